What follows belongs to an exercise in optimizing a design on an open flow for small area; a production flow would make more cautious choices.
Function was checked by simulation only, so behaviour that the tests miss may differ from the original.
Runs are listed by start time; runs that overlapped did not see each other's results, and the first one shown may already differ from the original design.
Not every run is shown, and edits may drop behaviour that the tests do not exercise.

File: run.sh
#!/bin/bash
# synth_recipe.tcl (not shown) runs the flow's synth.tcl, then flattens the netlist and writes it again
# the make line also repeats each setting of config.mk as NAME=value (left out here)
make -C /OpenROAD-flow-scripts/flow DESIGN_CONFIG=/design/flow/config.mk WORK_HOME=/design/flow/orfs CLKGATE_MAP_FILE= SYNTH_SCRIPT=/design/flow/synth_recipe.tcl finish
File: config.mk
export PLATFORM = sky130hd
export DESIGN_NAME = matmul3x3_top
export DESIGN_NICKNAME = matmul3x3_top
export VERILOG_FILES = /design/flow/design.v
export SDC_FILE = /design/flow/constraint.sdc
export NUM_CORES = 4
export LEC_CHECK = 0
export CAP_MARGIN = 20
export CORE_MARGIN = 2
export CORE_UTILIZATION = 40
export SLEW_MARGIN = 20
File: constraint.sdc
create_clock -name core_clock -period 11.0 [get_ports {clk}]
set_input_delay 2.2000 -clock core_clock [delete_from_list [all_inputs] [get_ports {clk}]]
set_output_delay 2.2000 -clock core_clock [all_outputs]
set_load 0.01 [all_outputs]
File: design.v
module matmul3x3_top (
    input clk,
    input [143:0] A,
    input [143:0] B,
    output reg [287:0] C
);
    wire [287:0] c_next;
    matrix_multiplication_3x3 mm (
        .A(A),
        .B(B),
        .C(c_next)
    );
    always @(posedge clk)
        C <= c_next;
endmodule

module matrix_multiplication_3x3 (
    input [143:0] A,   
    input [143:0] B,   
    output reg [287:0] C   
);
    integer i, j, k;
    always @(*) begin
        for (i = 0; i < 3; i = i + 1) begin
            for (j = 0; j < 3; j = j + 1) begin
                C[(i*3+j)*32 +: 32] = 0;
            end
        end
        for (i = 0; i < 3; i = i + 1) begin
            for (j = 0; j < 3; j = j + 1) begin
                for (k = 0; k < 3; k = k + 1) begin
                    C[(i*3+j)*32 +: 32] = C[(i*3+j)*32 +: 32] + (A[(i*3+k)*16 +: 16] * B[(k*3+j)*16 +: 16]);
                end
            end
        end
    end
endmodule
==> results of run 1 <==
==> worst paths after layout <==
check | cells past startpoint | slack (ps) | end
hold / removal | 3 | 2310 | C[64]
setup / recovery | 28 | 840 | C[127]
==> kinds of logic (layout without fill, tap and decap cells) <==
family,after synthesis,after routing
compound gates,607,607
fa+ha+maj,8734,8734
xor+xnor,327,327
buf+inv,9190,9260
mux,1,1
flops,288,288
other cells,0,99
simple gates,7338,7338
==> synth_stat cells (99+ instances only) <==
| master | instances | area, um2 |
|---|---|---|
| and2_1 | 4002 | 25000 |
| nand2_1 | 3007 | 11300 |
| inv_1 | 7744 | 29100 |
| clkbuf_1 | 1436 | 5390 |
| fa_1 | 6300 | 126000 |
| dfxtp_1 | 288 | 5770 |
| xnor2_1 | 259 | 2270 |
| a21o_1 | 105 | 788 |
| ha_1 | 2434 | 30500 |
| o21ai_0 | 99 | 495 |
| nor2_1 | 121 | 454 |
| a21oi_1 | 199 | 996 |
==> metal layers <==
metal	GRT usage	vias to the layer above	part of all wire
li1	-	74000	-
met1	0.376	90600	0.43
met2	0.430	6155	0.45
met3	0.0473	1122	0.082
met4	0.0772	72	0.035
met5	0	-	0.00053
==> through the flow <==
| stage | setup slack (ps) | area [um2] |
|---|---|---|
| after floorplan | 1230 | 242000 |
| after global placement | 118 | 259000 |
| after detailed placement | 74.3 | 259000 |
| after CTS | 934 | 261000 |
| after global routing | 474 | 261000 |
| final | 838 | 261000 |
==> critical path: cells and delay by family <==
kind                       cells  cell delay, ps
buffers and inverters          7            1350
and+or+nand+nor                3             600
xor gates and xnor gates       1             140
AOI/OAI and AO/OA              7            1510
adders and majority gates     10            5070
==> final cells by class <==
class                   instances  area share
well taps                    8036      0.0385
clock inverters                33     0.00146
diodes                         99    0.000949
repair buffers               1425      0.0490
inverters                    7744       0.111
flip-flops and latches        288      0.0221
clock buffers                  58     0.00510
multi-input cells           17000       0.772
==> results.cfg, run 1 <==
[clock_network]
clkTransAtPathRegs_ps = 70
hold_buffers = 0
root_buffer = clkbuf_16
cts_tree = done
cts_resized = 0
cts_made_buffers = 49
cts_htree_levels = 2
clk_path_buf_depth = 3
cts.sinks = 288
post-cts-setup-buffer-count = 0

[finish]
regMostFlops = C
mostFrequentLayoutCells = inv_1 (7,744), fa_1 (6,300), and2_1 (4,002), nand2_1 (3,007), ha_1 (2,434)
nets = 35500
largest_reg_flops = 288
final_cells = 34700
regArea_um2 = 5770
fill_cells = 59100
multi_input_area_um2 = 201000
reg_top3 = C: 288 flops
utilization = 0.433
drive_above_1_share = 0.0473
final_common_cell = inv_1
syn_to_final_growth_pct = 8.03

[synthesis]
synth_compound_area_frac = 0.0162
synth_cells = 26500
synth_seq_area_share = 0.0239
synth_top_family_by_area = adder cells
synthAdderAreaFrac = 0.648
yosys.area_share.simple = 0.157
netlist_area_um2 = 242000
synthMuxAreaShare = 0.0000414
synth.distinct_cells = 73
synth-async-reset-ratio = 0
synth_edf_count = 0
synth_xor_area_frac = 0.0119
synth-seq-cells = 288
avgSynthCellArea_um2 = 9.12
ys.flop_type = dfxtp_1
ys_warn_count = 2

[worst_setup_path]
path_common_cell = fa_1
required_ps = 11730
path_class = input port to flop
crit_path_start = B[6]
max_stage_delay_ps = 860
critPathArrivalTime_ps = 10890
worstSetupEndpointType = flop
crit_slowest_cell = buf_2
critPathLaunchType = input port
crit_fanout = 23

[timing]
drv_slew = 0
whs_ps = 2310
fin_crit_sh = 0.924
tightest_slew_ps = 1160
tns_ps = 0
fmax_mhz = 98.4
hold_viol_final = 0
relSlewSlack = 0.226
setup_violations = 0
finalCriticalPeriod_ps = 10160
rsz0062_at_grt = false

[detailed_routing]
vias = 172000
via_per_inst = 4.96
drt_iter0_markers = 12600
wl_per_cell_um = 23.1
ant_nets = 0
routed_wl_um = 800000
drcViolationCount = 0
dr.pass1.iters = 6

[global_route]
grt_pass1_vias = 189000
grt_pass1_wl_um = 1220000
grt_util_all_layers = 0.269
grt_overflow = 0
antenna_found_initial = 192
grt_max_degree = 49

[placement]
post-dp-hpwl_um = 688000
dp.cells = 34500
gp_congestion = 0.935
port_buffers = 576

[die]
dieHeight_um = 781
dieArea_um2 = 610000
die_w_um = 781
io_pins = 577
start_util = 0.401
coreArea_um2 = 602000
rows = 285

[job]
drv_cap = 0

[outcome]
outcome = timing/DRC/antenna clean

[worst_hold_path]
hp-class = input port to flop
hold_start = B[32]
Power of run 1 is not shown: default switching activity piles up to over one toggle a cycle in this logic, so the estimate is an artifact.
==> inputs of run 2 (changes only) <==
==> design.v (replaced) <==
module matmul3x3_top (
    input clk,
    input [143:0] A,
    input [143:0] B,
    output reg [287:0] C
);
    wire [287:0] c_next;
    matrix_multiplication_3x3 mm (
        .A(A),
        .B(B),
        .C(c_next)
    );
    always @(posedge clk)
        C <= c_next;
endmodule

module matrix_multiplication_3x3 (
    input [143:0] A,   
    input [143:0] B,   
    output [287:0] C   
);
    genvar i, j;
    generate
        for (i = 0; i < 3; i = i + 1) begin : row
            for (j = 0; j < 3; j = j + 1) begin : col
                dot3 d (
                    .a0(A[(i*3+0)*16 +: 16]), .a1(A[(i*3+1)*16 +: 16]), .a2(A[(i*3+2)*16 +: 16]),
                    .b0(B[(0*3+j)*16 +: 16]), .b1(B[(1*3+j)*16 +: 16]), .b2(B[(2*3+j)*16 +: 16]),
                    .c(C[(i*3+j)*32 +: 32])
                );
            end
        end
    endgenerate
endmodule
module fa (input x, input y, input z, output s, output c);
    assign s = x ^ y ^ z;
    assign c = (x & y) | (x & z) | (y & z);
endmodule
module han (input x, input y, output s, output c);
    assign s = ~(x ^ y);
    assign c = x | y;
endmodule
module dot3 (
    input [15:0] a0, a1, a2, b0, b1, b2,
    output [31:0] c
);
    wire [2332:0] n;
  assign n[0] = ~(a0[0] & b0[0]);
  assign n[1] = ~(a0[0] & b0[1]);
  assign n[2] = ~(a0[0] & b0[2]);
  assign n[3] = ~(a0[0] & b0[3]);
  assign n[4] = ~(a0[0] & b0[4]);
  assign n[5] = ~(a0[0] & b0[5]);
  assign n[6] = ~(a0[0] & b0[6]);
  assign n[7] = ~(a0[0] & b0[7]);
  assign n[8] = ~(a0[0] & b0[8]);
  assign n[9] = ~(a0[0] & b0[9]);
  assign n[10] = ~(a0[0] & b0[10]);
  assign n[11] = ~(a0[0] & b0[11]);
  assign n[12] = ~(a0[0] & b0[12]);
  assign n[13] = ~(a0[0] & b0[13]);
  assign n[14] = ~(a0[0] & b0[14]);
  assign n[15] = ~(a0[0] & b0[15]);
  assign n[16] = ~(a0[1] & b0[0]);
  assign n[17] = ~(a0[1] & b0[1]);
  assign n[18] = ~(a0[1] & b0[2]);
  assign n[19] = ~(a0[1] & b0[3]);
  assign n[20] = ~(a0[1] & b0[4]);
  assign n[21] = ~(a0[1] & b0[5]);
  assign n[22] = ~(a0[1] & b0[6]);
  assign n[23] = ~(a0[1] & b0[7]);
  assign n[24] = ~(a0[1] & b0[8]);
  assign n[25] = ~(a0[1] & b0[9]);
  assign n[26] = ~(a0[1] & b0[10]);
  assign n[27] = ~(a0[1] & b0[11]);
  assign n[28] = ~(a0[1] & b0[12]);
  assign n[29] = ~(a0[1] & b0[13]);
  assign n[30] = ~(a0[1] & b0[14]);
  assign n[31] = ~(a0[1] & b0[15]);
  assign n[32] = ~(a0[2] & b0[0]);
  assign n[33] = ~(a0[2] & b0[1]);
  assign n[34] = ~(a0[2] & b0[2]);
  assign n[35] = ~(a0[2] & b0[3]);
  assign n[36] = ~(a0[2] & b0[4]);
  assign n[37] = ~(a0[2] & b0[5]);
  assign n[38] = ~(a0[2] & b0[6]);
  assign n[39] = ~(a0[2] & b0[7]);
  assign n[40] = ~(a0[2] & b0[8]);
  assign n[41] = ~(a0[2] & b0[9]);
  assign n[42] = ~(a0[2] & b0[10]);
  assign n[43] = ~(a0[2] & b0[11]);
  assign n[44] = ~(a0[2] & b0[12]);
  assign n[45] = ~(a0[2] & b0[13]);
  assign n[46] = ~(a0[2] & b0[14]);
  assign n[47] = ~(a0[2] & b0[15]);
  assign n[48] = ~(a0[3] & b0[0]);
  assign n[49] = ~(a0[3] & b0[1]);
  assign n[50] = ~(a0[3] & b0[2]);
  assign n[51] = ~(a0[3] & b0[3]);
  assign n[52] = ~(a0[3] & b0[4]);
  assign n[53] = ~(a0[3] & b0[5]);
  assign n[54] = ~(a0[3] & b0[6]);
  assign n[55] = ~(a0[3] & b0[7]);
  assign n[56] = ~(a0[3] & b0[8]);
  assign n[57] = ~(a0[3] & b0[9]);
  assign n[58] = ~(a0[3] & b0[10]);
  assign n[59] = ~(a0[3] & b0[11]);
  assign n[60] = ~(a0[3] & b0[12]);
  assign n[61] = ~(a0[3] & b0[13]);
  assign n[62] = ~(a0[3] & b0[14]);
  assign n[63] = ~(a0[3] & b0[15]);
  assign n[64] = ~(a0[4] & b0[0]);
  assign n[65] = ~(a0[4] & b0[1]);
  assign n[66] = ~(a0[4] & b0[2]);
  assign n[67] = ~(a0[4] & b0[3]);
  assign n[68] = ~(a0[4] & b0[4]);
  assign n[69] = ~(a0[4] & b0[5]);
  assign n[70] = ~(a0[4] & b0[6]);
  assign n[71] = ~(a0[4] & b0[7]);
  assign n[72] = ~(a0[4] & b0[8]);
  assign n[73] = ~(a0[4] & b0[9]);
  assign n[74] = ~(a0[4] & b0[10]);
  assign n[75] = ~(a0[4] & b0[11]);
  assign n[76] = ~(a0[4] & b0[12]);
  assign n[77] = ~(a0[4] & b0[13]);
  assign n[78] = ~(a0[4] & b0[14]);
  assign n[79] = ~(a0[4] & b0[15]);
  assign n[80] = ~(a0[5] & b0[0]);
  assign n[81] = ~(a0[5] & b0[1]);
  assign n[82] = ~(a0[5] & b0[2]);
  assign n[83] = ~(a0[5] & b0[3]);
  assign n[84] = ~(a0[5] & b0[4]);
  assign n[85] = ~(a0[5] & b0[5]);
  assign n[86] = ~(a0[5] & b0[6]);
  assign n[87] = ~(a0[5] & b0[7]);
  assign n[88] = ~(a0[5] & b0[8]);
  assign n[89] = ~(a0[5] & b0[9]);
  assign n[90] = ~(a0[5] & b0[10]);
  assign n[91] = ~(a0[5] & b0[11]);
  assign n[92] = ~(a0[5] & b0[12]);
  assign n[93] = ~(a0[5] & b0[13]);
  assign n[94] = ~(a0[5] & b0[14]);
  assign n[95] = ~(a0[5] & b0[15]);
  assign n[96] = ~(a0[6] & b0[0]);
  assign n[97] = ~(a0[6] & b0[1]);
  assign n[98] = ~(a0[6] & b0[2]);
  assign n[99] = ~(a0[6] & b0[3]);
  assign n[100] = ~(a0[6] & b0[4]);
  assign n[101] = ~(a0[6] & b0[5]);
  assign n[102] = ~(a0[6] & b0[6]);
  assign n[103] = ~(a0[6] & b0[7]);
  assign n[104] = ~(a0[6] & b0[8]);
  assign n[105] = ~(a0[6] & b0[9]);
  assign n[106] = ~(a0[6] & b0[10]);
  assign n[107] = ~(a0[6] & b0[11]);
  assign n[108] = ~(a0[6] & b0[12]);
  assign n[109] = ~(a0[6] & b0[13]);
  assign n[110] = ~(a0[6] & b0[14]);
  assign n[111] = ~(a0[6] & b0[15]);
  assign n[112] = ~(a0[7] & b0[0]);
  assign n[113] = ~(a0[7] & b0[1]);
  assign n[114] = ~(a0[7] & b0[2]);
  assign n[115] = ~(a0[7] & b0[3]);
  assign n[116] = ~(a0[7] & b0[4]);
  assign n[117] = ~(a0[7] & b0[5]);
  assign n[118] = ~(a0[7] & b0[6]);
  assign n[119] = ~(a0[7] & b0[7]);
  assign n[120] = ~(a0[7] & b0[8]);
  assign n[121] = ~(a0[7] & b0[9]);
  assign n[122] = ~(a0[7] & b0[10]);
  assign n[123] = ~(a0[7] & b0[11]);
  assign n[124] = ~(a0[7] & b0[12]);
  assign n[125] = ~(a0[7] & b0[13]);
  assign n[126] = ~(a0[7] & b0[14]);
  assign n[127] = ~(a0[7] & b0[15]);
  assign n[128] = ~(a0[8] & b0[0]);
  assign n[129] = ~(a0[8] & b0[1]);
  assign n[130] = ~(a0[8] & b0[2]);
  assign n[131] = ~(a0[8] & b0[3]);
  assign n[132] = ~(a0[8] & b0[4]);
  assign n[133] = ~(a0[8] & b0[5]);
  assign n[134] = ~(a0[8] & b0[6]);
  assign n[135] = ~(a0[8] & b0[7]);
  assign n[136] = ~(a0[8] & b0[8]);
  assign n[137] = ~(a0[8] & b0[9]);
  assign n[138] = ~(a0[8] & b0[10]);
  assign n[139] = ~(a0[8] & b0[11]);
  assign n[140] = ~(a0[8] & b0[12]);
  assign n[141] = ~(a0[8] & b0[13]);
  assign n[142] = ~(a0[8] & b0[14]);
  assign n[143] = ~(a0[8] & b0[15]);
  assign n[144] = ~(a0[9] & b0[0]);
  assign n[145] = ~(a0[9] & b0[1]);
  assign n[146] = ~(a0[9] & b0[2]);
  assign n[147] = ~(a0[9] & b0[3]);
  assign n[148] = ~(a0[9] & b0[4]);
  assign n[149] = ~(a0[9] & b0[5]);
  assign n[150] = ~(a0[9] & b0[6]);
  assign n[151] = ~(a0[9] & b0[7]);
  assign n[152] = ~(a0[9] & b0[8]);
  assign n[153] = ~(a0[9] & b0[9]);
  assign n[154] = ~(a0[9] & b0[10]);
  assign n[155] = ~(a0[9] & b0[11]);
  assign n[156] = ~(a0[9] & b0[12]);
  assign n[157] = ~(a0[9] & b0[13]);
  assign n[158] = ~(a0[9] & b0[14]);
  assign n[159] = ~(a0[9] & b0[15]);
  assign n[160] = ~(a0[10] & b0[0]);
  assign n[161] = ~(a0[10] & b0[1]);
  assign n[162] = ~(a0[10] & b0[2]);
  assign n[163] = ~(a0[10] & b0[3]);
  assign n[164] = ~(a0[10] & b0[4]);
  assign n[165] = ~(a0[10] & b0[5]);
  assign n[166] = ~(a0[10] & b0[6]);
  assign n[167] = ~(a0[10] & b0[7]);
  assign n[168] = ~(a0[10] & b0[8]);
  assign n[169] = ~(a0[10] & b0[9]);
  assign n[170] = ~(a0[10] & b0[10]);
  assign n[171] = ~(a0[10] & b0[11]);
  assign n[172] = ~(a0[10] & b0[12]);
  assign n[173] = ~(a0[10] & b0[13]);
  assign n[174] = ~(a0[10] & b0[14]);
  assign n[175] = ~(a0[10] & b0[15]);
  assign n[176] = ~(a0[11] & b0[0]);
  assign n[177] = ~(a0[11] & b0[1]);
  assign n[178] = ~(a0[11] & b0[2]);
  assign n[179] = ~(a0[11] & b0[3]);
  assign n[180] = ~(a0[11] & b0[4]);
  assign n[181] = ~(a0[11] & b0[5]);
  assign n[182] = ~(a0[11] & b0[6]);
  assign n[183] = ~(a0[11] & b0[7]);
  assign n[184] = ~(a0[11] & b0[8]);
  assign n[185] = ~(a0[11] & b0[9]);
  assign n[186] = ~(a0[11] & b0[10]);
  assign n[187] = ~(a0[11] & b0[11]);
  assign n[188] = ~(a0[11] & b0[12]);
  assign n[189] = ~(a0[11] & b0[13]);
  assign n[190] = ~(a0[11] & b0[14]);
  assign n[191] = ~(a0[11] & b0[15]);
  assign n[192] = ~(a0[12] & b0[0]);
  assign n[193] = ~(a0[12] & b0[1]);
  assign n[194] = ~(a0[12] & b0[2]);
  assign n[195] = ~(a0[12] & b0[3]);
  assign n[196] = ~(a0[12] & b0[4]);
  assign n[197] = ~(a0[12] & b0[5]);
  assign n[198] = ~(a0[12] & b0[6]);
  assign n[199] = ~(a0[12] & b0[7]);
  assign n[200] = ~(a0[12] & b0[8]);
  assign n[201] = ~(a0[12] & b0[9]);
  assign n[202] = ~(a0[12] & b0[10]);
  assign n[203] = ~(a0[12] & b0[11]);
  assign n[204] = ~(a0[12] & b0[12]);
  assign n[205] = ~(a0[12] & b0[13]);
  assign n[206] = ~(a0[12] & b0[14]);
  assign n[207] = ~(a0[12] & b0[15]);
  assign n[208] = ~(a0[13] & b0[0]);
  assign n[209] = ~(a0[13] & b0[1]);
  assign n[210] = ~(a0[13] & b0[2]);
  assign n[211] = ~(a0[13] & b0[3]);
  assign n[212] = ~(a0[13] & b0[4]);
  assign n[213] = ~(a0[13] & b0[5]);
  assign n[214] = ~(a0[13] & b0[6]);
  assign n[215] = ~(a0[13] & b0[7]);
  assign n[216] = ~(a0[13] & b0[8]);
  assign n[217] = ~(a0[13] & b0[9]);
  assign n[218] = ~(a0[13] & b0[10]);
  assign n[219] = ~(a0[13] & b0[11]);
  assign n[220] = ~(a0[13] & b0[12]);
  assign n[221] = ~(a0[13] & b0[13]);
  assign n[222] = ~(a0[13] & b0[14]);
  assign n[223] = ~(a0[13] & b0[15]);
  assign n[224] = ~(a0[14] & b0[0]);
  assign n[225] = ~(a0[14] & b0[1]);
  assign n[226] = ~(a0[14] & b0[2]);
  assign n[227] = ~(a0[14] & b0[3]);
  assign n[228] = ~(a0[14] & b0[4]);
  assign n[229] = ~(a0[14] & b0[5]);
  assign n[230] = ~(a0[14] & b0[6]);
  assign n[231] = ~(a0[14] & b0[7]);
  assign n[232] = ~(a0[14] & b0[8]);
  assign n[233] = ~(a0[14] & b0[9]);
  assign n[234] = ~(a0[14] & b0[10]);
  assign n[235] = ~(a0[14] & b0[11]);
  assign n[236] = ~(a0[14] & b0[12]);
  assign n[237] = ~(a0[14] & b0[13]);
  assign n[238] = ~(a0[14] & b0[14]);
  assign n[239] = ~(a0[14] & b0[15]);
  assign n[240] = ~(a0[15] & b0[0]);
  assign n[241] = ~(a0[15] & b0[1]);
  assign n[242] = ~(a0[15] & b0[2]);
  assign n[243] = ~(a0[15] & b0[3]);
  assign n[244] = ~(a0[15] & b0[4]);
  assign n[245] = ~(a0[15] & b0[5]);
  assign n[246] = ~(a0[15] & b0[6]);
  assign n[247] = ~(a0[15] & b0[7]);
  assign n[248] = ~(a0[15] & b0[8]);
  assign n[249] = ~(a0[15] & b0[9]);
  assign n[250] = ~(a0[15] & b0[10]);
  assign n[251] = ~(a0[15] & b0[11]);
  assign n[252] = ~(a0[15] & b0[12]);
  assign n[253] = ~(a0[15] & b0[13]);
  assign n[254] = ~(a0[15] & b0[14]);
  assign n[255] = ~(a0[15] & b0[15]);
  assign n[256] = ~(a1[0] & b1[0]);
  assign n[257] = ~(a1[0] & b1[1]);
  assign n[258] = ~(a1[0] & b1[2]);
  assign n[259] = ~(a1[0] & b1[3]);
  assign n[260] = ~(a1[0] & b1[4]);
  assign n[261] = ~(a1[0] & b1[5]);
  assign n[262] = ~(a1[0] & b1[6]);
  assign n[263] = ~(a1[0] & b1[7]);
  assign n[264] = ~(a1[0] & b1[8]);
  assign n[265] = ~(a1[0] & b1[9]);
  assign n[266] = ~(a1[0] & b1[10]);
  assign n[267] = ~(a1[0] & b1[11]);
  assign n[268] = ~(a1[0] & b1[12]);
  assign n[269] = ~(a1[0] & b1[13]);
  assign n[270] = ~(a1[0] & b1[14]);
  assign n[271] = ~(a1[0] & b1[15]);
  assign n[272] = ~(a1[1] & b1[0]);
  assign n[273] = ~(a1[1] & b1[1]);
  assign n[274] = ~(a1[1] & b1[2]);
  assign n[275] = ~(a1[1] & b1[3]);
  assign n[276] = ~(a1[1] & b1[4]);
  assign n[277] = ~(a1[1] & b1[5]);
  assign n[278] = ~(a1[1] & b1[6]);
  assign n[279] = ~(a1[1] & b1[7]);
  assign n[280] = ~(a1[1] & b1[8]);
  assign n[281] = ~(a1[1] & b1[9]);
  assign n[282] = ~(a1[1] & b1[10]);
  assign n[283] = ~(a1[1] & b1[11]);
  assign n[284] = ~(a1[1] & b1[12]);
  assign n[285] = ~(a1[1] & b1[13]);
  assign n[286] = ~(a1[1] & b1[14]);
  assign n[287] = ~(a1[1] & b1[15]);
  assign n[288] = ~(a1[2] & b1[0]);
  assign n[289] = ~(a1[2] & b1[1]);
  assign n[290] = ~(a1[2] & b1[2]);
  assign n[291] = ~(a1[2] & b1[3]);
  assign n[292] = ~(a1[2] & b1[4]);
  assign n[293] = ~(a1[2] & b1[5]);
  assign n[294] = ~(a1[2] & b1[6]);
  assign n[295] = ~(a1[2] & b1[7]);
  assign n[296] = ~(a1[2] & b1[8]);
  assign n[297] = ~(a1[2] & b1[9]);
  assign n[298] = ~(a1[2] & b1[10]);
  assign n[299] = ~(a1[2] & b1[11]);
  assign n[300] = ~(a1[2] & b1[12]);
  assign n[301] = ~(a1[2] & b1[13]);
  assign n[302] = ~(a1[2] & b1[14]);
  assign n[303] = ~(a1[2] & b1[15]);
  assign n[304] = ~(a1[3] & b1[0]);
  assign n[305] = ~(a1[3] & b1[1]);
  assign n[306] = ~(a1[3] & b1[2]);
  assign n[307] = ~(a1[3] & b1[3]);
  assign n[308] = ~(a1[3] & b1[4]);
  assign n[309] = ~(a1[3] & b1[5]);
  assign n[310] = ~(a1[3] & b1[6]);
  assign n[311] = ~(a1[3] & b1[7]);
  assign n[312] = ~(a1[3] & b1[8]);
  assign n[313] = ~(a1[3] & b1[9]);
  assign n[314] = ~(a1[3] & b1[10]);
  assign n[315] = ~(a1[3] & b1[11]);
  assign n[316] = ~(a1[3] & b1[12]);
  assign n[317] = ~(a1[3] & b1[13]);
  assign n[318] = ~(a1[3] & b1[14]);
  assign n[319] = ~(a1[3] & b1[15]);
  assign n[320] = ~(a1[4] & b1[0]);
  assign n[321] = ~(a1[4] & b1[1]);
  assign n[322] = ~(a1[4] & b1[2]);
  assign n[323] = ~(a1[4] & b1[3]);
  assign n[324] = ~(a1[4] & b1[4]);
  assign n[325] = ~(a1[4] & b1[5]);
  assign n[326] = ~(a1[4] & b1[6]);
  assign n[327] = ~(a1[4] & b1[7]);
  assign n[328] = ~(a1[4] & b1[8]);
  assign n[329] = ~(a1[4] & b1[9]);
  assign n[330] = ~(a1[4] & b1[10]);
  assign n[331] = ~(a1[4] & b1[11]);
  assign n[332] = ~(a1[4] & b1[12]);
  assign n[333] = ~(a1[4] & b1[13]);
  assign n[334] = ~(a1[4] & b1[14]);
  assign n[335] = ~(a1[4] & b1[15]);
  assign n[336] = ~(a1[5] & b1[0]);
  assign n[337] = ~(a1[5] & b1[1]);
  assign n[338] = ~(a1[5] & b1[2]);
  assign n[339] = ~(a1[5] & b1[3]);
  assign n[340] = ~(a1[5] & b1[4]);
  assign n[341] = ~(a1[5] & b1[5]);
  assign n[342] = ~(a1[5] & b1[6]);
  assign n[343] = ~(a1[5] & b1[7]);
  assign n[344] = ~(a1[5] & b1[8]);
  assign n[345] = ~(a1[5] & b1[9]);
  assign n[346] = ~(a1[5] & b1[10]);
  assign n[347] = ~(a1[5] & b1[11]);
  assign n[348] = ~(a1[5] & b1[12]);
  assign n[349] = ~(a1[5] & b1[13]);
  assign n[350] = ~(a1[5] & b1[14]);
  assign n[351] = ~(a1[5] & b1[15]);
  assign n[352] = ~(a1[6] & b1[0]);
  assign n[353] = ~(a1[6] & b1[1]);
  assign n[354] = ~(a1[6] & b1[2]);
  assign n[355] = ~(a1[6] & b1[3]);
  assign n[356] = ~(a1[6] & b1[4]);
  assign n[357] = ~(a1[6] & b1[5]);
  assign n[358] = ~(a1[6] & b1[6]);
  assign n[359] = ~(a1[6] & b1[7]);
  assign n[360] = ~(a1[6] & b1[8]);
  assign n[361] = ~(a1[6] & b1[9]);
  assign n[362] = ~(a1[6] & b1[10]);
  assign n[363] = ~(a1[6] & b1[11]);
  assign n[364] = ~(a1[6] & b1[12]);
  assign n[365] = ~(a1[6] & b1[13]);
  assign n[366] = ~(a1[6] & b1[14]);
  assign n[367] = ~(a1[6] & b1[15]);
  assign n[368] = ~(a1[7] & b1[0]);
  assign n[369] = ~(a1[7] & b1[1]);
  assign n[370] = ~(a1[7] & b1[2]);
  assign n[371] = ~(a1[7] & b1[3]);
  assign n[372] = ~(a1[7] & b1[4]);
  assign n[373] = ~(a1[7] & b1[5]);
  assign n[374] = ~(a1[7] & b1[6]);
  assign n[375] = ~(a1[7] & b1[7]);
  assign n[376] = ~(a1[7] & b1[8]);
  assign n[377] = ~(a1[7] & b1[9]);
  assign n[378] = ~(a1[7] & b1[10]);
  assign n[379] = ~(a1[7] & b1[11]);
  assign n[380] = ~(a1[7] & b1[12]);
  assign n[381] = ~(a1[7] & b1[13]);
  assign n[382] = ~(a1[7] & b1[14]);
  assign n[383] = ~(a1[7] & b1[15]);
  assign n[384] = ~(a1[8] & b1[0]);
  assign n[385] = ~(a1[8] & b1[1]);
  assign n[386] = ~(a1[8] & b1[2]);
  assign n[387] = ~(a1[8] & b1[3]);
  assign n[388] = ~(a1[8] & b1[4]);
  assign n[389] = ~(a1[8] & b1[5]);
  assign n[390] = ~(a1[8] & b1[6]);
  assign n[391] = ~(a1[8] & b1[7]);
  assign n[392] = ~(a1[8] & b1[8]);
  assign n[393] = ~(a1[8] & b1[9]);
  assign n[394] = ~(a1[8] & b1[10]);
  assign n[395] = ~(a1[8] & b1[11]);
  assign n[396] = ~(a1[8] & b1[12]);
  assign n[397] = ~(a1[8] & b1[13]);
  assign n[398] = ~(a1[8] & b1[14]);
  assign n[399] = ~(a1[8] & b1[15]);
  assign n[400] = ~(a1[9] & b1[0]);
  assign n[401] = ~(a1[9] & b1[1]);
  assign n[402] = ~(a1[9] & b1[2]);
  assign n[403] = ~(a1[9] & b1[3]);
  assign n[404] = ~(a1[9] & b1[4]);
  assign n[405] = ~(a1[9] & b1[5]);
  assign n[406] = ~(a1[9] & b1[6]);
  assign n[407] = ~(a1[9] & b1[7]);
  assign n[408] = ~(a1[9] & b1[8]);
  assign n[409] = ~(a1[9] & b1[9]);
  assign n[410] = ~(a1[9] & b1[10]);
  assign n[411] = ~(a1[9] & b1[11]);
  assign n[412] = ~(a1[9] & b1[12]);
  assign n[413] = ~(a1[9] & b1[13]);
  assign n[414] = ~(a1[9] & b1[14]);
  assign n[415] = ~(a1[9] & b1[15]);
  assign n[416] = ~(a1[10] & b1[0]);
  assign n[417] = ~(a1[10] & b1[1]);
  assign n[418] = ~(a1[10] & b1[2]);
  assign n[419] = ~(a1[10] & b1[3]);
  assign n[420] = ~(a1[10] & b1[4]);
  assign n[421] = ~(a1[10] & b1[5]);
  assign n[422] = ~(a1[10] & b1[6]);
  assign n[423] = ~(a1[10] & b1[7]);
  assign n[424] = ~(a1[10] & b1[8]);
  assign n[425] = ~(a1[10] & b1[9]);
  assign n[426] = ~(a1[10] & b1[10]);
  assign n[427] = ~(a1[10] & b1[11]);
  assign n[428] = ~(a1[10] & b1[12]);
  assign n[429] = ~(a1[10] & b1[13]);
  assign n[430] = ~(a1[10] & b1[14]);
  assign n[431] = ~(a1[10] & b1[15]);
  assign n[432] = ~(a1[11] & b1[0]);
  assign n[433] = ~(a1[11] & b1[1]);
  assign n[434] = ~(a1[11] & b1[2]);
  assign n[435] = ~(a1[11] & b1[3]);
  assign n[436] = ~(a1[11] & b1[4]);
  assign n[437] = ~(a1[11] & b1[5]);
  assign n[438] = ~(a1[11] & b1[6]);
  assign n[439] = ~(a1[11] & b1[7]);
  assign n[440] = ~(a1[11] & b1[8]);
  assign n[441] = ~(a1[11] & b1[9]);
  assign n[442] = ~(a1[11] & b1[10]);
  assign n[443] = ~(a1[11] & b1[11]);
  assign n[444] = ~(a1[11] & b1[12]);
  assign n[445] = ~(a1[11] & b1[13]);
  assign n[446] = ~(a1[11] & b1[14]);
  assign n[447] = ~(a1[11] & b1[15]);
  assign n[448] = ~(a1[12] & b1[0]);
  assign n[449] = ~(a1[12] & b1[1]);
  assign n[450] = ~(a1[12] & b1[2]);
  assign n[451] = ~(a1[12] & b1[3]);
  assign n[452] = ~(a1[12] & b1[4]);
  assign n[453] = ~(a1[12] & b1[5]);
  assign n[454] = ~(a1[12] & b1[6]);
  assign n[455] = ~(a1[12] & b1[7]);
  assign n[456] = ~(a1[12] & b1[8]);
  assign n[457] = ~(a1[12] & b1[9]);
  assign n[458] = ~(a1[12] & b1[10]);
  assign n[459] = ~(a1[12] & b1[11]);
  assign n[460] = ~(a1[12] & b1[12]);
  assign n[461] = ~(a1[12] & b1[13]);
  assign n[462] = ~(a1[12] & b1[14]);
  assign n[463] = ~(a1[12] & b1[15]);
  assign n[464] = ~(a1[13] & b1[0]);
  assign n[465] = ~(a1[13] & b1[1]);
  assign n[466] = ~(a1[13] & b1[2]);
  assign n[467] = ~(a1[13] & b1[3]);
  assign n[468] = ~(a1[13] & b1[4]);
  assign n[469] = ~(a1[13] & b1[5]);
  assign n[470] = ~(a1[13] & b1[6]);
  assign n[471] = ~(a1[13] & b1[7]);
  assign n[472] = ~(a1[13] & b1[8]);
  assign n[473] = ~(a1[13] & b1[9]);
  assign n[474] = ~(a1[13] & b1[10]);
  assign n[475] = ~(a1[13] & b1[11]);
  assign n[476] = ~(a1[13] & b1[12]);
  assign n[477] = ~(a1[13] & b1[13]);
  assign n[478] = ~(a1[13] & b1[14]);
  assign n[479] = ~(a1[13] & b1[15]);
  assign n[480] = ~(a1[14] & b1[0]);
  assign n[481] = ~(a1[14] & b1[1]);
  assign n[482] = ~(a1[14] & b1[2]);
  assign n[483] = ~(a1[14] & b1[3]);
  assign n[484] = ~(a1[14] & b1[4]);
  assign n[485] = ~(a1[14] & b1[5]);
  assign n[486] = ~(a1[14] & b1[6]);
  assign n[487] = ~(a1[14] & b1[7]);
  assign n[488] = ~(a1[14] & b1[8]);
  assign n[489] = ~(a1[14] & b1[9]);
  assign n[490] = ~(a1[14] & b1[10]);
  assign n[491] = ~(a1[14] & b1[11]);
  assign n[492] = ~(a1[14] & b1[12]);
  assign n[493] = ~(a1[14] & b1[13]);
  assign n[494] = ~(a1[14] & b1[14]);
  assign n[495] = ~(a1[14] & b1[15]);
  assign n[496] = ~(a1[15] & b1[0]);
  assign n[497] = ~(a1[15] & b1[1]);
  assign n[498] = ~(a1[15] & b1[2]);
  assign n[499] = ~(a1[15] & b1[3]);
  assign n[500] = ~(a1[15] & b1[4]);
  assign n[501] = ~(a1[15] & b1[5]);
  assign n[502] = ~(a1[15] & b1[6]);
  assign n[503] = ~(a1[15] & b1[7]);
  assign n[504] = ~(a1[15] & b1[8]);
  assign n[505] = ~(a1[15] & b1[9]);
  assign n[506] = ~(a1[15] & b1[10]);
  assign n[507] = ~(a1[15] & b1[11]);
  assign n[508] = ~(a1[15] & b1[12]);
  assign n[509] = ~(a1[15] & b1[13]);
  assign n[510] = ~(a1[15] & b1[14]);
  assign n[511] = ~(a1[15] & b1[15]);
  assign n[512] = ~(a2[0] & b2[0]);
  assign n[513] = ~(a2[0] & b2[1]);
  assign n[514] = ~(a2[0] & b2[2]);
  assign n[515] = ~(a2[0] & b2[3]);
  assign n[516] = ~(a2[0] & b2[4]);
  assign n[517] = ~(a2[0] & b2[5]);
  assign n[518] = ~(a2[0] & b2[6]);
  assign n[519] = ~(a2[0] & b2[7]);
  assign n[520] = ~(a2[0] & b2[8]);
  assign n[521] = ~(a2[0] & b2[9]);
  assign n[522] = ~(a2[0] & b2[10]);
  assign n[523] = ~(a2[0] & b2[11]);
  assign n[524] = ~(a2[0] & b2[12]);
  assign n[525] = ~(a2[0] & b2[13]);
  assign n[526] = ~(a2[0] & b2[14]);
  assign n[527] = ~(a2[0] & b2[15]);
  assign n[528] = ~(a2[1] & b2[0]);
  assign n[529] = ~(a2[1] & b2[1]);
  assign n[530] = ~(a2[1] & b2[2]);
  assign n[531] = ~(a2[1] & b2[3]);
  assign n[532] = ~(a2[1] & b2[4]);
  assign n[533] = ~(a2[1] & b2[5]);
  assign n[534] = ~(a2[1] & b2[6]);
  assign n[535] = ~(a2[1] & b2[7]);
  assign n[536] = ~(a2[1] & b2[8]);
  assign n[537] = ~(a2[1] & b2[9]);
  assign n[538] = ~(a2[1] & b2[10]);
  assign n[539] = ~(a2[1] & b2[11]);
  assign n[540] = ~(a2[1] & b2[12]);
  assign n[541] = ~(a2[1] & b2[13]);
  assign n[542] = ~(a2[1] & b2[14]);
  assign n[543] = ~(a2[1] & b2[15]);
  assign n[544] = ~(a2[2] & b2[0]);
  assign n[545] = ~(a2[2] & b2[1]);
  assign n[546] = ~(a2[2] & b2[2]);
  assign n[547] = ~(a2[2] & b2[3]);
  assign n[548] = ~(a2[2] & b2[4]);
  assign n[549] = ~(a2[2] & b2[5]);
  assign n[550] = ~(a2[2] & b2[6]);
  assign n[551] = ~(a2[2] & b2[7]);
  assign n[552] = ~(a2[2] & b2[8]);
  assign n[553] = ~(a2[2] & b2[9]);
  assign n[554] = ~(a2[2] & b2[10]);
  assign n[555] = ~(a2[2] & b2[11]);
  assign n[556] = ~(a2[2] & b2[12]);
  assign n[557] = ~(a2[2] & b2[13]);
  assign n[558] = ~(a2[2] & b2[14]);
  assign n[559] = ~(a2[2] & b2[15]);
  assign n[560] = ~(a2[3] & b2[0]);
  assign n[561] = ~(a2[3] & b2[1]);
  assign n[562] = ~(a2[3] & b2[2]);
  assign n[563] = ~(a2[3] & b2[3]);
  assign n[564] = ~(a2[3] & b2[4]);
  assign n[565] = ~(a2[3] & b2[5]);
  assign n[566] = ~(a2[3] & b2[6]);
  assign n[567] = ~(a2[3] & b2[7]);
  assign n[568] = ~(a2[3] & b2[8]);
  assign n[569] = ~(a2[3] & b2[9]);
  assign n[570] = ~(a2[3] & b2[10]);
  assign n[571] = ~(a2[3] & b2[11]);
  assign n[572] = ~(a2[3] & b2[12]);
  assign n[573] = ~(a2[3] & b2[13]);
  assign n[574] = ~(a2[3] & b2[14]);
  assign n[575] = ~(a2[3] & b2[15]);
  assign n[576] = ~(a2[4] & b2[0]);
  assign n[577] = ~(a2[4] & b2[1]);
  assign n[578] = ~(a2[4] & b2[2]);
  assign n[579] = ~(a2[4] & b2[3]);
  assign n[580] = ~(a2[4] & b2[4]);
  assign n[581] = ~(a2[4] & b2[5]);
  assign n[582] = ~(a2[4] & b2[6]);
  assign n[583] = ~(a2[4] & b2[7]);
  assign n[584] = ~(a2[4] & b2[8]);
  assign n[585] = ~(a2[4] & b2[9]);
  assign n[586] = ~(a2[4] & b2[10]);
  assign n[587] = ~(a2[4] & b2[11]);
  assign n[588] = ~(a2[4] & b2[12]);
  assign n[589] = ~(a2[4] & b2[13]);
  assign n[590] = ~(a2[4] & b2[14]);
  assign n[591] = ~(a2[4] & b2[15]);
  assign n[592] = ~(a2[5] & b2[0]);
  assign n[593] = ~(a2[5] & b2[1]);
  assign n[594] = ~(a2[5] & b2[2]);
  assign n[595] = ~(a2[5] & b2[3]);
  assign n[596] = ~(a2[5] & b2[4]);
  assign n[597] = ~(a2[5] & b2[5]);
  assign n[598] = ~(a2[5] & b2[6]);
  assign n[599] = ~(a2[5] & b2[7]);
  assign n[600] = ~(a2[5] & b2[8]);
  assign n[601] = ~(a2[5] & b2[9]);
  assign n[602] = ~(a2[5] & b2[10]);
  assign n[603] = ~(a2[5] & b2[11]);
  assign n[604] = ~(a2[5] & b2[12]);
  assign n[605] = ~(a2[5] & b2[13]);
  assign n[606] = ~(a2[5] & b2[14]);
  assign n[607] = ~(a2[5] & b2[15]);
  assign n[608] = ~(a2[6] & b2[0]);
  assign n[609] = ~(a2[6] & b2[1]);
  assign n[610] = ~(a2[6] & b2[2]);
  assign n[611] = ~(a2[6] & b2[3]);
  assign n[612] = ~(a2[6] & b2[4]);
  assign n[613] = ~(a2[6] & b2[5]);
  assign n[614] = ~(a2[6] & b2[6]);
  assign n[615] = ~(a2[6] & b2[7]);
  assign n[616] = ~(a2[6] & b2[8]);
  assign n[617] = ~(a2[6] & b2[9]);
  assign n[618] = ~(a2[6] & b2[10]);
  assign n[619] = ~(a2[6] & b2[11]);
  assign n[620] = ~(a2[6] & b2[12]);
  assign n[621] = ~(a2[6] & b2[13]);
  assign n[622] = ~(a2[6] & b2[14]);
  assign n[623] = ~(a2[6] & b2[15]);
  assign n[624] = ~(a2[7] & b2[0]);
  assign n[625] = ~(a2[7] & b2[1]);
  assign n[626] = ~(a2[7] & b2[2]);
  assign n[627] = ~(a2[7] & b2[3]);
  assign n[628] = ~(a2[7] & b2[4]);
  assign n[629] = ~(a2[7] & b2[5]);
  assign n[630] = ~(a2[7] & b2[6]);
  assign n[631] = ~(a2[7] & b2[7]);
  assign n[632] = ~(a2[7] & b2[8]);
  assign n[633] = ~(a2[7] & b2[9]);
  assign n[634] = ~(a2[7] & b2[10]);
  assign n[635] = ~(a2[7] & b2[11]);
  assign n[636] = ~(a2[7] & b2[12]);
  assign n[637] = ~(a2[7] & b2[13]);
  assign n[638] = ~(a2[7] & b2[14]);
  assign n[639] = ~(a2[7] & b2[15]);
  assign n[640] = ~(a2[8] & b2[0]);
  assign n[641] = ~(a2[8] & b2[1]);
  assign n[642] = ~(a2[8] & b2[2]);
  assign n[643] = ~(a2[8] & b2[3]);
  assign n[644] = ~(a2[8] & b2[4]);
  assign n[645] = ~(a2[8] & b2[5]);
  assign n[646] = ~(a2[8] & b2[6]);
  assign n[647] = ~(a2[8] & b2[7]);
  assign n[648] = ~(a2[8] & b2[8]);
  assign n[649] = ~(a2[8] & b2[9]);
  assign n[650] = ~(a2[8] & b2[10]);
  assign n[651] = ~(a2[8] & b2[11]);
  assign n[652] = ~(a2[8] & b2[12]);
  assign n[653] = ~(a2[8] & b2[13]);
  assign n[654] = ~(a2[8] & b2[14]);
  assign n[655] = ~(a2[8] & b2[15]);
  assign n[656] = ~(a2[9] & b2[0]);
  assign n[657] = ~(a2[9] & b2[1]);
  assign n[658] = ~(a2[9] & b2[2]);
  assign n[659] = ~(a2[9] & b2[3]);
  assign n[660] = ~(a2[9] & b2[4]);
  assign n[661] = ~(a2[9] & b2[5]);
  assign n[662] = ~(a2[9] & b2[6]);
  assign n[663] = ~(a2[9] & b2[7]);
  assign n[664] = ~(a2[9] & b2[8]);
  assign n[665] = ~(a2[9] & b2[9]);
  assign n[666] = ~(a2[9] & b2[10]);
  assign n[667] = ~(a2[9] & b2[11]);
  assign n[668] = ~(a2[9] & b2[12]);
  assign n[669] = ~(a2[9] & b2[13]);
  assign n[670] = ~(a2[9] & b2[14]);
  assign n[671] = ~(a2[9] & b2[15]);
  assign n[672] = ~(a2[10] & b2[0]);
  assign n[673] = ~(a2[10] & b2[1]);
  assign n[674] = ~(a2[10] & b2[2]);
  assign n[675] = ~(a2[10] & b2[3]);
  assign n[676] = ~(a2[10] & b2[4]);
  assign n[677] = ~(a2[10] & b2[5]);
  assign n[678] = ~(a2[10] & b2[6]);
  assign n[679] = ~(a2[10] & b2[7]);
  assign n[680] = ~(a2[10] & b2[8]);
  assign n[681] = ~(a2[10] & b2[9]);
  assign n[682] = ~(a2[10] & b2[10]);
  assign n[683] = ~(a2[10] & b2[11]);
  assign n[684] = ~(a2[10] & b2[12]);
  assign n[685] = ~(a2[10] & b2[13]);
  assign n[686] = ~(a2[10] & b2[14]);
  assign n[687] = ~(a2[10] & b2[15]);
  assign n[688] = ~(a2[11] & b2[0]);
  assign n[689] = ~(a2[11] & b2[1]);
  assign n[690] = ~(a2[11] & b2[2]);
  assign n[691] = ~(a2[11] & b2[3]);
  assign n[692] = ~(a2[11] & b2[4]);
  assign n[693] = ~(a2[11] & b2[5]);
  assign n[694] = ~(a2[11] & b2[6]);
  assign n[695] = ~(a2[11] & b2[7]);
  assign n[696] = ~(a2[11] & b2[8]);
  assign n[697] = ~(a2[11] & b2[9]);
  assign n[698] = ~(a2[11] & b2[10]);
  assign n[699] = ~(a2[11] & b2[11]);
  assign n[700] = ~(a2[11] & b2[12]);
  assign n[701] = ~(a2[11] & b2[13]);
  assign n[702] = ~(a2[11] & b2[14]);
  assign n[703] = ~(a2[11] & b2[15]);
  assign n[704] = ~(a2[12] & b2[0]);
  assign n[705] = ~(a2[12] & b2[1]);
  assign n[706] = ~(a2[12] & b2[2]);
  assign n[707] = ~(a2[12] & b2[3]);
  assign n[708] = ~(a2[12] & b2[4]);
  assign n[709] = ~(a2[12] & b2[5]);
  assign n[710] = ~(a2[12] & b2[6]);
  assign n[711] = ~(a2[12] & b2[7]);
  assign n[712] = ~(a2[12] & b2[8]);
  assign n[713] = ~(a2[12] & b2[9]);
  assign n[714] = ~(a2[12] & b2[10]);
  assign n[715] = ~(a2[12] & b2[11]);
  assign n[716] = ~(a2[12] & b2[12]);
  assign n[717] = ~(a2[12] & b2[13]);
  assign n[718] = ~(a2[12] & b2[14]);
  assign n[719] = ~(a2[12] & b2[15]);
  assign n[720] = ~(a2[13] & b2[0]);
  assign n[721] = ~(a2[13] & b2[1]);
  assign n[722] = ~(a2[13] & b2[2]);
  assign n[723] = ~(a2[13] & b2[3]);
  assign n[724] = ~(a2[13] & b2[4]);
  assign n[725] = ~(a2[13] & b2[5]);
  assign n[726] = ~(a2[13] & b2[6]);
  assign n[727] = ~(a2[13] & b2[7]);
  assign n[728] = ~(a2[13] & b2[8]);
  assign n[729] = ~(a2[13] & b2[9]);
  assign n[730] = ~(a2[13] & b2[10]);
  assign n[731] = ~(a2[13] & b2[11]);
  assign n[732] = ~(a2[13] & b2[12]);
  assign n[733] = ~(a2[13] & b2[13]);
  assign n[734] = ~(a2[13] & b2[14]);
  assign n[735] = ~(a2[13] & b2[15]);
  assign n[736] = ~(a2[14] & b2[0]);
  assign n[737] = ~(a2[14] & b2[1]);
  assign n[738] = ~(a2[14] & b2[2]);
  assign n[739] = ~(a2[14] & b2[3]);
  assign n[740] = ~(a2[14] & b2[4]);
  assign n[741] = ~(a2[14] & b2[5]);
  assign n[742] = ~(a2[14] & b2[6]);
  assign n[743] = ~(a2[14] & b2[7]);
  assign n[744] = ~(a2[14] & b2[8]);
  assign n[745] = ~(a2[14] & b2[9]);
  assign n[746] = ~(a2[14] & b2[10]);
  assign n[747] = ~(a2[14] & b2[11]);
  assign n[748] = ~(a2[14] & b2[12]);
  assign n[749] = ~(a2[14] & b2[13]);
  assign n[750] = ~(a2[14] & b2[14]);
  assign n[751] = ~(a2[14] & b2[15]);
  assign n[752] = ~(a2[15] & b2[0]);
  assign n[753] = ~(a2[15] & b2[1]);
  assign n[754] = ~(a2[15] & b2[2]);
  assign n[755] = ~(a2[15] & b2[3]);
  assign n[756] = ~(a2[15] & b2[4]);
  assign n[757] = ~(a2[15] & b2[5]);
  assign n[758] = ~(a2[15] & b2[6]);
  assign n[759] = ~(a2[15] & b2[7]);
  assign n[760] = ~(a2[15] & b2[8]);
  assign n[761] = ~(a2[15] & b2[9]);
  assign n[762] = ~(a2[15] & b2[10]);
  assign n[763] = ~(a2[15] & b2[11]);
  assign n[764] = ~(a2[15] & b2[12]);
  assign n[765] = ~(a2[15] & b2[13]);
  assign n[766] = ~(a2[15] & b2[14]);
  assign n[767] = ~(a2[15] & b2[15]);
  fa u1 (n[0], n[256], n[512], n[768], n[769]);
  fa u2 (n[1], n[16], n[257], n[770], n[771]);
  fa u3 (n[272], n[513], n[528], n[772], n[773]);
  fa u4 (n[769], n[770], n[772], n[774], n[775]);
  fa u5 (n[2], n[17], n[32], n[776], n[777]);
  fa u6 (n[258], n[273], n[288], n[778], n[779]);
  fa u7 (n[514], n[529], n[544], n[780], n[781]);
  fa u8 (n[771], n[773], n[776], n[782], n[783]);
  fa u9 (n[778], n[780], n[775], n[784], n[785]);
  han h1 (n[782], n[784], n[786], n[787]);
  fa u10 (n[3], n[18], n[33], n[788], n[789]);
  fa u11 (n[48], n[259], n[274], n[790], n[791]);
  fa u12 (n[289], n[304], n[515], n[792], n[793]);
  fa u13 (n[530], n[545], n[560], n[794], n[795]);
  fa u14 (n[777], n[779], n[781], n[796], n[797]);
  fa u15 (n[788], n[790], n[792], n[798], n[799]);
  fa u16 (n[794], n[783], n[796], n[800], n[801]);
  fa u17 (n[798], n[785], n[800], n[802], n[803]);
  han h2 (n[787], n[802], n[804], n[805]);
  fa u18 (n[4], n[19], n[34], n[806], n[807]);
  fa u19 (n[49], n[64], n[260], n[808], n[809]);
  fa u20 (n[275], n[290], n[305], n[810], n[811]);
  fa u21 (n[320], n[516], n[531], n[812], n[813]);
  fa u22 (n[546], n[561], n[576], n[814], n[815]);
  fa u23 (n[789], n[791], n[793], n[816], n[817]);
  fa u24 (n[795], n[806], n[808], n[818], n[819]);
  fa u25 (n[810], n[812], n[814], n[820], n[821]);
  fa u26 (n[797], n[799], n[816], n[822], n[823]);
  fa u27 (n[818], n[820], n[801], n[824], n[825]);
  fa u28 (n[822], n[803], n[824], n[826], n[827]);
  han h3 (n[805], n[826], n[828], n[829]);
  fa u29 (n[5], n[20], n[35], n[830], n[831]);
  fa u30 (n[50], n[65], n[80], n[832], n[833]);
  fa u31 (n[261], n[276], n[291], n[834], n[835]);
  fa u32 (n[306], n[321], n[336], n[836], n[837]);
  fa u33 (n[517], n[532], n[547], n[838], n[839]);
  fa u34 (n[562], n[577], n[592], n[840], n[841]);
  fa u35 (n[807], n[809], n[811], n[842], n[843]);
  fa u36 (n[813], n[815], n[830], n[844], n[845]);
  fa u37 (n[832], n[834], n[836], n[846], n[847]);
  fa u38 (n[838], n[840], n[817], n[848], n[849]);
  fa u39 (n[819], n[821], n[842], n[850], n[851]);
  fa u40 (n[844], n[846], n[823], n[852], n[853]);
  fa u41 (n[848], n[850], n[825], n[854], n[855]);
  fa u42 (n[852], n[827], n[854], n[856], n[857]);
  han h4 (n[829], n[856], n[858], n[859]);
  fa u43 (n[6], n[21], n[36], n[860], n[861]);
  fa u44 (n[51], n[66], n[81], n[862], n[863]);
  fa u45 (n[96], n[262], n[277], n[864], n[865]);
  fa u46 (n[292], n[307], n[322], n[866], n[867]);
  fa u47 (n[337], n[352], n[518], n[868], n[869]);
  fa u48 (n[533], n[548], n[563], n[870], n[871]);
  fa u49 (n[578], n[593], n[608], n[872], n[873]);
  fa u50 (n[831], n[833], n[835], n[874], n[875]);
  fa u51 (n[837], n[839], n[841], n[876], n[877]);
  fa u52 (n[860], n[862], n[864], n[878], n[879]);
  fa u53 (n[866], n[868], n[870], n[880], n[881]);
  fa u54 (n[872], n[843], n[845], n[882], n[883]);
  fa u55 (n[847], n[874], n[876], n[884], n[885]);
  fa u56 (n[878], n[880], n[849], n[886], n[887]);
  fa u57 (n[851], n[882], n[884], n[888], n[889]);
  fa u58 (n[853], n[886], n[888], n[890], n[891]);
  fa u59 (n[855], n[890], n[857], n[892], n[893]);
  han h5 (n[859], n[892], n[894], n[895]);
  fa u60 (n[7], n[22], n[37], n[896], n[897]);
  fa u61 (n[52], n[67], n[82], n[898], n[899]);
  fa u62 (n[97], n[112], n[263], n[900], n[901]);
  fa u63 (n[278], n[293], n[308], n[902], n[903]);
  fa u64 (n[323], n[338], n[353], n[904], n[905]);
  fa u65 (n[368], n[519], n[534], n[906], n[907]);
  fa u66 (n[549], n[564], n[579], n[908], n[909]);
  fa u67 (n[594], n[609], n[624], n[910], n[911]);
  fa u68 (n[861], n[863], n[865], n[912], n[913]);
  fa u69 (n[867], n[869], n[871], n[914], n[915]);
  fa u70 (n[873], n[896], n[898], n[916], n[917]);
  fa u71 (n[900], n[902], n[904], n[918], n[919]);
  fa u72 (n[906], n[908], n[910], n[920], n[921]);
  fa u73 (n[875], n[877], n[879], n[922], n[923]);
  fa u74 (n[881], n[912], n[914], n[924], n[925]);
  fa u75 (n[916], n[918], n[920], n[926], n[927]);
  fa u76 (n[883], n[885], n[922], n[928], n[929]);
  fa u77 (n[924], n[926], n[887], n[930], n[931]);
  fa u78 (n[889], n[928], n[930], n[932], n[933]);
  fa u79 (n[891], n[932], n[893], n[934], n[935]);
  han h6 (n[895], n[934], n[936], n[937]);
  fa u80 (n[8], n[23], n[38], n[938], n[939]);
  fa u81 (n[53], n[68], n[83], n[940], n[941]);
  fa u82 (n[98], n[113], n[128], n[942], n[943]);
  fa u83 (n[264], n[279], n[294], n[944], n[945]);
  fa u84 (n[309], n[324], n[339], n[946], n[947]);
  fa u85 (n[354], n[369], n[384], n[948], n[949]);
  fa u86 (n[520], n[535], n[550], n[950], n[951]);
  fa u87 (n[565], n[580], n[595], n[952], n[953]);
  fa u88 (n[610], n[625], n[640], n[954], n[955]);
  fa u89 (n[897], n[899], n[901], n[956], n[957]);
  fa u90 (n[903], n[905], n[907], n[958], n[959]);
  fa u91 (n[909], n[911], n[938], n[960], n[961]);
  fa u92 (n[940], n[942], n[944], n[962], n[963]);
  fa u93 (n[946], n[948], n[950], n[964], n[965]);
  fa u94 (n[952], n[954], n[913], n[966], n[967]);
  fa u95 (n[915], n[917], n[919], n[968], n[969]);
  fa u96 (n[921], n[956], n[958], n[970], n[971]);
  fa u97 (n[960], n[962], n[964], n[972], n[973]);
  fa u98 (n[923], n[925], n[966], n[974], n[975]);
  fa u99 (n[927], n[968], n[970], n[976], n[977]);
  fa u100 (n[972], n[929], n[974], n[978], n[979]);
  fa u101 (n[976], n[931], n[978], n[980], n[981]);
  fa u102 (n[933], n[980], n[935], n[982], n[983]);
  han h7 (n[937], n[982], n[984], n[985]);
  fa u103 (n[9], n[24], n[39], n[986], n[987]);
  fa u104 (n[54], n[69], n[84], n[988], n[989]);
  fa u105 (n[99], n[114], n[129], n[990], n[991]);
  fa u106 (n[144], n[265], n[280], n[992], n[993]);
  fa u107 (n[295], n[310], n[325], n[994], n[995]);
  fa u108 (n[340], n[355], n[370], n[996], n[997]);
  fa u109 (n[385], n[400], n[521], n[998], n[999]);
  fa u110 (n[536], n[551], n[566], n[1000], n[1001]);
  fa u111 (n[581], n[596], n[611], n[1002], n[1003]);
  fa u112 (n[626], n[641], n[656], n[1004], n[1005]);
  fa u113 (n[939], n[941], n[943], n[1006], n[1007]);
  fa u114 (n[945], n[947], n[949], n[1008], n[1009]);
  fa u115 (n[951], n[953], n[955], n[1010], n[1011]);
  fa u116 (n[986], n[988], n[990], n[1012], n[1013]);
  fa u117 (n[992], n[994], n[996], n[1014], n[1015]);
  fa u118 (n[998], n[1000], n[1002], n[1016], n[1017]);
  fa u119 (n[1004], n[957], n[959], n[1018], n[1019]);
  fa u120 (n[961], n[963], n[965], n[1020], n[1021]);
  fa u121 (n[1006], n[1008], n[1010], n[1022], n[1023]);
  fa u122 (n[1012], n[1014], n[1016], n[1024], n[1025]);
  fa u123 (n[967], n[969], n[971], n[1026], n[1027]);
  fa u124 (n[1018], n[973], n[1020], n[1028], n[1029]);
  fa u125 (n[1022], n[1024], n[975], n[1030], n[1031]);
  fa u126 (n[977], n[1026], n[1028], n[1032], n[1033]);
  fa u127 (n[979], n[1030], n[1032], n[1034], n[1035]);
  han h8 (n[981], n[1034], n[1036], n[1037]);
  fa u128 (n[10], n[25], n[40], n[1038], n[1039]);
  fa u129 (n[55], n[70], n[85], n[1040], n[1041]);
  fa u130 (n[100], n[115], n[130], n[1042], n[1043]);
  fa u131 (n[145], n[160], n[266], n[1044], n[1045]);
  fa u132 (n[281], n[296], n[311], n[1046], n[1047]);
  fa u133 (n[326], n[341], n[356], n[1048], n[1049]);
  fa u134 (n[371], n[386], n[401], n[1050], n[1051]);
  fa u135 (n[416], n[522], n[537], n[1052], n[1053]);
  fa u136 (n[552], n[567], n[582], n[1054], n[1055]);
  fa u137 (n[597], n[612], n[627], n[1056], n[1057]);
  fa u138 (n[642], n[657], n[672], n[1058], n[1059]);
  fa u139 (n[987], n[989], n[991], n[1060], n[1061]);
  fa u140 (n[993], n[995], n[997], n[1062], n[1063]);
  fa u141 (n[999], n[1001], n[1003], n[1064], n[1065]);
  fa u142 (n[1005], n[1038], n[1040], n[1066], n[1067]);
  fa u143 (n[1042], n[1044], n[1046], n[1068], n[1069]);
  fa u144 (n[1048], n[1050], n[1052], n[1070], n[1071]);
  fa u145 (n[1054], n[1056], n[1058], n[1072], n[1073]);
  fa u146 (n[1007], n[1009], n[1011], n[1074], n[1075]);
  fa u147 (n[1013], n[1015], n[1017], n[1076], n[1077]);
  fa u148 (n[1060], n[1062], n[1064], n[1078], n[1079]);
  fa u149 (n[1066], n[1068], n[1070], n[1080], n[1081]);
  fa u150 (n[1072], n[1019], n[1021], n[1082], n[1083]);
  fa u151 (n[1023], n[1074], n[1025], n[1084], n[1085]);
  fa u152 (n[1076], n[1078], n[1080], n[1086], n[1087]);
  fa u153 (n[1027], n[1029], n[1082], n[1088], n[1089]);
  fa u154 (n[1084], n[1086], n[1031], n[1090], n[1091]);
  fa u155 (n[1033], n[1088], n[1090], n[1092], n[1093]);
  han h9 (n[1035], n[1037], n[1094], n[1095]);
  fa u156 (n[11], n[26], n[41], n[1096], n[1097]);
  fa u157 (n[56], n[71], n[86], n[1098], n[1099]);
  fa u158 (n[101], n[116], n[131], n[1100], n[1101]);
  fa u159 (n[146], n[161], n[176], n[1102], n[1103]);
  fa u160 (n[267], n[282], n[297], n[1104], n[1105]);
  fa u161 (n[312], n[327], n[342], n[1106], n[1107]);
  fa u162 (n[357], n[372], n[387], n[1108], n[1109]);
  fa u163 (n[402], n[417], n[432], n[1110], n[1111]);
  fa u164 (n[523], n[538], n[553], n[1112], n[1113]);
  fa u165 (n[568], n[583], n[598], n[1114], n[1115]);
  fa u166 (n[613], n[628], n[643], n[1116], n[1117]);
  fa u167 (n[658], n[673], n[688], n[1118], n[1119]);
  fa u168 (n[1039], n[1041], n[1043], n[1120], n[1121]);
  fa u169 (n[1045], n[1047], n[1049], n[1122], n[1123]);
  fa u170 (n[1051], n[1053], n[1055], n[1124], n[1125]);
  fa u171 (n[1057], n[1059], n[1096], n[1126], n[1127]);
  fa u172 (n[1098], n[1100], n[1102], n[1128], n[1129]);
  fa u173 (n[1104], n[1106], n[1108], n[1130], n[1131]);
  fa u174 (n[1110], n[1112], n[1114], n[1132], n[1133]);
  fa u175 (n[1116], n[1118], n[1061], n[1134], n[1135]);
  fa u176 (n[1063], n[1065], n[1067], n[1136], n[1137]);
  fa u177 (n[1069], n[1071], n[1073], n[1138], n[1139]);
  fa u178 (n[1120], n[1122], n[1124], n[1140], n[1141]);
  fa u179 (n[1126], n[1128], n[1130], n[1142], n[1143]);
  fa u180 (n[1132], n[1075], n[1077], n[1144], n[1145]);
  fa u181 (n[1079], n[1134], n[1081], n[1146], n[1147]);
  fa u182 (n[1136], n[1138], n[1140], n[1148], n[1149]);
  fa u183 (n[1142], n[1083], n[1085], n[1150], n[1151]);
  fa u184 (n[1144], n[1087], n[1146], n[1152], n[1153]);
  fa u185 (n[1148], n[1089], n[1150], n[1154], n[1155]);
  fa u186 (n[1152], n[1091], n[1154], n[1156], n[1157]);
  han h10 (n[1093], n[1156], n[1158], n[1159]);
  fa u187 (n[12], n[27], n[42], n[1160], n[1161]);
  fa u188 (n[57], n[72], n[87], n[1162], n[1163]);
  fa u189 (n[102], n[117], n[132], n[1164], n[1165]);
  fa u190 (n[147], n[162], n[177], n[1166], n[1167]);
  fa u191 (n[192], n[268], n[283], n[1168], n[1169]);
  fa u192 (n[298], n[313], n[328], n[1170], n[1171]);
  fa u193 (n[343], n[358], n[373], n[1172], n[1173]);
  fa u194 (n[388], n[403], n[418], n[1174], n[1175]);
  fa u195 (n[433], n[448], n[524], n[1176], n[1177]);
  fa u196 (n[539], n[554], n[569], n[1178], n[1179]);
  fa u197 (n[584], n[599], n[614], n[1180], n[1181]);
  fa u198 (n[629], n[644], n[659], n[1182], n[1183]);
  fa u199 (n[674], n[689], n[704], n[1184], n[1185]);
  fa u200 (n[1097], n[1099], n[1101], n[1186], n[1187]);
  fa u201 (n[1103], n[1105], n[1107], n[1188], n[1189]);
  fa u202 (n[1109], n[1111], n[1113], n[1190], n[1191]);
  fa u203 (n[1115], n[1117], n[1119], n[1192], n[1193]);
  fa u204 (n[1160], n[1162], n[1164], n[1194], n[1195]);
  fa u205 (n[1166], n[1168], n[1170], n[1196], n[1197]);
  fa u206 (n[1172], n[1174], n[1176], n[1198], n[1199]);
  fa u207 (n[1178], n[1180], n[1182], n[1200], n[1201]);
  fa u208 (n[1184], n[1121], n[1123], n[1202], n[1203]);
  fa u209 (n[1125], n[1127], n[1129], n[1204], n[1205]);
  fa u210 (n[1131], n[1133], n[1186], n[1206], n[1207]);
  fa u211 (n[1188], n[1190], n[1192], n[1208], n[1209]);
  fa u212 (n[1194], n[1196], n[1198], n[1210], n[1211]);
  fa u213 (n[1200], n[1135], n[1137], n[1212], n[1213]);
  fa u214 (n[1139], n[1141], n[1202], n[1214], n[1215]);
  fa u215 (n[1143], n[1204], n[1206], n[1216], n[1217]);
  fa u216 (n[1208], n[1210], n[1145], n[1218], n[1219]);
  fa u217 (n[1147], n[1149], n[1212], n[1220], n[1221]);
  fa u218 (n[1214], n[1216], n[1151], n[1222], n[1223]);
  fa u219 (n[1218], n[1153], n[1220], n[1224], n[1225]);
  fa u220 (n[1155], n[1222], n[1224], n[1226], n[1227]);
  han h11 (n[1157], n[1226], n[1228], n[1229]);
  fa u221 (n[13], n[28], n[43], n[1230], n[1231]);
  fa u222 (n[58], n[73], n[88], n[1232], n[1233]);
  fa u223 (n[103], n[118], n[133], n[1234], n[1235]);
  fa u224 (n[148], n[163], n[178], n[1236], n[1237]);
  fa u225 (n[193], n[208], n[269], n[1238], n[1239]);
  fa u226 (n[284], n[299], n[314], n[1240], n[1241]);
  fa u227 (n[329], n[344], n[359], n[1242], n[1243]);
  fa u228 (n[374], n[389], n[404], n[1244], n[1245]);
  fa u229 (n[419], n[434], n[449], n[1246], n[1247]);
  fa u230 (n[464], n[525], n[540], n[1248], n[1249]);
  fa u231 (n[555], n[570], n[585], n[1250], n[1251]);
  fa u232 (n[600], n[615], n[630], n[1252], n[1253]);
  fa u233 (n[645], n[660], n[675], n[1254], n[1255]);
  fa u234 (n[690], n[705], n[720], n[1256], n[1257]);
  fa u235 (n[1161], n[1163], n[1165], n[1258], n[1259]);
  fa u236 (n[1167], n[1169], n[1171], n[1260], n[1261]);
  fa u237 (n[1173], n[1175], n[1177], n[1262], n[1263]);
  fa u238 (n[1179], n[1181], n[1183], n[1264], n[1265]);
  fa u239 (n[1185], n[1230], n[1232], n[1266], n[1267]);
  fa u240 (n[1234], n[1236], n[1238], n[1268], n[1269]);
  fa u241 (n[1240], n[1242], n[1244], n[1270], n[1271]);
  fa u242 (n[1246], n[1248], n[1250], n[1272], n[1273]);
  fa u243 (n[1252], n[1254], n[1256], n[1274], n[1275]);
  fa u244 (n[1187], n[1189], n[1191], n[1276], n[1277]);
  fa u245 (n[1193], n[1195], n[1197], n[1278], n[1279]);
  fa u246 (n[1199], n[1201], n[1258], n[1280], n[1281]);
  fa u247 (n[1260], n[1262], n[1264], n[1282], n[1283]);
  fa u248 (n[1266], n[1268], n[1270], n[1284], n[1285]);
  fa u249 (n[1272], n[1274], n[1203], n[1286], n[1287]);
  fa u250 (n[1205], n[1207], n[1209], n[1288], n[1289]);
  fa u251 (n[1276], n[1211], n[1278], n[1290], n[1291]);
  fa u252 (n[1280], n[1282], n[1284], n[1292], n[1293]);
  fa u253 (n[1213], n[1215], n[1286], n[1294], n[1295]);
  fa u254 (n[1217], n[1288], n[1290], n[1296], n[1297]);
  fa u255 (n[1292], n[1219], n[1221], n[1298], n[1299]);
  fa u256 (n[1294], n[1296], n[1223], n[1300], n[1301]);
  fa u257 (n[1225], n[1298], n[1300], n[1302], n[1303]);
  han h12 (n[1227], n[1229], n[1304], n[1305]);
  fa u258 (n[14], n[29], n[44], n[1306], n[1307]);
  fa u259 (n[59], n[74], n[89], n[1308], n[1309]);
  fa u260 (n[104], n[119], n[134], n[1310], n[1311]);
  fa u261 (n[149], n[164], n[179], n[1312], n[1313]);
  fa u262 (n[194], n[209], n[224], n[1314], n[1315]);
  fa u263 (n[270], n[285], n[300], n[1316], n[1317]);
  fa u264 (n[315], n[330], n[345], n[1318], n[1319]);
  fa u265 (n[360], n[375], n[390], n[1320], n[1321]);
  fa u266 (n[405], n[420], n[435], n[1322], n[1323]);
  fa u267 (n[450], n[465], n[480], n[1324], n[1325]);
  fa u268 (n[526], n[541], n[556], n[1326], n[1327]);
  fa u269 (n[571], n[586], n[601], n[1328], n[1329]);
  fa u270 (n[616], n[631], n[646], n[1330], n[1331]);
  fa u271 (n[661], n[676], n[691], n[1332], n[1333]);
  fa u272 (n[706], n[721], n[736], n[1334], n[1335]);
  fa u273 (n[1231], n[1233], n[1235], n[1336], n[1337]);
  fa u274 (n[1237], n[1239], n[1241], n[1338], n[1339]);
  fa u275 (n[1243], n[1245], n[1247], n[1340], n[1341]);
  fa u276 (n[1249], n[1251], n[1253], n[1342], n[1343]);
  fa u277 (n[1255], n[1257], n[1306], n[1344], n[1345]);
  fa u278 (n[1308], n[1310], n[1312], n[1346], n[1347]);
  fa u279 (n[1314], n[1316], n[1318], n[1348], n[1349]);
  fa u280 (n[1320], n[1322], n[1324], n[1350], n[1351]);
  fa u281 (n[1326], n[1328], n[1330], n[1352], n[1353]);
  fa u282 (n[1332], n[1334], n[1259], n[1354], n[1355]);
  fa u283 (n[1261], n[1263], n[1265], n[1356], n[1357]);
  fa u284 (n[1267], n[1269], n[1271], n[1358], n[1359]);
  fa u285 (n[1273], n[1275], n[1336], n[1360], n[1361]);
  fa u286 (n[1338], n[1340], n[1342], n[1362], n[1363]);
  fa u287 (n[1344], n[1346], n[1348], n[1364], n[1365]);
  fa u288 (n[1350], n[1352], n[1277], n[1366], n[1367]);
  fa u289 (n[1279], n[1281], n[1283], n[1368], n[1369]);
  fa u290 (n[1354], n[1356], n[1285], n[1370], n[1371]);
  fa u291 (n[1358], n[1360], n[1362], n[1372], n[1373]);
  fa u292 (n[1364], n[1287], n[1289], n[1374], n[1375]);
  fa u293 (n[1366], n[1291], n[1368], n[1376], n[1377]);
  fa u294 (n[1293], n[1370], n[1372], n[1378], n[1379]);
  fa u295 (n[1295], n[1374], n[1297], n[1380], n[1381]);
  fa u296 (n[1376], n[1378], n[1299], n[1382], n[1383]);
  fa u297 (n[1380], n[1301], n[1382], n[1384], n[1385]);
  han h13 (n[1303], n[1384], n[1386], n[1387]);
  fa u298 (n[15], n[30], n[45], n[1388], n[1389]);
  fa u299 (n[60], n[75], n[90], n[1390], n[1391]);
  fa u300 (n[105], n[120], n[135], n[1392], n[1393]);
  fa u301 (n[150], n[165], n[180], n[1394], n[1395]);
  fa u302 (n[195], n[210], n[225], n[1396], n[1397]);
  fa u303 (n[240], n[271], n[286], n[1398], n[1399]);
  fa u304 (n[301], n[316], n[331], n[1400], n[1401]);
  fa u305 (n[346], n[361], n[376], n[1402], n[1403]);
  fa u306 (n[391], n[406], n[421], n[1404], n[1405]);
  fa u307 (n[436], n[451], n[466], n[1406], n[1407]);
  fa u308 (n[481], n[496], n[527], n[1408], n[1409]);
  fa u309 (n[542], n[557], n[572], n[1410], n[1411]);
  fa u310 (n[587], n[602], n[617], n[1412], n[1413]);
  fa u311 (n[632], n[647], n[662], n[1414], n[1415]);
  fa u312 (n[677], n[692], n[707], n[1416], n[1417]);
  fa u313 (n[722], n[737], n[752], n[1418], n[1419]);
  fa u314 (n[1307], n[1309], n[1311], n[1420], n[1421]);
  fa u315 (n[1313], n[1315], n[1317], n[1422], n[1423]);
  fa u316 (n[1319], n[1321], n[1323], n[1424], n[1425]);
  fa u317 (n[1325], n[1327], n[1329], n[1426], n[1427]);
  fa u318 (n[1331], n[1333], n[1335], n[1428], n[1429]);
  fa u319 (n[1388], n[1390], n[1392], n[1430], n[1431]);
  fa u320 (n[1394], n[1396], n[1398], n[1432], n[1433]);
  fa u321 (n[1400], n[1402], n[1404], n[1434], n[1435]);
  fa u322 (n[1406], n[1408], n[1410], n[1436], n[1437]);
  fa u323 (n[1412], n[1414], n[1416], n[1438], n[1439]);
  fa u324 (n[1418], n[1337], n[1339], n[1440], n[1441]);
  fa u325 (n[1341], n[1343], n[1345], n[1442], n[1443]);
  fa u326 (n[1347], n[1349], n[1351], n[1444], n[1445]);
  fa u327 (n[1353], n[1420], n[1422], n[1446], n[1447]);
  fa u328 (n[1424], n[1426], n[1428], n[1448], n[1449]);
  fa u329 (n[1430], n[1432], n[1434], n[1450], n[1451]);
  fa u330 (n[1436], n[1438], n[1355], n[1452], n[1453]);
  fa u331 (n[1357], n[1359], n[1361], n[1454], n[1455]);
  fa u332 (n[1363], n[1440], n[1365], n[1456], n[1457]);
  fa u333 (n[1442], n[1444], n[1446], n[1458], n[1459]);
  fa u334 (n[1448], n[1450], n[1367], n[1460], n[1461]);
  fa u335 (n[1369], n[1452], n[1371], n[1462], n[1463]);
  fa u336 (n[1373], n[1454], n[1456], n[1464], n[1465]);
  fa u337 (n[1458], n[1375], n[1460], n[1466], n[1467]);
  fa u338 (n[1377], n[1379], n[1462], n[1468], n[1469]);
  fa u339 (n[1464], n[1466], n[1381], n[1470], n[1471]);
  fa u340 (n[1468], n[1383], n[1470], n[1472], n[1473]);
  han h14 (n[1385], n[1472], n[1474], n[1475]);
  fa u341 (n[31], n[46], n[61], n[1476], n[1477]);
  fa u342 (n[76], n[91], n[106], n[1478], n[1479]);
  fa u343 (n[121], n[136], n[151], n[1480], n[1481]);
  fa u344 (n[166], n[181], n[196], n[1482], n[1483]);
  fa u345 (n[211], n[226], n[241], n[1484], n[1485]);
  fa u346 (n[287], n[302], n[317], n[1486], n[1487]);
  fa u347 (n[332], n[347], n[362], n[1488], n[1489]);
  fa u348 (n[377], n[392], n[407], n[1490], n[1491]);
  fa u349 (n[422], n[437], n[452], n[1492], n[1493]);
  fa u350 (n[467], n[482], n[497], n[1494], n[1495]);
  fa u351 (n[543], n[558], n[573], n[1496], n[1497]);
  fa u352 (n[588], n[603], n[618], n[1498], n[1499]);
  fa u353 (n[633], n[648], n[663], n[1500], n[1501]);
  fa u354 (n[678], n[693], n[708], n[1502], n[1503]);
  fa u355 (n[723], n[738], n[753], n[1504], n[1505]);
  fa u356 (n[1389], n[1391], n[1393], n[1506], n[1507]);
  fa u357 (n[1395], n[1397], n[1399], n[1508], n[1509]);
  fa u358 (n[1401], n[1403], n[1405], n[1510], n[1511]);
  fa u359 (n[1407], n[1409], n[1411], n[1512], n[1513]);
  fa u360 (n[1413], n[1415], n[1417], n[1514], n[1515]);
  fa u361 (n[1419], n[1476], n[1478], n[1516], n[1517]);
  fa u362 (n[1480], n[1482], n[1484], n[1518], n[1519]);
  fa u363 (n[1486], n[1488], n[1490], n[1520], n[1521]);
  fa u364 (n[1492], n[1494], n[1496], n[1522], n[1523]);
  fa u365 (n[1498], n[1500], n[1502], n[1524], n[1525]);
  fa u366 (n[1504], n[1421], n[1423], n[1526], n[1527]);
  fa u367 (n[1425], n[1427], n[1429], n[1528], n[1529]);
  fa u368 (n[1431], n[1433], n[1435], n[1530], n[1531]);
  fa u369 (n[1437], n[1439], n[1506], n[1532], n[1533]);
  fa u370 (n[1508], n[1510], n[1512], n[1534], n[1535]);
  fa u371 (n[1514], n[1516], n[1518], n[1536], n[1537]);
  fa u372 (n[1520], n[1522], n[1524], n[1538], n[1539]);
  fa u373 (n[1441], n[1443], n[1445], n[1540], n[1541]);
  fa u374 (n[1447], n[1449], n[1526], n[1542], n[1543]);
  fa u375 (n[1528], n[1451], n[1530], n[1544], n[1545]);
  fa u376 (n[1532], n[1534], n[1536], n[1546], n[1547]);
  fa u377 (n[1538], n[1453], n[1455], n[1548], n[1549]);
  fa u378 (n[1457], n[1459], n[1540], n[1550], n[1551]);
  fa u379 (n[1542], n[1544], n[1461], n[1552], n[1553]);
  fa u380 (n[1546], n[1463], n[1548], n[1554], n[1555]);
  fa u381 (n[1465], n[1550], n[1467], n[1556], n[1557]);
  fa u382 (n[1552], n[1469], n[1554], n[1558], n[1559]);
  fa u383 (n[1556], n[1471], n[1558], n[1560], n[1561]);
  han h15 (n[1473], n[1560], n[1562], n[1563]);
  fa u384 (n[47], n[62], n[77], n[1564], n[1565]);
  fa u385 (n[92], n[107], n[122], n[1566], n[1567]);
  fa u386 (n[137], n[152], n[167], n[1568], n[1569]);
  fa u387 (n[182], n[197], n[212], n[1570], n[1571]);
  fa u388 (n[227], n[242], n[303], n[1572], n[1573]);
  fa u389 (n[318], n[333], n[348], n[1574], n[1575]);
  fa u390 (n[363], n[378], n[393], n[1576], n[1577]);
  fa u391 (n[408], n[423], n[438], n[1578], n[1579]);
  fa u392 (n[453], n[468], n[483], n[1580], n[1581]);
  fa u393 (n[498], n[559], n[574], n[1582], n[1583]);
  fa u394 (n[589], n[604], n[619], n[1584], n[1585]);
  fa u395 (n[634], n[649], n[664], n[1586], n[1587]);
  fa u396 (n[679], n[694], n[709], n[1588], n[1589]);
  fa u397 (n[724], n[739], n[754], n[1590], n[1591]);
  fa u398 (n[1477], n[1479], n[1481], n[1592], n[1593]);
  fa u399 (n[1483], n[1485], n[1487], n[1594], n[1595]);
  fa u400 (n[1489], n[1491], n[1493], n[1596], n[1597]);
  fa u401 (n[1495], n[1497], n[1499], n[1598], n[1599]);
  fa u402 (n[1501], n[1503], n[1505], n[1600], n[1601]);
  fa u403 (n[1564], n[1566], n[1568], n[1602], n[1603]);
  fa u404 (n[1570], n[1572], n[1574], n[1604], n[1605]);
  fa u405 (n[1576], n[1578], n[1580], n[1606], n[1607]);
  fa u406 (n[1582], n[1584], n[1586], n[1608], n[1609]);
  fa u407 (n[1588], n[1590], n[1507], n[1610], n[1611]);
  fa u408 (n[1509], n[1511], n[1513], n[1612], n[1613]);
  fa u409 (n[1515], n[1517], n[1519], n[1614], n[1615]);
  fa u410 (n[1521], n[1523], n[1525], n[1616], n[1617]);
  fa u411 (n[1592], n[1594], n[1596], n[1618], n[1619]);
  fa u412 (n[1598], n[1600], n[1602], n[1620], n[1621]);
  fa u413 (n[1604], n[1606], n[1608], n[1622], n[1623]);
  fa u414 (n[1527], n[1529], n[1531], n[1624], n[1625]);
  fa u415 (n[1533], n[1535], n[1610], n[1626], n[1627]);
  fa u416 (n[1612], n[1537], n[1539], n[1628], n[1629]);
  fa u417 (n[1614], n[1616], n[1618], n[1630], n[1631]);
  fa u418 (n[1620], n[1622], n[1541], n[1632], n[1633]);
  fa u419 (n[1543], n[1545], n[1624], n[1634], n[1635]);
  fa u420 (n[1626], n[1547], n[1628], n[1636], n[1637]);
  fa u421 (n[1630], n[1549], n[1551], n[1638], n[1639]);
  fa u422 (n[1632], n[1634], n[1553], n[1640], n[1641]);
  fa u423 (n[1636], n[1555], n[1638], n[1642], n[1643]);
  fa u424 (n[1557], n[1640], n[1559], n[1644], n[1645]);
  fa u425 (n[1642], n[1561], n[1644], n[1646], n[1647]);
  fa u426 (n[63], n[78], n[93], n[1648], n[1649]);
  fa u427 (n[108], n[123], n[138], n[1650], n[1651]);
  fa u428 (n[153], n[168], n[183], n[1652], n[1653]);
  fa u429 (n[198], n[213], n[228], n[1654], n[1655]);
  fa u430 (n[243], n[319], n[334], n[1656], n[1657]);
  fa u431 (n[349], n[364], n[379], n[1658], n[1659]);
  fa u432 (n[394], n[409], n[424], n[1660], n[1661]);
  fa u433 (n[439], n[454], n[469], n[1662], n[1663]);
  fa u434 (n[484], n[499], n[575], n[1664], n[1665]);
  fa u435 (n[590], n[605], n[620], n[1666], n[1667]);
  fa u436 (n[635], n[650], n[665], n[1668], n[1669]);
  fa u437 (n[680], n[695], n[710], n[1670], n[1671]);
  fa u438 (n[725], n[740], n[755], n[1672], n[1673]);
  fa u439 (n[1565], n[1567], n[1569], n[1674], n[1675]);
  fa u440 (n[1571], n[1573], n[1575], n[1676], n[1677]);
  fa u441 (n[1577], n[1579], n[1581], n[1678], n[1679]);
  fa u442 (n[1583], n[1585], n[1587], n[1680], n[1681]);
  fa u443 (n[1589], n[1591], n[1648], n[1682], n[1683]);
  fa u444 (n[1650], n[1652], n[1654], n[1684], n[1685]);
  fa u445 (n[1656], n[1658], n[1660], n[1686], n[1687]);
  fa u446 (n[1662], n[1664], n[1666], n[1688], n[1689]);
  fa u447 (n[1668], n[1670], n[1672], n[1690], n[1691]);
  fa u448 (n[1593], n[1595], n[1597], n[1692], n[1693]);
  fa u449 (n[1599], n[1601], n[1603], n[1694], n[1695]);
  fa u450 (n[1605], n[1607], n[1609], n[1696], n[1697]);
  fa u451 (n[1674], n[1676], n[1678], n[1698], n[1699]);
  fa u452 (n[1680], n[1682], n[1684], n[1700], n[1701]);
  fa u453 (n[1686], n[1688], n[1690], n[1702], n[1703]);
  fa u454 (n[1611], n[1613], n[1615], n[1704], n[1705]);
  fa u455 (n[1617], n[1619], n[1692], n[1706], n[1707]);
  fa u456 (n[1621], n[1623], n[1694], n[1708], n[1709]);
  fa u457 (n[1696], n[1698], n[1700], n[1710], n[1711]);
  fa u458 (n[1702], n[1625], n[1627], n[1712], n[1713]);
  fa u459 (n[1629], n[1631], n[1704], n[1714], n[1715]);
  fa u460 (n[1706], n[1708], n[1710], n[1716], n[1717]);
  fa u461 (n[1633], n[1635], n[1712], n[1718], n[1719]);
  fa u462 (n[1637], n[1714], n[1716], n[1720], n[1721]);
  fa u463 (n[1639], n[1718], n[1641], n[1722], n[1723]);
  fa u464 (n[1720], n[1643], n[1722], n[1724], n[1725]);
  han h16 (n[1645], n[1724], n[1726], n[1727]);
  fa u465 (n[79], n[94], n[109], n[1728], n[1729]);
  fa u466 (n[124], n[139], n[154], n[1730], n[1731]);
  fa u467 (n[169], n[184], n[199], n[1732], n[1733]);
  fa u468 (n[214], n[229], n[244], n[1734], n[1735]);
  fa u469 (n[335], n[350], n[365], n[1736], n[1737]);
  fa u470 (n[380], n[395], n[410], n[1738], n[1739]);
  fa u471 (n[425], n[440], n[455], n[1740], n[1741]);
  fa u472 (n[470], n[485], n[500], n[1742], n[1743]);
  fa u473 (n[591], n[606], n[621], n[1744], n[1745]);
  fa u474 (n[636], n[651], n[666], n[1746], n[1747]);
  fa u475 (n[681], n[696], n[711], n[1748], n[1749]);
  fa u476 (n[726], n[741], n[756], n[1750], n[1751]);
  fa u477 (n[1649], n[1651], n[1653], n[1752], n[1753]);
  fa u478 (n[1655], n[1657], n[1659], n[1754], n[1755]);
  fa u479 (n[1661], n[1663], n[1665], n[1756], n[1757]);
  fa u480 (n[1667], n[1669], n[1671], n[1758], n[1759]);
  fa u481 (n[1673], n[1728], n[1730], n[1760], n[1761]);
  fa u482 (n[1732], n[1734], n[1736], n[1762], n[1763]);
  fa u483 (n[1738], n[1740], n[1742], n[1764], n[1765]);
  fa u484 (n[1744], n[1746], n[1748], n[1766], n[1767]);
  fa u485 (n[1750], n[1675], n[1677], n[1768], n[1769]);
  fa u486 (n[1679], n[1681], n[1683], n[1770], n[1771]);
  fa u487 (n[1685], n[1687], n[1689], n[1772], n[1773]);
  fa u488 (n[1691], n[1752], n[1754], n[1774], n[1775]);
  fa u489 (n[1756], n[1758], n[1760], n[1776], n[1777]);
  fa u490 (n[1762], n[1764], n[1766], n[1778], n[1779]);
  fa u491 (n[1693], n[1695], n[1697], n[1780], n[1781]);
  fa u492 (n[1699], n[1768], n[1701], n[1782], n[1783]);
  fa u493 (n[1703], n[1770], n[1772], n[1784], n[1785]);
  fa u494 (n[1774], n[1776], n[1778], n[1786], n[1787]);
  fa u495 (n[1705], n[1707], n[1709], n[1788], n[1789]);
  fa u496 (n[1780], n[1711], n[1782], n[1790], n[1791]);
  fa u497 (n[1784], n[1786], n[1713], n[1792], n[1793]);
  fa u498 (n[1715], n[1788], n[1717], n[1794], n[1795]);
  fa u499 (n[1790], n[1719], n[1792], n[1796], n[1797]);
  fa u500 (n[1721], n[1794], n[1796], n[1798], n[1799]);
  fa u501 (n[1723], n[1798], n[1725], n[1800], n[1801]);
  fa u502 (n[95], n[110], n[125], n[1802], n[1803]);
  fa u503 (n[140], n[155], n[170], n[1804], n[1805]);
  fa u504 (n[185], n[200], n[215], n[1806], n[1807]);
  fa u505 (n[230], n[245], n[351], n[1808], n[1809]);
  fa u506 (n[366], n[381], n[396], n[1810], n[1811]);
  fa u507 (n[411], n[426], n[441], n[1812], n[1813]);
  fa u508 (n[456], n[471], n[486], n[1814], n[1815]);
  fa u509 (n[501], n[607], n[622], n[1816], n[1817]);
  fa u510 (n[637], n[652], n[667], n[1818], n[1819]);
  fa u511 (n[682], n[697], n[712], n[1820], n[1821]);
  fa u512 (n[727], n[742], n[757], n[1822], n[1823]);
  fa u513 (n[1729], n[1731], n[1733], n[1824], n[1825]);
  fa u514 (n[1735], n[1737], n[1739], n[1826], n[1827]);
  fa u515 (n[1741], n[1743], n[1745], n[1828], n[1829]);
  fa u516 (n[1747], n[1749], n[1751], n[1830], n[1831]);
  fa u517 (n[1802], n[1804], n[1806], n[1832], n[1833]);
  fa u518 (n[1808], n[1810], n[1812], n[1834], n[1835]);
  fa u519 (n[1814], n[1816], n[1818], n[1836], n[1837]);
  fa u520 (n[1820], n[1822], n[1753], n[1838], n[1839]);
  fa u521 (n[1755], n[1757], n[1759], n[1840], n[1841]);
  fa u522 (n[1761], n[1763], n[1765], n[1842], n[1843]);
  fa u523 (n[1767], n[1824], n[1826], n[1844], n[1845]);
  fa u524 (n[1828], n[1830], n[1832], n[1846], n[1847]);
  fa u525 (n[1834], n[1836], n[1769], n[1848], n[1849]);
  fa u526 (n[1771], n[1773], n[1775], n[1850], n[1851]);
  fa u527 (n[1838], n[1840], n[1777], n[1852], n[1853]);
  fa u528 (n[1779], n[1842], n[1844], n[1854], n[1855]);
  fa u529 (n[1846], n[1781], n[1848], n[1856], n[1857]);
  fa u530 (n[1783], n[1785], n[1850], n[1858], n[1859]);
  fa u531 (n[1787], n[1852], n[1854], n[1860], n[1861]);
  fa u532 (n[1789], n[1856], n[1791], n[1862], n[1863]);
  fa u533 (n[1858], n[1860], n[1793], n[1864], n[1865]);
  fa u534 (n[1795], n[1862], n[1797], n[1866], n[1867]);
  fa u535 (n[1864], n[1799], n[1866], n[1868], n[1869]);
  fa u536 (n[111], n[126], n[141], n[1870], n[1871]);
  fa u537 (n[156], n[171], n[186], n[1872], n[1873]);
  fa u538 (n[201], n[216], n[231], n[1874], n[1875]);
  fa u539 (n[246], n[367], n[382], n[1876], n[1877]);
  fa u540 (n[397], n[412], n[427], n[1878], n[1879]);
  fa u541 (n[442], n[457], n[472], n[1880], n[1881]);
  fa u542 (n[487], n[502], n[623], n[1882], n[1883]);
  fa u543 (n[638], n[653], n[668], n[1884], n[1885]);
  fa u544 (n[683], n[698], n[713], n[1886], n[1887]);
  fa u545 (n[728], n[743], n[758], n[1888], n[1889]);
  fa u546 (n[1803], n[1805], n[1807], n[1890], n[1891]);
  fa u547 (n[1809], n[1811], n[1813], n[1892], n[1893]);
  fa u548 (n[1815], n[1817], n[1819], n[1894], n[1895]);
  fa u549 (n[1821], n[1823], n[1870], n[1896], n[1897]);
  fa u550 (n[1872], n[1874], n[1876], n[1898], n[1899]);
  fa u551 (n[1878], n[1880], n[1882], n[1900], n[1901]);
  fa u552 (n[1884], n[1886], n[1888], n[1902], n[1903]);
  fa u553 (n[1825], n[1827], n[1829], n[1904], n[1905]);
  fa u554 (n[1831], n[1833], n[1835], n[1906], n[1907]);
  fa u555 (n[1837], n[1890], n[1892], n[1908], n[1909]);
  fa u556 (n[1894], n[1896], n[1898], n[1910], n[1911]);
  fa u557 (n[1900], n[1902], n[1839], n[1912], n[1913]);
  fa u558 (n[1841], n[1843], n[1845], n[1914], n[1915]);
  fa u559 (n[1904], n[1847], n[1906], n[1916], n[1917]);
  fa u560 (n[1908], n[1910], n[1849], n[1918], n[1919]);
  fa u561 (n[1851], n[1912], n[1853], n[1920], n[1921]);
  fa u562 (n[1855], n[1914], n[1916], n[1922], n[1923]);
  fa u563 (n[1857], n[1918], n[1859], n[1924], n[1925]);
  fa u564 (n[1861], n[1920], n[1922], n[1926], n[1927]);
  fa u565 (n[1863], n[1924], n[1865], n[1928], n[1929]);
  fa u566 (n[1926], n[1867], n[1928], n[1930], n[1931]);
  fa u567 (n[127], n[142], n[157], n[1932], n[1933]);
  fa u568 (n[172], n[187], n[202], n[1934], n[1935]);
  fa u569 (n[217], n[232], n[247], n[1936], n[1937]);
  fa u570 (n[383], n[398], n[413], n[1938], n[1939]);
  fa u571 (n[428], n[443], n[458], n[1940], n[1941]);
  fa u572 (n[473], n[488], n[503], n[1942], n[1943]);
  fa u573 (n[639], n[654], n[669], n[1944], n[1945]);
  fa u574 (n[684], n[699], n[714], n[1946], n[1947]);
  fa u575 (n[729], n[744], n[759], n[1948], n[1949]);
  fa u576 (n[1871], n[1873], n[1875], n[1950], n[1951]);
  fa u577 (n[1877], n[1879], n[1881], n[1952], n[1953]);
  fa u578 (n[1883], n[1885], n[1887], n[1954], n[1955]);
  fa u579 (n[1889], n[1932], n[1934], n[1956], n[1957]);
  fa u580 (n[1936], n[1938], n[1940], n[1958], n[1959]);
  fa u581 (n[1942], n[1944], n[1946], n[1960], n[1961]);
  fa u582 (n[1948], n[1891], n[1893], n[1962], n[1963]);
  fa u583 (n[1895], n[1897], n[1899], n[1964], n[1965]);
  fa u584 (n[1901], n[1903], n[1950], n[1966], n[1967]);
  fa u585 (n[1952], n[1954], n[1956], n[1968], n[1969]);
  fa u586 (n[1958], n[1960], n[1905], n[1970], n[1971]);
  fa u587 (n[1907], n[1909], n[1962], n[1972], n[1973]);
  fa u588 (n[1911], n[1964], n[1966], n[1974], n[1975]);
  fa u589 (n[1968], n[1913], n[1915], n[1976], n[1977]);
  fa u590 (n[1970], n[1917], n[1972], n[1978], n[1979]);
  fa u591 (n[1974], n[1919], n[1921], n[1980], n[1981]);
  fa u592 (n[1976], n[1923], n[1978], n[1982], n[1983]);
  fa u593 (n[1925], n[1980], n[1927], n[1984], n[1985]);
  fa u594 (n[1982], n[1929], n[1984], n[1986], n[1987]);
  fa u595 (n[143], n[158], n[173], n[1988], n[1989]);
  fa u596 (n[188], n[203], n[218], n[1990], n[1991]);
  fa u597 (n[233], n[248], n[399], n[1992], n[1993]);
  fa u598 (n[414], n[429], n[444], n[1994], n[1995]);
  fa u599 (n[459], n[474], n[489], n[1996], n[1997]);
  fa u600 (n[504], n[655], n[670], n[1998], n[1999]);
  fa u601 (n[685], n[700], n[715], n[2000], n[2001]);
  fa u602 (n[730], n[745], n[760], n[2002], n[2003]);
  fa u603 (n[1933], n[1935], n[1937], n[2004], n[2005]);
  fa u604 (n[1939], n[1941], n[1943], n[2006], n[2007]);
  fa u605 (n[1945], n[1947], n[1949], n[2008], n[2009]);
  fa u606 (n[1988], n[1990], n[1992], n[2010], n[2011]);
  fa u607 (n[1994], n[1996], n[1998], n[2012], n[2013]);
  fa u608 (n[2000], n[2002], n[1951], n[2014], n[2015]);
  fa u609 (n[1953], n[1955], n[1957], n[2016], n[2017]);
  fa u610 (n[1959], n[1961], n[2004], n[2018], n[2019]);
  fa u611 (n[2006], n[2008], n[2010], n[2020], n[2021]);
  fa u612 (n[2012], n[1963], n[1965], n[2022], n[2023]);
  fa u613 (n[1967], n[2014], n[1969], n[2024], n[2025]);
  fa u614 (n[2016], n[2018], n[2020], n[2026], n[2027]);
  fa u615 (n[1971], n[1973], n[1975], n[2028], n[2029]);
  fa u616 (n[2022], n[2024], n[2026], n[2030], n[2031]);
  fa u617 (n[1977], n[1979], n[2028], n[2032], n[2033]);
  fa u618 (n[2030], n[1981], n[1983], n[2034], n[2035]);
  fa u619 (n[2032], n[1985], n[2034], n[2036], n[2037]);
  fa u620 (n[159], n[174], n[189], n[2038], n[2039]);
  fa u621 (n[204], n[219], n[234], n[2040], n[2041]);
  fa u622 (n[249], n[415], n[430], n[2042], n[2043]);
  fa u623 (n[445], n[460], n[475], n[2044], n[2045]);
  fa u624 (n[490], n[505], n[671], n[2046], n[2047]);
  fa u625 (n[686], n[701], n[716], n[2048], n[2049]);
  fa u626 (n[731], n[746], n[761], n[2050], n[2051]);
  fa u627 (n[1989], n[1991], n[1993], n[2052], n[2053]);
  fa u628 (n[1995], n[1997], n[1999], n[2054], n[2055]);
  fa u629 (n[2001], n[2003], n[2038], n[2056], n[2057]);
  fa u630 (n[2040], n[2042], n[2044], n[2058], n[2059]);
  fa u631 (n[2046], n[2048], n[2050], n[2060], n[2061]);
  fa u632 (n[2005], n[2007], n[2009], n[2062], n[2063]);
  fa u633 (n[2011], n[2013], n[2052], n[2064], n[2065]);
  fa u634 (n[2054], n[2056], n[2058], n[2066], n[2067]);
  fa u635 (n[2060], n[2015], n[2017], n[2068], n[2069]);
  fa u636 (n[2019], n[2062], n[2021], n[2070], n[2071]);
  fa u637 (n[2064], n[2066], n[2023], n[2072], n[2073]);
  fa u638 (n[2025], n[2068], n[2027], n[2074], n[2075]);
  fa u639 (n[2070], n[2029], n[2072], n[2076], n[2077]);
  fa u640 (n[2031], n[2074], n[2033], n[2078], n[2079]);
  fa u641 (n[2076], n[2035], n[2078], n[2080], n[2081]);
  fa u642 (n[175], n[190], n[205], n[2082], n[2083]);
  fa u643 (n[220], n[235], n[250], n[2084], n[2085]);
  fa u644 (n[431], n[446], n[461], n[2086], n[2087]);
  fa u645 (n[476], n[491], n[506], n[2088], n[2089]);
  fa u646 (n[687], n[702], n[717], n[2090], n[2091]);
  fa u647 (n[732], n[747], n[762], n[2092], n[2093]);
  fa u648 (n[2039], n[2041], n[2043], n[2094], n[2095]);
  fa u649 (n[2045], n[2047], n[2049], n[2096], n[2097]);
  fa u650 (n[2051], n[2082], n[2084], n[2098], n[2099]);
  fa u651 (n[2086], n[2088], n[2090], n[2100], n[2101]);
  fa u652 (n[2092], n[2053], n[2055], n[2102], n[2103]);
  fa u653 (n[2057], n[2059], n[2061], n[2104], n[2105]);
  fa u654 (n[2094], n[2096], n[2098], n[2106], n[2107]);
  fa u655 (n[2100], n[2063], n[2065], n[2108], n[2109]);
  fa u656 (n[2102], n[2067], n[2104], n[2110], n[2111]);
  fa u657 (n[2106], n[2069], n[2071], n[2112], n[2113]);
  fa u658 (n[2108], n[2110], n[2073], n[2114], n[2115]);
  fa u659 (n[2075], n[2112], n[2077], n[2116], n[2117]);
  fa u660 (n[2114], n[2079], n[2116], n[2118], n[2119]);
  fa u661 (n[191], n[206], n[221], n[2120], n[2121]);
  fa u662 (n[236], n[251], n[447], n[2122], n[2123]);
  fa u663 (n[462], n[477], n[492], n[2124], n[2125]);
  fa u664 (n[507], n[703], n[718], n[2126], n[2127]);
  fa u665 (n[733], n[748], n[763], n[2128], n[2129]);
  fa u666 (n[2083], n[2085], n[2087], n[2130], n[2131]);
  fa u667 (n[2089], n[2091], n[2093], n[2132], n[2133]);
  fa u668 (n[2120], n[2122], n[2124], n[2134], n[2135]);
  fa u669 (n[2126], n[2128], n[2095], n[2136], n[2137]);
  fa u670 (n[2097], n[2099], n[2101], n[2138], n[2139]);
  fa u671 (n[2130], n[2132], n[2134], n[2140], n[2141]);
  fa u672 (n[2103], n[2105], n[2136], n[2142], n[2143]);
  fa u673 (n[2107], n[2138], n[2140], n[2144], n[2145]);
  fa u674 (n[2109], n[2111], n[2142], n[2146], n[2147]);
  fa u675 (n[2144], n[2113], n[2146], n[2148], n[2149]);
  fa u676 (n[2115], n[2148], n[2117], n[2150], n[2151]);
  fa u677 (n[207], n[222], n[237], n[2152], n[2153]);
  fa u678 (n[252], n[463], n[478], n[2154], n[2155]);
  fa u679 (n[493], n[508], n[719], n[2156], n[2157]);
  fa u680 (n[734], n[749], n[764], n[2158], n[2159]);
  fa u681 (n[2121], n[2123], n[2125], n[2160], n[2161]);
  fa u682 (n[2127], n[2129], n[2152], n[2162], n[2163]);
  fa u683 (n[2154], n[2156], n[2158], n[2164], n[2165]);
  fa u684 (n[2131], n[2133], n[2135], n[2166], n[2167]);
  fa u685 (n[2160], n[2162], n[2164], n[2168], n[2169]);
  fa u686 (n[2137], n[2139], n[2141], n[2170], n[2171]);
  fa u687 (n[2166], n[2168], n[2143], n[2172], n[2173]);
  fa u688 (n[2145], n[2170], n[2147], n[2174], n[2175]);
  fa u689 (n[2172], n[2149], n[2174], n[2176], n[2177]);
  fa u690 (n[223], n[238], n[253], n[2178], n[2179]);
  fa u691 (n[479], n[494], n[509], n[2180], n[2181]);
  fa u692 (n[735], n[750], n[765], n[2182], n[2183]);
  fa u693 (n[2153], n[2155], n[2157], n[2184], n[2185]);
  fa u694 (n[2159], n[2178], n[2180], n[2186], n[2187]);
  fa u695 (n[2182], n[2161], n[2163], n[2188], n[2189]);
  fa u696 (n[2165], n[2184], n[2186], n[2190], n[2191]);
  fa u697 (n[2167], n[2169], n[2188], n[2192], n[2193]);
  fa u698 (n[2190], n[2171], n[2192], n[2194], n[2195]);
  fa u699 (n[2173], n[2194], n[2175], n[2196], n[2197]);
  fa u700 (n[239], n[254], n[495], n[2198], n[2199]);
  fa u701 (n[510], n[751], n[766], n[2200], n[2201]);
  fa u702 (n[2179], n[2181], n[2183], n[2202], n[2203]);
  fa u703 (n[2198], n[2200], n[2185], n[2204], n[2205]);
  fa u704 (n[2187], n[2202], n[2189], n[2206], n[2207]);
  fa u705 (n[2204], n[2191], n[2193], n[2208], n[2209]);
  fa u706 (n[2206], n[2195], n[2208], n[2210], n[2211]);
  fa u707 (n[255], n[511], n[767], n[2212], n[2213]);
  fa u708 (n[2199], n[2201], n[2212], n[2214], n[2215]);
  fa u709 (n[2203], n[2214], n[2205], n[2216], n[2217]);
  fa u710 (n[2207], n[2216], n[2209], n[2218], n[2219]);
  assign n[2220] = ~(n[2213] ^ n[2215]);
  assign n[2221] = ~(n[2220] ^ n[2217]);
  assign n[2222] = ~(n[2221] ^ n[2219]);
  fa u711 (n[1036], n[983], n[985], n[2223], n[2224]);
  fa u712 (n[1092], n[1094], n[2224], n[2225], n[2226]);
  han h17 (n[1095], n[1158], n[2227], n[2228]);
  fa u713 (n[1159], n[1228], n[2228], n[2229], n[2230]);
  fa u714 (n[1302], n[1304], n[2230], n[2231], n[2232]);
  fa u715 (n[1305], n[1386], n[2232], n[2233], n[2234]);
  fa u716 (n[1387], n[1474], n[2234], n[2235], n[2236]);
  fa u717 (n[1095], n[1158], 1'b0, n[2237], n[2238]);
  fa u718 (n[1159], n[1228], n[2238], n[2239], n[2240]);
  fa u719 (n[1302], n[1304], n[2240], n[2241], n[2242]);
  fa u720 (n[1305], n[1386], n[2242], n[2243], n[2244]);
  fa u721 (n[1387], n[1474], n[2244], n[2245], n[2246]);
  assign n[2247] = n[2226] ? n[2227] : n[2237];
  assign n[2248] = n[2226] ? n[2229] : n[2239];
  assign n[2249] = n[2226] ? n[2231] : n[2241];
  assign n[2250] = n[2226] ? n[2233] : n[2243];
  assign n[2251] = n[2226] ? n[2235] : n[2245];
  assign n[2252] = n[2226] ? n[2236] : n[2246];
  han h18 (n[1475], n[1562], n[2253], n[2254]);
  fa u722 (n[1563], n[1646], n[2254], n[2255], n[2256]);
  fa u723 (n[1647], n[1726], n[2256], n[2257], n[2258]);
  fa u724 (n[1727], n[1800], n[2258], n[2259], n[2260]);
  fa u725 (n[1868], n[1801], n[2260], n[2261], n[2262]);
  fa u726 (n[1869], n[1930], n[2262], n[2263], n[2264]);
  fa u727 (n[1475], n[1562], 1'b0, n[2265], n[2266]);
  fa u728 (n[1563], n[1646], n[2266], n[2267], n[2268]);
  fa u729 (n[1647], n[1726], n[2268], n[2269], n[2270]);
  fa u730 (n[1727], n[1800], n[2270], n[2271], n[2272]);
  fa u731 (n[1868], n[1801], n[2272], n[2273], n[2274]);
  fa u732 (n[1869], n[1930], n[2274], n[2275], n[2276]);
  assign n[2277] = n[2252] ? n[2253] : n[2265];
  assign n[2278] = n[2252] ? n[2255] : n[2267];
  assign n[2279] = n[2252] ? n[2257] : n[2269];
  assign n[2280] = n[2252] ? n[2259] : n[2271];
  assign n[2281] = n[2252] ? n[2261] : n[2273];
  assign n[2282] = n[2252] ? n[2263] : n[2275];
  assign n[2283] = n[2252] ? n[2264] : n[2276];
  han h19 (n[1931], n[1986], n[2284], n[2285]);
  fa u733 (n[1987], n[2036], n[2285], n[2286], n[2287]);
  fa u734 (n[2037], n[2080], n[2287], n[2288], n[2289]);
  fa u735 (n[2081], n[2118], n[2289], n[2290], n[2291]);
  fa u736 (n[2119], n[2150], n[2291], n[2292], n[2293]);
  fa u737 (n[2176], n[2151], n[2293], n[2294], n[2295]);
  fa u738 (n[2177], n[2196], n[2295], n[2296], n[2297]);
  fa u739 (n[1931], n[1986], 1'b0, n[2298], n[2299]);
  fa u740 (n[1987], n[2036], n[2299], n[2300], n[2301]);
  fa u741 (n[2037], n[2080], n[2301], n[2302], n[2303]);
  fa u742 (n[2081], n[2118], n[2303], n[2304], n[2305]);
  fa u743 (n[2119], n[2150], n[2305], n[2306], n[2307]);
  fa u744 (n[2176], n[2151], n[2307], n[2308], n[2309]);
  fa u745 (n[2177], n[2196], n[2309], n[2310], n[2311]);
  assign n[2312] = n[2283] ? n[2284] : n[2298];
  assign n[2313] = n[2283] ? n[2286] : n[2300];
  assign n[2314] = n[2283] ? n[2288] : n[2302];
  assign n[2315] = n[2283] ? n[2290] : n[2304];
  assign n[2316] = n[2283] ? n[2292] : n[2306];
  assign n[2317] = n[2283] ? n[2294] : n[2308];
  assign n[2318] = n[2283] ? n[2296] : n[2310];
  assign n[2319] = n[2283] ? n[2297] : n[2311];
  han h20 (n[2210], n[2197], n[2320], n[2321]);
  fa u746 (n[2211], n[2218], n[2321], n[2322], n[2323]);
  assign n[2324] = ~(n[2222] ^ n[2323]);
  fa u747 (n[2210], n[2197], 1'b0, n[2325], n[2326]);
  fa u748 (n[2211], n[2218], n[2326], n[2327], n[2328]);
  assign n[2329] = ~(n[2222] ^ n[2328]);
  assign n[2330] = n[2319] ? n[2320] : n[2325];
  assign n[2331] = n[2319] ? n[2322] : n[2327];
  assign n[2332] = n[2319] ? n[2324] : n[2329];
  assign c[0] = ~n[768];
  assign c[1] = ~n[774];
  assign c[2] = ~n[786];
  assign c[3] = ~n[804];
  assign c[4] = ~n[828];
  assign c[5] = ~n[858];
  assign c[6] = ~n[894];
  assign c[7] = ~n[936];
  assign c[8] = ~n[984];
  assign c[9] = ~n[2223];
  assign c[10] = ~n[2225];
  assign c[11] = ~n[2247];
  assign c[12] = ~n[2248];
  assign c[13] = ~n[2249];
  assign c[14] = ~n[2250];
  assign c[15] = ~n[2251];
  assign c[16] = ~n[2277];
  assign c[17] = ~n[2278];
  assign c[18] = ~n[2279];
  assign c[19] = ~n[2280];
  assign c[20] = ~n[2281];
  assign c[21] = ~n[2282];
  assign c[22] = ~n[2312];
  assign c[23] = ~n[2313];
  assign c[24] = ~n[2314];
  assign c[25] = ~n[2315];
  assign c[26] = ~n[2316];
  assign c[27] = ~n[2317];
  assign c[28] = ~n[2318];
  assign c[29] = ~n[2330];
  assign c[30] = ~n[2331];
  assign c[31] = ~n[2332];
endmodule
--- a/config.mk
+++ b/config.mk
@@ -7,5 +7,6 @@
 export LEC_CHECK = 0
 export CAP_MARGIN = 20
 export CORE_MARGIN = 2
-export CORE_UTILIZATION = 40
+export CORE_UTILIZATION = 55
 export SLEW_MARGIN = 20
+export SYNTH_HIERARCHICAL = 1
==> results.cfg, run 2 <==
[outcome]
outcome = timing/DRC/antenna clean

[synthesis]
synth_cells = 16900
yosys-top-cells-area = fa_1 (74%), nand2_1 (14%), clkbuf_1 (3.6%)
yosysTopAreaCell = fa_1
synth_most_common_cell = nand2_1
synth_edf_count = 0
synth-seq-cells = 288
synth_seq_area_share = 0.0318
yosys.area.top_type_share = 0.744
netlist_area_um2 = 181000
synth.distinct_cells = 12
synth-async-reset-ratio = 0
yosys-top-cells-count = nand2_1 (6,912), fa_1 (6,732), clkbuf_1 (1,728)
ys_warn_count = 7
avgSynthCellArea_um2 = 10.7
ys.flop_type = dfxtp_1

[detailed_routing]
vias = 137000
routed_wl_um = 761000
ant_nets = 0
dr.pass1.iters = 8
drcViolationCount = 0
wl_per_cell_um = 35.1
via_per_inst = 6.29
drt_iter0_markers = 15600

[finish]
syn_to_final_growth_pct = 11.8
fill_cells = 27000
final_common_cell = nand2_1
drive_above_1_share = 0.105
reg_top3 = C: 288 flops
nets = 24500
largest_reg_flops = 288
mostFrequentLayoutCells = nand2_1 (6,912), fa_1 (6,732), buf_4 (1,005), inv_1 (819), buf_12 (441)
regMostFlops = C

[die]
start_util = 0.553
coreArea_um2 = 328000
dieHeight_um = 578
rows = 210
io_pins = 577
die_w_um = 578
dieArea_um2 = 334000

[global_route]
antenna_found_initial = 52
grt_pass1_wl_um = 1110000
grt_overflow = 0
grt_util_all_layers = 0.478
grt_max_degree = 38
grt_pass1_vias = 156000

[timing]
setup_violations = 0
tightest_slew_ps = 799
relSlewSlack = 0.452
finalWorstSetupSlack_ps = 523
hold_viol_final = 0
finalCriticalPeriod_ps = 10480
rsz0062_at_grt = false
drv_slew = 0
fin_crit_sh = 0.952
fmax_mhz = 95.4

[placement]
port_buffers = 576
pre_cts_ws_ps = -211
gp_congestion = 1.05
post-dp-hpwl_um = 629000

[clock_network]
cts_made_buffers = 45
cts_htree_levels = 2
post-cts-setup-buffer-count = 0
cts.sinks = 288
clkTransAtPathRegs_ps = 70
clk_path_buf_depth = 3
cts_resized = 0
cts_tree = done
hold_buffers = 0
root_buffer = clkbuf_16

[worst_setup_path]
critPathLaunchType = input port
critPathArrivalTime_ps = 11180
path_class = input port to flop
crit_fanout = 16
worstSetupEndpointType = flop
required_ps = 11700

[worst_hold_path]
hp-class = input port to flop

[job]
drv_cap = 0
==> run 2: cell types whose count changed after synthesis, sizes merged, moves of 39 or more <==
cell    delta
xor2      -68
nand3     -39
and2    -4002
clkbuf   +292
fa       +432
o21ai    -102
inv     -6925
a21oi    -199
mux2i    +233
ha      -2254
nor2     -121
xnor2    -223
a21o     -106
nand2   +3905
==> run 2: stage by stage <==
step / setup TNS, ps / instance area [um2] / cells / hold slack (ps) / utilization
final: 0 / 203000 / 21700 / 2180 / 0.618
after floorplan: 0 / 181000 / 17000 / 2500 / -
after global placement: -742 / 201000 / 21600 / 2930 / 0.613
after detailed placement: -1380 / 201000 / 21600 / 2930 / 0.613
after global routing: 0 / 202000 / 21700 / 2180 / 0.618
after CTS: 0 / 202000 / 21700 / 2120 / 0.618
==> run 2: worst paths after layout <==
path	start	to	slack [ps]	cells past startpoint
max	B[132]	C[191]	520	23
min	A[64]	C[128]	2180	5
==> run 2: area by class of cell <==
type	instances	area [um2]	share of cell area
multi-input combinational	14100	166000	0.819
inverter	819	3070	0.0152
antenna	44	110	0.000544
clock inverter	25	385	0.00190
sequential	288	5770	0.0285
timing repair buffer	2009	20600	0.102
tap	4346	5440	0.0268
clock buffer	57	1240	0.00614
==> run 2: per-layer routing <==
layer | vias to the layer above | wire length (um) | track usage
met4 | 28 | 68400 | 0.331
met3 | 3010 | 110000 | 0.186
li1 | 49500 | - | -
met5 | - | 197 | 0
met2 | 11200 | 328000 | 0.691
met1 | 72900 | 254000 | 0.595
==> run 2: worst max-delay path, cell delays in order <==
cell and delay [ps]:
buf_2 430, buf_4 390, nand2_1 130, fa_1 470
fa_1 470, fa_1 480, fa_1 490, fa_1 480
fa_1 430, fa_1 430, fa_1 430, fa_1 550
fa_1 490, fa_1 440, fa_1 430, fa_1 440
fa_1 430, fa_1 430, fa_1 420, mux2i_1 140
mux2i_1 160, mux2i_1 220, xnor2_1 150
==> run 2: cells by family after synthesis <==
kind of cell,count (synthesis),share of synthesized area
xor gates and xnor gates,36,0.00174
adders and majority gates,6912,0.756
buffers and inverters,2556,0.0533
DFF,288,0.0318
muxes,234,0.0137
other,9,0.000186
and+or+nand+nor,6912,0.143
==> run 2: modules after synthesis, one instance, submodules excluded, excerpt <==
module	times used	cell area, um2	cells inside	flops+latches
matmul3x3_top	1	5770	288	288
dot3	9	3970	1003	0
han	180	27.5	5	0
fa	6732	20.0	1	0
Power of run 2 is left out for the same reason.
==> inputs of run 3 (changes only) <==
==> design.v (replaced) <==
module matmul3x3_top (
    input clk,
    input [143:0] A,
    input [143:0] B,
    output reg [287:0] C
);
    wire [287:0] c_next;
    matrix_multiplication_3x3 mm (
        .A(A),
        .B(B),
        .C(c_next)
    );
    always @(posedge clk)
        C <= c_next;
endmodule

module matrix_multiplication_3x3 (
    input [143:0] A,   
    input [143:0] B,   
    output [287:0] C   
);
    wire [17:0] T [0:8];
    genvar i, j;
    generate
        for (i = 0; i < 9; i = i + 1) begin : pre
            triple tr (.a(A[i*16 +: 16]), .t(T[i]));
        end
        for (i = 0; i < 3; i = i + 1) begin : row
            for (j = 0; j < 3; j = j + 1) begin : col
                dot3 d (
                    .a0(A[(i*3+0)*16 +: 16]), .a1(A[(i*3+1)*16 +: 16]), .a2(A[(i*3+2)*16 +: 16]),
                    .t0(T[i*3+0]), .t1(T[i*3+1]), .t2(T[i*3+2]),
                    .b0(B[(0*3+j)*16 +: 16]), .b1(B[(1*3+j)*16 +: 16]), .b2(B[(2*3+j)*16 +: 16]),
                    .c(C[(i*3+j)*32 +: 32])
                );
            end
        end
    endgenerate
endmodule
module triple (input [15:0] a, output [17:0] t);
    assign t[0] = a[0];
    tadd u (.x({2'b00, a[15:1]}), .y({1'b0, a}), .ci(1'b0), .s(t[17:1]));
endmodule
module digits (input [15:0] b, output [7:0] s1, output [7:0] s2, output [7:0] s3);
    genvar i;
    generate
        for (i = 0; i < 8; i = i + 1) begin : d
            assign s1[i] = b[2*i] & ~b[2*i+1];
            assign s2[i] = ~b[2*i] & b[2*i+1];
            assign s3[i] = b[2*i] & b[2*i+1];
        end
    endgenerate
endmodule
module xr (input p, input c, output s);
    assign s = p ^ c;
endmodule
module xn (input p, input c, output s);
    assign s = ~(p ^ c);
endmodule
module tadd (input [16:0] x, input [16:0] y, input ci, output [16:0] s);
    wire [17:0] g0, p0;
    assign g0[0] = ci;
    assign p0[0] = 1'b0;
    assign g0[17:1] = x & y;
    assign p0[17:1] = x ^ y;
    wire g1_1 = g0[1] | (p0[1] & g0[0]);
    wire p1_1 = p0[1] & p0[0];
    wire g1_3 = g0[3] | (p0[3] & g0[2]);
    wire p1_3 = p0[3] & p0[2];
    wire g1_5 = g0[5] | (p0[5] & g0[4]);
    wire p1_5 = p0[5] & p0[4];
    wire g1_7 = g0[7] | (p0[7] & g0[6]);
    wire p1_7 = p0[7] & p0[6];
    wire g1_9 = g0[9] | (p0[9] & g0[8]);
    wire p1_9 = p0[9] & p0[8];
    wire g1_11 = g0[11] | (p0[11] & g0[10]);
    wire p1_11 = p0[11] & p0[10];
    wire g1_13 = g0[13] | (p0[13] & g0[12]);
    wire p1_13 = p0[13] & p0[12];
    wire g1_15 = g0[15] | (p0[15] & g0[14]);
    wire p1_15 = p0[15] & p0[14];
    wire g2_2 = g0[2] | (p0[2] & g1_1);
    wire p2_2 = p0[2] & p1_1;
    wire g2_3 = g1_3 | (p1_3 & g1_1);
    wire p2_3 = p1_3 & p1_1;
    wire g2_6 = g0[6] | (p0[6] & g1_5);
    wire p2_6 = p0[6] & p1_5;
    wire g2_7 = g1_7 | (p1_7 & g1_5);
    wire p2_7 = p1_7 & p1_5;
    wire g2_10 = g0[10] | (p0[10] & g1_9);
    wire p2_10 = p0[10] & p1_9;
    wire g2_11 = g1_11 | (p1_11 & g1_9);
    wire p2_11 = p1_11 & p1_9;
    wire g2_14 = g0[14] | (p0[14] & g1_13);
    wire p2_14 = p0[14] & p1_13;
    wire g2_15 = g1_15 | (p1_15 & g1_13);
    wire p2_15 = p1_15 & p1_13;
    wire g3_4 = g0[4] | (p0[4] & g2_3);
    wire p3_4 = p0[4] & p2_3;
    wire g3_5 = g1_5 | (p1_5 & g2_3);
    wire p3_5 = p1_5 & p2_3;
    wire g3_6 = g2_6 | (p2_6 & g2_3);
    wire p3_6 = p2_6 & p2_3;
    wire g3_7 = g2_7 | (p2_7 & g2_3);
    wire p3_7 = p2_7 & p2_3;
    wire g3_12 = g0[12] | (p0[12] & g2_11);
    wire p3_12 = p0[12] & p2_11;
    wire g3_13 = g1_13 | (p1_13 & g2_11);
    wire p3_13 = p1_13 & p2_11;
    wire g3_14 = g2_14 | (p2_14 & g2_11);
    wire p3_14 = p2_14 & p2_11;
    wire g3_15 = g2_15 | (p2_15 & g2_11);
    wire p3_15 = p2_15 & p2_11;
    wire g4_8 = g0[8] | (p0[8] & g3_7);
    wire p4_8 = p0[8] & p3_7;
    wire g4_9 = g1_9 | (p1_9 & g3_7);
    wire p4_9 = p1_9 & p3_7;
    wire g4_10 = g2_10 | (p2_10 & g3_7);
    wire p4_10 = p2_10 & p3_7;
    wire g4_11 = g2_11 | (p2_11 & g3_7);
    wire p4_11 = p2_11 & p3_7;
    wire g4_12 = g3_12 | (p3_12 & g3_7);
    wire p4_12 = p3_12 & p3_7;
    wire g4_13 = g3_13 | (p3_13 & g3_7);
    wire p4_13 = p3_13 & p3_7;
    wire g4_14 = g3_14 | (p3_14 & g3_7);
    wire p4_14 = p3_14 & p3_7;
    wire g4_15 = g3_15 | (p3_15 & g3_7);
    wire p4_15 = p3_15 & p3_7;
    wire g5_16 = g0[16] | (p0[16] & g4_15);
    wire p5_16 = p0[16] & p4_15;
    xr u0 (p0[1], g0[0], s[0]);
    xr u1 (p0[2], g1_1, s[1]);
    xr u2 (p0[3], g2_2, s[2]);
    xr u3 (p0[4], g2_3, s[3]);
    xr u4 (p0[5], g3_4, s[4]);
    xr u5 (p0[6], g3_5, s[5]);
    xr u6 (p0[7], g3_6, s[6]);
    xr u7 (p0[8], g3_7, s[7]);
    xr u8 (p0[9], g4_8, s[8]);
    xr u9 (p0[10], g4_9, s[9]);
    xr u10 (p0[11], g4_10, s[10]);
    xr u11 (p0[12], g4_11, s[11]);
    xr u12 (p0[13], g4_12, s[12]);
    xr u13 (p0[14], g4_13, s[13]);
    xr u14 (p0[15], g4_14, s[14]);
    xr u15 (p0[16], g4_15, s[15]);
    xr u16 (p0[17], g5_16, s[16]);
endmodule
module hadd (input [22:0] x, input [22:0] y, input ci, output [22:0] s);
    wire [23:0] g0, p0;
    assign g0[0] = ci;
    assign p0[0] = 1'b0;
    assign g0[23:1] = x & y;
    assign p0[23:1] = x ^ y;
    wire g1_1 = g0[1] | (p0[1] & g0[0]);
    wire p1_1 = p0[1] & p0[0];
    wire g1_3 = g0[3] | (p0[3] & g0[2]);
    wire p1_3 = p0[3] & p0[2];
    wire g1_5 = g0[5] | (p0[5] & g0[4]);
    wire p1_5 = p0[5] & p0[4];
    wire g1_7 = g0[7] | (p0[7] & g0[6]);
    wire p1_7 = p0[7] & p0[6];
    wire g1_9 = g0[9] | (p0[9] & g0[8]);
    wire p1_9 = p0[9] & p0[8];
    wire g1_11 = g0[11] | (p0[11] & g0[10]);
    wire p1_11 = p0[11] & p0[10];
    wire g1_13 = g0[13] | (p0[13] & g0[12]);
    wire p1_13 = p0[13] & p0[12];
    wire g1_15 = g0[15] | (p0[15] & g0[14]);
    wire p1_15 = p0[15] & p0[14];
    wire g1_17 = g0[17] | (p0[17] & g0[16]);
    wire p1_17 = p0[17] & p0[16];
    wire g1_19 = g0[19] | (p0[19] & g0[18]);
    wire p1_19 = p0[19] & p0[18];
    wire g1_21 = g0[21] | (p0[21] & g0[20]);
    wire p1_21 = p0[21] & p0[20];
    wire g2_2 = g0[2] | (p0[2] & g1_1);
    wire p2_2 = p0[2] & p1_1;
    wire g2_3 = g1_3 | (p1_3 & g1_1);
    wire p2_3 = p1_3 & p1_1;
    wire g2_6 = g0[6] | (p0[6] & g1_5);
    wire p2_6 = p0[6] & p1_5;
    wire g2_7 = g1_7 | (p1_7 & g1_5);
    wire p2_7 = p1_7 & p1_5;
    wire g2_10 = g0[10] | (p0[10] & g1_9);
    wire p2_10 = p0[10] & p1_9;
    wire g2_11 = g1_11 | (p1_11 & g1_9);
    wire p2_11 = p1_11 & p1_9;
    wire g2_14 = g0[14] | (p0[14] & g1_13);
    wire p2_14 = p0[14] & p1_13;
    wire g2_15 = g1_15 | (p1_15 & g1_13);
    wire p2_15 = p1_15 & p1_13;
    wire g2_18 = g0[18] | (p0[18] & g1_17);
    wire p2_18 = p0[18] & p1_17;
    wire g2_19 = g1_19 | (p1_19 & g1_17);
    wire p2_19 = p1_19 & p1_17;
    wire g2_22 = g0[22] | (p0[22] & g1_21);
    wire p2_22 = p0[22] & p1_21;
    wire g3_4 = g0[4] | (p0[4] & g2_3);
    wire p3_4 = p0[4] & p2_3;
    wire g3_5 = g1_5 | (p1_5 & g2_3);
    wire p3_5 = p1_5 & p2_3;
    wire g3_6 = g2_6 | (p2_6 & g2_3);
    wire p3_6 = p2_6 & p2_3;
    wire g3_7 = g2_7 | (p2_7 & g2_3);
    wire p3_7 = p2_7 & p2_3;
    wire g3_12 = g0[12] | (p0[12] & g2_11);
    wire p3_12 = p0[12] & p2_11;
    wire g3_13 = g1_13 | (p1_13 & g2_11);
    wire p3_13 = p1_13 & p2_11;
    wire g3_14 = g2_14 | (p2_14 & g2_11);
    wire p3_14 = p2_14 & p2_11;
    wire g3_15 = g2_15 | (p2_15 & g2_11);
    wire p3_15 = p2_15 & p2_11;
    wire g3_20 = g0[20] | (p0[20] & g2_19);
    wire p3_20 = p0[20] & p2_19;
    wire g3_21 = g1_21 | (p1_21 & g2_19);
    wire p3_21 = p1_21 & p2_19;
    wire g3_22 = g2_22 | (p2_22 & g2_19);
    wire p3_22 = p2_22 & p2_19;
    wire g4_8 = g0[8] | (p0[8] & g3_7);
    wire p4_8 = p0[8] & p3_7;
    wire g4_9 = g1_9 | (p1_9 & g3_7);
    wire p4_9 = p1_9 & p3_7;
    wire g4_10 = g2_10 | (p2_10 & g3_7);
    wire p4_10 = p2_10 & p3_7;
    wire g4_11 = g2_11 | (p2_11 & g3_7);
    wire p4_11 = p2_11 & p3_7;
    wire g4_12 = g3_12 | (p3_12 & g3_7);
    wire p4_12 = p3_12 & p3_7;
    wire g4_13 = g3_13 | (p3_13 & g3_7);
    wire p4_13 = p3_13 & p3_7;
    wire g4_14 = g3_14 | (p3_14 & g3_7);
    wire p4_14 = p3_14 & p3_7;
    wire g4_15 = g3_15 | (p3_15 & g3_7);
    wire p4_15 = p3_15 & p3_7;
    wire g5_16 = g0[16] | (p0[16] & g4_15);
    wire p5_16 = p0[16] & p4_15;
    wire g5_17 = g1_17 | (p1_17 & g4_15);
    wire p5_17 = p1_17 & p4_15;
    wire g5_18 = g2_18 | (p2_18 & g4_15);
    wire p5_18 = p2_18 & p4_15;
    wire g5_19 = g2_19 | (p2_19 & g4_15);
    wire p5_19 = p2_19 & p4_15;
    wire g5_20 = g3_20 | (p3_20 & g4_15);
    wire p5_20 = p3_20 & p4_15;
    wire g5_21 = g3_21 | (p3_21 & g4_15);
    wire p5_21 = p3_21 & p4_15;
    wire g5_22 = g3_22 | (p3_22 & g4_15);
    wire p5_22 = p3_22 & p4_15;
    xn u0 (p0[1], g0[0], s[0]);
    xn u1 (p0[2], g1_1, s[1]);
    xn u2 (p0[3], g2_2, s[2]);
    xn u3 (p0[4], g2_3, s[3]);
    xn u4 (p0[5], g3_4, s[4]);
    xn u5 (p0[6], g3_5, s[5]);
    xn u6 (p0[7], g3_6, s[6]);
    xn u7 (p0[8], g3_7, s[7]);
    xn u8 (p0[9], g4_8, s[8]);
    xn u9 (p0[10], g4_9, s[9]);
    xn u10 (p0[11], g4_10, s[10]);
    xn u11 (p0[12], g4_11, s[11]);
    xn u12 (p0[13], g4_12, s[12]);
    xn u13 (p0[14], g4_13, s[13]);
    xn u14 (p0[15], g4_14, s[14]);
    xn u15 (p0[16], g4_15, s[15]);
    xn u16 (p0[17], g5_16, s[16]);
    xn u17 (p0[18], g5_17, s[17]);
    xn u18 (p0[19], g5_18, s[18]);
    xn u19 (p0[20], g5_19, s[19]);
    xn u20 (p0[21], g5_20, s[20]);
    xn u21 (p0[22], g5_21, s[21]);
    xn u22 (p0[23], g5_22, s[22]);
endmodule
module fa (input x, input y, input z, output s, output c);
    assign s = x ^ y ^ z;
    assign c = (x & y) | (x & z) | (y & z);
endmodule
module hxn (input x, input y, output s);
    assign s = ~(x ^ y);
endmodule
module hor (input x, input y, output c);
    assign c = x | y;
endmodule
module dot3 (
    input [15:0] a0, a1, a2, b0, b1, b2,
    input [17:0] t0, t1, t2,
    output [31:0] c
);
    wire [7:0] s10, s11, s12, s20, s21, s22, s30, s31, s32;
    digits d0 (.b(b0), .s1(s10), .s2(s20), .s3(s30));
    digits d1 (.b(b1), .s1(s11), .s2(s21), .s3(s31));
    digits d2 (.b(b2), .s1(s12), .s2(s22), .s3(s32));
    wire [1235:0] n;
  assign n[0] = ~((b0[0] & a0[0]));
  assign n[1] = ~((s10[0] & a0[1]) | (s20[0] & a0[0]) | (s30[0] & t0[1]));
  assign n[2] = ~((s10[0] & a0[2]) | (s20[0] & a0[1]) | (s30[0] & t0[2]));
  assign n[3] = ~((s10[0] & a0[3]) | (s20[0] & a0[2]) | (s30[0] & t0[3]));
  assign n[4] = ~((s10[0] & a0[4]) | (s20[0] & a0[3]) | (s30[0] & t0[4]));
  assign n[5] = ~((s10[0] & a0[5]) | (s20[0] & a0[4]) | (s30[0] & t0[5]));
  assign n[6] = ~((s10[0] & a0[6]) | (s20[0] & a0[5]) | (s30[0] & t0[6]));
  assign n[7] = ~((s10[0] & a0[7]) | (s20[0] & a0[6]) | (s30[0] & t0[7]));
  assign n[8] = ~((s10[0] & a0[8]) | (s20[0] & a0[7]) | (s30[0] & t0[8]));
  assign n[9] = ~((s10[0] & a0[9]) | (s20[0] & a0[8]) | (s30[0] & t0[9]));
  assign n[10] = ~((s10[0] & a0[10]) | (s20[0] & a0[9]) | (s30[0] & t0[10]));
  assign n[11] = ~((s10[0] & a0[11]) | (s20[0] & a0[10]) | (s30[0] & t0[11]));
  assign n[12] = ~((s10[0] & a0[12]) | (s20[0] & a0[11]) | (s30[0] & t0[12]));
  assign n[13] = ~((s10[0] & a0[13]) | (s20[0] & a0[12]) | (s30[0] & t0[13]));
  assign n[14] = ~((s10[0] & a0[14]) | (s20[0] & a0[13]) | (s30[0] & t0[14]));
  assign n[15] = ~((s10[0] & a0[15]) | (s20[0] & a0[14]) | (s30[0] & t0[15]));
  assign n[16] = ~((s20[0] & a0[15]) | (s30[0] & t0[16]));
  assign n[17] = ~((s30[0] & t0[17]));
  assign n[18] = ~((b0[2] & a0[0]));
  assign n[19] = ~((s10[1] & a0[1]) | (s20[1] & a0[0]) | (s30[1] & t0[1]));
  assign n[20] = ~((s10[1] & a0[2]) | (s20[1] & a0[1]) | (s30[1] & t0[2]));
  assign n[21] = ~((s10[1] & a0[3]) | (s20[1] & a0[2]) | (s30[1] & t0[3]));
  assign n[22] = ~((s10[1] & a0[4]) | (s20[1] & a0[3]) | (s30[1] & t0[4]));
  assign n[23] = ~((s10[1] & a0[5]) | (s20[1] & a0[4]) | (s30[1] & t0[5]));
  assign n[24] = ~((s10[1] & a0[6]) | (s20[1] & a0[5]) | (s30[1] & t0[6]));
  assign n[25] = ~((s10[1] & a0[7]) | (s20[1] & a0[6]) | (s30[1] & t0[7]));
  assign n[26] = ~((s10[1] & a0[8]) | (s20[1] & a0[7]) | (s30[1] & t0[8]));
  assign n[27] = ~((s10[1] & a0[9]) | (s20[1] & a0[8]) | (s30[1] & t0[9]));
  assign n[28] = ~((s10[1] & a0[10]) | (s20[1] & a0[9]) | (s30[1] & t0[10]));
  assign n[29] = ~((s10[1] & a0[11]) | (s20[1] & a0[10]) | (s30[1] & t0[11]));
  assign n[30] = ~((s10[1] & a0[12]) | (s20[1] & a0[11]) | (s30[1] & t0[12]));
  assign n[31] = ~((s10[1] & a0[13]) | (s20[1] & a0[12]) | (s30[1] & t0[13]));
  assign n[32] = ~((s10[1] & a0[14]) | (s20[1] & a0[13]) | (s30[1] & t0[14]));
  assign n[33] = ~((s10[1] & a0[15]) | (s20[1] & a0[14]) | (s30[1] & t0[15]));
  assign n[34] = ~((s20[1] & a0[15]) | (s30[1] & t0[16]));
  assign n[35] = ~((s30[1] & t0[17]));
  assign n[36] = ~((b0[4] & a0[0]));
  assign n[37] = ~((s10[2] & a0[1]) | (s20[2] & a0[0]) | (s30[2] & t0[1]));
  assign n[38] = ~((s10[2] & a0[2]) | (s20[2] & a0[1]) | (s30[2] & t0[2]));
  assign n[39] = ~((s10[2] & a0[3]) | (s20[2] & a0[2]) | (s30[2] & t0[3]));
  assign n[40] = ~((s10[2] & a0[4]) | (s20[2] & a0[3]) | (s30[2] & t0[4]));
  assign n[41] = ~((s10[2] & a0[5]) | (s20[2] & a0[4]) | (s30[2] & t0[5]));
  assign n[42] = ~((s10[2] & a0[6]) | (s20[2] & a0[5]) | (s30[2] & t0[6]));
  assign n[43] = ~((s10[2] & a0[7]) | (s20[2] & a0[6]) | (s30[2] & t0[7]));
  assign n[44] = ~((s10[2] & a0[8]) | (s20[2] & a0[7]) | (s30[2] & t0[8]));
  assign n[45] = ~((s10[2] & a0[9]) | (s20[2] & a0[8]) | (s30[2] & t0[9]));
  assign n[46] = ~((s10[2] & a0[10]) | (s20[2] & a0[9]) | (s30[2] & t0[10]));
  assign n[47] = ~((s10[2] & a0[11]) | (s20[2] & a0[10]) | (s30[2] & t0[11]));
  assign n[48] = ~((s10[2] & a0[12]) | (s20[2] & a0[11]) | (s30[2] & t0[12]));
  assign n[49] = ~((s10[2] & a0[13]) | (s20[2] & a0[12]) | (s30[2] & t0[13]));
  assign n[50] = ~((s10[2] & a0[14]) | (s20[2] & a0[13]) | (s30[2] & t0[14]));
  assign n[51] = ~((s10[2] & a0[15]) | (s20[2] & a0[14]) | (s30[2] & t0[15]));
  assign n[52] = ~((s20[2] & a0[15]) | (s30[2] & t0[16]));
  assign n[53] = ~((s30[2] & t0[17]));
  assign n[54] = ~((b0[6] & a0[0]));
  assign n[55] = ~((s10[3] & a0[1]) | (s20[3] & a0[0]) | (s30[3] & t0[1]));
  assign n[56] = ~((s10[3] & a0[2]) | (s20[3] & a0[1]) | (s30[3] & t0[2]));
  assign n[57] = ~((s10[3] & a0[3]) | (s20[3] & a0[2]) | (s30[3] & t0[3]));
  assign n[58] = ~((s10[3] & a0[4]) | (s20[3] & a0[3]) | (s30[3] & t0[4]));
  assign n[59] = ~((s10[3] & a0[5]) | (s20[3] & a0[4]) | (s30[3] & t0[5]));
  assign n[60] = ~((s10[3] & a0[6]) | (s20[3] & a0[5]) | (s30[3] & t0[6]));
  assign n[61] = ~((s10[3] & a0[7]) | (s20[3] & a0[6]) | (s30[3] & t0[7]));
  assign n[62] = ~((s10[3] & a0[8]) | (s20[3] & a0[7]) | (s30[3] & t0[8]));
  assign n[63] = ~((s10[3] & a0[9]) | (s20[3] & a0[8]) | (s30[3] & t0[9]));
  assign n[64] = ~((s10[3] & a0[10]) | (s20[3] & a0[9]) | (s30[3] & t0[10]));
  assign n[65] = ~((s10[3] & a0[11]) | (s20[3] & a0[10]) | (s30[3] & t0[11]));
  assign n[66] = ~((s10[3] & a0[12]) | (s20[3] & a0[11]) | (s30[3] & t0[12]));
  assign n[67] = ~((s10[3] & a0[13]) | (s20[3] & a0[12]) | (s30[3] & t0[13]));
  assign n[68] = ~((s10[3] & a0[14]) | (s20[3] & a0[13]) | (s30[3] & t0[14]));
  assign n[69] = ~((s10[3] & a0[15]) | (s20[3] & a0[14]) | (s30[3] & t0[15]));
  assign n[70] = ~((s20[3] & a0[15]) | (s30[3] & t0[16]));
  assign n[71] = ~((s30[3] & t0[17]));
  assign n[72] = ~((b0[8] & a0[0]));
  assign n[73] = ~((s10[4] & a0[1]) | (s20[4] & a0[0]) | (s30[4] & t0[1]));
  assign n[74] = ~((s10[4] & a0[2]) | (s20[4] & a0[1]) | (s30[4] & t0[2]));
  assign n[75] = ~((s10[4] & a0[3]) | (s20[4] & a0[2]) | (s30[4] & t0[3]));
  assign n[76] = ~((s10[4] & a0[4]) | (s20[4] & a0[3]) | (s30[4] & t0[4]));
  assign n[77] = ~((s10[4] & a0[5]) | (s20[4] & a0[4]) | (s30[4] & t0[5]));
  assign n[78] = ~((s10[4] & a0[6]) | (s20[4] & a0[5]) | (s30[4] & t0[6]));
  assign n[79] = ~((s10[4] & a0[7]) | (s20[4] & a0[6]) | (s30[4] & t0[7]));
  assign n[80] = ~((s10[4] & a0[8]) | (s20[4] & a0[7]) | (s30[4] & t0[8]));
  assign n[81] = ~((s10[4] & a0[9]) | (s20[4] & a0[8]) | (s30[4] & t0[9]));
  assign n[82] = ~((s10[4] & a0[10]) | (s20[4] & a0[9]) | (s30[4] & t0[10]));
  assign n[83] = ~((s10[4] & a0[11]) | (s20[4] & a0[10]) | (s30[4] & t0[11]));
  assign n[84] = ~((s10[4] & a0[12]) | (s20[4] & a0[11]) | (s30[4] & t0[12]));
  assign n[85] = ~((s10[4] & a0[13]) | (s20[4] & a0[12]) | (s30[4] & t0[13]));
  assign n[86] = ~((s10[4] & a0[14]) | (s20[4] & a0[13]) | (s30[4] & t0[14]));
  assign n[87] = ~((s10[4] & a0[15]) | (s20[4] & a0[14]) | (s30[4] & t0[15]));
  assign n[88] = ~((s20[4] & a0[15]) | (s30[4] & t0[16]));
  assign n[89] = ~((s30[4] & t0[17]));
  assign n[90] = ~((b0[10] & a0[0]));
  assign n[91] = ~((s10[5] & a0[1]) | (s20[5] & a0[0]) | (s30[5] & t0[1]));
  assign n[92] = ~((s10[5] & a0[2]) | (s20[5] & a0[1]) | (s30[5] & t0[2]));
  assign n[93] = ~((s10[5] & a0[3]) | (s20[5] & a0[2]) | (s30[5] & t0[3]));
  assign n[94] = ~((s10[5] & a0[4]) | (s20[5] & a0[3]) | (s30[5] & t0[4]));
  assign n[95] = ~((s10[5] & a0[5]) | (s20[5] & a0[4]) | (s30[5] & t0[5]));
  assign n[96] = ~((s10[5] & a0[6]) | (s20[5] & a0[5]) | (s30[5] & t0[6]));
  assign n[97] = ~((s10[5] & a0[7]) | (s20[5] & a0[6]) | (s30[5] & t0[7]));
  assign n[98] = ~((s10[5] & a0[8]) | (s20[5] & a0[7]) | (s30[5] & t0[8]));
  assign n[99] = ~((s10[5] & a0[9]) | (s20[5] & a0[8]) | (s30[5] & t0[9]));
  assign n[100] = ~((s10[5] & a0[10]) | (s20[5] & a0[9]) | (s30[5] & t0[10]));
  assign n[101] = ~((s10[5] & a0[11]) | (s20[5] & a0[10]) | (s30[5] & t0[11]));
  assign n[102] = ~((s10[5] & a0[12]) | (s20[5] & a0[11]) | (s30[5] & t0[12]));
  assign n[103] = ~((s10[5] & a0[13]) | (s20[5] & a0[12]) | (s30[5] & t0[13]));
  assign n[104] = ~((s10[5] & a0[14]) | (s20[5] & a0[13]) | (s30[5] & t0[14]));
  assign n[105] = ~((s10[5] & a0[15]) | (s20[5] & a0[14]) | (s30[5] & t0[15]));
  assign n[106] = ~((s20[5] & a0[15]) | (s30[5] & t0[16]));
  assign n[107] = ~((s30[5] & t0[17]));
  assign n[108] = ~((b0[12] & a0[0]));
  assign n[109] = ~((s10[6] & a0[1]) | (s20[6] & a0[0]) | (s30[6] & t0[1]));
  assign n[110] = ~((s10[6] & a0[2]) | (s20[6] & a0[1]) | (s30[6] & t0[2]));
  assign n[111] = ~((s10[6] & a0[3]) | (s20[6] & a0[2]) | (s30[6] & t0[3]));
  assign n[112] = ~((s10[6] & a0[4]) | (s20[6] & a0[3]) | (s30[6] & t0[4]));
  assign n[113] = ~((s10[6] & a0[5]) | (s20[6] & a0[4]) | (s30[6] & t0[5]));
  assign n[114] = ~((s10[6] & a0[6]) | (s20[6] & a0[5]) | (s30[6] & t0[6]));
  assign n[115] = ~((s10[6] & a0[7]) | (s20[6] & a0[6]) | (s30[6] & t0[7]));
  assign n[116] = ~((s10[6] & a0[8]) | (s20[6] & a0[7]) | (s30[6] & t0[8]));
  assign n[117] = ~((s10[6] & a0[9]) | (s20[6] & a0[8]) | (s30[6] & t0[9]));
  assign n[118] = ~((s10[6] & a0[10]) | (s20[6] & a0[9]) | (s30[6] & t0[10]));
  assign n[119] = ~((s10[6] & a0[11]) | (s20[6] & a0[10]) | (s30[6] & t0[11]));
  assign n[120] = ~((s10[6] & a0[12]) | (s20[6] & a0[11]) | (s30[6] & t0[12]));
  assign n[121] = ~((s10[6] & a0[13]) | (s20[6] & a0[12]) | (s30[6] & t0[13]));
  assign n[122] = ~((s10[6] & a0[14]) | (s20[6] & a0[13]) | (s30[6] & t0[14]));
  assign n[123] = ~((s10[6] & a0[15]) | (s20[6] & a0[14]) | (s30[6] & t0[15]));
  assign n[124] = ~((s20[6] & a0[15]) | (s30[6] & t0[16]));
  assign n[125] = ~((s30[6] & t0[17]));
  assign n[126] = ~((b0[14] & a0[0]));
  assign n[127] = ~((s10[7] & a0[1]) | (s20[7] & a0[0]) | (s30[7] & t0[1]));
  assign n[128] = ~((s10[7] & a0[2]) | (s20[7] & a0[1]) | (s30[7] & t0[2]));
  assign n[129] = ~((s10[7] & a0[3]) | (s20[7] & a0[2]) | (s30[7] & t0[3]));
  assign n[130] = ~((s10[7] & a0[4]) | (s20[7] & a0[3]) | (s30[7] & t0[4]));
  assign n[131] = ~((s10[7] & a0[5]) | (s20[7] & a0[4]) | (s30[7] & t0[5]));
  assign n[132] = ~((s10[7] & a0[6]) | (s20[7] & a0[5]) | (s30[7] & t0[6]));
  assign n[133] = ~((s10[7] & a0[7]) | (s20[7] & a0[6]) | (s30[7] & t0[7]));
  assign n[134] = ~((s10[7] & a0[8]) | (s20[7] & a0[7]) | (s30[7] & t0[8]));
  assign n[135] = ~((s10[7] & a0[9]) | (s20[7] & a0[8]) | (s30[7] & t0[9]));
  assign n[136] = ~((s10[7] & a0[10]) | (s20[7] & a0[9]) | (s30[7] & t0[10]));
  assign n[137] = ~((s10[7] & a0[11]) | (s20[7] & a0[10]) | (s30[7] & t0[11]));
  assign n[138] = ~((s10[7] & a0[12]) | (s20[7] & a0[11]) | (s30[7] & t0[12]));
  assign n[139] = ~((s10[7] & a0[13]) | (s20[7] & a0[12]) | (s30[7] & t0[13]));
  assign n[140] = ~((s10[7] & a0[14]) | (s20[7] & a0[13]) | (s30[7] & t0[14]));
  assign n[141] = ~((s10[7] & a0[15]) | (s20[7] & a0[14]) | (s30[7] & t0[15]));
  assign n[142] = ~((s20[7] & a0[15]) | (s30[7] & t0[16]));
  assign n[143] = ~((s30[7] & t0[17]));
  assign n[144] = ~((b1[0] & a1[0]));
  assign n[145] = ~((s11[0] & a1[1]) | (s21[0] & a1[0]) | (s31[0] & t1[1]));
  assign n[146] = ~((s11[0] & a1[2]) | (s21[0] & a1[1]) | (s31[0] & t1[2]));
  assign n[147] = ~((s11[0] & a1[3]) | (s21[0] & a1[2]) | (s31[0] & t1[3]));
  assign n[148] = ~((s11[0] & a1[4]) | (s21[0] & a1[3]) | (s31[0] & t1[4]));
  assign n[149] = ~((s11[0] & a1[5]) | (s21[0] & a1[4]) | (s31[0] & t1[5]));
  assign n[150] = ~((s11[0] & a1[6]) | (s21[0] & a1[5]) | (s31[0] & t1[6]));
  assign n[151] = ~((s11[0] & a1[7]) | (s21[0] & a1[6]) | (s31[0] & t1[7]));
  assign n[152] = ~((s11[0] & a1[8]) | (s21[0] & a1[7]) | (s31[0] & t1[8]));
  assign n[153] = ~((s11[0] & a1[9]) | (s21[0] & a1[8]) | (s31[0] & t1[9]));
  assign n[154] = ~((s11[0] & a1[10]) | (s21[0] & a1[9]) | (s31[0] & t1[10]));
  assign n[155] = ~((s11[0] & a1[11]) | (s21[0] & a1[10]) | (s31[0] & t1[11]));
  assign n[156] = ~((s11[0] & a1[12]) | (s21[0] & a1[11]) | (s31[0] & t1[12]));
  assign n[157] = ~((s11[0] & a1[13]) | (s21[0] & a1[12]) | (s31[0] & t1[13]));
  assign n[158] = ~((s11[0] & a1[14]) | (s21[0] & a1[13]) | (s31[0] & t1[14]));
  assign n[159] = ~((s11[0] & a1[15]) | (s21[0] & a1[14]) | (s31[0] & t1[15]));
  assign n[160] = ~((s21[0] & a1[15]) | (s31[0] & t1[16]));
  assign n[161] = ~((s31[0] & t1[17]));
  assign n[162] = ~((b1[2] & a1[0]));
  assign n[163] = ~((s11[1] & a1[1]) | (s21[1] & a1[0]) | (s31[1] & t1[1]));
  assign n[164] = ~((s11[1] & a1[2]) | (s21[1] & a1[1]) | (s31[1] & t1[2]));
  assign n[165] = ~((s11[1] & a1[3]) | (s21[1] & a1[2]) | (s31[1] & t1[3]));
  assign n[166] = ~((s11[1] & a1[4]) | (s21[1] & a1[3]) | (s31[1] & t1[4]));
  assign n[167] = ~((s11[1] & a1[5]) | (s21[1] & a1[4]) | (s31[1] & t1[5]));
  assign n[168] = ~((s11[1] & a1[6]) | (s21[1] & a1[5]) | (s31[1] & t1[6]));
  assign n[169] = ~((s11[1] & a1[7]) | (s21[1] & a1[6]) | (s31[1] & t1[7]));
  assign n[170] = ~((s11[1] & a1[8]) | (s21[1] & a1[7]) | (s31[1] & t1[8]));
  assign n[171] = ~((s11[1] & a1[9]) | (s21[1] & a1[8]) | (s31[1] & t1[9]));
  assign n[172] = ~((s11[1] & a1[10]) | (s21[1] & a1[9]) | (s31[1] & t1[10]));
  assign n[173] = ~((s11[1] & a1[11]) | (s21[1] & a1[10]) | (s31[1] & t1[11]));
  assign n[174] = ~((s11[1] & a1[12]) | (s21[1] & a1[11]) | (s31[1] & t1[12]));
  assign n[175] = ~((s11[1] & a1[13]) | (s21[1] & a1[12]) | (s31[1] & t1[13]));
  assign n[176] = ~((s11[1] & a1[14]) | (s21[1] & a1[13]) | (s31[1] & t1[14]));
  assign n[177] = ~((s11[1] & a1[15]) | (s21[1] & a1[14]) | (s31[1] & t1[15]));
  assign n[178] = ~((s21[1] & a1[15]) | (s31[1] & t1[16]));
  assign n[179] = ~((s31[1] & t1[17]));
  assign n[180] = ~((b1[4] & a1[0]));
  assign n[181] = ~((s11[2] & a1[1]) | (s21[2] & a1[0]) | (s31[2] & t1[1]));
  assign n[182] = ~((s11[2] & a1[2]) | (s21[2] & a1[1]) | (s31[2] & t1[2]));
  assign n[183] = ~((s11[2] & a1[3]) | (s21[2] & a1[2]) | (s31[2] & t1[3]));
  assign n[184] = ~((s11[2] & a1[4]) | (s21[2] & a1[3]) | (s31[2] & t1[4]));
  assign n[185] = ~((s11[2] & a1[5]) | (s21[2] & a1[4]) | (s31[2] & t1[5]));
  assign n[186] = ~((s11[2] & a1[6]) | (s21[2] & a1[5]) | (s31[2] & t1[6]));
  assign n[187] = ~((s11[2] & a1[7]) | (s21[2] & a1[6]) | (s31[2] & t1[7]));
  assign n[188] = ~((s11[2] & a1[8]) | (s21[2] & a1[7]) | (s31[2] & t1[8]));
  assign n[189] = ~((s11[2] & a1[9]) | (s21[2] & a1[8]) | (s31[2] & t1[9]));
  assign n[190] = ~((s11[2] & a1[10]) | (s21[2] & a1[9]) | (s31[2] & t1[10]));
  assign n[191] = ~((s11[2] & a1[11]) | (s21[2] & a1[10]) | (s31[2] & t1[11]));
  assign n[192] = ~((s11[2] & a1[12]) | (s21[2] & a1[11]) | (s31[2] & t1[12]));
  assign n[193] = ~((s11[2] & a1[13]) | (s21[2] & a1[12]) | (s31[2] & t1[13]));
  assign n[194] = ~((s11[2] & a1[14]) | (s21[2] & a1[13]) | (s31[2] & t1[14]));
  assign n[195] = ~((s11[2] & a1[15]) | (s21[2] & a1[14]) | (s31[2] & t1[15]));
  assign n[196] = ~((s21[2] & a1[15]) | (s31[2] & t1[16]));
  assign n[197] = ~((s31[2] & t1[17]));
  assign n[198] = ~((b1[6] & a1[0]));
  assign n[199] = ~((s11[3] & a1[1]) | (s21[3] & a1[0]) | (s31[3] & t1[1]));
  assign n[200] = ~((s11[3] & a1[2]) | (s21[3] & a1[1]) | (s31[3] & t1[2]));
  assign n[201] = ~((s11[3] & a1[3]) | (s21[3] & a1[2]) | (s31[3] & t1[3]));
  assign n[202] = ~((s11[3] & a1[4]) | (s21[3] & a1[3]) | (s31[3] & t1[4]));
  assign n[203] = ~((s11[3] & a1[5]) | (s21[3] & a1[4]) | (s31[3] & t1[5]));
  assign n[204] = ~((s11[3] & a1[6]) | (s21[3] & a1[5]) | (s31[3] & t1[6]));
  assign n[205] = ~((s11[3] & a1[7]) | (s21[3] & a1[6]) | (s31[3] & t1[7]));
  assign n[206] = ~((s11[3] & a1[8]) | (s21[3] & a1[7]) | (s31[3] & t1[8]));
  assign n[207] = ~((s11[3] & a1[9]) | (s21[3] & a1[8]) | (s31[3] & t1[9]));
  assign n[208] = ~((s11[3] & a1[10]) | (s21[3] & a1[9]) | (s31[3] & t1[10]));
  assign n[209] = ~((s11[3] & a1[11]) | (s21[3] & a1[10]) | (s31[3] & t1[11]));
  assign n[210] = ~((s11[3] & a1[12]) | (s21[3] & a1[11]) | (s31[3] & t1[12]));
  assign n[211] = ~((s11[3] & a1[13]) | (s21[3] & a1[12]) | (s31[3] & t1[13]));
  assign n[212] = ~((s11[3] & a1[14]) | (s21[3] & a1[13]) | (s31[3] & t1[14]));
  assign n[213] = ~((s11[3] & a1[15]) | (s21[3] & a1[14]) | (s31[3] & t1[15]));
  assign n[214] = ~((s21[3] & a1[15]) | (s31[3] & t1[16]));
  assign n[215] = ~((s31[3] & t1[17]));
  assign n[216] = ~((b1[8] & a1[0]));
  assign n[217] = ~((s11[4] & a1[1]) | (s21[4] & a1[0]) | (s31[4] & t1[1]));
  assign n[218] = ~((s11[4] & a1[2]) | (s21[4] & a1[1]) | (s31[4] & t1[2]));
  assign n[219] = ~((s11[4] & a1[3]) | (s21[4] & a1[2]) | (s31[4] & t1[3]));
  assign n[220] = ~((s11[4] & a1[4]) | (s21[4] & a1[3]) | (s31[4] & t1[4]));
  assign n[221] = ~((s11[4] & a1[5]) | (s21[4] & a1[4]) | (s31[4] & t1[5]));
  assign n[222] = ~((s11[4] & a1[6]) | (s21[4] & a1[5]) | (s31[4] & t1[6]));
  assign n[223] = ~((s11[4] & a1[7]) | (s21[4] & a1[6]) | (s31[4] & t1[7]));
  assign n[224] = ~((s11[4] & a1[8]) | (s21[4] & a1[7]) | (s31[4] & t1[8]));
  assign n[225] = ~((s11[4] & a1[9]) | (s21[4] & a1[8]) | (s31[4] & t1[9]));
  assign n[226] = ~((s11[4] & a1[10]) | (s21[4] & a1[9]) | (s31[4] & t1[10]));
  assign n[227] = ~((s11[4] & a1[11]) | (s21[4] & a1[10]) | (s31[4] & t1[11]));
  assign n[228] = ~((s11[4] & a1[12]) | (s21[4] & a1[11]) | (s31[4] & t1[12]));
  assign n[229] = ~((s11[4] & a1[13]) | (s21[4] & a1[12]) | (s31[4] & t1[13]));
  assign n[230] = ~((s11[4] & a1[14]) | (s21[4] & a1[13]) | (s31[4] & t1[14]));
  assign n[231] = ~((s11[4] & a1[15]) | (s21[4] & a1[14]) | (s31[4] & t1[15]));
  assign n[232] = ~((s21[4] & a1[15]) | (s31[4] & t1[16]));
  assign n[233] = ~((s31[4] & t1[17]));
  assign n[234] = ~((b1[10] & a1[0]));
  assign n[235] = ~((s11[5] & a1[1]) | (s21[5] & a1[0]) | (s31[5] & t1[1]));
  assign n[236] = ~((s11[5] & a1[2]) | (s21[5] & a1[1]) | (s31[5] & t1[2]));
  assign n[237] = ~((s11[5] & a1[3]) | (s21[5] & a1[2]) | (s31[5] & t1[3]));
  assign n[238] = ~((s11[5] & a1[4]) | (s21[5] & a1[3]) | (s31[5] & t1[4]));
  assign n[239] = ~((s11[5] & a1[5]) | (s21[5] & a1[4]) | (s31[5] & t1[5]));
  assign n[240] = ~((s11[5] & a1[6]) | (s21[5] & a1[5]) | (s31[5] & t1[6]));
  assign n[241] = ~((s11[5] & a1[7]) | (s21[5] & a1[6]) | (s31[5] & t1[7]));
  assign n[242] = ~((s11[5] & a1[8]) | (s21[5] & a1[7]) | (s31[5] & t1[8]));
  assign n[243] = ~((s11[5] & a1[9]) | (s21[5] & a1[8]) | (s31[5] & t1[9]));
  assign n[244] = ~((s11[5] & a1[10]) | (s21[5] & a1[9]) | (s31[5] & t1[10]));
  assign n[245] = ~((s11[5] & a1[11]) | (s21[5] & a1[10]) | (s31[5] & t1[11]));
  assign n[246] = ~((s11[5] & a1[12]) | (s21[5] & a1[11]) | (s31[5] & t1[12]));
  assign n[247] = ~((s11[5] & a1[13]) | (s21[5] & a1[12]) | (s31[5] & t1[13]));
  assign n[248] = ~((s11[5] & a1[14]) | (s21[5] & a1[13]) | (s31[5] & t1[14]));
  assign n[249] = ~((s11[5] & a1[15]) | (s21[5] & a1[14]) | (s31[5] & t1[15]));
  assign n[250] = ~((s21[5] & a1[15]) | (s31[5] & t1[16]));
  assign n[251] = ~((s31[5] & t1[17]));
  assign n[252] = ~((b1[12] & a1[0]));
  assign n[253] = ~((s11[6] & a1[1]) | (s21[6] & a1[0]) | (s31[6] & t1[1]));
  assign n[254] = ~((s11[6] & a1[2]) | (s21[6] & a1[1]) | (s31[6] & t1[2]));
  assign n[255] = ~((s11[6] & a1[3]) | (s21[6] & a1[2]) | (s31[6] & t1[3]));
  assign n[256] = ~((s11[6] & a1[4]) | (s21[6] & a1[3]) | (s31[6] & t1[4]));
  assign n[257] = ~((s11[6] & a1[5]) | (s21[6] & a1[4]) | (s31[6] & t1[5]));
  assign n[258] = ~((s11[6] & a1[6]) | (s21[6] & a1[5]) | (s31[6] & t1[6]));
  assign n[259] = ~((s11[6] & a1[7]) | (s21[6] & a1[6]) | (s31[6] & t1[7]));
  assign n[260] = ~((s11[6] & a1[8]) | (s21[6] & a1[7]) | (s31[6] & t1[8]));
  assign n[261] = ~((s11[6] & a1[9]) | (s21[6] & a1[8]) | (s31[6] & t1[9]));
  assign n[262] = ~((s11[6] & a1[10]) | (s21[6] & a1[9]) | (s31[6] & t1[10]));
  assign n[263] = ~((s11[6] & a1[11]) | (s21[6] & a1[10]) | (s31[6] & t1[11]));
  assign n[264] = ~((s11[6] & a1[12]) | (s21[6] & a1[11]) | (s31[6] & t1[12]));
  assign n[265] = ~((s11[6] & a1[13]) | (s21[6] & a1[12]) | (s31[6] & t1[13]));
  assign n[266] = ~((s11[6] & a1[14]) | (s21[6] & a1[13]) | (s31[6] & t1[14]));
  assign n[267] = ~((s11[6] & a1[15]) | (s21[6] & a1[14]) | (s31[6] & t1[15]));
  assign n[268] = ~((s21[6] & a1[15]) | (s31[6] & t1[16]));
  assign n[269] = ~((s31[6] & t1[17]));
  assign n[270] = ~((b1[14] & a1[0]));
  assign n[271] = ~((s11[7] & a1[1]) | (s21[7] & a1[0]) | (s31[7] & t1[1]));
  assign n[272] = ~((s11[7] & a1[2]) | (s21[7] & a1[1]) | (s31[7] & t1[2]));
  assign n[273] = ~((s11[7] & a1[3]) | (s21[7] & a1[2]) | (s31[7] & t1[3]));
  assign n[274] = ~((s11[7] & a1[4]) | (s21[7] & a1[3]) | (s31[7] & t1[4]));
  assign n[275] = ~((s11[7] & a1[5]) | (s21[7] & a1[4]) | (s31[7] & t1[5]));
  assign n[276] = ~((s11[7] & a1[6]) | (s21[7] & a1[5]) | (s31[7] & t1[6]));
  assign n[277] = ~((s11[7] & a1[7]) | (s21[7] & a1[6]) | (s31[7] & t1[7]));
  assign n[278] = ~((s11[7] & a1[8]) | (s21[7] & a1[7]) | (s31[7] & t1[8]));
  assign n[279] = ~((s11[7] & a1[9]) | (s21[7] & a1[8]) | (s31[7] & t1[9]));
  assign n[280] = ~((s11[7] & a1[10]) | (s21[7] & a1[9]) | (s31[7] & t1[10]));
  assign n[281] = ~((s11[7] & a1[11]) | (s21[7] & a1[10]) | (s31[7] & t1[11]));
  assign n[282] = ~((s11[7] & a1[12]) | (s21[7] & a1[11]) | (s31[7] & t1[12]));
  assign n[283] = ~((s11[7] & a1[13]) | (s21[7] & a1[12]) | (s31[7] & t1[13]));
  assign n[284] = ~((s11[7] & a1[14]) | (s21[7] & a1[13]) | (s31[7] & t1[14]));
  assign n[285] = ~((s11[7] & a1[15]) | (s21[7] & a1[14]) | (s31[7] & t1[15]));
  assign n[286] = ~((s21[7] & a1[15]) | (s31[7] & t1[16]));
  assign n[287] = ~((s31[7] & t1[17]));
  assign n[288] = ~((b2[0] & a2[0]));
  assign n[289] = ~((s12[0] & a2[1]) | (s22[0] & a2[0]) | (s32[0] & t2[1]));
  assign n[290] = ~((s12[0] & a2[2]) | (s22[0] & a2[1]) | (s32[0] & t2[2]));
  assign n[291] = ~((s12[0] & a2[3]) | (s22[0] & a2[2]) | (s32[0] & t2[3]));
  assign n[292] = ~((s12[0] & a2[4]) | (s22[0] & a2[3]) | (s32[0] & t2[4]));
  assign n[293] = ~((s12[0] & a2[5]) | (s22[0] & a2[4]) | (s32[0] & t2[5]));
  assign n[294] = ~((s12[0] & a2[6]) | (s22[0] & a2[5]) | (s32[0] & t2[6]));
  assign n[295] = ~((s12[0] & a2[7]) | (s22[0] & a2[6]) | (s32[0] & t2[7]));
  assign n[296] = ~((s12[0] & a2[8]) | (s22[0] & a2[7]) | (s32[0] & t2[8]));
  assign n[297] = ~((s12[0] & a2[9]) | (s22[0] & a2[8]) | (s32[0] & t2[9]));
  assign n[298] = ~((s12[0] & a2[10]) | (s22[0] & a2[9]) | (s32[0] & t2[10]));
  assign n[299] = ~((s12[0] & a2[11]) | (s22[0] & a2[10]) | (s32[0] & t2[11]));
  assign n[300] = ~((s12[0] & a2[12]) | (s22[0] & a2[11]) | (s32[0] & t2[12]));
  assign n[301] = ~((s12[0] & a2[13]) | (s22[0] & a2[12]) | (s32[0] & t2[13]));
  assign n[302] = ~((s12[0] & a2[14]) | (s22[0] & a2[13]) | (s32[0] & t2[14]));
  assign n[303] = ~((s12[0] & a2[15]) | (s22[0] & a2[14]) | (s32[0] & t2[15]));
  assign n[304] = ~((s22[0] & a2[15]) | (s32[0] & t2[16]));
  assign n[305] = ~((s32[0] & t2[17]));
  assign n[306] = ~((b2[2] & a2[0]));
  assign n[307] = ~((s12[1] & a2[1]) | (s22[1] & a2[0]) | (s32[1] & t2[1]));
  assign n[308] = ~((s12[1] & a2[2]) | (s22[1] & a2[1]) | (s32[1] & t2[2]));
  assign n[309] = ~((s12[1] & a2[3]) | (s22[1] & a2[2]) | (s32[1] & t2[3]));
  assign n[310] = ~((s12[1] & a2[4]) | (s22[1] & a2[3]) | (s32[1] & t2[4]));
  assign n[311] = ~((s12[1] & a2[5]) | (s22[1] & a2[4]) | (s32[1] & t2[5]));
  assign n[312] = ~((s12[1] & a2[6]) | (s22[1] & a2[5]) | (s32[1] & t2[6]));
  assign n[313] = ~((s12[1] & a2[7]) | (s22[1] & a2[6]) | (s32[1] & t2[7]));
  assign n[314] = ~((s12[1] & a2[8]) | (s22[1] & a2[7]) | (s32[1] & t2[8]));
  assign n[315] = ~((s12[1] & a2[9]) | (s22[1] & a2[8]) | (s32[1] & t2[9]));
  assign n[316] = ~((s12[1] & a2[10]) | (s22[1] & a2[9]) | (s32[1] & t2[10]));
  assign n[317] = ~((s12[1] & a2[11]) | (s22[1] & a2[10]) | (s32[1] & t2[11]));
  assign n[318] = ~((s12[1] & a2[12]) | (s22[1] & a2[11]) | (s32[1] & t2[12]));
  assign n[319] = ~((s12[1] & a2[13]) | (s22[1] & a2[12]) | (s32[1] & t2[13]));
  assign n[320] = ~((s12[1] & a2[14]) | (s22[1] & a2[13]) | (s32[1] & t2[14]));
  assign n[321] = ~((s12[1] & a2[15]) | (s22[1] & a2[14]) | (s32[1] & t2[15]));
  assign n[322] = ~((s22[1] & a2[15]) | (s32[1] & t2[16]));
  assign n[323] = ~((s32[1] & t2[17]));
  assign n[324] = ~((b2[4] & a2[0]));
  assign n[325] = ~((s12[2] & a2[1]) | (s22[2] & a2[0]) | (s32[2] & t2[1]));
  assign n[326] = ~((s12[2] & a2[2]) | (s22[2] & a2[1]) | (s32[2] & t2[2]));
  assign n[327] = ~((s12[2] & a2[3]) | (s22[2] & a2[2]) | (s32[2] & t2[3]));
  assign n[328] = ~((s12[2] & a2[4]) | (s22[2] & a2[3]) | (s32[2] & t2[4]));
  assign n[329] = ~((s12[2] & a2[5]) | (s22[2] & a2[4]) | (s32[2] & t2[5]));
  assign n[330] = ~((s12[2] & a2[6]) | (s22[2] & a2[5]) | (s32[2] & t2[6]));
  assign n[331] = ~((s12[2] & a2[7]) | (s22[2] & a2[6]) | (s32[2] & t2[7]));
  assign n[332] = ~((s12[2] & a2[8]) | (s22[2] & a2[7]) | (s32[2] & t2[8]));
  assign n[333] = ~((s12[2] & a2[9]) | (s22[2] & a2[8]) | (s32[2] & t2[9]));
  assign n[334] = ~((s12[2] & a2[10]) | (s22[2] & a2[9]) | (s32[2] & t2[10]));
  assign n[335] = ~((s12[2] & a2[11]) | (s22[2] & a2[10]) | (s32[2] & t2[11]));
  assign n[336] = ~((s12[2] & a2[12]) | (s22[2] & a2[11]) | (s32[2] & t2[12]));
  assign n[337] = ~((s12[2] & a2[13]) | (s22[2] & a2[12]) | (s32[2] & t2[13]));
  assign n[338] = ~((s12[2] & a2[14]) | (s22[2] & a2[13]) | (s32[2] & t2[14]));
  assign n[339] = ~((s12[2] & a2[15]) | (s22[2] & a2[14]) | (s32[2] & t2[15]));
  assign n[340] = ~((s22[2] & a2[15]) | (s32[2] & t2[16]));
  assign n[341] = ~((s32[2] & t2[17]));
  assign n[342] = ~((b2[6] & a2[0]));
  assign n[343] = ~((s12[3] & a2[1]) | (s22[3] & a2[0]) | (s32[3] & t2[1]));
  assign n[344] = ~((s12[3] & a2[2]) | (s22[3] & a2[1]) | (s32[3] & t2[2]));
  assign n[345] = ~((s12[3] & a2[3]) | (s22[3] & a2[2]) | (s32[3] & t2[3]));
  assign n[346] = ~((s12[3] & a2[4]) | (s22[3] & a2[3]) | (s32[3] & t2[4]));
  assign n[347] = ~((s12[3] & a2[5]) | (s22[3] & a2[4]) | (s32[3] & t2[5]));
  assign n[348] = ~((s12[3] & a2[6]) | (s22[3] & a2[5]) | (s32[3] & t2[6]));
  assign n[349] = ~((s12[3] & a2[7]) | (s22[3] & a2[6]) | (s32[3] & t2[7]));
  assign n[350] = ~((s12[3] & a2[8]) | (s22[3] & a2[7]) | (s32[3] & t2[8]));
  assign n[351] = ~((s12[3] & a2[9]) | (s22[3] & a2[8]) | (s32[3] & t2[9]));
  assign n[352] = ~((s12[3] & a2[10]) | (s22[3] & a2[9]) | (s32[3] & t2[10]));
  assign n[353] = ~((s12[3] & a2[11]) | (s22[3] & a2[10]) | (s32[3] & t2[11]));
  assign n[354] = ~((s12[3] & a2[12]) | (s22[3] & a2[11]) | (s32[3] & t2[12]));
  assign n[355] = ~((s12[3] & a2[13]) | (s22[3] & a2[12]) | (s32[3] & t2[13]));
  assign n[356] = ~((s12[3] & a2[14]) | (s22[3] & a2[13]) | (s32[3] & t2[14]));
  assign n[357] = ~((s12[3] & a2[15]) | (s22[3] & a2[14]) | (s32[3] & t2[15]));
  assign n[358] = ~((s22[3] & a2[15]) | (s32[3] & t2[16]));
  assign n[359] = ~((s32[3] & t2[17]));
  assign n[360] = ~((b2[8] & a2[0]));
  assign n[361] = ~((s12[4] & a2[1]) | (s22[4] & a2[0]) | (s32[4] & t2[1]));
  assign n[362] = ~((s12[4] & a2[2]) | (s22[4] & a2[1]) | (s32[4] & t2[2]));
  assign n[363] = ~((s12[4] & a2[3]) | (s22[4] & a2[2]) | (s32[4] & t2[3]));
  assign n[364] = ~((s12[4] & a2[4]) | (s22[4] & a2[3]) | (s32[4] & t2[4]));
  assign n[365] = ~((s12[4] & a2[5]) | (s22[4] & a2[4]) | (s32[4] & t2[5]));
  assign n[366] = ~((s12[4] & a2[6]) | (s22[4] & a2[5]) | (s32[4] & t2[6]));
  assign n[367] = ~((s12[4] & a2[7]) | (s22[4] & a2[6]) | (s32[4] & t2[7]));
  assign n[368] = ~((s12[4] & a2[8]) | (s22[4] & a2[7]) | (s32[4] & t2[8]));
  assign n[369] = ~((s12[4] & a2[9]) | (s22[4] & a2[8]) | (s32[4] & t2[9]));
  assign n[370] = ~((s12[4] & a2[10]) | (s22[4] & a2[9]) | (s32[4] & t2[10]));
  assign n[371] = ~((s12[4] & a2[11]) | (s22[4] & a2[10]) | (s32[4] & t2[11]));
  assign n[372] = ~((s12[4] & a2[12]) | (s22[4] & a2[11]) | (s32[4] & t2[12]));
  assign n[373] = ~((s12[4] & a2[13]) | (s22[4] & a2[12]) | (s32[4] & t2[13]));
  assign n[374] = ~((s12[4] & a2[14]) | (s22[4] & a2[13]) | (s32[4] & t2[14]));
  assign n[375] = ~((s12[4] & a2[15]) | (s22[4] & a2[14]) | (s32[4] & t2[15]));
  assign n[376] = ~((s22[4] & a2[15]) | (s32[4] & t2[16]));
  assign n[377] = ~((s32[4] & t2[17]));
  assign n[378] = ~((b2[10] & a2[0]));
  assign n[379] = ~((s12[5] & a2[1]) | (s22[5] & a2[0]) | (s32[5] & t2[1]));
  assign n[380] = ~((s12[5] & a2[2]) | (s22[5] & a2[1]) | (s32[5] & t2[2]));
  assign n[381] = ~((s12[5] & a2[3]) | (s22[5] & a2[2]) | (s32[5] & t2[3]));
  assign n[382] = ~((s12[5] & a2[4]) | (s22[5] & a2[3]) | (s32[5] & t2[4]));
  assign n[383] = ~((s12[5] & a2[5]) | (s22[5] & a2[4]) | (s32[5] & t2[5]));
  assign n[384] = ~((s12[5] & a2[6]) | (s22[5] & a2[5]) | (s32[5] & t2[6]));
  assign n[385] = ~((s12[5] & a2[7]) | (s22[5] & a2[6]) | (s32[5] & t2[7]));
  assign n[386] = ~((s12[5] & a2[8]) | (s22[5] & a2[7]) | (s32[5] & t2[8]));
  assign n[387] = ~((s12[5] & a2[9]) | (s22[5] & a2[8]) | (s32[5] & t2[9]));
  assign n[388] = ~((s12[5] & a2[10]) | (s22[5] & a2[9]) | (s32[5] & t2[10]));
  assign n[389] = ~((s12[5] & a2[11]) | (s22[5] & a2[10]) | (s32[5] & t2[11]));
  assign n[390] = ~((s12[5] & a2[12]) | (s22[5] & a2[11]) | (s32[5] & t2[12]));
  assign n[391] = ~((s12[5] & a2[13]) | (s22[5] & a2[12]) | (s32[5] & t2[13]));
  assign n[392] = ~((s12[5] & a2[14]) | (s22[5] & a2[13]) | (s32[5] & t2[14]));
  assign n[393] = ~((s12[5] & a2[15]) | (s22[5] & a2[14]) | (s32[5] & t2[15]));
  assign n[394] = ~((s22[5] & a2[15]) | (s32[5] & t2[16]));
  assign n[395] = ~((s32[5] & t2[17]));
  assign n[396] = ~((b2[12] & a2[0]));
  assign n[397] = ~((s12[6] & a2[1]) | (s22[6] & a2[0]) | (s32[6] & t2[1]));
  assign n[398] = ~((s12[6] & a2[2]) | (s22[6] & a2[1]) | (s32[6] & t2[2]));
  assign n[399] = ~((s12[6] & a2[3]) | (s22[6] & a2[2]) | (s32[6] & t2[3]));
  assign n[400] = ~((s12[6] & a2[4]) | (s22[6] & a2[3]) | (s32[6] & t2[4]));
  assign n[401] = ~((s12[6] & a2[5]) | (s22[6] & a2[4]) | (s32[6] & t2[5]));
  assign n[402] = ~((s12[6] & a2[6]) | (s22[6] & a2[5]) | (s32[6] & t2[6]));
  assign n[403] = ~((s12[6] & a2[7]) | (s22[6] & a2[6]) | (s32[6] & t2[7]));
  assign n[404] = ~((s12[6] & a2[8]) | (s22[6] & a2[7]) | (s32[6] & t2[8]));
  assign n[405] = ~((s12[6] & a2[9]) | (s22[6] & a2[8]) | (s32[6] & t2[9]));
  assign n[406] = ~((s12[6] & a2[10]) | (s22[6] & a2[9]) | (s32[6] & t2[10]));
  assign n[407] = ~((s12[6] & a2[11]) | (s22[6] & a2[10]) | (s32[6] & t2[11]));
  assign n[408] = ~((s12[6] & a2[12]) | (s22[6] & a2[11]) | (s32[6] & t2[12]));
  assign n[409] = ~((s12[6] & a2[13]) | (s22[6] & a2[12]) | (s32[6] & t2[13]));
  assign n[410] = ~((s12[6] & a2[14]) | (s22[6] & a2[13]) | (s32[6] & t2[14]));
  assign n[411] = ~((s12[6] & a2[15]) | (s22[6] & a2[14]) | (s32[6] & t2[15]));
  assign n[412] = ~((s22[6] & a2[15]) | (s32[6] & t2[16]));
  assign n[413] = ~((s32[6] & t2[17]));
  assign n[414] = ~((b2[14] & a2[0]));
  assign n[415] = ~((s12[7] & a2[1]) | (s22[7] & a2[0]) | (s32[7] & t2[1]));
  assign n[416] = ~((s12[7] & a2[2]) | (s22[7] & a2[1]) | (s32[7] & t2[2]));
  assign n[417] = ~((s12[7] & a2[3]) | (s22[7] & a2[2]) | (s32[7] & t2[3]));
  assign n[418] = ~((s12[7] & a2[4]) | (s22[7] & a2[3]) | (s32[7] & t2[4]));
  assign n[419] = ~((s12[7] & a2[5]) | (s22[7] & a2[4]) | (s32[7] & t2[5]));
  assign n[420] = ~((s12[7] & a2[6]) | (s22[7] & a2[5]) | (s32[7] & t2[6]));
  assign n[421] = ~((s12[7] & a2[7]) | (s22[7] & a2[6]) | (s32[7] & t2[7]));
  assign n[422] = ~((s12[7] & a2[8]) | (s22[7] & a2[7]) | (s32[7] & t2[8]));
  assign n[423] = ~((s12[7] & a2[9]) | (s22[7] & a2[8]) | (s32[7] & t2[9]));
  assign n[424] = ~((s12[7] & a2[10]) | (s22[7] & a2[9]) | (s32[7] & t2[10]));
  assign n[425] = ~((s12[7] & a2[11]) | (s22[7] & a2[10]) | (s32[7] & t2[11]));
  assign n[426] = ~((s12[7] & a2[12]) | (s22[7] & a2[11]) | (s32[7] & t2[12]));
  assign n[427] = ~((s12[7] & a2[13]) | (s22[7] & a2[12]) | (s32[7] & t2[13]));
  assign n[428] = ~((s12[7] & a2[14]) | (s22[7] & a2[13]) | (s32[7] & t2[14]));
  assign n[429] = ~((s12[7] & a2[15]) | (s22[7] & a2[14]) | (s32[7] & t2[15]));
  assign n[430] = ~((s22[7] & a2[15]) | (s32[7] & t2[16]));
  assign n[431] = ~((s32[7] & t2[17]));
  fa u1 (n[0], n[144], n[288], n[432], n[433]);
  fa u2 (n[433], n[1], n[145], n[434], n[435]);
  hxn x1 (n[289], n[434], n[436]);  hor o1 (n[289], n[434], n[437]);
  fa u3 (n[18], n[162], n[306], n[438], n[439]);
  fa u4 (n[438], n[2], n[146], n[440], n[441]);
  fa u5 (n[290], n[435], n[437], n[442], n[443]);
  hxn x2 (n[440], n[442], n[444]);  hor o2 (n[440], n[442], n[445]);
  fa u6 (n[439], n[19], n[163], n[446], n[447]);
  fa u7 (n[307], n[3], n[147], n[448], n[449]);
  fa u8 (n[291], n[446], n[441], n[450], n[451]);
  fa u9 (n[448], n[443], n[450], n[452], n[453]);
  hxn x3 (n[445], n[452], n[454]);  hor o3 (n[445], n[452], n[455]);
  fa u10 (n[36], n[180], n[324], n[456], n[457]);
  fa u11 (n[456], n[20], n[164], n[458], n[459]);
  fa u12 (n[308], n[4], n[148], n[460], n[461]);
  fa u13 (n[292], n[447], n[449], n[462], n[463]);
  fa u14 (n[458], n[460], n[451], n[464], n[465]);
  fa u15 (n[462], n[453], n[464], n[466], n[467]);
  hxn x4 (n[455], n[466], n[468]);  hor o4 (n[455], n[466], n[469]);
  fa u16 (n[457], n[37], n[181], n[470], n[471]);
  fa u17 (n[325], n[21], n[165], n[472], n[473]);
  fa u18 (n[309], n[5], n[149], n[474], n[475]);
  fa u19 (n[293], n[470], n[459], n[476], n[477]);
  fa u20 (n[472], n[461], n[474], n[478], n[479]);
  fa u21 (n[463], n[476], n[478], n[480], n[481]);
  fa u22 (n[465], n[480], n[467], n[482], n[483]);
  hxn x5 (n[469], n[482], n[484]);  hor o5 (n[469], n[482], n[485]);
  fa u23 (n[54], n[198], n[342], n[486], n[487]);
  fa u24 (n[486], n[38], n[182], n[488], n[489]);
  fa u25 (n[326], n[6], n[22], n[490], n[491]);
  fa u26 (n[150], n[166], n[294], n[492], n[493]);
  fa u27 (n[310], n[471], n[473], n[494], n[495]);
  fa u28 (n[488], n[475], n[490], n[496], n[497]);
  fa u29 (n[492], n[477], n[494], n[498], n[499]);
  fa u30 (n[479], n[496], n[498], n[500], n[501]);
  fa u31 (n[481], n[500], n[483], n[502], n[503]);
  hxn x6 (n[485], n[502], n[504]);  hor o6 (n[485], n[502], n[505]);
  fa u32 (n[487], n[55], n[199], n[506], n[507]);
  fa u33 (n[343], n[39], n[183], n[508], n[509]);
  fa u34 (n[327], n[7], n[23], n[510], n[511]);
  fa u35 (n[151], n[167], n[295], n[512], n[513]);
  fa u36 (n[311], n[506], n[489], n[514], n[515]);
  fa u37 (n[508], n[491], n[493], n[516], n[517]);
  fa u38 (n[510], n[512], n[495], n[518], n[519]);
  fa u39 (n[514], n[497], n[516], n[520], n[521]);
  fa u40 (n[499], n[518], n[520], n[522], n[523]);
  fa u41 (n[501], n[522], n[503], n[524], n[525]);
  hxn x7 (n[505], n[524], n[526]);  hor o7 (n[505], n[524], n[527]);
  fa u42 (n[72], n[216], n[360], n[528], n[529]);
  fa u43 (n[528], n[56], n[200], n[530], n[531]);
  fa u44 (n[344], n[24], n[40], n[532], n[533]);
  fa u45 (n[168], n[184], n[312], n[534], n[535]);
  fa u46 (n[328], n[507], n[8], n[536], n[537]);
  fa u47 (n[152], n[296], n[509], n[538], n[539]);
  fa u48 (n[530], n[511], n[513], n[540], n[541]);
  fa u49 (n[532], n[534], n[515], n[542], n[543]);
  fa u50 (n[536], n[538], n[517], n[544], n[545]);
  fa u51 (n[540], n[519], n[542], n[546], n[547]);
  fa u52 (n[521], n[544], n[546], n[548], n[549]);
  fa u53 (n[523], n[548], n[525], n[550], n[551]);
  hxn x8 (n[527], n[550], n[552]);  hor o8 (n[527], n[550], n[553]);
  fa u54 (n[529], n[73], n[217], n[554], n[555]);
  fa u55 (n[361], n[57], n[201], n[556], n[557]);
  fa u56 (n[345], n[25], n[41], n[558], n[559]);
  fa u57 (n[169], n[185], n[313], n[560], n[561]);
  fa u58 (n[329], n[554], n[9], n[562], n[563]);
  fa u59 (n[153], n[297], n[531], n[564], n[565]);
  fa u60 (n[556], n[533], n[535], n[566], n[567]);
  fa u61 (n[558], n[560], n[537], n[568], n[569]);
  fa u62 (n[539], n[562], n[564], n[570], n[571]);
  fa u63 (n[541], n[566], n[543], n[572], n[573]);
  fa u64 (n[568], n[570], n[545], n[574], n[575]);
  fa u65 (n[547], n[572], n[574], n[576], n[577]);
  hxn x9 (n[549], n[576], n[578]);  hor o9 (n[549], n[576], n[579]);
  fa u66 (n[90], n[234], n[378], n[580], n[581]);
  fa u67 (n[580], n[74], n[218], n[582], n[583]);
  fa u68 (n[362], n[42], n[58], n[584], n[585]);
  fa u69 (n[186], n[202], n[330], n[586], n[587]);
  fa u70 (n[346], n[555], n[10], n[588], n[589]);
  fa u71 (n[26], n[154], n[170], n[590], n[591]);
  fa u72 (n[298], n[314], n[557], n[592], n[593]);
  fa u73 (n[582], n[559], n[561], n[594], n[595]);
  fa u74 (n[584], n[586], n[563], n[596], n[597]);
  fa u75 (n[565], n[588], n[590], n[598], n[599]);
  fa u76 (n[592], n[567], n[594], n[600], n[601]);
  fa u77 (n[569], n[596], n[571], n[602], n[603]);
  fa u78 (n[598], n[600], n[573], n[604], n[605]);
  fa u79 (n[602], n[575], n[604], n[606], n[607]);
  hxn x10 (n[577], n[579], n[608]);  hor o10 (n[577], n[579], n[609]);
  fa u80 (n[581], n[91], n[235], n[610], n[611]);
  fa u81 (n[379], n[75], n[219], n[612], n[613]);
  fa u82 (n[363], n[43], n[59], n[614], n[615]);
  fa u83 (n[187], n[203], n[331], n[616], n[617]);
  fa u84 (n[347], n[610], n[11], n[618], n[619]);
  fa u85 (n[27], n[155], n[171], n[620], n[621]);
  fa u86 (n[299], n[315], n[583], n[622], n[623]);
  fa u87 (n[612], n[585], n[587], n[624], n[625]);
  fa u88 (n[614], n[616], n[589], n[626], n[627]);
  fa u89 (n[591], n[593], n[618], n[628], n[629]);
  fa u90 (n[620], n[622], n[595], n[630], n[631]);
  fa u91 (n[624], n[597], n[599], n[632], n[633]);
  fa u92 (n[626], n[628], n[601], n[634], n[635]);
  fa u93 (n[630], n[603], n[632], n[636], n[637]);
  fa u94 (n[634], n[605], n[636], n[638], n[639]);
  hxn x11 (n[607], n[638], n[640]);  hor o11 (n[607], n[638], n[641]);
  fa u95 (n[108], n[252], n[396], n[642], n[643]);
  fa u96 (n[642], n[92], n[236], n[644], n[645]);
  fa u97 (n[380], n[60], n[76], n[646], n[647]);
  fa u98 (n[204], n[220], n[348], n[648], n[649]);
  fa u99 (n[364], n[611], n[12], n[650], n[651]);
  fa u100 (n[28], n[44], n[156], n[652], n[653]);
  fa u101 (n[172], n[188], n[300], n[654], n[655]);
  fa u102 (n[316], n[332], n[613], n[656], n[657]);
  fa u103 (n[644], n[615], n[617], n[658], n[659]);
  fa u104 (n[646], n[648], n[619], n[660], n[661]);
  fa u105 (n[621], n[623], n[650], n[662], n[663]);
  fa u106 (n[652], n[654], n[656], n[664], n[665]);
  fa u107 (n[625], n[658], n[627], n[666], n[667]);
  fa u108 (n[629], n[660], n[662], n[668], n[669]);
  fa u109 (n[664], n[631], n[633], n[670], n[671]);
  fa u110 (n[666], n[668], n[635], n[672], n[673]);
  fa u111 (n[637], n[670], n[672], n[674], n[675]);
  hxn x12 (n[639], n[674], n[676]);  hor o12 (n[639], n[674], n[677]);
  fa u112 (n[643], n[109], n[253], n[678], n[679]);
  fa u113 (n[397], n[93], n[237], n[680], n[681]);
  fa u114 (n[381], n[61], n[77], n[682], n[683]);
  fa u115 (n[205], n[221], n[349], n[684], n[685]);
  fa u116 (n[365], n[678], n[13], n[686], n[687]);
  fa u117 (n[29], n[45], n[157], n[688], n[689]);
  fa u118 (n[173], n[189], n[301], n[690], n[691]);
  fa u119 (n[317], n[333], n[645], n[692], n[693]);
  fa u120 (n[680], n[647], n[649], n[694], n[695]);
  fa u121 (n[682], n[684], n[651], n[696], n[697]);
  fa u122 (n[653], n[655], n[657], n[698], n[699]);
  fa u123 (n[686], n[688], n[690], n[700], n[701]);
  fa u124 (n[692], n[659], n[694], n[702], n[703]);
  fa u125 (n[661], n[663], n[696], n[704], n[705]);
  fa u126 (n[665], n[698], n[700], n[706], n[707]);
  fa u127 (n[702], n[667], n[669], n[708], n[709]);
  fa u128 (n[704], n[706], n[671], n[710], n[711]);
  fa u129 (n[708], n[673], n[710], n[712], n[713]);
  hxn x13 (n[675], n[677], n[714]);  hor o13 (n[675], n[677], n[715]);
  fa u130 (n[126], n[270], n[414], n[716], n[717]);
  fa u131 (n[716], n[110], n[254], n[718], n[719]);
  fa u132 (n[398], n[78], n[94], n[720], n[721]);
  fa u133 (n[222], n[238], n[366], n[722], n[723]);
  fa u134 (n[382], n[679], n[14], n[724], n[725]);
  fa u135 (n[30], n[46], n[62], n[726], n[727]);
  fa u136 (n[158], n[174], n[190], n[728], n[729]);
  fa u137 (n[206], n[302], n[318], n[730], n[731]);
  fa u138 (n[334], n[350], n[681], n[732], n[733]);
  fa u139 (n[718], n[683], n[685], n[734], n[735]);
  fa u140 (n[720], n[722], n[687], n[736], n[737]);
  fa u141 (n[689], n[691], n[693], n[738], n[739]);
  fa u142 (n[724], n[726], n[728], n[740], n[741]);
  fa u143 (n[730], n[732], n[695], n[742], n[743]);
  fa u144 (n[734], n[697], n[699], n[744], n[745]);
  fa u145 (n[701], n[736], n[738], n[746], n[747]);
  fa u146 (n[740], n[703], n[742], n[748], n[749]);
  fa u147 (n[705], n[744], n[707], n[750], n[751]);
  fa u148 (n[746], n[748], n[709], n[752], n[753]);
  fa u149 (n[750], n[711], n[752], n[754], n[755]);
  hxn x14 (n[713], n[754], n[756]);  hor o14 (n[713], n[754], n[757]);
  fa u150 (n[717], n[127], n[271], n[758], n[759]);
  fa u151 (n[415], n[111], n[255], n[760], n[761]);
  fa u152 (n[399], n[79], n[95], n[762], n[763]);
  fa u153 (n[223], n[239], n[367], n[764], n[765]);
  fa u154 (n[383], n[758], n[15], n[766], n[767]);
  fa u155 (n[31], n[47], n[63], n[768], n[769]);
  fa u156 (n[159], n[175], n[191], n[770], n[771]);
  fa u157 (n[207], n[303], n[319], n[772], n[773]);
  fa u158 (n[335], n[351], n[719], n[774], n[775]);
  fa u159 (n[760], n[721], n[723], n[776], n[777]);
  fa u160 (n[762], n[764], n[725], n[778], n[779]);
  fa u161 (n[727], n[729], n[731], n[780], n[781]);
  fa u162 (n[733], n[766], n[768], n[782], n[783]);
  fa u163 (n[770], n[772], n[774], n[784], n[785]);
  fa u164 (n[735], n[776], n[737], n[786], n[787]);
  fa u165 (n[739], n[741], n[778], n[788], n[789]);
  fa u166 (n[780], n[782], n[784], n[790], n[791]);
  fa u167 (n[743], n[745], n[786], n[792], n[793]);
  fa u168 (n[747], n[788], n[790], n[794], n[795]);
  fa u169 (n[749], n[751], n[792], n[796], n[797]);
  fa u170 (n[794], n[753], n[796], n[798], n[799]);
  hxn x15 (n[755], n[798], n[800]);  hor o15 (n[755], n[798], n[801]);
  fa u171 (n[128], n[272], n[416], n[802], n[803]);
  fa u172 (n[96], n[112], n[240], n[804], n[805]);
  fa u173 (n[256], n[384], n[400], n[806], n[807]);
  fa u174 (n[759], n[32], n[48], n[808], n[809]);
  fa u175 (n[64], n[80], n[176], n[810], n[811]);
  fa u176 (n[192], n[208], n[224], n[812], n[813]);
  fa u177 (n[320], n[336], n[352], n[814], n[815]);
  fa u178 (n[368], n[761], n[802], n[816], n[817]);
  fa u179 (n[16], n[160], n[304], n[818], n[819]);
  fa u180 (n[763], n[765], n[804], n[820], n[821]);
  fa u181 (n[806], n[767], n[769], n[822], n[823]);
  fa u182 (n[771], n[773], n[775], n[824], n[825]);
  fa u183 (n[808], n[810], n[812], n[826], n[827]);
  fa u184 (n[814], n[816], n[777], n[828], n[829]);
  fa u185 (n[818], n[820], n[779], n[830], n[831]);
  fa u186 (n[781], n[783], n[822], n[832], n[833]);
  fa u187 (n[785], n[824], n[826], n[834], n[835]);
  fa u188 (n[828], n[787], n[789], n[836], n[837]);
  fa u189 (n[830], n[832], n[791], n[838], n[839]);
  fa u190 (n[834], n[793], n[836], n[840], n[841]);
  fa u191 (n[795], n[838], n[797], n[842], n[843]);
  fa u192 (n[840], n[799], n[842], n[844], n[845]);
  fa u193 (n[129], n[273], n[417], n[846], n[847]);
  fa u194 (n[97], n[113], n[241], n[848], n[849]);
  fa u195 (n[257], n[385], n[401], n[850], n[851]);
  fa u196 (n[33], n[49], n[65], n[852], n[853]);
  fa u197 (n[81], n[177], n[193], n[854], n[855]);
  fa u198 (n[209], n[225], n[321], n[856], n[857]);
  fa u199 (n[337], n[353], n[369], n[858], n[859]);
  fa u200 (n[803], n[846], n[17], n[860], n[861]);
  fa u201 (n[161], n[305], n[805], n[862], n[863]);
  fa u202 (n[807], n[848], n[850], n[864], n[865]);
  fa u203 (n[809], n[811], n[813], n[866], n[867]);
  fa u204 (n[815], n[852], n[854], n[868], n[869]);
  fa u205 (n[856], n[858], n[817], n[870], n[871]);
  fa u206 (n[819], n[860], n[821], n[872], n[873]);
  fa u207 (n[862], n[864], n[823], n[874], n[875]);
  fa u208 (n[825], n[827], n[866], n[876], n[877]);
  fa u209 (n[868], n[870], n[829], n[878], n[879]);
  fa u210 (n[872], n[831], n[833], n[880], n[881]);
  fa u211 (n[874], n[835], n[876], n[882], n[883]);
  fa u212 (n[878], n[837], n[880], n[884], n[885]);
  fa u213 (n[839], n[882], n[841], n[886], n[887]);
  fa u214 (n[884], n[843], n[886], n[888], n[889]);
  fa u215 (n[114], n[130], n[258], n[890], n[891]);
  fa u216 (n[274], n[402], n[418], n[892], n[893]);
  fa u217 (n[50], n[66], n[82], n[894], n[895]);
  fa u218 (n[98], n[194], n[210], n[896], n[897]);
  fa u219 (n[226], n[242], n[338], n[898], n[899]);
  fa u220 (n[354], n[370], n[386], n[900], n[901]);
  fa u221 (n[847], n[34], n[178], n[902], n[903]);
  fa u222 (n[322], n[849], n[851], n[904], n[905]);
  fa u223 (n[890], n[892], n[853], n[906], n[907]);
  fa u224 (n[855], n[857], n[859], n[908], n[909]);
  fa u225 (n[894], n[896], n[898], n[910], n[911]);
  fa u226 (n[900], n[861], n[863], n[912], n[913]);
  fa u227 (n[902], n[865], n[904], n[914], n[915]);
  fa u228 (n[867], n[869], n[906], n[916], n[917]);
  fa u229 (n[908], n[871], n[910], n[918], n[919]);
  fa u230 (n[873], n[912], n[914], n[920], n[921]);
  fa u231 (n[875], n[877], n[916], n[922], n[923]);
  fa u232 (n[879], n[918], n[920], n[924], n[925]);
  fa u233 (n[881], n[883], n[922], n[926], n[927]);
  fa u234 (n[924], n[885], n[926], n[928], n[929]);
  hxn x16 (n[887], n[928], n[930]);  hor o16 (n[887], n[928], n[931]);
  fa u235 (n[115], n[131], n[259], n[932], n[933]);
  fa u236 (n[275], n[403], n[419], n[934], n[935]);
  fa u237 (n[51], n[67], n[83], n[936], n[937]);
  fa u238 (n[99], n[195], n[211], n[938], n[939]);
  fa u239 (n[227], n[243], n[339], n[940], n[941]);
  fa u240 (n[355], n[371], n[387], n[942], n[943]);
  fa u241 (n[35], n[179], n[323], n[944], n[945]);
  fa u242 (n[891], n[893], n[932], n[946], n[947]);
  fa u243 (n[934], n[895], n[897], n[948], n[949]);
  fa u244 (n[899], n[901], n[936], n[950], n[951]);
  fa u245 (n[938], n[940], n[942], n[952], n[953]);
  fa u246 (n[903], n[905], n[944], n[954], n[955]);
  fa u247 (n[946], n[907], n[909], n[956], n[957]);
  fa u248 (n[911], n[948], n[950], n[958], n[959]);
  fa u249 (n[952], n[913], n[915], n[960], n[961]);
  fa u250 (n[954], n[917], n[956], n[962], n[963]);
  fa u251 (n[919], n[958], n[921], n[964], n[965]);
  fa u252 (n[960], n[923], n[962], n[966], n[967]);
  fa u253 (n[925], n[964], n[927], n[968], n[969]);
  fa u254 (n[966], n[929], n[968], n[970], n[971]);
  fa u255 (n[132], n[276], n[420], n[972], n[973]);
  fa u256 (n[68], n[84], n[100], n[974], n[975]);
  fa u257 (n[116], n[212], n[228], n[976], n[977]);
  fa u258 (n[244], n[260], n[356], n[978], n[979]);
  fa u259 (n[372], n[388], n[404], n[980], n[981]);
  fa u260 (n[52], n[196], n[340], n[982], n[983]);
  fa u261 (n[933], n[935], n[972], n[984], n[985]);
  fa u262 (n[937], n[939], n[941], n[986], n[987]);
  fa u263 (n[943], n[974], n[976], n[988], n[989]);
  fa u264 (n[978], n[980], n[945], n[990], n[991]);
  fa u265 (n[982], n[947], n[984], n[992], n[993]);
  fa u266 (n[949], n[951], n[953], n[994], n[995]);
  fa u267 (n[986], n[988], n[955], n[996], n[997]);
  fa u268 (n[990], n[957], n[992], n[998], n[999]);
  fa u269 (n[959], n[994], n[961], n[1000], n[1001]);
  fa u270 (n[996], n[963], n[998], n[1002], n[1003]);
  fa u271 (n[965], n[1000], n[967], n[1004], n[1005]);
  fa u272 (n[1002], n[969], n[1004], n[1006], n[1007]);
  fa u273 (n[133], n[277], n[421], n[1008], n[1009]);
  fa u274 (n[69], n[85], n[101], n[1010], n[1011]);
  fa u275 (n[117], n[213], n[229], n[1012], n[1013]);
  fa u276 (n[245], n[261], n[357], n[1014], n[1015]);
  fa u277 (n[373], n[389], n[405], n[1016], n[1017]);
  fa u278 (n[53], n[197], n[341], n[1018], n[1019]);
  fa u279 (n[973], n[1008], n[975], n[1020], n[1021]);
  fa u280 (n[977], n[979], n[981], n[1022], n[1023]);
  fa u281 (n[1010], n[1012], n[1014], n[1024], n[1025]);
  fa u282 (n[1016], n[983], n[1018], n[1026], n[1027]);
  fa u283 (n[985], n[987], n[989], n[1028], n[1029]);
  fa u284 (n[1020], n[1022], n[1024], n[1030], n[1031]);
  fa u285 (n[991], n[1026], n[993], n[1032], n[1033]);
  fa u286 (n[995], n[1028], n[1030], n[1034], n[1035]);
  fa u287 (n[997], n[999], n[1032], n[1036], n[1037]);
  fa u288 (n[1001], n[1034], n[1003], n[1038], n[1039]);
  fa u289 (n[1036], n[1005], n[1038], n[1040], n[1041]);
  fa u290 (n[86], n[102], n[118], n[1042], n[1043]);
  fa u291 (n[134], n[230], n[246], n[1044], n[1045]);
  fa u292 (n[262], n[278], n[374], n[1046], n[1047]);
  fa u293 (n[390], n[406], n[422], n[1048], n[1049]);
  fa u294 (n[70], n[214], n[358], n[1050], n[1051]);
  fa u295 (n[1009], n[1011], n[1013], n[1052], n[1053]);
  fa u296 (n[1015], n[1017], n[1042], n[1054], n[1055]);
  fa u297 (n[1044], n[1046], n[1048], n[1056], n[1057]);
  fa u298 (n[1019], n[1050], n[1021], n[1058], n[1059]);
  fa u299 (n[1023], n[1025], n[1052], n[1060], n[1061]);
  fa u300 (n[1054], n[1056], n[1027], n[1062], n[1063]);
  fa u301 (n[1029], n[1058], n[1031], n[1064], n[1065]);
  fa u302 (n[1060], n[1062], n[1033], n[1066], n[1067]);
  fa u303 (n[1035], n[1064], n[1037], n[1068], n[1069]);
  fa u304 (n[1066], n[1039], n[1068], n[1070], n[1071]);
  fa u305 (n[87], n[103], n[119], n[1072], n[1073]);
  fa u306 (n[135], n[231], n[247], n[1074], n[1075]);
  fa u307 (n[263], n[279], n[375], n[1076], n[1077]);
  fa u308 (n[391], n[407], n[423], n[1078], n[1079]);
  fa u309 (n[71], n[215], n[359], n[1080], n[1081]);
  fa u310 (n[1043], n[1045], n[1047], n[1082], n[1083]);
  fa u311 (n[1049], n[1072], n[1074], n[1084], n[1085]);
  fa u312 (n[1076], n[1078], n[1051], n[1086], n[1087]);
  fa u313 (n[1080], n[1053], n[1055], n[1088], n[1089]);
  fa u314 (n[1057], n[1082], n[1084], n[1090], n[1091]);
  fa u315 (n[1086], n[1059], n[1061], n[1092], n[1093]);
  fa u316 (n[1088], n[1090], n[1063], n[1094], n[1095]);
  fa u317 (n[1065], n[1092], n[1094], n[1096], n[1097]);
  fa u318 (n[1067], n[1096], n[1069], n[1098], n[1099]);
  fa u319 (n[104], n[120], n[136], n[1100], n[1101]);
  fa u320 (n[248], n[264], n[280], n[1102], n[1103]);
  fa u321 (n[392], n[408], n[424], n[1104], n[1105]);
  fa u322 (n[88], n[232], n[376], n[1106], n[1107]);
  fa u323 (n[1073], n[1075], n[1077], n[1108], n[1109]);
  fa u324 (n[1079], n[1100], n[1102], n[1110], n[1111]);
  fa u325 (n[1104], n[1081], n[1106], n[1112], n[1113]);
  fa u326 (n[1083], n[1085], n[1108], n[1114], n[1115]);
  fa u327 (n[1110], n[1087], n[1112], n[1116], n[1117]);
  fa u328 (n[1089], n[1091], n[1114], n[1118], n[1119]);
  fa u329 (n[1116], n[1093], n[1118], n[1120], n[1121]);
  fa u330 (n[1095], n[1120], n[1097], n[1122], n[1123]);
  fa u331 (n[105], n[121], n[137], n[1124], n[1125]);
  fa u332 (n[249], n[265], n[281], n[1126], n[1127]);
  fa u333 (n[393], n[409], n[425], n[1128], n[1129]);
  fa u334 (n[89], n[233], n[377], n[1130], n[1131]);
  fa u335 (n[1101], n[1103], n[1105], n[1132], n[1133]);
  fa u336 (n[1124], n[1126], n[1128], n[1134], n[1135]);
  fa u337 (n[1107], n[1130], n[1109], n[1136], n[1137]);
  fa u338 (n[1111], n[1132], n[1134], n[1138], n[1139]);
  fa u339 (n[1113], n[1115], n[1136], n[1140], n[1141]);
  fa u340 (n[1138], n[1117], n[1119], n[1142], n[1143]);
  fa u341 (n[1140], n[1121], n[1142], n[1144], n[1145]);
  fa u342 (n[122], n[138], n[266], n[1146], n[1147]);
  fa u343 (n[282], n[410], n[426], n[1148], n[1149]);
  fa u344 (n[106], n[250], n[394], n[1150], n[1151]);
  fa u345 (n[1125], n[1127], n[1129], n[1152], n[1153]);
  fa u346 (n[1146], n[1148], n[1131], n[1154], n[1155]);
  fa u347 (n[1150], n[1133], n[1135], n[1156], n[1157]);
  fa u348 (n[1152], n[1154], n[1137], n[1158], n[1159]);
  fa u349 (n[1139], n[1156], n[1141], n[1160], n[1161]);
  fa u350 (n[1158], n[1143], n[1160], n[1162], n[1163]);
  fa u351 (n[123], n[139], n[267], n[1164], n[1165]);
  fa u352 (n[283], n[411], n[427], n[1166], n[1167]);
  fa u353 (n[107], n[251], n[395], n[1168], n[1169]);
  fa u354 (n[1147], n[1149], n[1164], n[1170], n[1171]);
  fa u355 (n[1166], n[1151], n[1168], n[1172], n[1173]);
  fa u356 (n[1153], n[1170], n[1155], n[1174], n[1175]);
  fa u357 (n[1172], n[1157], n[1174], n[1176], n[1177]);
  fa u358 (n[1159], n[1176], n[1161], n[1178], n[1179]);
  fa u359 (n[140], n[284], n[428], n[1180], n[1181]);
  fa u360 (n[124], n[268], n[412], n[1182], n[1183]);
  fa u361 (n[1165], n[1167], n[1180], n[1184], n[1185]);
  fa u362 (n[1169], n[1182], n[1171], n[1186], n[1187]);
  fa u363 (n[1184], n[1173], n[1186], n[1188], n[1189]);
  fa u364 (n[1175], n[1188], n[1177], n[1190], n[1191]);
  fa u365 (n[141], n[285], n[429], n[1192], n[1193]);
  fa u366 (n[125], n[269], n[413], n[1194], n[1195]);
  fa u367 (n[1181], n[1192], n[1183], n[1196], n[1197]);
  fa u368 (n[1194], n[1185], n[1196], n[1198], n[1199]);
  fa u369 (n[1187], n[1198], n[1189], n[1200], n[1201]);
  fa u370 (n[142], n[286], n[430], n[1202], n[1203]);
  fa u371 (n[1193], n[1195], n[1202], n[1204], n[1205]);
  fa u372 (n[1197], n[1204], n[1199], n[1206], n[1207]);
  assign n[1208] = ~(n[143] ^ n[287]);
  assign n[1209] = ~(n[431] ^ n[1208]);
  assign n[1210] = ~(n[1203] ^ n[1209]);
  assign n[1211] = ~(n[1210] ^ n[1205]);
  assign n[1212] = ~(n[1211] ^ n[1207]);
  hadd ha (.x({n[1212], n[1206], n[1200], n[1190], n[1163], n[1145], n[1144], n[1122], n[1071], n[1041], n[1007], n[971], n[931], n[889], n[845], n[801], n[757], n[715], n[712], n[641], n[609], n[606], n[578]}), .y({1'b1, n[1201], n[1191], n[1179], n[1178], n[1162], n[1123], n[1099], n[1098], n[1070], n[1040], n[1006], n[970], n[930], n[888], n[844], n[800], n[756], n[714], n[676], n[640], n[608], n[551]}), .ci(n[553]), .s({n[1235], n[1234], n[1233], n[1232], n[1231], n[1230], n[1229], n[1228], n[1227], n[1226], n[1225], n[1224], n[1223], n[1222], n[1221], n[1220], n[1219], n[1218], n[1217], n[1216], n[1215], n[1214], n[1213]}));
  assign c[0] = ~n[432];
  assign c[1] = ~n[436];
  assign c[2] = ~n[444];
  assign c[3] = ~n[454];
  assign c[4] = ~n[468];
  assign c[5] = ~n[484];
  assign c[6] = ~n[504];
  assign c[7] = ~n[526];
  assign c[8] = ~n[552];
  assign c[9] = n[1213];
  assign c[10] = n[1214];
  assign c[11] = n[1215];
  assign c[12] = n[1216];
  assign c[13] = n[1217];
  assign c[14] = n[1218];
  assign c[15] = n[1219];
  assign c[16] = n[1220];
  assign c[17] = n[1221];
  assign c[18] = n[1222];
  assign c[19] = n[1223];
  assign c[20] = n[1224];
  assign c[21] = n[1225];
  assign c[22] = n[1226];
  assign c[23] = n[1227];
  assign c[24] = n[1228];
  assign c[25] = n[1229];
  assign c[26] = n[1230];
  assign c[27] = n[1231];
  assign c[28] = n[1232];
  assign c[29] = n[1233];
  assign c[30] = n[1234];
  assign c[31] = n[1235];
endmodule
--- a/config.mk
+++ b/config.mk
@@ -7,6 +7,8 @@
 export LEC_CHECK = 0
 export CAP_MARGIN = 20
 export CORE_MARGIN = 2
-export CORE_UTILIZATION = 55
+export CORE_UTILIZATION = 40
+export MIN_ROUTING_LAYER = met2
+export PLACE_DENSITY = 0.5
 export SLEW_MARGIN = 20
 export SYNTH_HIERARCHICAL = 1
==> results.cfg, run 3 <==
[clock_network]
cts_htree_levels = 2
cts_made_buffers = 49
post-cts-setup-buffer-count = 0
hold_buffers = 0
root_buffer = clkbuf_16
cts.sinks = 288
clk_path_buf_depth = 3
cts_resized = 0

[global_route]
grt_max_degree = 49
grt_pass1_vias = 248000
grt_pass1_wl_um = 1620000
grt_util_all_layers = 0.953
grt_overflow = 6645

[placement]
dp.cells = 16600
port_buffers = 576
pre_cts_ws_ps = 197
post-dp-hpwl_um = 707000
gp_congestion = 1.36

[die]
die_w_um = 593
io_pins = 577
start_util = 0.401
dieHeight_um = 593
rows = 216

[synthesis]
ys_warn_count = 8
avgSynthCellArea_um2 = 11.4
netlist_area_um2 = 139000
synth_cells = 12200

[outcome]
outcome = aborted with a tool error
error_line = [ERROR GRT-0116] Global routing finished with congestion. Check the congestion regions in the DRC Viewer.
haltStage = global routing
run 3: how the worst min path moves through the flow:
stage / end / cells after the start / startpoint
4_1_cts: C[192] / 5 / A[128]
3_5_place_dp: C[279] / 1 / C[279]
3_3_place_gp: C[181] / 1 / C[181]
2_1_floorplan: C[0] / 3 / B[0]
run 3: stage by stage:
stage               utilization  cell area [um2]
global placement          0.441           152000
detailed placement        0.441           152000
CTS                       0.446           154000
floorplan                     -           139000
run 3: layer usage:
metal / GRT overflow / track usage
met5: 599 / 0.904
met1: - / -
met4: 952 / 0.877
met2: 1222 / 0.947
met3: 3872 / 1.01

[port drivers added, routing unchanged]
In the flow no input, the clock included, has a driving cell. The finished layouts below were timed again as built, in two steps.
Step 1 assumes that a clkbuf_16 drives the clock port and a buf_2 every other input.
Step 2, shift: input delay + t, output delay - t, t = (earliest + latest rising clock arrival at the registers) / 2. This alone moves slack from input paths to output paths.
Three values: no drivers, after step 1, after step 2; two values: the first two.
run | t, ns | setup slack, ns | clock arrival spread, ns
run 1 | 0.927 | 0.838 / 0.940 / 0.013 | 0.079 / 0.080
run 2 | 0.885 | 0.523 / 0.605 / -0.280 | 0.028 / 0.028
Met with ideal ports but missed after step 2: setup timing in run 2. For run 1, which loses most, drivers alone change the setup slack by +0.102 ns; drivers and shift together by -0.825 ns.
